This is an optimization exercise on Yosys and OpenROAD, whose aim is a short achievable clock period and few clock cycles, not a production implementation.
At most, simulation tests tie the RTL to the original design; equivalence was not proved.
The runs stand in the order in which they began. Some may have run side by side, so a run need not build on the results above it, and the first need not be the original design.
The series may have gaps, and a smaller design here may also do less where the tests do not look.
Only the layout flow was run in runs 3 and 4; the RTL was not checked for function there.
Power and IR drop assume default switching activity.

## design.v

```verilog
module cpu (
    input           clk,
    input           rst,
    output          imem_en,
    output          imem_wen,
    output  [31:0]  imem_addr,
    output  [31:0]  imem_wdata,
    input   [31:0]  imem_rdata,
    output          dmem_en,
    output          dmem_wen,
    output  [31:0]  dmem_addr,
    output  [31:0]  dmem_wdata,
    input   [31:0]  dmem_rdata
);
    wire    [31:0]  pc;
    wire    [31:0]  inst;
    wire            branch_en;
    wire    [31:0]  branch_addr;
    wire    [31:0]  imm;
    wire            mem_read;
    wire            mem_write;
    wire            mem2reg;
    wire    [ 3:0]  aluop;
    wire    [ 1:0]  alu_src_a;
    wire    [ 1:0]  alu_src_b;
    wire    [31:0]  rf_qa;
    wire    [31:0]  rf_qb;
    wire    [31:0]  rf_di;
    wire    [31:0]  alu_do;
    wire    [31:0]  mem_do;
    PC u_PC (clk, rst, 32'h00001000, branch_en, branch_addr, pc);
    IF u_IF (pc, inst, imem_en, imem_wen, imem_addr, imem_wdata, imem_rdata);
    ID u_ID (clk, rst, pc, inst, imm, branch_en, branch_addr, mem_read, mem_write, mem2reg, aluop, alu_src_a, alu_src_b, rf_qa, rf_qb, rf_di);
    EX u_EX (pc, imm, rf_qa, rf_qb, aluop, alu_src_a, alu_src_b, alu_do);
    MA u_MA (alu_do, mem_read, mem_do, mem_write, rf_qb, dmem_en, dmem_wen, dmem_addr, dmem_wdata, dmem_rdata);
    WB u_WB (alu_do, mem_do, mem2reg, rf_di);
endmodule
module regfile (
    input           clk,
    input           rst,
    input   [ 4:0]  ra,
    input   [ 4:0]  rb,
    input           we,
    input   [ 4:0]  rd,
    input   [31:0]  di,
    output  [31:0]  qa,
    output  [31:0]  qb
);
    reg [31:0] rf [0:31];
    assign qa = ra == 0 ? 'h0 : rf[ra];
    assign qb = rb == 0 ? 'h0 : rf[rb];
    always @(posedge clk) begin
        if (!rst && we && rd != 0)
            rf[rd] <= di;
    end
endmodule
module PC (
    input           clk,
    input           rst_en,
    input   [31:0]  rst_addr,
    input           branch_en,
    input   [31:0]  branch_addr,
    output  [31:0]  pc
);
    reg [31:0] pcr;
    always @(posedge clk) begin
        if (rst_en)
            pcr <= rst_addr;
        else if (branch_en)
            pcr <= branch_addr;
        else
            pcr <= pcr + 'h4;
    end
    assign pc = pcr;
endmodule
module IF (
    input   [31:0]  pc,
    output  [31:0]  inst,
    output          imem_en,
    output          imem_wen,
    output  [31:0]  imem_addr,
    output  [31:0]  imem_wdata,
    input   [31:0]  imem_rdata
);
    assign  imem_en     = 1;
    assign  imem_wen    = 0;
    assign  imem_addr   = pc;
    assign  imem_wdata  = 'h0;
    assign  inst = { imem_rdata[7:0], imem_rdata[15:8], imem_rdata[23:16], imem_rdata[31:24] };
endmodule
module ID (
    input           clk,
    input           rst,
    input   [31:0]  pc,
    input   [31:0]  inst,
    output  [31:0]  imm,
    output          branch_en,
    output  [31:0]  branch_addr,
    output          mem_read,
    output          mem_write,
    output          mem2reg,
    output  [ 3:0]  aluop,
    output  [ 1:0]  alu_src_a,
    output  [ 1:0]  alu_src_b,
    output  [31:0]  rf_qa,
    output  [31:0]  rf_qb,
    input   [31:0]  rf_di
);
    wire [6:0] opcode = inst[6:0];
    wire [2:0] funct3 = inst[14:12];
    wire [6:0] funct7 = inst[31:25];
    wire lui    = opcode == 7'b0110111;
    wire auipc  = opcode == 7'b0010111;
    wire jal    = opcode == 7'b1101111;
    wire jalr   = opcode == 7'b1100111;
    wire beq    = opcode == 7'b1100011 && funct3 == 3'b000;
    wire bne    = opcode == 7'b1100011 && funct3 == 3'b001;
    wire blt    = opcode == 7'b1100011 && funct3 == 3'b100;
    wire bge    = opcode == 7'b1100011 && funct3 == 3'b101;
    wire bltu   = opcode == 7'b1100011 && funct3 == 3'b110;
    wire bgeu   = opcode == 7'b1100011 && funct3 == 3'b111;
    wire lw     = opcode == 7'b0000011 && funct3 == 3'b010;
    wire sw     = opcode == 7'b0100011 && funct3 == 3'b010;
    wire i_type = opcode == 7'b0010011;
    wire r_type = opcode == 7'b0110011;
    wire       rf_we = lui | auipc | jal | jalr | lw | i_type | r_type;
    wire [4:0] rf_ra = inst[19:15];
    wire [4:0] rf_rb = inst[24:20];
    wire [4:0] rf_rd = inst[11:7];
    regfile u_regfile (clk, rst, rf_ra, rf_rb, rf_we, rf_rd, rf_di, rf_qa, rf_qb);
    assign imm          =   lui | auipc                            ? { inst[31:12], 12'b0 }                                             :
                            jal                                    ? { {12{inst[31]}}, inst[31], inst[19:12], inst[20], inst[30:21] }   :
                            jalr | lw | i_type                     ? { {20{inst[31]}}, inst[31:20] }                                    :
                            beq | bne | blt | bge | bltu | bgeu    ? { {20{inst[31]}}, inst[31], inst[7], inst[30:25], inst[11:8] }     :
                            sw                                     ? { {20{inst[31]}}, inst[31:25], inst[11:7] }                        :
                            'h0;
    assign branch_en    =   jal | jalr |
                            (beq && rf_qa == rf_qb) |
                            (bne && rf_qa != rf_qb) |
                            (blt && $signed(rf_qa) <  $signed(rf_qb)) |
                            (bge && $signed(rf_qa) >= $signed(rf_qb)) |
                            (bltu && $unsigned(rf_qa) <  $unsigned(rf_qb)) |
                            (bgeu && $unsigned(rf_qa) >= $unsigned(rf_qb)) ;
    assign branch_addr  =   jal | beq | bne | blt | bge | bltu | bgeu   ? pc + (imm << 1)               :
                            jalr                                        ? (rf_qa + imm) & 32'hfffffffe  :
                            'h0;
    assign mem_read     =   lw;
    assign mem_write    =   sw;
    assign mem2reg      =   mem_read;
    assign aluop        =   lui | auipc | jal | jalr | lw | sw  ? 4'b0000                                   :
                            i_type                              ? { funct3 == 3'b101 & funct7[5] , funct3 } :
                            r_type                              ? { funct7[5], funct3 }                     :
                            4'b1111;
    assign alu_src_a    =   lw | sw | i_type | r_type        ? 2'b00 :    
                            lui                              ? 2'b10 :    
                            auipc | jal | jalr               ? 2'b01 :    
                            2'b11;
    assign alu_src_b    =   r_type                           ? 2'b00 :    
                            lui | auipc | lw | sw | i_type   ? 2'b01 :    
                            jal | jalr                       ? 2'b10 :    
                            2'b11;
endmodule
module EX (
    input   [31:0]  pc,
    input   [31:0]  imm,
    input   [31:0]  rf_qa,
    input   [31:0]  rf_qb,
    input   [ 3:0]  aluop,
    input   [ 1:0]  alu_src_a,
    input   [ 1:0]  alu_src_b,
    output  [31:0]  alu_do
);
    reg [31:0] at;
    reg [31:0] bt;
    reg [31:0] rt;
    always @(alu_src_a, pc, rf_qa) begin
        case (alu_src_a)
            2'b00: at = rf_qa; 
            2'b01: at = pc; 
            2'b10: at = 'h0; 
            default: at = 'h0;
        endcase
    end
    always @(alu_src_b, imm, rf_qb) begin
        case (alu_src_b)
            2'b00: bt = rf_qb;
            2'b01: bt = imm;
            2'b10: bt = 'h4; 
            default: bt = 'h0;
        endcase
    end
    always @(aluop, at, bt) begin
        case (aluop)
            4'b0000: rt = at + bt;
            4'b1000: rt = at - bt;
            4'b0001: rt = at << bt[4:0];
            4'b0010: rt = $signed(at) < $signed(bt) ? 'h1 : 'h0;
            4'b0011: rt = $unsigned(at) < $unsigned(bt) ? 'h1 : 'h0;
            4'b0100: rt = at ^ bt;
            4'b0101: rt = at >> bt[4:0];
            4'b1101: rt = $signed(at) >>> bt[4:0];
            4'b0110: rt = at | bt;
            4'b0111: rt = at & bt;
            default: rt = 'h0;
        endcase
    end
    assign alu_do = rt;
endmodule
module MA (
    input   [31:0]  alu_do,
    input           mem_read,
    output  [31:0]  mem_do,
    input           mem_write,
    input   [31:0]  rf_qb,
    output          dmem_en,
    output          dmem_wen,
    output  [31:0]  dmem_addr,
    output  [31:0]  dmem_wdata,
    input   [31:0]  dmem_rdata
);
    assign  dmem_en     = mem_read | mem_write;
    assign  dmem_wen    = mem_write;
    assign  dmem_addr   = dmem_en ? alu_do : 'h0;
    assign  dmem_wdata  = dmem_wen ? { rf_qb[7:0], rf_qb[15:8], rf_qb[23:16], rf_qb[31:24] } : 'h0;
    assign  mem_do = { dmem_rdata[7:0], dmem_rdata[15:8], dmem_rdata[23:16], dmem_rdata[31:24] };
endmodule
module WB (
    input   [31:0]  alu_do,
    input   [31:0]  mem_do,
    input           mem2reg,
    output  [31:0]  rf_di
);
    assign rf_di = mem2reg ? mem_do : alu_do;
endmodule
```

## run.sh

```bash
#!/bin/bash
# synth_recipe.tcl (not shown) runs the flow's synth.tcl, then flattens the netlist and writes it again
# the make line also repeats each setting of config.mk as NAME=value (left out here)
make -C /OpenROAD-flow-scripts/flow DESIGN_CONFIG=/design/flow/config.mk WORK_HOME=/design/flow/orfs CLKGATE_MAP_FILE= SYNTH_SCRIPT=/design/flow/synth_recipe.tcl finish
```

## config.mk

```make
export PLATFORM = sky130hd
export DESIGN_NAME = cpu
export DESIGN_NICKNAME = cpu
export VERILOG_FILES = /design/flow/design.v
export SDC_FILE = /design/flow/constraint.sdc
export NUM_CORES = 4
export LEC_CHECK = 0
export CAP_MARGIN = 20
export CORE_MARGIN = 2
export CORE_UTILIZATION = 40
export SLEW_MARGIN = 20
```

## constraint.sdc

```tcl
create_clock -name core_clock -period 11.0 [get_ports {clk}]
set_input_delay 2.2000 -clock core_clock [delete_from_list [all_inputs] [get_ports {clk}]]
set_output_delay 2.2000 -clock core_clock [all_outputs]
set_load 0.01 [all_outputs]
```

==> summary.md, run 1 <==
| Metric | Value |
|---|---|
| Outcome | `finished clean` |
| Yosys reg bits | `1055` |
| Pwr per Cell Area | `124 mW/mm2` |
| Floorplan row count | `147` |
| DP Cell Count | `7329` |
| Avg Cell Area, Syn | `13.2 um2` |
| Total GRT Usage | `0.313` |
| Setup crit end kind | `output pin` |
| Core area | `0.160 mm2` |
| Sequential area share after synthesis | `0.486` |
| Number of global-route vias before repair | `47800` |
| Initial antenna violation count | `9` |
| Wire per inst | `34.8 um` |
| Ys flop type | `edfxtp_1` |
| Fin nets | `5547` |
| Least-Margin Pin Slew | `1.14 ns` |
| Launch point of the worst path | `imem_rdata[9]` |
| Post-DRT Antenna Nets | `0` |
| HP Start | `u_PC.pcr[29]` |
| Async set or reset register ratio after synthesis | `0` |
| Clock skew | `0.0951 ns` |
| CTS tree | `built` |
| DRC | `0` |
| Global-route wire length before repair | `364000 um` |
| Drt via density | `6.57` |
| Commonest non-fill, non-tap cell in the layout | `edfxtp_1` |
| Worst slack at placement | `-0.589 ns` |
| Clock buffer depth | `3` |
| Root Buffer | `clkbuf_16` |
| Mapped cell area | `0.0646 mm2` |
| H-tree level count | `3` |
| Fin crit share | `0.986` |
| Io pins | `198` |
| Drt total wl | `262000 um` |
| Top post-synthesis cells by area | `edfxtp_1 48%, mux4_2 15%, mux2i_1 6.4%` |
| Hold WC Path Type | `flop to flop` |
| Synth-to-layout area growth | `16.3%` |
| Number of DRC markers in iteration 0 | `6776` |
| Critical Path RT | `8.80 ns` |
| Final setup viols | `0` |
| Cell count of the worst hold path | `3` |
| Commonest cells after routing, fill and taps aside | `1024 x edfxtp_1, 434 x mux4_2, 412 x buf_4` |
| DR vias | `49600` |
| Grt ovf | `0` |
| RSZ-0062 raised after global routing | `true` |
| Area share of the largest cell type after synthesis | `0.476` |
| Start of the worst register-to-register path | `u_ID.u_regfile.rf[6][0]` |
| Placer Congestion | `1.06` |
| Library cells used by synthesis | `117` |
| VDD IR-drop max | `0.126 mV` |
| Fin cells | `7544` |
| Fin. Hold Viols | `0` |
| Port Buf Inserts | `162` |
| Maximum clock rate | `92.2 MHz` |
| DIE WIDTH | `406 um` |
| Syn Inst Count | `4887` |
| Clock tree sinks | `1055` |
| Synth warn | `3` |
| Clock latency (worst-skew pair) | `0.80 ns` |
| Die Height | `406 um` |
| Min Tclk post-route | `10.84 ns` |
| Worst relative slew slack | `0.241` |
| Pins Over Slew Limit | `0` |
| Post-synth EDFFs | `1024` |
| Die footprint | `0.165 mm2` |
| Worst Path Max Fanout | `27` |
| R2R depth | `19` |
| Largest net degree at the start of global routing | `76` |
| Area leader, netlist | `edfxtp_1` |
| Worst hold path endpoint | `u_PC.pcr[29]` |
| Arrival @ worst endpoint | `8.64 ns` |
| CP Class | `input port to output pin` |
| Setup WS post-layout | `0.159 ns` |
| Hpwl dp | `184000 um` |
| FF-to-FF End | `u_ID.u_regfile.rf[26][12]` |
| Drt first pass iters | `8` |
| Crit start category | `input port` |
| Reg2Reg Setup Slack | `4.36 ns` |
| Clk pin slew, worst setup/hold paths | `0.05 ns` |
| CTS buffer count | `112` |
| Final core occ | `0.468` |
| Max-cap violation count | `0` |
| Initial Util | `0.403` |
| Pleak | `28.1 nW` |
| Fraction of layout cells with a size suffix above 1 | `0.234` |
-- sequential cells by signal, summed over array words and instances, names as in the netlist --
signal and flops:
u_ID.u_regfile.rf 1024, u_PC.pcr 31
-- cell type report --
cell class / instances / area [um2]
repair buffers: 600 / 5270
flip-flops and latches: 1055 / 31400
clock buffers: 141 / 2940
multi-input cells: 3378 / 31500
diodes: 3 / 7.51
fillers: 14300 / 85300
inverters: 138 / 528
well taps: 2160 / 2700
clock inverters: 69 / 790
-- cell usage after synthesis, types with 49 or more instances --
| cell type | number |
|---|---|
| nand3_1 | 85 |
| inv_1 | 130 |
| mux2i_1 | 411 |
| xnor2_1 | 59 |
| clkbuf_1 | 190 |
| mux4_2 | 434 |
| a21oi_1 | 219 |
| a21o_1 | 73 |
| ha_1 | 192 |
| nand2_1 | 210 |
| buf_4 | 62 |
| a22oi_1 | 219 |
| nor3_1 | 63 |
| mux2_2 | 60 |
| edfxtp_1 | 1024 |
| o21ai_0 | 118 |
| a211oi_1 | 49 |
| nor2_1 | 340 |
| buf_2 | 56 |
-- cell families after synthesis --
group                      share of synthesized area
AOI/OAI and AO/OA                              0.125
xor gates and xnor gates                      0.0122
adders and majority gates                     0.0384
buffers and inverters                         0.0394
DFF                                            0.486
muxes                                          0.227
other                                       0.000116
and+or+nand+nor                               0.0729
-- power breakdown --
part           leakage (nW)  internal [mW]  total (mW)  switching (mW)
Clock                  1.79           2.21        3.85            1.64
Sequential             10.7           4.36        4.38          0.0114
Combinational          15.6          0.423        1.06           0.633
Total                  28.1           6.99        9.28            2.29
-- worst max-delay path: stages --
cell,delay [ns]
clkdlybuf4s50_1,0.58
buf_4,0.35
nor2_4,0.09
buf_12,0.20
buf_4,0.20
a22oi_1,0.23
nand3_1,0.18
nand4_1,0.41
a22o_1,0.34
inv_1,0.07
ha_1,0.37
nand3_1,0.12
o21ai_0,0.40
o2111ai_1,0.27
a311oi_2,0.42
buf_4,0.20
a2111oi_1,0.07
buf_4,0.15
nor2_1,0.15
buf_4,0.14
o21ai_0,0.08
a2bb2oi_2,0.21
a2111oi_4,0.42
buf_4,0.19
a21oi_1,0.06
clkdlybuf4s50_1,0.50
-- through the flow --
stage                     power [mW]  setup TNS, ns  instance area (um2)  hold WS [ns]
after floorplan                 5.07              0                64800         0.547
after global placement          5.48         -0.499                71200         0.691
after detailed placement        5.48         -0.761                71200         0.698
after CTS                       9.29              0                75000         0.704
after global routing            9.52        -0.0312                75100         0.744
final                           9.28              0                75100         0.725
-- worst max path at each step --
stage / endpoint / slack (ns) / cells past startpoint
floorplan: dmem_addr[27] / 0.59 / 25
global placement: dmem_addr[27] / -0.50 / 25
detailed placement: dmem_addr[27] / -0.59 / 25
CTS: dmem_addr[27] / 0.01 / 28
global route: dmem_addr[27] / -0.03 / 26
finish: dmem_addr[27] / 0.16 / 26
-- what timing repair did --
| item | CTS | global route |
|---|---|---|
| setup endpoints to repair | 5 | 11 |
| gates cloned | 0 | 0 |
| resized for setup | 6 | 28 |
| hold buffers | 0 | 0 |
| setup buffers | 0 | 2 |
| pin swaps | 0 | 1 |
-- per-layer routing --
metal  GRT usage  routed length [um]  share of wire
met5           0                  43        0.00016
met2       0.490              119000           0.45
met4       0.151               14900          0.057
met3      0.0703               27400           0.10
met1       0.413              101000           0.38
==> inputs of run 2 (changes only) <==
==> design.v (replaced) <==
module cpu (
    input           clk,
    input           rst,
    output          imem_en,
    output          imem_wen,
    output  [31:0]  imem_addr,
    output  [31:0]  imem_wdata,
    input   [31:0]  imem_rdata,
    output          dmem_en,
    output          dmem_wen,
    output  [31:0]  dmem_addr,
    output  [31:0]  dmem_wdata,
    input   [31:0]  dmem_rdata
);
    function [31:0] bswap(input [31:0] v);
        bswap = {v[7:0], v[15:8], v[23:16], v[31:24]};
    endfunction
    assign imem_en    = 1'b1;
    assign imem_wen   = 1'b0;
    assign imem_wdata = 32'h0;
    wire        flush;           
    wire [31:2] redirect;        
    wire        stall;           
    reg  [31:2] f_pc;
    assign imem_addr = {f_pc, 2'b00};
    reg  [15:0] btb_v;
    reg  [ 9:0] btb_tag [0:15];
    reg  [31:2] btb_tgt [0:15];
    reg  [ 1:0] btb_ctr [0:15];
    wire [ 3:0] f_idx    = f_pc[5:2];
    wire        f_hit    = btb_v[f_idx] && btb_tag[f_idx] == f_pc[15:6];
    wire        f_ptaken = f_hit && btb_ctr[f_idx][1];
    wire [31:2] f_pc4    = f_pc + 30'd1;
    wire [31:2] f_pred   = f_ptaken ? btb_tgt[f_idx] : f_pc4;
    always @(posedge clk) begin
        if (rst)
            f_pc <= 30'h400;
        else if (flush)
            f_pc <= redirect;
        else if (!stall)
            f_pc <= f_pred;
    end
    reg         d_valid;
    reg  [31:0] d_ir;
    reg  [31:2] d_pc;
    reg  [31:2] d_pred;
    always @(posedge clk) begin
        if (rst || flush)
            d_valid <= 1'b0;
        else if (!stall)
            d_valid <= 1'b1;
        if (!stall) begin
            d_ir   <= bswap(imem_rdata);
            d_pc   <= f_pc;
            d_pred <= f_pred;
        end
    end
    wire [6:0] d_op  = d_ir[6:0];
    wire [2:0] d_f3  = d_ir[14:12];
    wire [4:0] d_rs1 = d_ir[19:15];
    wire [4:0] d_rs2 = d_ir[24:20];
    wire [4:0] d_rd  = d_ir[11:7];
    wire d_lui   = d_op == 7'b0110111;
    wire d_auipc = d_op == 7'b0010111;
    wire d_jal   = d_op == 7'b1101111;
    wire d_jalr  = d_op == 7'b1100111;
    wire d_br    = d_op == 7'b1100011;
    wire d_ld    = d_op == 7'b0000011;
    wire d_st    = d_op == 7'b0100011;
    wire d_iop   = d_op == 7'b0010011;
    wire d_rop   = d_op == 7'b0110011;
    wire d_wr      = (d_lui | d_auipc | d_jal | d_jalr | d_ld | d_iop | d_rop) && d_rd != 5'd0;
    wire d_use1    = d_jalr | d_br | d_ld | d_st | d_iop | d_rop;
    wire d_use2    = d_br | d_st | d_rop;
    wire [31:0] d_immI = {{20{d_ir[31]}}, d_ir[31:20]};
    wire [31:0] d_immS = {{20{d_ir[31]}}, d_ir[31:25], d_ir[11:7]};
    wire [31:0] d_immB = {{20{d_ir[31]}}, d_ir[7], d_ir[30:25], d_ir[11:8], 1'b0};
    wire [31:0] d_immU = {d_ir[31:12], 12'b0};
    wire [31:0] d_immJ = {{12{d_ir[31]}}, d_ir[19:12], d_ir[20], d_ir[30:21], 1'b0};
    wire [31:0] d_imm = d_st            ? d_immS :
                        (d_lui|d_auipc) ? d_immU :
                        d_jal           ? 32'd4  :
                                          d_immI;
    wire [31:2] d_tgt = d_pc + (d_jal ? d_immJ[31:2] : d_immB[31:2]);
    wire [31:2] d_pc4 = d_pc + 30'd1;
    reg  [31:0] rf [0:31];
    reg         w_valid;
    reg         w_wr;
    reg  [ 4:0] w_rd;
    reg  [31:0] w_data;
    wire        w_we = w_valid && w_wr;
    always @(posedge clk) begin
        if (w_we)
            rf[w_rd] <= w_data;
    end
    wire [31:0] d_ra = d_rs1 == 5'd0 ? 32'h0 : (w_we && w_rd == d_rs1) ? w_data : rf[d_rs1];
    wire [31:0] d_rb = d_rs2 == 5'd0 ? 32'h0 : (w_we && w_rd == d_rs2) ? w_data : rf[d_rs2];
    reg         e_valid;
    reg         e_wr;
    reg  [ 4:0] e_rd;
    reg         e_ld;
    reg         m_valid;
    reg         m_wr;
    reg  [ 4:0] m_rd;
    wire d_fa_m = e_valid && e_wr && e_rd == d_rs1;
    wire d_fa_w = m_valid && m_wr && m_rd == d_rs1;
    wire d_fb_m = e_valid && e_wr && e_rd == d_rs2;
    wire d_fb_w = m_valid && m_wr && m_rd == d_rs2;
    assign stall = d_valid && e_ld && !d_br &&
                   ((d_fa_m && d_use1) || (d_fb_m && d_use2));
    reg  [31:2] e_pc4;
    reg  [31:2] e_pc;
    reg  [31:2] e_pred;
    reg  [31:2] e_tgt;
    reg  [31:0] e_ra;
    reg  [31:0] e_rb;
    reg  [31:0] e_imm;
    reg         e_bimm;
    reg         e_fa_m, e_fa_w, e_fb_m, e_fb_w;
    reg         e_late_a, e_late_b;
    reg         e_st, e_br, e_jal, e_jalr;
    reg  [ 2:0] e_f3;
    reg  [ 3:0] e_aluop;
    always @(posedge clk) begin
        if (rst || flush || stall)
            e_valid <= 1'b0;
        else
            e_valid <= d_valid;
        e_wr     <= d_wr;
        e_rd     <= d_rd;
        e_ld     <= d_ld;
        e_st     <= d_st;
        e_br     <= d_br;
        e_jal    <= d_jal;
        e_jalr   <= d_jalr;
        e_f3     <= d_f3;
        e_pc     <= d_pc;
        e_pc4    <= d_pc4;
        e_pred   <= d_pred;
        e_tgt    <= d_tgt;
        e_ra     <= d_auipc | d_jal ? {d_pc, 2'b00} : d_lui ? 32'h0 : d_ra;
        e_rb     <= d_rb;
        e_imm    <= d_imm;
        e_bimm   <= !(d_rop | d_br);
        e_fa_m   <= d_fa_m && d_use1;
        e_fa_w   <= d_fa_w && d_use1;
        e_fb_m   <= d_fb_m && d_use2;
        e_fb_w   <= d_fb_w && d_use2;
        e_late_a <= d_fa_m && d_br && e_ld;
        e_late_b <= d_fb_m && d_br && e_ld;
        e_aluop  <= d_rop ? {d_ir[30], d_f3} :
                    d_iop ? {d_f3 == 3'b101 && d_ir[30], d_f3} : 4'b0000;
    end
    reg  [31:0] m_res;
    wire [31:0] e_a  = e_fa_m ? m_res : e_fa_w ? w_data : e_ra;
    wire [31:0] e_b  = e_fb_m ? m_res : e_fb_w ? w_data : e_rb;
    wire [31:0] e_ob = e_bimm ? e_imm : e_b;
    wire [ 4:0] e_sh = e_ob[4:0];
    reg  [31:0] e_alu;
    always @(*) begin
        case (e_aluop)
            4'b0000: e_alu = e_a + e_ob;
            4'b1000: e_alu = e_a - e_ob;
            4'b0001: e_alu = e_a << e_sh;
            4'b0010: e_alu = {31'b0, $signed(e_a) < $signed(e_ob)};
            4'b0011: e_alu = {31'b0, e_a < e_ob};
            4'b0100: e_alu = e_a ^ e_ob;
            4'b0101: e_alu = e_a >> e_sh;
            4'b1101: e_alu = $signed(e_a) >>> e_sh;
            4'b0110: e_alu = e_a | e_ob;
            4'b0111: e_alu = e_a & e_ob;
            default: e_alu = e_a + e_ob;
        endcase
    end
    reg         m_ld, m_br, m_jalr, m_taken_always;
    reg  [ 2:0] m_f3;
    reg  [31:0] m_a, m_b;
    reg         m_late_a, m_late_b;
    reg  [31:2] m_pc, m_pc4, m_tgt;
    reg         m_t_bad, m_nt_bad;
    reg         m_jal;
    reg         m_den, m_dwen;
    reg  [31:0] m_sdata;
    always @(posedge clk) begin
        if (rst || flush) begin
            m_valid <= 1'b0;
            m_den   <= 1'b0;
            m_dwen  <= 1'b0;
        end else begin
            m_valid <= e_valid;
            m_den   <= e_valid && (e_ld || e_st);
            m_dwen  <= e_valid && e_st;
        end
        m_wr     <= e_wr;
        m_rd     <= e_rd;
        m_ld     <= e_ld;
        m_br     <= e_br;
        m_jal    <= e_jal;
        m_jalr   <= e_jalr;
        m_taken_always <= e_jal || e_jalr;
        m_f3     <= e_f3;
        m_a      <= e_a;
        m_b      <= e_b;
        m_late_a <= e_late_a;
        m_late_b <= e_late_b;
        m_pc     <= e_pc;
        m_pc4    <= e_pc4;
        m_tgt    <= e_tgt;
        m_t_bad  <= e_jalr || e_tgt != e_pred;
        m_nt_bad <= e_pc4 != e_pred;
        m_res    <= e_alu;
        m_sdata  <= bswap(e_b);
    end
    assign dmem_en    = m_den;
    assign dmem_wen   = m_dwen;
    assign dmem_addr  = m_res;
    assign dmem_wdata = m_sdata;
    wire [31:0] m_ca = m_late_a ? w_data : m_a;
    wire [31:0] m_cb = m_late_b ? w_data : m_b;
    wire m_eq  = m_ca == m_cb;
    wire m_lt  = $signed(m_ca) < $signed(m_cb);
    wire m_ltu = m_ca < m_cb;
    reg  m_cond;
    always @(*) begin
        case (m_f3)
            3'b000:  m_cond = m_eq;
            3'b001:  m_cond = !m_eq;
            3'b100:  m_cond = m_lt;
            3'b101:  m_cond = !m_lt;
            3'b110:  m_cond = m_ltu;
            default: m_cond = !m_ltu;
        endcase
    end
    wire m_taken = m_taken_always || (m_br && m_cond);
    assign flush    = m_valid && (m_taken ? m_t_bad : m_nt_bad);
    assign redirect = !m_taken ? m_pc4 : m_jalr ? m_res[31:2] : m_tgt;
    always @(posedge clk) begin
        if (rst)
            w_valid <= 1'b0;
        else
            w_valid <= m_valid;
        w_wr   <= m_wr;
        w_rd   <= m_rd;
        w_data <= m_jalr ? {m_pc4, 2'b00} : m_ld ? bswap(dmem_rdata) : m_res;
    end
    reg         u_valid;
    reg         u_taken;
    reg         u_jal;
    reg  [31:2] u_pc;
    reg  [31:2] u_tgt;
    always @(posedge clk) begin
        if (rst)
            u_valid <= 1'b0;
        else
            u_valid <= m_valid && (m_br || m_jal);
        u_taken <= m_taken;
        u_jal   <= m_jal;
        u_pc    <= m_pc;
        u_tgt   <= m_tgt;
    end
    wire [3:0] u_idx = u_pc[5:2];
    wire       u_hit = btb_v[u_idx] && btb_tag[u_idx] == u_pc[15:6];
    wire [1:0] u_ctr = btb_ctr[u_idx];
    always @(posedge clk) begin
        if (rst)
            btb_v <= 16'h0;
        else if (u_valid && u_taken)
            btb_v[u_idx] <= 1'b1;
        if (u_valid) begin
            if (u_taken) begin
                btb_tag[u_idx] <= u_pc[15:6];
                btb_tgt[u_idx] <= u_tgt;
                btb_ctr[u_idx] <= u_jal ? 2'b11 : !u_hit ? 2'b10 : u_ctr == 2'b11 ? 2'b11 : u_ctr + 2'b01;
            end else if (u_hit) begin
                btb_ctr[u_idx] <= u_ctr == 2'b00 ? 2'b00 : u_ctr - 2'b01;
            end
        end
    end
endmodule
==> run 2 against run 1 <==
Net effect:
- still clean
- via count up 36%
- core utilization down 1.5 points
- clock skew is 0.032 ns lower
- hold slack worse by 0.40 ns
==> summary.md, run 2 <==
| Metric | Value |
|---|---|
| Outcome | `finished clean` |
| Placer Congestion | `0.962 (-9.3%)` |
| Fin. Hold Viols | `0 (unchanged)` |
| Drt via density | `6.24 (-5.0%)` |
| Fraction of layout cells with a size suffix above 1 | `0.235 (+0.00116)` |
| Die Height | `524 um (+29%)` |
| Root Buffer | `clkbuf_16` |
| Final setup viols | `0 (unchanged)` |
| Post-DRT Antenna Nets | `0 (unchanged)` |
| Library cells used by synthesis | `93 (-21%)` |
| Setup crit end kind | `flop` |
| Commonest cells after routing, fill and taps aside | `1788 x edfxtp_1, 900 x mux4_2, 538 x dfxtp_1` |
| Wire per inst | `34.5 um (-0.73%)` |
| Pins Over Slew Limit | `0 (unchanged)` |
| Pwr per Cell Area | `185 mW/mm2 (+50%)` |
| CP Class | `flop to flop` |
| Pleak | `41.1 nW (+46%)` |
| Yosys reg bits | `2347 (+120%)` |
| Post_cts resized | `0 (-6)` |
| Least-Margin Pin Slew | `1.20 ns (+0.0646 ns)` |
| Final core occ | `0.454 (-0.0147)` |
| RSZ-0062 raised after global routing | `false` |
| Sequential area share after synthesis | `0.599 (+0.113)` |
| Commonest non-fill, non-tap cell in the layout | `edfxtp_1` |
| Setup WS post-layout | `4.68 ns (+4.52 ns)` |
| Number of DRC markers in iteration 0 | `9416 (+39%)` |
| Global-route wire length before repair | `516000 um (+42%)` |
| Clock tree sinks | `2347 (+120%)` |
| Max stage delay on crit path | `0.70 ns (+0.12 ns)` |
| Synth-to-layout area growth | `13.1%` |
| Critical Path RT | `11.80 ns (+3.00 ns)` |
| Clk pin slew, worst setup/hold paths | `0.06 ns (about the same)` |
| Worst slack at placement | `4.90 ns (+5.49 ns)` |
| Crit start category | `flop` |
| Cts hold-fix bufs | `0 (unchanged)` |
| H-tree level count | `4 (+1)` |
| VDD IR-drop max | `0.162 mV (+28%)` |
| Worst Path Max Fanout | `61 (+130%)` |
| CTS tree | `built` |
| CP top delay family | `compound AO/OA/AOI/OAI gates` |
| Synth top cells by count | `1788 x edfxtp_1, 900 x mux4_2, 559 x dfxtp_1` |
| HP Start | `m_pc[8]` |
| DRC | `0 (unchanged)` |
| Clock skew | `0.0633 ns (-0.0317 ns)` |
| Syn Inst Count | `6849 (+40%)` |
| Min Tclk post-route | `6.32 ns (-4.52 ns)` |
| Fin crit share | `0.575 (-0.411)` |
| Synth warn | `1 (-2)` |
| Setup TNS | `0 ns (unchanged)` |
| Clock power share | `0.362 (-0.053)` |
| Io pins | `198 (unchanged)` |
| Fill count | `23200 (+63%)` |
| Critical path buffer and inverter count | `4 (-6)` |
| Area leader, netlist | `edfxtp_1` |
| Async set or reset register ratio after synthesis | `0 (unchanged)` |
| Total GRT Usage | `0.265 (-0.0486)` |
| CTS buffer count | `237 (+110%)` |
| Number of flip-flops in the largest register | `1024 (unchanged)` |
| Drt total wl | `373000 um (+42%)` |
| Floorplan row count | `191 (+30%)` |
| Mapped cell area | `0.108 mm2 (+68%)` |
| Pwr Total | `22.7 mW (+140%)` |
| P_int | `16.2 mW (+130%)` |
| Port Buf Inserts | `161 (-0.62%)` |
| Hold WC Path Type | `flop to flop` |
| Worst hold path endpoint | `u_pc[8]` |
| Largest net degree at the start of global routing | `127 (+67%)` |
| Core area | `0.270 mm2 (+68%)` |
| Maximum clock rate | `158 MHz (+71%)` |
| Hpwl dp | `238000 um (+29%)` |
| Initial Util | `0.401 (-0.00150)` |
| Top reg by flops | `rf` |
| Top post-synthesis cells by area | `edfxtp_1 50%, mux4_2 19%, dfxtp_1 10%` |
| Switching Fraction | `0.286 (+0.0399)` |
| Seq pwr share | `0.479 (+0.007)` |
| Start of the worst register-to-register path | `e_fb_m` |
| Largest registers | `rf: 1024 flops, btb_tgt: 480 flops, btb_tag: 160 flops` |
| Initial antenna violation count | `17 (+8)` |
| Worst relative slew slack | `0.176 (-0.0642)` |
| Grt ovf | `0 (unchanged)` |
| Most frequent cell after synthesis | `edfxtp_1` |
| DR vias | `67400 (+36%)` |
| Clock buffer depth | `3 (unchanged)` |
| Switch Pwr | `6.49 mW (+180%)` |
| Critical path cell sequence | `buf_4 > inv_1 > a211oi_1 > nor2_4 > inv_2 > buf_4 > fa_1 > nand2b_1 > a2111oi_0 > o31ai_1 > a31oi_1 > a31oi_1 > o21ai_1 > a311oi_1 > o41ai_1 > o32ai_1 > nor3_1` |
| Area share of the largest cell type after synthesis | `0.496 (+0.0195)` |
| Number of global-route vias before repair | `65600 (+37%)` |
| Reg2Reg Setup Slack | `4.68 ns (+0.32 ns)` |
| Avg Cell Area, Syn | `15.8 um2 (+20%)` |
| Max-cap violation count | `0 (unchanged)` |
| Arrival @ worst endpoint | `7.13 ns (-1.51 ns)` |
| Drt first pass iters | `6 (-2)` |
| Die footprint | `0.275 mm2 (+67%)` |
| Post-CTS Setup Inserts | `0 (unchanged)` |
| FF-to-FF End | `m_res[30]` |
| R2R depth | `17 (-2)` |
| Part of the power in combinational logic | `0.159 (+0.045)` |
| Fin nets | `7235 (+30%)` |
| Cell count of the worst hold path | `0 (-3)` |
| Post-synth EDFFs | `1788 (+75%)` |
| DIE WIDTH | `524 um (+29%)` |
| Clock latency (worst-skew pair) | `0.91 ns (+0.11 ns)` |
| Ys flop type | `edfxtp_1` |
| Worst path slowest cell | `a31oi_1` |
[run 2: cell type report]
type                       instances  area (um2)  area share
inverter                         163         618     0.00505
multi-input combinational       3875       41200       0.336
clock buffer                     324        6500      0.0531
sequential                      2347       64900       0.530
clock inverter                   127        1430      0.0117
tap                             3570        4470      0.0365
antenna                           13        32.5    0.000266
timing repair buffer             377        3340      0.0272
[run 2: kinds of logic (layout without fill, tap and decap cells)]
family          count (synthesis)  count (layout)  share of synthesized area
compound gates                972             972                     0.0601
mux                          1357            1357                      0.231
buf+inv                       661             991                     0.0262
other cells                     2              49                  0.0000693
xor+xnor                      203             203                     0.0164
simple gates                 1139            1139                     0.0475
flops                        2347            2347                      0.599
fa+ha+maj                     168             168                     0.0196
[run 2: per-stage QoR]
stage	cell area, um2	hold WS (ns)	cells
floorplan	108000	0.310	6883
detailed placement	115000	0.313	10300
CTS	122000	0.328	10800
global route	122000	0.329	10800
global placement	115000	0.311	10300
finish	123000	0.326	10800
[run 2: how the worst max path moves through the flow]
stage	slack, ns	to	startpoint	depth (start not counted)
floorplan	5.90	m_res[28]	w_data[1]	19
global placement	4.92	m_res[30]	e_fb_m	17
detailed placement	4.90	m_res[30]	e_fb_m	17
CTS	4.85	m_res[30]	e_fb_m	17
global route	4.28	m_res[30]	e_fb_m	17
finish	4.68	m_res[30]	e_fb_m	17
[run 2: per-layer routing]
metal | part of all wire | wire length [um] | up-vias | GRT usage
met5 | 0.000064 | 24 | - | 0
li1 | - | - | 27500 | -
met1 | 0.40 | 149000 | 35400 | 0.366
met4 | 0.053 | 19700 | 4 | 0.128
met3 | 0.090 | 33600 | 647 | 0.0452
met2 | 0.46 | 170000 | 3842 | 0.407
[run 2: power groups by stage]
| stage | combinational (mW) | sequential [mW] | clock [mW] |
|---|---|---|---|
| 2_1_floorplan | 1.84 | 10.9 | 0 |
| 3_3_place_gp | 3.53 | 11.0 | 0 |
| 3_5_place_dp | 3.55 | 11.0 | 0 |
| 4_1_cts | 3.56 | 10.8 | 8.29 |
| 5_1_grt | 3.76 | 10.9 | 8.63 |
| 6_report | 3.61 | 10.9 | 8.20 |
Testbench counts for the RTL of run 2, summed over its fixed seeds: cycles 136,935.
==> inputs of run 3 (changes only) <==
--- a/design.v
+++ b/design.v
@@ -25,10 +25,12 @@
     assign imem_addr = {f_pc, 2'b00};
     reg  [15:0] btb_v;
-    reg  [ 9:0] btb_tag [0:15];
+    reg  [15:0] btb_fold;
+    reg  [31:6] btb_tag [0:15];
     reg  [31:2] btb_tgt [0:15];
     reg  [ 1:0] btb_ctr [0:15];
     wire [ 3:0] f_idx    = f_pc[5:2];
-    wire        f_hit    = btb_v[f_idx] && btb_tag[f_idx] == f_pc[15:6];
+    wire        f_hit    = btb_v[f_idx] && btb_tag[f_idx] == f_pc[31:6];
     wire        f_ptaken = f_hit && btb_ctr[f_idx][1];
+    wire        f_fold   = f_hit && btb_fold[f_idx];
     wire [31:2] f_pc4    = f_pc + 30'd1;
     wire [31:2] f_pred   = f_ptaken ? btb_tgt[f_idx] : f_pc4;
@@ -45,4 +47,5 @@
     reg  [31:2] d_pc;
     reg  [31:2] d_pred;
+    reg         d_fold;
     always @(posedge clk) begin
         if (rst || flush)
@@ -54,4 +57,5 @@
             d_pc   <= f_pc;
             d_pred <= f_pred;
+            d_fold <= f_fold;
         end
     end
@@ -112,4 +116,5 @@
     reg  [31:2] e_pc;
     reg  [31:2] e_pred;
+    reg         e_fold;
     reg  [31:2] e_tgt;
     reg  [31:0] e_ra;
@@ -138,4 +143,5 @@
         e_pc4    <= d_pc4;
         e_pred   <= d_pred;
+        e_fold   <= d_fold;
         e_tgt    <= d_tgt;
         e_ra     <= d_auipc | d_jal ? {d_pc, 2'b00} : d_lui ? 32'h0 : d_ra;
@@ -208,5 +214,5 @@
         m_tgt    <= e_tgt;
         m_t_bad  <= e_jalr || e_tgt != e_pred;
-        m_nt_bad <= e_pc4 != e_pred;
+        m_nt_bad <= (e_br || !e_fold) && e_pc4 != e_pred;
         m_res    <= e_alu;
         m_sdata  <= bswap(e_b);
@@ -235,4 +241,6 @@
     assign flush    = m_valid && (m_taken ? m_t_bad : m_nt_bad);
     assign redirect = !m_taken ? m_pc4 : m_jalr ? m_res[31:2] : m_tgt;
+    reg  [31:2] w_pc;
+    reg         w_ctrl;
     always @(posedge clk) begin
         if (rst)
@@ -242,4 +250,6 @@
         w_wr   <= m_wr;
         w_rd   <= m_rd;
+        w_pc   <= m_pc;
+        w_ctrl <= m_br || m_jal || m_jalr;
         w_data <= m_jalr ? {m_pc4, 2'b00} : m_ld ? bswap(dmem_rdata) : m_res;
     end
@@ -249,4 +259,6 @@
     reg  [31:2] u_pc;
     reg  [31:2] u_tgt;
+    reg         u_fold;
+    reg  [31:2] u_ppc;
     always @(posedge clk) begin
         if (rst)
@@ -258,7 +270,10 @@
         u_pc    <= m_pc;
         u_tgt   <= m_tgt;
-    end
-    wire [3:0] u_idx = u_pc[5:2];
-    wire       u_hit = btb_v[u_idx] && btb_tag[u_idx] == u_pc[15:6];
+        u_fold  <= m_jal && !m_wr && w_valid && !w_ctrl && w_pc + 30'd1 == m_pc;
+        u_ppc   <= w_pc;
+    end
+    wire [31:2] u_epc = u_fold ? u_ppc : u_pc;
+    wire [3:0] u_idx = u_epc[5:2];
+    wire       u_hit = btb_v[u_idx] && !btb_fold[u_idx] && btb_tag[u_idx] == u_epc[31:6];
     wire [1:0] u_ctr = btb_ctr[u_idx];
     always @(posedge clk) begin
@@ -269,5 +284,6 @@
         if (u_valid) begin
             if (u_taken) begin
-                btb_tag[u_idx] <= u_pc[15:6];
+                btb_fold[u_idx] <= u_fold;
+                btb_tag[u_idx] <= u_epc[31:6];
                 btb_tgt[u_idx] <= u_tgt;
                 btb_ctr[u_idx] <= u_jal ? 2'b11 : !u_hit ? 2'b10 : u_ctr == 2'b11 ? 2'b11 : u_ctr + 2'b01;
--- a/config.mk
+++ b/config.mk
@@ -9,3 +9,4 @@
 export CORE_MARGIN = 2
 export CORE_UTILIZATION = 40
+export SETUP_SLACK_MARGIN = 5
 export SLEW_MARGIN = 20
==> run 3 against run 2 <==
Net effect:
- clock skew rose by 0.021 ns
- register-to-register slack improved by 0.49 ns
- synthesized area rose by 15%
- largest power group unchanged
- critical endpoint unchanged
- critical path type unchanged
- combinational power rose by 3%
==> summary.md, run 3 <==
| Metric | Value |
|---|---|
| Worst hold path endpoint | `m_pc[4]` |
| Die Height | `563 um (+7.3%)` |
| Pins Over Slew Limit | `0 (unchanged)` |
| Async set or reset register ratio after synthesis | `0 (unchanged)` |
| DRC | `0 (unchanged)` |
| Floorplan row count | `205 (+7.3%)` |
| Placed Area | `0.132 mm2 (+15%)` |
| Fill count | `27000 (+16%)` |
| Drt total wl | `424000 um (+14%)` |
| Post-DRT Antenna Nets | `0 (unchanged)` |
| Fin nets | `8601 (+19%)` |
| Root Buffer | `clkbuf_16` |
| Core area | `0.311 mm2 (+15%)` |
| Mapped cell area | `0.125 mm2 (+15%)` |
| Setup crit end kind | `flop` |
| CP Class | `flop to flop` |
| Worst slack at placement | `4.07 ns (-0.832 ns)` |
| Commonest cells after routing, fill and taps aside | `2061 x edfxtp_1, 928 x mux4_2, 621 x dfxtp_1` |
| Clk pin slew, worst setup/hold paths | `0.06 ns (about the same)` |
| VDD IR-drop max | `0.108 mV (-33%)` |
| Cts hold-fix bufs | `0 (unchanged)` |
| Arrival @ worst endpoint | `6.55 ns (-0.58 ns)` |
| Min Tclk post-route | `5.84 ns (-0.486 ns)` |
| Synth warn | `1 (unchanged)` |
| Crit start category | `flop` |
| R2R depth | `17 (unchanged)` |
| Maximum clock rate | `171 MHz (+8.3%)` |
| Critical path cell sequence | `buf_4 > mux2_2 > mux2i_1 > o21a_2 > buf_4 > buf_4 > ha_1 > o21ai_0 > o21bai_1 > a21oi_1 > nor3_2 > nor4_1 > or4_1 > a31oi_2 > o41ai_1 > or3b_2 > a32o_1` |
| Number of DRC markers in iteration 0 | `11000 (+16%)` |
| Syn Inst Count | `8220 (+20%)` |
| Drt via density | `6.23 (-0.12%)` |
| Largest registers | `rf: 1024 flops, btb_tgt: 480 flops, btb_tag: 416 flops` |
| Fraction of layout cells with a size suffix above 1 | `0.218 (-0.0175)` |
| Pleak | `47.5 nW (+16%)` |
| Worst path slowest cell | `or4_1` |
| Least-Margin Pin Slew | `1.27 ns (+0.0714 ns)` |
| Setup TNS | `0 ns (unchanged)` |
| Global-route wire length before repair | `593000 um (+15%)` |
| Pwr per Cell Area | `183 mW/mm2 (-1.1%)` |
| Largest net degree at the start of global routing | `141 (+11%)` |
| Final Cell Area | `0.141 mm2 (+15%)` |
| Hold slack | `0.267 ns (-0.0596 ns)` |
| Outcome | `finished clean` |
| Storage element area | `0.0747 mm2 (+15%)` |
| Drt first pass iters | `6 (unchanged)` |
| Grt ovf | `0 (unchanged)` |
| Library cells used by synthesis | `88 (-5.4%)` |
| Launch point of the worst path | `e_fb_w` |
| Number of flip-flops in the largest register | `1024 (unchanged)` |
| Setup WS post-layout | `5.16 ns (+0.486 ns)` |
| Area share of the largest cell type after synthesis | `0.495 (about the same)` |
| Start of the worst register-to-register path | `e_fb_w` |
| Clock buffer depth | `4 (+1)` |
| Worst Path Max Fanout | `37 (-39%)` |
| FF-to-FF End | `m_res[30]` |
| Initial Util | `0.401 (about the same)` |
| Yosys reg bits | `2701 (+15%)` |
| Synth top cells by count | `2061 x edfxtp_1, 928 x mux4_2, 640 x dfxtp_1` |
| Top post-synthesis cells by area | `edfxtp_1 50%, mux4_2 17%, dfxtp_1 10%` |
| Port Buf Inserts | `161 (unchanged)` |
| CTS tree | `built` |
| Final setup viols | `0 (unchanged)` |
| CP most frequent cell | `buf_4` |
| Post-synth EDFFs | `2061 (+15%)` |
| Synth-to-layout area growth | `13.2% (about the same)` |
| Total GRT Usage | `0.262 (-0.00295)` |
| Fin crit share | `0.531 (-0.0442)` |
| Avg Cell Area, Syn | `15.2 um2 (-3.9%)` |
| Clock skew | `0.0844 ns (+0.0211 ns)` |
| Max stage delay on crit path | `0.60 ns (-0.10 ns)` |
| DR vias | `79500 (+18%)` |
| Critical Path RT | `11.71 ns (-0.09 ns)` |
| Number of global-route vias before repair | `78300 (+19%)` |
| Worst relative slew slack | `0.130 (-0.0467)` |
| Hpwl dp | `270000 um (+13%)` |
| Sequential area share after synthesis | `0.598 (-0.00117)` |
| Most frequent cell after synthesis | `edfxtp_1` |
| Post-CTS Setup Inserts | `0 (unchanged)` |
| Reg2Reg Setup Slack | `5.16 ns (+0.49 ns)` |
| Cell count of the worst hold path | `0 (unchanged)` |
| Commonest non-fill, non-tap cell in the layout | `edfxtp_1` |
| Io pins | `198 (unchanged)` |
| Max-cap violation count | `0 (unchanged)` |
| DIE WIDTH | `563 um (+7.3%)` |
| Die footprint | `0.317 mm2 (+15%)` |
| Hold WC Path Type | `flop to flop` |
| Clock tree sinks | `2701 (+15%)` |
| Top reg by flops | `rf` |
| H-tree level count | `5 (+1)` |
| Wire per inst | `33.3 um (-3.7%)` |
| Fin. Hold Viols | `0 (unchanged)` |
| CTS buffer count | `294 (+24%)` |
| Clock latency (worst-skew pair) | `0.88 ns (-0.03 ns)` |
| Placer Congestion | `0.952 (-1.0%)` |
| RSZ-0062 raised after global routing | `false` |
| HP Start | `e_pc[4]` |
| Area leader, netlist | `edfxtp_1` |
| Area of the multi-input gates | `0.0477 mm2 (+16%)` |
| Initial antenna violation count | `25 (+8)` |
| Ys flop type | `edfxtp_1` |
[run 3: changes by cell type after synthesis, moves of 34 or more]
cell,before,now
clkbuf_1,307,342
dfxtp_1,559,640
nand2_1,375,535
edfxtp_1,1788,2061
nand3_1,60,153
o22ai_1,21,70
xnor2_1,129,163
mux2i_1,380,565
a21oi_1,210,295
buf_1,84,131
mux2_2,69,119
[run 3: cells by family (layout without fill, tap and decap cells)]
group | after synthesis | after routing | synth area share
buf+inv | 761 | 1108 | 0.0256
xor+xnor | 264 | 264 | 0.0185
flops | 2701 | 2701 | 0.598
compound gates | 1195 | 1195 | 0.0615
simple gates | 1514 | 1514 | 0.0561
other cells | 2 | 46 | 0.0000601
fa+ha+maj | 168 | 168 | 0.0170
mux | 1615 | 1615 | 0.224
[run 3: critical path: cells and delay by family, from the launching register on]
family,cells,cell delay [ns]
AND/OR/NAND/NOR,4,1.65
AO/OA/AOI/OAI,7,1.46
buffers and inverters,3,1.27
multiplexers,2,0.61
adder cells (fa/ha/maj),1,0.34
flip-flops,1,0.31
[run 3: through the flow]
stage               instances  power [mW]   util
global route            12700        26.6  0.454
detailed placement      12200        16.1  0.423
global placement        12200        16.1  0.423
finish                  12800        25.9  0.454
floorplan                8254        14.3      -
CTS                     12700        25.9  0.454
[run 3: how the worst max path moves through the flow]
stage,end,depth (start not counted),slack (ns)
2_1_floorplan,btb_tag[0][0],11,5.18
3_3_place_gp,btb_ctr[6][0],15,4.12
3_5_place_dp,btb_ctr[6][0],15,4.07
4_1_cts,btb_ctr[10][0],15,5.02
5_1_grt,m_res[30],17,5.02
6_report,m_res[30],17,5.16
[run 3: power by group]
group / switching (mW) / total, mW / internal, mW
Sequential: 0.608 / 12.3 / 11.7
Combinational: 2.40 / 3.71 / 1.32
Clock: 4.18 / 9.86 / 5.69
Total: 7.18 / 25.9 / 18.7
[run 3: timing repair]
item                                   CTS  global route
setup endpoints to repair               64            68
endpoints found under the hold margin    0             0
cloned                                   0             1
resized for setup                        5            12
[run 3: metal layers]
metal / global-route usage / vias to the layer above / routed length (um)
met4: 0.119 / 10 / 22200
li1: - / 32800 / -
met5: 0 / - / 81
met1: 0.357 / 41400 / 168000
met2: 0.410 / 4443 / 195000
met3: 0.0451 / 880 / 38700
[run 3: area by class of cell]
type / instances / area share
Tap cell: 4140 / 0.0366
Timing Repair Buffer: 407 / 0.0253
Clock inverter: 163 / 0.0102
Antenna cell: 10 / 0.000177
Clock buffer: 367 / 0.0572
Inverter: 170 / 0.00473
Sequential cell: 2701 / 0.528
Multi-Input combinational cell: 4792 / 0.337
Timing Repair inverter: 1 / 0.0000796
==> inputs of run 4 (changes only) <==
==> flow/run.sh (new file) <==
#!/bin/bash
# Standard layout, with timing repair aimed at a shorter period than the
# 11 ns constraint (the constraint itself is unchanged).
set -euo pipefail
bash standard.sh SETUP_SLACK_MARGIN=7.5 finish > standard_flow.log 2>&1
==> standard.sh (new file) <==
#!/bin/bash
# synth_recipe.tcl (not shown) runs the flow's synth.tcl, then flattens the netlist and writes it again
# the make line also repeats each setting of config.mk as NAME=value (left out here)
make -C /OpenROAD-flow-scripts/flow DESIGN_CONFIG=/design/flow/config.mk WORK_HOME=/design/flow/orfs CLKGATE_MAP_FILE= SYNTH_SCRIPT=/design/flow/synth_recipe.tcl "${@:-finish}"
--- a/config.mk
+++ b/config.mk
@@ -9,4 +9,3 @@
 export CORE_MARGIN = 2
 export CORE_UTILIZATION = 40
-export SETUP_SLACK_MARGIN = 5
 export SLEW_MARGIN = 20
removed: run.sh
==> run 4 against run 3 <==
Net effect:
- synthesized cell count unchanged
- sequential cell count unchanged
- die area unchanged
- final cell count increased by 3.5%
- critical path type unchanged
- core utilization increased by 3.4 points
- highest routed layer unchanged
- power increased by 4.1%
- critical path depth increased by 2
- final area increased by 7.6%
- sequential share of layout area decreased by 3.5 points
- clock power decreased by 0.9%
- sequential power about the same
- still clean on timing, DRC and antenna
- non-clock buffer count increased by 417
==> summary.md, run 4 <==
| Metric | Value |
|---|---|
| Port Buf Inserts | `161 (unchanged)` |
| Worst path slowest cell | `nor3b_1` |
| Floorplan row count | `205 (unchanged)` |
| Final core occ | `0.489 (+0.0344)` |
| Max stage delay on crit path | `0.53 ns (-0.07 ns)` |
| CP most frequent cell | `a21oi_1` |
| Core area | `0.311 mm2 (unchanged)` |
| Post-synth EDFFs | `2061 (unchanged)` |
| Fraction of layout cells with a size suffix above 1 | `0.328 (+0.110)` |
| DRC | `0 (unchanged)` |
| R2R depth | `19 (+2)` |
| Synth warn | `1 (unchanged)` |
| Drt total wl | `473000 um (+11%)` |
| Post-DRT Antenna Nets | `0 (unchanged)` |
| Switch Pwr | `7.78 mW (+8.3%)` |
| Io pins | `198 (unchanged)` |
| Max-cap violation count | `0 (unchanged)` |
| Pins Over Slew Limit | `0 (unchanged)` |
| Commonest cells after routing, fill and taps aside | `2061 x edfxtp_1, 928 x mux4_2, 516 x nand2_1` |
| Final setup viols | `0 (unchanged)` |
| Sequential area share after synthesis | `0.598 (unchanged)` |
| DIE WIDTH | `563 um (unchanged)` |
| Synth-to-layout area growth | `21.8%` |
| Top reg by flops | `rf` |
| Setup TNS | `0 ns (unchanged)` |
| Pleak | `51.9 nW (+9.3%)` |
| Clock buffer depth | `4 (unchanged)` |
| HP Start | `e_pc[5]` |
| Hpwl dp | `274000 um (+1.7%)` |
| Total GRT Usage | `0.289 (+0.0278)` |
| Initial antenna violation count | `22 (-12%)` |
| Critical path buffer and inverter count | `4 (+1)` |
| Wire per inst | `35.8 um (+7.7%)` |
| Initial Util | `0.401 (unchanged)` |
| Number of DRC markers in iteration 0 | `12000 (+9.1%)` |
| Cell count of the worst hold path | `0 (unchanged)` |
| Ys flop type | `edfxtp_1` |
| Largest registers | `rf: 1024 flops, btb_tgt: 480 flops, btb_tag: 416 flops` |
| CTS buffer count | `294 (unchanged)` |
| Library cells used by synthesis | `88 (unchanged)` |
| Start of the worst register-to-register path | `e_fb_w` |
| Most frequent cell after synthesis | `edfxtp_1` |
| Fill count | `26100 (-3.5%)` |
| Largest net degree at the start of global routing | `72 (-49%)` |
| Synth top cells by count | `2061 x edfxtp_1, 928 x mux4_2, 640 x dfxtp_1` |
| Syn Inst Count | `8220 (unchanged)` |
| Maximum clock rate | `228 MHz (+33%)` |
| FF-to-FF End | `m_res[30]` |
| Clock latency (worst-skew pair) | `0.93 ns (+0.05 ns)` |
| Mapped cell area | `0.125 mm2 (unchanged)` |
| H-tree level count | `5 (unchanged)` |
| Least-Margin Pin Slew | `1.28 ns (+0.00558 ns)` |
| Pwr per Cell Area | `177 mW/mm2 (-3.2%)` |
| Fin crit share | `0.398 (-0.132)` |
| CP Class | `flop to flop` |
| Reg2Reg Setup Slack | `6.62 ns (+1.45 ns)` |
| Die Height | `563 um (unchanged)` |
| CP top delay family | `compound AO/OA/AOI/OAI gates` |
| Grt ovf | `0 (unchanged)` |
| Seq pwr share | `0.461 (-0.015)` |
| Setup crit end kind | `flop` |
| Top post-synthesis cells by area | `edfxtp_1 50%, mux4_2 17%, dfxtp_1 10%` |
| Clk pin slew, worst setup/hold paths | `0.07 ns (about the same)` |
| Clock power share | `0.362 (-0.019)` |
| Fin nets | `9034 (+5.0%)` |
| Arrival @ worst endpoint | `5.16 ns (-1.39 ns)` |
| Die footprint | `0.317 mm2 (unchanged)` |
| Placer Congestion | `0.948 (-0.40%)` |
| Worst relative slew slack | `0.139 (+0.00921)` |
| Number of flip-flops in the largest register | `1024 (unchanged)` |
| Drt via density | `6.33 (+1.5%)` |
| Commonest non-fill, non-tap cell in the layout | `edfxtp_1` |
| CTS tree | `built` |
| Min Tclk post-route | `4.38 ns (-1.45 ns)` |
| RSZ-0062 raised after global routing | `true` |
| Worst hold path endpoint | `m_pc[5]` |
| P_int | `19.2 mW (+2.5%)` |
| Hold WC Path Type | `flop to flop` |
| Worst Path Max Fanout | `8 (-78%)` |
| Clock skew | `0.0603 ns (-0.0241 ns)` |
| Number of global-route vias before repair | `81800 (+4.5%)` |
| Avg Cell Area, Syn | `15.2 um2 (unchanged)` |
| Root Buffer | `clkbuf_16` |
| Outcome | `finished clean` |
| Pwr Total | `27.0 mW (+4.1%)` |
| Critical path cell sequence | `buf_12 > buf_12 > buf_4 > mux2i_2 > nor2_1 > a21oi_1 > o21a_2 > inv_1 > ha_1 > a21oi_1 > nor2b_1 > nor3b_1 > o21ai_4 > a31oi_4 > a21oi_4 > o221ai_1 > a21oi_1 > or3b_2 > a32o_1` |
| Clock tree sinks | `2701 (unchanged)` |
| Crit start category | `flop` |
| Area share of the largest cell type after synthesis | `0.495 (unchanged)` |
| Fin. Hold Viols | `0 (unchanged)` |
| Area leader, netlist | `edfxtp_1` |
| Yosys reg bits | `2701 (unchanged)` |
| Drt first pass iters | `8 (+2)` |
| Critical Path RT | `11.78 ns (+0.07 ns)` |
| Async set or reset register ratio after synthesis | `0 (unchanged)` |
| VDD IR-drop max | `0.121 mV (+12%)` |
| Switching Fraction | `0.288 (+0.0112)` |
| Part of the power in combinational logic | `0.177 (+0.034)` |
| Global-route wire length before repair | `645000 um (+8.8%)` |
| DR vias | `83500 (+5.0%)` |
## run 4: cell counts after synthesis
No cell type changed its count.
## run 4: final cells by class
class	count	area, um2	area share
antenna	19	47.5	0.000312
clock buffer	382	7860	0.0517
clock inverter	147	1460	0.00959
inverter	170	756	0.00497
multi-input combinational	4802	51300	0.337
sequential	2701	75100	0.494
tap	4140	5180	0.0340
timing repair buffer	824	10400	0.0685
timing repair inverter	7	71.3	0.000469
## run 4: power by group through the flow
stage | Clock [mW] | Combinational (mW) | Sequential (mW)
after floorplan | 0 | 2.05 | 12.4
after global placement | 0 | 3.36 | 12.8
after detailed placement | 0 | 3.39 | 12.8
after CTS | 9.84 | 4.44 | 12.4
after global routing | 10.2 | 4.92 | 12.4
final | 9.77 | 4.78 | 12.4
## run 4: repair_timing
item                       4_1_cts  5_1_grt
hold buffers                     0        0
gates cloned                    68       13
setup buffers                  283       94
pin swaps                      123      126
gates resized for setup       1340      276
setup endpoints to repair     1258      353
## run 4: worst max-delay path by stage
| stage | depth (start not counted) | endpoint | slack (ns) | startpoint |
|---|---|---|---|---|
| floorplan | 19 | m_res[30] | 6.73 | e_fb_w |
| global placement | 12 | f_pc[3] | 4.97 | flop |
| detailed placement | 12 | f_pc[3] | 4.87 | flop |
| CTS | 17 | m_res[30] | 6.69 | e_fb_w |
| global route | 19 | m_res[30] | 6.56 | e_fb_w |
| finish | 19 | m_res[30] | 6.62 | e_fb_w |
## run 4: logic make-up (layout without fill, tap and decap cells)
logic type | after synthesis | in the layout | synth area share
DFF | 2701 | 2701 | 0.598
AOI/OAI and AO/OA | 1195 | 1196 | 0.0615
other | 2 | 55 | 0.0000601
and+or+nand+nor | 1514 | 1519 | 0.0561
buffers and inverters | 761 | 1530 | 0.0256
muxes | 1615 | 1619 | 0.224
xor gates and xnor gates | 264 | 264 | 0.0185
adders and majority gates | 168 | 168 | 0.0170
## run 4: layer usage
metal / track usage / share of wire / up-vias
met2: 0.456 / 0.46 / 5305
met1: 0.375 / 0.37 / 43400
met5: 0 / 0.000042 / -
met3: 0.0625 / 0.10 / 1110
li1: - / - / 33700
met4: 0.158 / 0.066 / 4
## run 4: stage by stage
| step | setup WS (ns) | std cells | hold WS, ns | cell area (um2) |
|---|---|---|---|---|
| 6_report | 6.62 | 13200 | 0.316 | 152000 |
| 5_1_grt | 6.56 | 13200 | 0.322 | 152000 |
| 4_1_cts | 6.69 | 13100 | 0.319 | 150000 |
| 3_5_place_dp | 4.87 | 12200 | 0.312 | 133000 |
| 3_3_place_gp | 4.97 | 12200 | 0.311 | 133000 |
| 2_1_floorplan | 6.73 | 8254 | 0.310 | 127000 |
==> inputs of run 5 (changes only) <==
--- a/design.v
+++ b/design.v
@@ -16,4 +16,14 @@
         bswap = {v[7:0], v[15:8], v[23:16], v[31:24]};
     endfunction
+    function cond(input [2:0] f3, input [31:0] a, input [31:0] b);
+        case (f3)
+            3'b000:  cond = a == b;
+            3'b001:  cond = a != b;
+            3'b100:  cond = $signed(a) < $signed(b);
+            3'b101:  cond = $signed(a) >= $signed(b);
+            3'b110:  cond = a < b;
+            default: cond = a >= b;
+        endcase
+    endfunction
     assign imem_en    = 1'b1;
     assign imem_wen   = 1'b0;
@@ -26,13 +36,17 @@
     reg  [15:0] btb_v;
     reg  [15:0] btb_fold;
+    reg  [15:0] btb_br;          
     reg  [31:6] btb_tag [0:15];
-    reg  [31:2] btb_tgt [0:15];
+    reg  [31:2] btb_t   [0:15];  
+    reg  [31:2] btb_nt  [0:15];  
     reg  [ 1:0] btb_ctr [0:15];
+    reg  [ 2:0] btb_f3  [0:15];
+    reg  [ 4:0] btb_rs1 [0:15];
+    reg  [ 4:0] btb_rs2 [0:15];
     wire [ 3:0] f_idx    = f_pc[5:2];
     wire        f_hit    = btb_v[f_idx] && btb_tag[f_idx] == f_pc[31:6];
-    wire        f_ptaken = f_hit && btb_ctr[f_idx][1];
-    wire        f_fold   = f_hit && btb_fold[f_idx];
+    wire        f_ptaken = btb_ctr[f_idx][1];
     wire [31:2] f_pc4    = f_pc + 30'd1;
-    wire [31:2] f_pred   = f_ptaken ? btb_tgt[f_idx] : f_pc4;
+    wire [31:2] f_pred   = !f_hit ? f_pc4 : f_ptaken ? btb_t[f_idx] : btb_nt[f_idx];
     always @(posedge clk) begin
         if (rst)
@@ -47,5 +61,11 @@
     reg  [31:2] d_pc;
     reg  [31:2] d_pred;
-    reg         d_fold;
+    reg         d_fold;          
+    reg         d_bf;            
+    reg         d_bf_pt;         
+    reg  [31:2] d_bf_alt;        
+    reg  [ 2:0] d_bf_f3;
+    reg  [ 4:0] d_bf_rs1;
+    reg  [ 4:0] d_bf_rs2;
     always @(posedge clk) begin
         if (rst || flush)
@@ -54,8 +74,14 @@
             d_valid <= 1'b1;
         if (!stall) begin
-            d_ir   <= bswap(imem_rdata);
-            d_pc   <= f_pc;
-            d_pred <= f_pred;
-            d_fold <= f_fold;
+            d_ir     <= bswap(imem_rdata);
+            d_pc     <= f_pc;
+            d_pred   <= f_pred;
+            d_fold   <= f_hit && btb_fold[f_idx];
+            d_bf     <= f_hit && btb_fold[f_idx] && btb_br[f_idx];
+            d_bf_pt  <= f_ptaken;
+            d_bf_alt <= f_ptaken ? btb_nt[f_idx] : btb_t[f_idx];
+            d_bf_f3  <= btb_f3[f_idx];
+            d_bf_rs1 <= btb_rs1[f_idx];
+            d_bf_rs2 <= btb_rs2[f_idx];
         end
     end
@@ -98,6 +124,11 @@
             rf[w_rd] <= w_data;
     end
-    wire [31:0] d_ra = d_rs1 == 5'd0 ? 32'h0 : (w_we && w_rd == d_rs1) ? w_data : rf[d_rs1];
-    wire [31:0] d_rb = d_rs2 == 5'd0 ? 32'h0 : (w_we && w_rd == d_rs2) ? w_data : rf[d_rs2];
+    function [31:0] rd_reg(input [4:0] r);
+        rd_reg = r == 5'd0 ? 32'h0 : (w_we && w_rd == r) ? w_data : rf[r];
+    endfunction
+    wire [31:0] d_ra = rd_reg(d_rs1);
+    wire [31:0] d_rb = rd_reg(d_rs2);
+    wire [31:0] d_rx = rd_reg(d_bf_rs1);
+    wire [31:0] d_ry = rd_reg(d_bf_rs2);
     reg         e_valid;
     reg         e_wr;
@@ -111,4 +142,8 @@
     wire d_fb_m = e_valid && e_wr && e_rd == d_rs2;
     wire d_fb_w = m_valid && m_wr && m_rd == d_rs2;
+    wire d_fx_m = e_valid && e_wr && e_rd == d_bf_rs1;
+    wire d_fx_w = m_valid && m_wr && m_rd == d_bf_rs1;
+    wire d_fy_m = e_valid && e_wr && e_rd == d_bf_rs2;
+    wire d_fy_w = m_valid && m_wr && m_rd == d_bf_rs2;
     assign stall = d_valid && e_ld && !d_br &&
                    ((d_fa_m && d_use1) || (d_fb_m && d_use2));
@@ -116,15 +151,24 @@
     reg  [31:2] e_pc;
     reg  [31:2] e_pred;
-    reg         e_fold;
     reg  [31:2] e_tgt;
     reg  [31:0] e_ra;
     reg  [31:0] e_rb;
+    reg  [31:0] e_rx;
+    reg  [31:0] e_ry;
     reg  [31:0] e_imm;
     reg         e_bimm;
     reg         e_fa_m, e_fa_w, e_fb_m, e_fb_w;
-    reg         e_late_a, e_late_b;
+    reg         e_fx_m, e_fx_w, e_fy_m, e_fy_w;
+    reg         e_late_a, e_late_b, e_late_x, e_late_y;
+    reg         e_self_x, e_self_y;
     reg         e_st, e_br, e_jal, e_jalr;
     reg  [ 2:0] e_f3;
+    reg  [ 4:0] e_rs1, e_rs2;
     reg  [ 3:0] e_aluop;
+    reg         e_fold;
+    reg         e_bf;
+    reg         e_bf_pt;
+    reg  [31:2] e_bf_alt;
+    reg  [ 2:0] e_bf_f3;
     always @(posedge clk) begin
         if (rst || flush || stall)
@@ -140,11 +184,14 @@
         e_jalr   <= d_jalr;
         e_f3     <= d_f3;
+        e_rs1    <= d_rs1;
+        e_rs2    <= d_rs2;
         e_pc     <= d_pc;
         e_pc4    <= d_pc4;
         e_pred   <= d_pred;
-        e_fold   <= d_fold;
         e_tgt    <= d_tgt;
         e_ra     <= d_auipc | d_jal ? {d_pc, 2'b00} : d_lui ? 32'h0 : d_ra;
         e_rb     <= d_rb;
+        e_rx     <= d_rx;
+        e_ry     <= d_ry;
         e_imm    <= d_imm;
         e_bimm   <= !(d_rop | d_br);
@@ -153,6 +200,19 @@
         e_fb_m   <= d_fb_m && d_use2;
         e_fb_w   <= d_fb_w && d_use2;
+        e_fx_m   <= d_fx_m;
+        e_fx_w   <= d_fx_w;
+        e_fy_m   <= d_fy_m;
+        e_fy_w   <= d_fy_w;
         e_late_a <= d_fa_m && d_br && e_ld;
         e_late_b <= d_fb_m && d_br && e_ld;
+        e_late_x <= d_fx_m && e_ld;
+        e_late_y <= d_fy_m && e_ld;
+        e_self_x <= d_wr && d_rd == d_bf_rs1;
+        e_self_y <= d_wr && d_rd == d_bf_rs2;
+        e_fold   <= d_fold;
+        e_bf     <= d_bf;
+        e_bf_pt  <= d_bf_pt;
+        e_bf_alt <= d_bf_alt;
+        e_bf_f3  <= d_bf_f3;
         e_aluop  <= d_rop ? {d_ir[30], d_f3} :
                     d_iop ? {d_f3 == 3'b101 && d_ir[30], d_f3} : 4'b0000;
@@ -161,4 +221,6 @@
     wire [31:0] e_a  = e_fa_m ? m_res : e_fa_w ? w_data : e_ra;
     wire [31:0] e_b  = e_fb_m ? m_res : e_fb_w ? w_data : e_rb;
+    wire [31:0] e_x  = e_fx_m ? m_res : e_fx_w ? w_data : e_rx;
+    wire [31:0] e_y  = e_fy_m ? m_res : e_fy_w ? w_data : e_ry;
     wire [31:0] e_ob = e_bimm ? e_imm : e_b;
     wire [ 4:0] e_sh = e_ob[4:0];
@@ -181,4 +243,5 @@
     reg         m_ld, m_br, m_jalr, m_taken_always;
     reg  [ 2:0] m_f3;
+    reg  [ 4:0] m_rs1, m_rs2;
     reg  [31:0] m_a, m_b;
     reg         m_late_a, m_late_b;
@@ -188,4 +251,8 @@
     reg         m_den, m_dwen;
     reg  [31:0] m_sdata;
+    reg         m_self_a, m_self_b;
+    reg         m_fold, m_bf, m_bf_pt;
+    reg  [31:2] m_bf_alt;
+    reg  [ 2:0] m_cf3;
     always @(posedge clk) begin
         if (rst || flush) begin
@@ -206,8 +273,13 @@
         m_taken_always <= e_jal || e_jalr;
         m_f3     <= e_f3;
-        m_a      <= e_a;
-        m_b      <= e_b;
-        m_late_a <= e_late_a;
-        m_late_b <= e_late_b;
+        m_rs1    <= e_rs1;
+        m_rs2    <= e_rs2;
+        m_cf3    <= e_bf ? e_bf_f3 : e_f3;
+        m_a      <= e_bf ? e_x : e_a;
+        m_b      <= e_bf ? e_y : e_b;
+        m_late_a <= e_bf ? e_late_x : e_late_a;
+        m_late_b <= e_bf ? e_late_y : e_late_b;
+        m_self_a <= e_bf && e_self_x;
+        m_self_b <= e_bf && e_self_y;
         m_pc     <= e_pc;
         m_pc4    <= e_pc4;
@@ -217,4 +289,8 @@
         m_res    <= e_alu;
         m_sdata  <= bswap(e_b);
+        m_fold   <= e_fold;
+        m_bf     <= e_bf;
+        m_bf_pt  <= e_bf_pt;
+        m_bf_alt <= e_bf_alt;
     end
     assign dmem_en    = m_den;
@@ -222,25 +298,14 @@
     assign dmem_addr  = m_res;
     assign dmem_wdata = m_sdata;
-    wire [31:0] m_ca = m_late_a ? w_data : m_a;
-    wire [31:0] m_cb = m_late_b ? w_data : m_b;
-    wire m_eq  = m_ca == m_cb;
-    wire m_lt  = $signed(m_ca) < $signed(m_cb);
-    wire m_ltu = m_ca < m_cb;
-    reg  m_cond;
-    always @(*) begin
-        case (m_f3)
-            3'b000:  m_cond = m_eq;
-            3'b001:  m_cond = !m_eq;
-            3'b100:  m_cond = m_lt;
-            3'b101:  m_cond = !m_lt;
-            3'b110:  m_cond = m_ltu;
-            default: m_cond = !m_ltu;
-        endcase
-    end
-    wire m_taken = m_taken_always || (m_br && m_cond);
-    assign flush    = m_valid && (m_taken ? m_t_bad : m_nt_bad);
-    assign redirect = !m_taken ? m_pc4 : m_jalr ? m_res[31:2] : m_tgt;
+    wire [31:0] m_host = m_ld ? bswap(dmem_rdata) : m_res;
+    wire [31:0] m_ca = m_self_a ? m_host : m_late_a ? w_data : m_a;
+    wire [31:0] m_cb = m_self_b ? m_host : m_late_b ? w_data : m_b;
+    wire        m_cond  = cond(m_cf3, m_ca, m_cb);
+    wire        m_taken = m_taken_always || (m_br && m_cond);
+    assign flush    = m_valid && (m_bf ? m_cond != m_bf_pt : m_taken ? m_t_bad : m_nt_bad);
+    assign redirect = m_bf ? m_bf_alt : !m_taken ? m_pc4 : m_jalr ? m_res[31:2] : m_tgt;
     reg  [31:2] w_pc;
     reg         w_ctrl;
+    reg         w_bf;
     always @(posedge clk) begin
         if (rst)
@@ -248,17 +313,24 @@
         else
             w_valid <= m_valid;
-        w_wr   <= m_wr;
-        w_rd   <= m_rd;
-        w_pc   <= m_pc;
-        w_ctrl <= m_br || m_jal || m_jalr;
-        w_data <= m_jalr ? {m_pc4, 2'b00} : m_ld ? bswap(dmem_rdata) : m_res;
+        w_wr     <= m_wr;
+        w_rd     <= m_rd;
+        w_data   <= m_jalr ? {m_pc4, 2'b00} : m_ld ? bswap(dmem_rdata) : m_res;
+        w_pc     <= m_pc;
+        w_ctrl   <= m_br || m_jal || m_jalr;
+        w_bf     <= m_bf;
     end
     reg         u_valid;
     reg         u_taken;
     reg         u_jal;
+    reg         u_fold;
     reg  [31:2] u_pc;
     reg  [31:2] u_tgt;
-    reg         u_fold;
-    reg  [31:2] u_ppc;
+    reg  [31:2] u_pc4;
+    reg  [ 2:0] u_f3;
+    reg  [ 4:0] u_rs1, u_rs2;
+    reg         v_valid;
+    reg         v_taken;
+    reg  [31:2] v_pc;
+    wire m_host_ok = w_valid && !w_ctrl && !w_bf;
     always @(posedge clk) begin
         if (rst)
@@ -268,28 +340,62 @@
         u_taken <= m_taken;
         u_jal   <= m_jal;
-        u_pc    <= m_pc;
+        u_fold  <= m_host_ok && (m_br || !m_wr);
+        u_pc    <= (m_host_ok && (m_br || !m_wr)) ? w_pc : m_pc;
         u_tgt   <= m_tgt;
-        u_fold  <= m_jal && !m_wr && w_valid && !w_ctrl && w_pc + 30'd1 == m_pc;
-        u_ppc   <= w_pc;
+        u_pc4   <= m_pc4;
+        u_f3    <= m_f3;
+        u_rs1   <= m_rs1;
+        u_rs2   <= m_rs2;
+        if (rst)
+            v_valid <= 1'b0;
+        else
+            v_valid <= m_valid && m_bf;
+        v_taken <= m_cond;
+        v_pc    <= m_pc;
     end
-    wire [31:2] u_epc = u_fold ? u_ppc : u_pc;
-    wire [3:0] u_idx = u_epc[5:2];
-    wire       u_hit = btb_v[u_idx] && !btb_fold[u_idx] && btb_tag[u_idx] == u_epc[31:6];
+    wire [3:0] u_idx = u_pc[5:2];
+    wire       u_hit = btb_v[u_idx] && !btb_fold[u_idx] && btb_tag[u_idx] == u_pc[31:6];
     wire [1:0] u_ctr = btb_ctr[u_idx];
+    wire [3:0] v_idx = v_pc[5:2];
+    wire       v_hit = btb_v[v_idx] && btb_fold[v_idx] && btb_br[v_idx] && btb_tag[v_idx] == v_pc[31:6];
+    wire [1:0] v_ctr = btb_ctr[v_idx];
+    wire       v_do  = v_valid && v_hit;
     always @(posedge clk) begin
         if (rst)
             btb_v <= 16'h0;
-        else if (u_valid && u_taken)
+        else if (u_valid && (u_taken || u_fold))
             btb_v[u_idx] <= 1'b1;
         if (u_valid) begin
-            if (u_taken) begin
-                btb_fold[u_idx] <= u_fold;
-                btb_tag[u_idx] <= u_epc[31:6];
-                btb_tgt[u_idx] <= u_tgt;
-                btb_ctr[u_idx] <= u_jal ? 2'b11 : !u_hit ? 2'b10 : u_ctr == 2'b11 ? 2'b11 : u_ctr + 2'b01;
+            if (u_fold) begin
+                btb_fold[u_idx] <= 1'b1;
+                btb_br[u_idx]   <= !u_jal;
+                btb_tag[u_idx]  <= u_pc[31:6];
+                btb_rs1[u_idx]  <= u_rs1;
+                btb_rs2[u_idx]  <= u_rs2;
+                btb_f3[u_idx]   <= u_f3;
+                if (u_jal) begin
+                    btb_nt[u_idx]  <= u_tgt;
+                    btb_ctr[u_idx] <= 2'b00;
+                end else begin
+                    btb_t[u_idx]   <= u_tgt;
+                    btb_nt[u_idx]  <= u_pc4;
+                    btb_ctr[u_idx] <= u_taken ? 2'b10 : 2'b01;
+                end
+            end else if (u_taken) begin
+                btb_fold[u_idx] <= 1'b0;
+                btb_tag[u_idx]  <= u_pc[31:6];
+                btb_t[u_idx]    <= u_tgt;
+                btb_nt[u_idx]   <= u_pc4;
+                btb_ctr[u_idx]  <= u_jal ? 2'b11 : !u_hit ? 2'b10 : u_ctr == 2'b11 ? 2'b11 : u_ctr + 2'b01;
             end else if (u_hit) begin
-                btb_ctr[u_idx] <= u_ctr == 2'b00 ? 2'b00 : u_ctr - 2'b01;
+                btb_ctr[u_idx]  <= u_ctr == 2'b00 ? 2'b00 : u_ctr - 2'b01;
             end
         end
+        if (v_do) begin
+            if (v_taken)
+                btb_ctr[v_idx] <= v_ctr == 2'b11 ? 2'b11 : v_ctr + 2'b01;
+            else
+                btb_ctr[v_idx] <= v_ctr == 2'b00 ? 2'b00 : v_ctr - 2'b01;
+        end
     end
 endmodule
==> run 5 against run 4 <==
Net effect:
- hold slack got worse by 0.028 ns
- final area rose by 45%
- clock power up 42%
- register-to-register slack got worse by 0.64 ns
- clock skew grew 0.042 ns
- highest routed layer unchanged
- sequential share of layout area fell by 2.9 points
- die area grew 46%
- sequential cell count increased by 991
- routed wire length increased by 60%
==> summary.md, run 5 <==
| Metric | Value |
|---|---|
| Clock tree sinks | `3692 (+37%)` |
| DRC | `0 (unchanged)` |
| Clock latency (worst-skew pair) | `1.06 ns (+0.13 ns)` |
| Top post-synthesis cells by area | `edfxtp_1 46%, mux4_2 22%, dfxtp_1 9.7%` |
| Clock skew | `0.102 ns (+0.0418 ns)` |
| Commonest cells after routing, fill and taps aside | `2810 x edfxtp_1, 1821 x mux4_2, 746 x dfxtp_1` |
| Post-DRT Antenna Nets | `0 (unchanged)` |
| Root Buffer | `clkbuf_16` |
| Critical Path RT | `11.92 ns (+0.14 ns)` |
| Core area | `0.456 mm2 (+46%)` |
| Number of DRC markers in iteration 0 | `19500 (+63%)` |
| Top reg by flops | `rf` |
| Commonest non-fill, non-tap cell in the layout | `edfxtp_1` |
| Max-cap violation count | `0 (unchanged)` |
| DP Cell Count | `17300 (+42%)` |
| Grt ovf | `0 (unchanged)` |
| Total GRT Usage | `0.316 (+0.0267)` |
| Avg Cell Area, Syn | `15.6 um2 (+2.9%)` |
| Fraction of layout cells with a size suffix above 1 | `0.374 (+0.0457)` |
| Initial Util | `0.401 (about the same)` |
| Ys flop type | `edfxtp_1` |
| Min Tclk post-route | `5.13 ns (+0.752 ns)` |
| Largest registers | `rf: 1024 flops, btb_nt: 480 flops, btb_t: 480 flops` |
| CTS tree | `built` |
| Fin nets | `12500 (+39%)` |
| Port Buf Inserts | `161 (unchanged)` |
| Async set or reset register ratio after synthesis | `0 (unchanged)` |
| Area leader, netlist | `edfxtp_1` |
| Area share of the largest cell type after synthesis | `0.462 (-0.0334)` |
| Syn Inst Count | `11700 (+42%)` |
| Global-route wire length before repair | `1020000 um (+58%)` |
| Yosys reg bits | `3692 (+37%)` |
| Arrival @ worst endpoint | `6.06 ns (+0.90 ns)` |
| Synth-to-layout area growth | `20.5%` |
| Wire per inst | `40.4 um (+13%)` |
| Floorplan row count | `248 (+21%)` |
| Worst Path Max Fanout | `7 (-1)` |
| Synth warn | `1 (unchanged)` |
| Post-synth EDFFs | `2810 (+36%)` |
| Setup WS post-layout | `5.87 ns (-0.752 ns)` |
| Worst slack at placement | `3.39 ns (-1.48 ns)` |
| Hpwl dp | `448000 um (+63%)` |
| Maximum clock rate | `195 MHz (-15%)` |
| Outcome | `finished clean` |
| Hold slack | `0.288 ns (-0.0278 ns)` |
| Largest net degree at the start of global routing | `129 (+79%)` |
| Setup crit end kind | `flop` |
| Number of global-route vias before repair | `122000 (+49%)` |
| Most frequent cell after synthesis | `edfxtp_1` |
| Drt via density | `6.74 (+6.6%)` |
| Pleak | `73.7 nW (+42%)` |
| Synth top cells by count | `2810 x edfxtp_1, 1811 x mux4_2, 882 x dfxtp_1` |
| Final setup viols | `0 (unchanged)` |
| CTS buffer count | `392 (+33%)` |
| Clk pin slew, worst setup/hold paths | `0.06 ns (about the same)` |
| Pins Over Slew Limit | `0 (unchanged)` |
| H-tree level count | `5 (unchanged)` |
| Mapped cell area | `0.183 mm2 (+46%)` |
| Fin cells | `18700 (+41%)` |
| Drt first pass iters | `6 (-2)` |
| VDD IR-drop max | `0.146 mV (+20%)` |
| DIE WIDTH | `680 um (+21%)` |
| Worst relative slew slack | `0.154 (+0.0148)` |
| Pwr Total | `40.1 mW (+49%)` |
| Io pins | `198 (unchanged)` |
| Sequential area share after synthesis | `0.558 (-0.0393)` |
| Initial antenna violation count | `76 (+250%)` |
| Setup TNS | `0 ns (unchanged)` |
| Fill count | `37900 (+45%)` |
| Placer Congestion | `0.957 (+0.90%)` |
| Clock buffer depth | `4 (unchanged)` |
| RSZ-0062 raised after global routing | `true` |
| Die footprint | `0.462 mm2 (+46%)` |
| Drt total wl | `755000 um (+60%)` |
| Final Cell Area | `0.220 mm2 (+45%)` |
| Final core occ | `0.483 (-0.00527)` |
| Die Height | `680 um (+21%)` |
| Fin crit share | `0.467 (+0.0683)` |
| CP Class | `input port to flop` |
| Fin. Hold Viols | `0 (unchanged)` |
| Crit start category | `input port` |
| Library cells used by synthesis | `89 (+1.1%)` |
| Number of flip-flops in the largest register | `1024 (unchanged)` |
| Pwr per Cell Area | `182 mW/mm2 (+2.7%)` |
| Hold WC Path Type | `flop to flop` |
| Placed Area | `0.193 mm2 (+45%)` |
| Least-Margin Pin Slew | `1.27 ns (-0.00866 ns)` |
| DR vias | `126000 (+51%)` |
==> run 5: cell count changes after synthesis, moves of 66 or more <==
| cell | delta |
|---|---|
| buf_1 | +106 |
| nand2_1 | +137 |
| clkbuf_1 | +262 |
| mux2i_1 | +215 |
| mux4_2 | +883 |
| dfxtp_1 | +242 |
| nand3_1 | -66 |
| a221oi_1 | +66 |
| nor2_1 | +174 |
| mux2_2 | +138 |
| a21oi_1 | +76 |
| edfxtp_1 | +749 |
| o21ai_0 | +131 |
==> run 5: metal layers <==
layer | track usage | wire, um | vias to the layer above
li1 | - | - | 48600
met1 | 0.408 | 270000 | 65300
met2 | 0.472 | 330000 | 9681
met3 | 0.0884 | 94300 | 2261
met4 | 0.198 | 59700 | 50
met5 | 0.00271 | 734 | -
==> run 5: kinds of logic after synthesis <==
family | share of synthesized area
muxes | 0.283
xor gates and xnor gates | 0.0142
buffers and inverters | 0.0263
and+or+nand+nor | 0.0431
other | 0.0000411
DFF | 0.558
adders and majority gates | 0.0117
AOI/OAI and AO/OA | 0.0632
==> run 5: path summary, 6_finish.rpt <==
kind / cells past startpoint / to / start / slack [ns]
min: 0 / m_pc[30] / e_pc[30] / 0.29
min reg2reg: 0 / m_pc[30] / e_pc[30] / 0.29
max reg2reg: 20 / f_pc[4] / m_ld / 5.98
max: 19 / f_pc[4] / dmem_rdata[3] / 5.87
==> run 5: repair_timing <==
action | CTS | global route
endpoints found under the hold margin | 0 | 0
gates resized for setup | 1906 | 335
setup endpoints to repair | 2026 | 537
hold buffers | 0 | 0
cloned | 78 | 17
setup buffers | 408 | 101
pin swaps | 262 | 157
==> run 5: critical path, stage by stage <==
cell and delay (ns):
buf_12 0.12, mux2_4 0.31, nand2_2 0.08, o21ai_2 0.08, ha_4 0.31, nand4_1 0.26
or4_4 0.61, a31oi_4 0.26, o31a_1 0.18, nand4_1 0.12, buf_6 0.18, a31oi_4 0.19
buf_12 0.15, buf_6 0.10, mux2i_4 0.24, buf_6 0.14, buf_12 0.12, o211ai_1 0.12
o221a_1 0.27
==> run 5: layout make-up <==
type / instances / area (um2) / share of cell area
Inverter: 195 / 856 / 0.00389
Clock buffer: 500 / 10900 / 0.0495
Timing Repair Buffer: 1143 / 14200 / 0.0644
Clock inverter: 232 / 2480 / 0.0113
Sequential cell: 3692 / 102000 / 0.465
Antenna cell: 35 / 87.6 / 0.000398
Tap cell: 6000 / 7510 / 0.0341
Multi-Input combinational cell: 6854 / 81700 / 0.371
Timing Repair inverter: 9 / 141 / 0.000642
==> run 5: where the power goes <==
part           switching [mW]  internal [mW]  total, mW
sequential              0.755           16.0       16.8
combinational            5.61           3.76       9.37
clock                    5.93           7.99       13.9
total                    12.3           27.8       40.1
Testbench counts for the RTL of run 5, summed over its fixed seeds: cycles 92,093.
==> inputs of run 6 (changes only) <==
--- a/design.v
+++ b/design.v
@@ -16,13 +16,44 @@
         bswap = {v[7:0], v[15:8], v[23:16], v[31:24]};
     endfunction
-    function cond(input [2:0] f3, input [31:0] a, input [31:0] b);
-        case (f3)
-            3'b000:  cond = a == b;
-            3'b001:  cond = a != b;
-            3'b100:  cond = $signed(a) < $signed(b);
-            3'b101:  cond = $signed(a) >= $signed(b);
-            3'b110:  cond = a < b;
-            default: cond = a >= b;
-        endcase
+    function ltu32(input [31:0] a, input [31:0] b);
+        reg [31:0] p, g, gn;
+        integer i, d;
+        begin
+            p = ~(a ^ b);
+            g = a & ~b;
+            g[0] = g[0] | p[0];
+            for (d = 1; d < 32; d = d * 2) begin
+                gn = g;
+                for (i = d; i < 32; i = i + 1) begin
+                    gn[i] = g[i] | (p[i] & g[i-d]);
+                end
+                for (i = 31; i >= d; i = i - 1) begin
+                    p[i] = p[i] & p[i-d];
+                end
+                g = gn;
+            end
+            ltu32 = !g[31];
+        end
+    endfunction
+    function [32:0] add32(input [31:0] a, input [31:0] b, input ci);
+        reg [31:0] p, g, gn, pn;
+        integer i, d;
+        begin
+            p = a ^ b;
+            g = a & b;
+            g[0] = g[0] | (p[0] & ci);
+            pn = p;
+            for (d = 1; d < 32; d = d * 2) begin
+                gn = g;
+                for (i = d; i < 32; i = i + 1) begin
+                    gn[i] = g[i] | (pn[i] & g[i-d]);
+                end
+                for (i = 31; i >= d; i = i - 1) begin
+                    pn[i] = pn[i] & pn[i-d];
+                end
+                g = gn;
+            end
+            add32 = {g[31], p ^ {g[30:0], ci}};
+        end
     endfunction
     assign imem_en    = 1'b1;
@@ -49,11 +80,36 @@
     wire [31:2] f_pc4    = f_pc + 30'd1;
     wire [31:2] f_pred   = !f_hit ? f_pc4 : f_ptaken ? btb_t[f_idx] : btb_nt[f_idx];
+    reg  [15:0] ic_v;
+    reg  [31:6] ic_tag  [0:15];
+    reg  [31:0] ic_word [0:15];
+    reg         f_fill;
+    always @(posedge clk) begin
+        if (rst)
+            ic_v <= 16'h0;
+        else if (f_fill)
+            ic_v[f_idx] <= 1'b1;
+        if (f_fill) begin
+            ic_tag[f_idx]  <= f_pc[31:6];
+            ic_word[f_idx] <= bswap(imem_rdata);
+        end
+    end
+    reg  [31:2] m_bf_alt;
+    wire [ 3:0] a_idx    = m_bf_alt[5:2];
+    wire        a_ic     = ic_v[a_idx] && ic_tag[a_idx] == m_bf_alt[31:6];
+    wire        a_hit    = btb_v[a_idx] && btb_tag[a_idx] == m_bf_alt[31:6];
+    wire        a_ptaken = btb_ctr[a_idx][1];
+    wire [31:2] a_pc4    = m_bf_alt + 30'd1;
+    wire [31:2] a_pred   = !a_hit ? a_pc4 : a_ptaken ? btb_t[a_idx] : btb_nt[a_idx];
+    reg         m_bf;
+    wire        ic_ok    = m_bf && a_ic;
+    wire        use_ic   = flush && ic_ok;
     always @(posedge clk) begin
         if (rst)
             f_pc <= 30'h400;
         else if (flush)
-            f_pc <= redirect;
+            f_pc <= use_ic ? a_pred : redirect;
         else if (!stall)
             f_pc <= f_pred;
+        f_fill <= !rst && flush && !use_ic;
     end
     reg         d_valid;
@@ -69,9 +125,22 @@
     reg  [ 4:0] d_bf_rs2;
     always @(posedge clk) begin
-        if (rst || flush)
+        if (rst)
             d_valid <= 1'b0;
+        else if (flush)
+            d_valid <= use_ic;
         else if (!stall)
             d_valid <= 1'b1;
-        if (!stall) begin
+        if (use_ic) begin
+            d_ir     <= ic_word[a_idx];
+            d_pc     <= m_bf_alt;
+            d_pred   <= a_pred;
+            d_fold   <= a_hit && btb_fold[a_idx];
+            d_bf     <= a_hit && btb_fold[a_idx] && btb_br[a_idx];
+            d_bf_pt  <= a_ptaken;
+            d_bf_alt <= a_ptaken ? btb_nt[a_idx] : btb_t[a_idx];
+            d_bf_f3  <= btb_f3[a_idx];
+            d_bf_rs1 <= btb_rs1[a_idx];
+            d_bf_rs2 <= btb_rs2[a_idx];
+        end else if (!stall) begin
             d_ir     <= bswap(imem_rdata);
             d_pc     <= f_pc;
@@ -147,5 +216,5 @@
     wire d_fy_w = m_valid && m_wr && m_rd == d_bf_rs2;
     assign stall = d_valid && e_ld && !d_br &&
-                   ((d_fa_m && d_use1) || (d_fb_m && d_use2));
+                   ((d_fa_m && d_use1) || (d_fb_m && d_rop));
     reg  [31:2] e_pc4;
     reg  [31:2] e_pc;
@@ -156,14 +225,17 @@
     reg  [31:0] e_rx;
     reg  [31:0] e_ry;
-    reg  [31:0] e_imm;
-    reg         e_bimm;
+    reg  [31:0] e_sv;
+    reg         e_fs_m, e_fs_w;
+    reg         e_sub;
+    reg         e_sel_add, e_sel_sll, e_sel_sr, e_sel_sra, e_sel_slt, e_sel_sltu;
+    reg         e_sel_xor, e_sel_or, e_sel_and;
     reg         e_fa_m, e_fa_w, e_fb_m, e_fb_w;
     reg         e_fx_m, e_fx_w, e_fy_m, e_fy_w;
     reg         e_late_a, e_late_b, e_late_x, e_late_y;
+    reg         e_late_s;
     reg         e_self_x, e_self_y;
     reg         e_st, e_br, e_jal, e_jalr;
     reg  [ 2:0] e_f3;
     reg  [ 4:0] e_rs1, e_rs2;
-    reg  [ 3:0] e_aluop;
     reg         e_fold;
     reg         e_bf;
@@ -191,13 +263,14 @@
         e_tgt    <= d_tgt;
         e_ra     <= d_auipc | d_jal ? {d_pc, 2'b00} : d_lui ? 32'h0 : d_ra;
-        e_rb     <= d_rb;
+        e_rb     <= (d_rop | d_br) ? d_rb : d_imm;
+        e_sv     <= d_rb;
+        e_fs_m   <= d_fb_m && d_st;
+        e_fs_w   <= d_fb_w && d_st;
         e_rx     <= d_rx;
         e_ry     <= d_ry;
-        e_imm    <= d_imm;
-        e_bimm   <= !(d_rop | d_br);
         e_fa_m   <= d_fa_m && d_use1;
         e_fa_w   <= d_fa_w && d_use1;
-        e_fb_m   <= d_fb_m && d_use2;
-        e_fb_w   <= d_fb_w && d_use2;
+        e_fb_m   <= d_fb_m && (d_rop | d_br);
+        e_fb_w   <= d_fb_w && (d_rop | d_br);
         e_fx_m   <= d_fx_m;
         e_fx_w   <= d_fx_w;
@@ -206,4 +279,5 @@
         e_late_a <= d_fa_m && d_br && e_ld;
         e_late_b <= d_fb_m && d_br && e_ld;
+        e_late_s <= d_fb_m && d_st && e_ld;
         e_late_x <= d_fx_m && e_ld;
         e_late_y <= d_fy_m && e_ld;
@@ -215,30 +289,38 @@
         e_bf_alt <= d_bf_alt;
         e_bf_f3  <= d_bf_f3;
-        e_aluop  <= d_rop ? {d_ir[30], d_f3} :
-                    d_iop ? {d_f3 == 3'b101 && d_ir[30], d_f3} : 4'b0000;
+        e_sub      <= (d_rop && d_ir[30] && d_f3 == 3'b000) ||
+                      ((d_rop | d_iop) && (d_f3 == 3'b010 || d_f3 == 3'b011));
+        e_sel_add  <= !(d_rop | d_iop) || d_f3 == 3'b000;
+        e_sel_sll  <= (d_rop | d_iop) && d_f3 == 3'b001;
+        e_sel_slt  <= (d_rop | d_iop) && d_f3 == 3'b010;
+        e_sel_sltu <= (d_rop | d_iop) && d_f3 == 3'b011;
+        e_sel_xor  <= (d_rop | d_iop) && d_f3 == 3'b100;
+        e_sel_sr   <= (d_rop | d_iop) && d_f3 == 3'b101;
+        e_sel_sra  <= d_ir[30];
+        e_sel_or   <= (d_rop | d_iop) && d_f3 == 3'b110;
+        e_sel_and  <= (d_rop | d_iop) && d_f3 == 3'b111;
     end
     reg  [31:0] m_res;
     wire [31:0] e_a  = e_fa_m ? m_res : e_fa_w ? w_data : e_ra;
     wire [31:0] e_b  = e_fb_m ? m_res : e_fb_w ? w_data : e_rb;
+    wire [31:0] e_s  = e_fs_m ? m_res : e_fs_w ? w_data : e_sv;
     wire [31:0] e_x  = e_fx_m ? m_res : e_fx_w ? w_data : e_rx;
     wire [31:0] e_y  = e_fy_m ? m_res : e_fy_w ? w_data : e_ry;
-    wire [31:0] e_ob = e_bimm ? e_imm : e_b;
-    wire [ 4:0] e_sh = e_ob[4:0];
-    reg  [31:0] e_alu;
-    always @(*) begin
-        case (e_aluop)
-            4'b0000: e_alu = e_a + e_ob;
-            4'b1000: e_alu = e_a - e_ob;
-            4'b0001: e_alu = e_a << e_sh;
-            4'b0010: e_alu = {31'b0, $signed(e_a) < $signed(e_ob)};
-            4'b0011: e_alu = {31'b0, e_a < e_ob};
-            4'b0100: e_alu = e_a ^ e_ob;
-            4'b0101: e_alu = e_a >> e_sh;
-            4'b1101: e_alu = $signed(e_a) >>> e_sh;
-            4'b0110: e_alu = e_a | e_ob;
-            4'b0111: e_alu = e_a & e_ob;
-            default: e_alu = e_a + e_ob;
-        endcase
-    end
+    wire [ 2:0] e_cf3    = e_bf ? e_bf_f3 : e_f3;
+    wire        e_t_bad  = e_jalr || e_tgt != e_pred;
+    wire        e_nt_bad = (e_br || !e_fold) && e_pc4 != e_pred;
+    wire [ 4:0] e_sh  = e_b[4:0];
+    wire [32:0] e_sum = add32(e_a, e_b ^ {32{e_sub}}, e_sub);
+    wire        e_ltu = !e_sum[32];
+    wire        e_lt  = e_a[31] != e_b[31] ? e_a[31] : e_sum[31];
+    wire [31:0] e_srx = $signed({e_sel_sra & e_a[31], e_a}) >>> e_sh;
+    wire [31:0] e_alu = ({32{e_sel_add}} & e_sum[31:0]) |
+                        ({32{e_sel_sll}} & (e_a << e_sh)) |
+                        ({32{e_sel_sr}}  & e_srx) |
+                        ({32{e_sel_slt}} & {31'b0, e_lt}) |
+                        ({32{e_sel_sltu}} & {31'b0, e_ltu}) |
+                        ({32{e_sel_xor}} & (e_a ^ e_b)) |
+                        ({32{e_sel_or}}  & (e_a | e_b)) |
+                        ({32{e_sel_and}} & (e_a & e_b));
     reg         m_ld, m_br, m_jalr, m_taken_always;
     reg  [ 2:0] m_f3;
@@ -247,12 +329,14 @@
     reg         m_late_a, m_late_b;
     reg  [31:2] m_pc, m_pc4, m_tgt;
-    reg         m_t_bad, m_nt_bad;
     reg         m_jal;
     reg         m_den, m_dwen;
     reg  [31:0] m_sdata;
-    reg         m_self_a, m_self_b;
-    reg         m_fold, m_bf, m_bf_pt;
-    reg  [31:2] m_bf_alt;
-    reg  [ 2:0] m_cf3;
+    reg  [31:0] m_addr;
+    reg         m_res_a, m_res_b;    
+    reg         m_in_a, m_in_b;      
+    reg         m_fold, m_bf_pt;
+    reg         m_c_eq, m_c_lt, m_c_ltu, m_c_inv;
+    reg         m_fl_t, m_fl_nt, m_fl;
+    reg  [31:2] m_redir;
     always @(posedge clk) begin
         if (rst || flush) begin
@@ -275,18 +359,27 @@
         m_rs1    <= e_rs1;
         m_rs2    <= e_rs2;
-        m_cf3    <= e_bf ? e_bf_f3 : e_f3;
+        m_c_eq   <= !e_cf3[2];
+        m_c_lt   <= e_cf3[2:1] == 2'b10;
+        m_c_ltu  <= e_cf3[2:1] == 2'b11;
+        m_c_inv  <= e_cf3[0];
         m_a      <= e_bf ? e_x : e_a;
         m_b      <= e_bf ? e_y : e_b;
         m_late_a <= e_bf ? e_late_x : e_late_a;
         m_late_b <= e_bf ? e_late_y : e_late_b;
-        m_self_a <= e_bf && e_self_x;
-        m_self_b <= e_bf && e_self_y;
+        m_res_a  <= e_bf && e_self_x && !e_ld;
+        m_res_b  <= e_bf && e_self_y && !e_ld;
+        m_in_a   <= e_bf && e_self_x && e_ld;
+        m_in_b   <= e_bf && e_self_y && e_ld;
+        m_fl_t   <= (e_bf && !e_bf_pt) || (e_br && e_t_bad);
+        m_fl_nt  <= (e_bf && e_bf_pt) || (e_br && e_nt_bad);
+        m_fl     <= !e_bf && !e_br && ((e_jal || e_jalr) ? e_t_bad : e_nt_bad);
+        m_redir  <= e_bf ? e_bf_alt : (e_jal || (e_br && e_t_bad)) ? e_tgt : e_pc4;
         m_pc     <= e_pc;
         m_pc4    <= e_pc4;
         m_tgt    <= e_tgt;
-        m_t_bad  <= e_jalr || e_tgt != e_pred;
-        m_nt_bad <= (e_br || !e_fold) && e_pc4 != e_pred;
         m_res    <= e_alu;
-        m_sdata  <= bswap(e_b);
+        if (e_ld || e_st)
+            m_addr <= e_alu;
+        m_sdata  <= e_late_s ? dmem_rdata : bswap(e_s);
         m_fold   <= e_fold;
         m_bf     <= e_bf;
@@ -296,13 +389,17 @@
     assign dmem_en    = m_den;
     assign dmem_wen   = m_dwen;
-    assign dmem_addr  = m_res;
+    assign dmem_addr  = m_addr;
     assign dmem_wdata = m_sdata;
-    wire [31:0] m_host = m_ld ? bswap(dmem_rdata) : m_res;
-    wire [31:0] m_ca = m_self_a ? m_host : m_late_a ? w_data : m_a;
-    wire [31:0] m_cb = m_self_b ? m_host : m_late_b ? w_data : m_b;
-    wire        m_cond  = cond(m_cf3, m_ca, m_cb);
+    wire [31:0] m_ra = m_res_a ? m_res : m_late_a ? w_data : m_a;
+    wire [31:0] m_rb = m_res_b ? m_res : m_late_b ? w_data : m_b;
+    wire [31:0] m_ca = m_in_a ? bswap(dmem_rdata) : m_ra;
+    wire [31:0] m_cb = m_in_b ? bswap(dmem_rdata) : m_rb;
+    wire        m_eq    = m_ca == m_cb;
+    wire        m_ltu   = ltu32(m_ca, m_cb);
+    wire        m_lt    = ltu32({!m_ca[31], m_ca[30:0]}, {!m_cb[31], m_cb[30:0]});
+    wire        m_cond  = m_c_inv ^ ((m_c_eq & m_eq) | (m_c_lt & m_lt) | (m_c_ltu & m_ltu));
     wire        m_taken = m_taken_always || (m_br && m_cond);
-    assign flush    = m_valid && (m_bf ? m_cond != m_bf_pt : m_taken ? m_t_bad : m_nt_bad);
-    assign redirect = m_bf ? m_bf_alt : !m_taken ? m_pc4 : m_jalr ? m_res[31:2] : m_tgt;
+    assign flush    = m_valid && (m_fl || (m_cond ? m_fl_t : m_fl_nt));
+    assign redirect = m_jalr ? m_res[31:2] : m_redir;
     reg  [31:2] w_pc;
     reg         w_ctrl;
==> run 6 against run 5 <==
Net effect:
- routed wire length rose by 28%
- register-to-register slack improved by 0.10 ns
- die area rose by 29%
- final cell count rose by 25%
- core utilization fell by 0.88 points
- sequential power rose by 27%
- power rose by 42%
- fmax rose by 3.7%
- clock power rose by 32%
- worst setup slack improved by 0.18 ns
- critical path type unchanged
- largest cell class unchanged
- highest routed layer unchanged
==> summary.md, run 6 <==
| Metric | Value |
|---|---|
| Floorplan row count | `282 (+14%)` |
| Number of flip-flops in the largest register | `1024 (unchanged)` |
| Synth warn | `1 (unchanged)` |
| Global-route wire length before repair | `1290000 um (+27%)` |
| Die Height | `773 um (+14%)` |
| Max stage delay on crit path | `0.42 ns (-0.19 ns)` |
| Drt first pass iters | `11 (+5)` |
| Total GRT Usage | `0.312 (-0.00425)` |
| DRC | `0 (unchanged)` |
| Hpwl dp | `562000 um (+25%)` |
| Pwr per Cell Area | `204 mW/mm2 (+12%)` |
| Synth top cells by count | `3770 x edfxtp_1, 2755 x mux4_2, 1028 x nand2_1` |
| Max-cap violation count | `0 (unchanged)` |
| Maximum clock rate | `202 MHz (+3.7%)` |
| Drt via density | `6.79 (+0.70%)` |
| Final core occ | `0.475 (-0.00880)` |
| Commonest non-fill, non-tap cell in the layout | `edfxtp_1` |
| CTS buffer count | `526 (+34%)` |
| Mapped cell area | `0.236 mm2 (+29%)` |
| Part of the power in combinational logic | `0.303 (+0.069)` |
| Clock tree sinks | `4715 (+28%)` |
| Least-Margin Pin Slew | `1.29 ns (+0.0225 ns)` |
| VDD IR-drop max | `0.240 mV (+65%)` |
| Port Buf Inserts | `161 (unchanged)` |
| Area leader, netlist | `edfxtp_1` |
| Async set or reset register ratio after synthesis | `0 (unchanged)` |
| Final setup viols | `0 (unchanged)` |
| Hold slack | `0.325 ns (+0.0372 ns)` |
| Worst Path Max Fanout | `9 (+2)` |
| Synth-to-layout area growth | `18.3%` |
| Fraction of layout cells with a size suffix above 1 | `0.368 (-0.00590)` |
| Post-synth EDFFs | `3770 (+34%)` |
| Most frequent cell after synthesis | `edfxtp_1` |
| Die footprint | `0.597 mm2 (+29%)` |
| Critical path cell sequence | `buf_2 > nand2_1 > o21ai_0 > ha_1 > nand3_4 > o21bai_4 > a211oi_2 > a2111o_1 > buf_6 > a211oi_2 > a31o_4 > o41ai_4 > buf_12 > buf_4 > nor2_4 > buf_12 > buf_16 > a211oi_2 > a21oi_1` |
| Number of DRC markers in iteration 0 | `26200 (+35%)` |
| DR vias | `158000 (+26%)` |
| Drt total wl | `964000 um (+28%)` |
| Largest net degree at the start of global routing | `112 (-13%)` |
| Switching Fraction | `0.334 (+0.0276)` |
| Avg Cell Area, Syn | `16.4 um2 (+4.9%)` |
| Clock skew | `0.0740 ns (-0.0282 ns)` |
| CP Class | `input port to flop` |
| Critical Path RT | `11.87 ns (-0.05 ns)` |
| Io pins | `198 (unchanged)` |
| Top reg by flops | `rf` |
| P_int | `38.0 mW (+37%)` |
| Wire per inst | `41.3 um (+2.2%)` |
| Initial antenna violation count | `117 (+54%)` |
| Core area | `0.589 mm2 (+29%)` |
| Number of global-route vias before repair | `150000 (+23%)` |
| Seq pwr share | `0.375 (-0.044)` |
| Top post-synthesis cells by area | `edfxtp_1 48%, mux4_2 26%, dfxtp_1 8.0%` |
| Min Tclk post-route | `4.95 ns (-0.181 ns)` |
| Largest registers | `rf: 1024 flops, ic_word: 512 flops` |
| Worst relative slew slack | `0.114 (-0.0396)` |
| Hold WC Path Type | `flop to flop` |
| Clock buffer depth | `4 (unchanged)` |
| Area share of the largest cell type after synthesis | `0.479 (+0.0170)` |
| Root Buffer | `clkbuf_16` |
| Commonest cells after routing, fill and taps aside | `3770 x edfxtp_1, 2753 x mux4_2, 1007 x nand2_1` |
| DIE WIDTH | `773 um (+14%)` |
| RSZ-0062 raised after global routing | `true` |
| Arrival @ worst endpoint | `5.82 ns (-0.24 ns)` |
| Pleak | `92.4 nW (+25%)` |
| Post-DRT Antenna Nets | `0 (unchanged)` |
| Grt ovf | `0 (unchanged)` |
| Crit start category | `input port` |
| Initial Util | `0.401 (about the same)` |
| Ys flop type | `edfxtp_1` |
| Clock latency (worst-skew pair) | `1.17 ns (+0.11 ns)` |
| CP top delay family | `compound AO/OA/AOI/OAI gates` |
| Setup crit end kind | `flop` |
| Switch Pwr | `19.1 mW (+55%)` |
| Critical path buffer and inverter count | `6 (unchanged)` |
| Library cells used by synthesis | `98 (+10%)` |
| Fin crit share | `0.450 (-0.0165)` |
| Fin. Hold Viols | `0 (unchanged)` |
| Sequential area share after synthesis | `0.559 (about the same)` |
| Syn Inst Count | `14400 (+23%)` |
| Fill count | `49500 (+30%)` |
| Worst path slowest cell | `ha_1` |
| Clock power share | `0.323 (-0.024)` |
| H-tree level count | `6 (+1)` |
| Yosys reg bits | `4715 (+28%)` |
| Clk pin slew, worst setup/hold paths | `0.06 ns (about the same)` |
| Fin nets | `15300 (+22%)` |
| Pins Over Slew Limit | `0 (unchanged)` |
| CTS tree | `built` |
| Placer Congestion | `0.986 (+3.1%)` |
| Setup TNS | `0 ns (unchanged)` |
| CP most frequent cell | `a211oi_2` |
| Outcome | `finished clean` |
-- run 6: cell types whose count changed after synthesis, sizes merged, moves of 82 or more --
cell,change
a221oi,-82
buf,+142
clkbuf,+117
edfxtp,+960
mux2,-134
mux2i,+95
mux4,+934
nand2,+356
nor2,+97
o21ai,+191
-- run 6: final timing paths --
path                                     start            to  slack, ns  depth (start not counted)
worst max-delay path            dmem_rdata[28]  d_bf_alt[14]       6.05                         19
worst min-delay path                  e_pc[23]      m_pc[23]       0.33                          0
worst max register to register     m_bf_alt[3]       d_ir[6]       6.08                         15
worst min register to register        e_pc[23]      m_pc[23]       0.33                          0
-- run 6: area by class of cell --
type | instances | area, um2 | area share
Clock inverter | 267 | 3230 | 0.0115
Clock buffer | 695 | 14700 | 0.0525
Inverter | 169 | 686 | 0.00245
Sequential cell | 4715 | 132000 | 0.474
Timing Repair Buffer | 1273 | 15900 | 0.0569
Antenna cell | 64 | 160 | 0.000573
Tap cell | 7810 | 9770 | 0.0349
Multi-Input combinational cell | 8337 | 103000 | 0.368
-- run 6: logic make-up (layout without fill, tap and decap cells) --
kind of cell	Yosys count	after routing	share of synthesized area
flops	4715	4715	0.559
mux	3753	3753	0.305
simple gates	2302	2318	0.0426
compound gates	1639	1639	0.0431
buf+inv	1412	2404	0.0255
xor+xnor	416	416	0.0154
fa+ha+maj	174	175	0.00925
other cells	2	100	0.0000318
-- run 6: what timing repair did --
| item | 4_1_cts | 5_1_grt |
|---|---|---|
| hold buffers | 0 | 0 |
| gates cloned | 114 | 32 |
| pin swaps | 207 | 117 |
| gates resized for setup | 1664 | 287 |
| setup buffers | 350 | 119 |
| endpoints found under the setup margin | 2502 | 992 |
| endpoints found under the hold margin | 0 | 0 |
-- run 6: power by group through the flow --
stage | sequential (mW) | clock, mW | combinational [mW]
2_1_floorplan | 21.1 | 0 | 8.74
5_1_grt | 21.3 | 19.2 | 17.6
6_report | 21.4 | 18.4 | 17.3
3_3_place_gp | 21.8 | 0 | 15.0
3_5_place_dp | 21.8 | 0 | 15.0
4_1_cts | 21.3 | 18.5 | 16.4
-- run 6: per-layer routing --
| layer | wire (um) | global-route usage | vias up |
|---|---|---|---|
| li1 | - | - | 60300 |
| met1 | 334000 | 0.393 | 82300 |
| met2 | 412000 | 0.449 | 12600 |
| met3 | 131000 | 0.111 | 3132 |
| met4 | 86300 | 0.218 | 72 |
| met5 | 785 | 0.000797 | - |
-- run 6: metrics by stage --
| step | total power [mW] | cell area (um2) | setup slack (ns) | instances |
|---|---|---|---|---|
| after floorplan | 29.9 | 237000 | 4.40 | 14400 |
| after global placement | 36.8 | 248000 | 3.11 | 21700 |
| after detailed placement | 36.8 | 248000 | 3.01 | 21700 |
| after CTS | 56.1 | 276000 | 6.29 | 23100 |
| after global routing | 58.1 | 280000 | 6.01 | 23300 |
| final | 57.1 | 280000 | 6.05 | 23300 |
Testbench counts for the RTL of run 6, summed over its fixed seeds: cycles 80,939.
==> inputs of run 7 (changes only) <==
--- a/design.v
+++ b/design.v
@@ -80,79 +80,25 @@
     wire [31:2] f_pc4    = f_pc + 30'd1;
     wire [31:2] f_pred   = !f_hit ? f_pc4 : f_ptaken ? btb_t[f_idx] : btb_nt[f_idx];
-    reg  [15:0] ic_v;
-    reg  [31:6] ic_tag  [0:15];
-    reg  [31:0] ic_word [0:15];
-    reg         f_fill;
-    always @(posedge clk) begin
-        if (rst)
-            ic_v <= 16'h0;
-        else if (f_fill)
-            ic_v[f_idx] <= 1'b1;
-        if (f_fill) begin
-            ic_tag[f_idx]  <= f_pc[31:6];
-            ic_word[f_idx] <= bswap(imem_rdata);
-        end
-    end
-    reg  [31:2] m_bf_alt;
-    wire [ 3:0] a_idx    = m_bf_alt[5:2];
-    wire        a_ic     = ic_v[a_idx] && ic_tag[a_idx] == m_bf_alt[31:6];
-    wire        a_hit    = btb_v[a_idx] && btb_tag[a_idx] == m_bf_alt[31:6];
-    wire        a_ptaken = btb_ctr[a_idx][1];
-    wire [31:2] a_pc4    = m_bf_alt + 30'd1;
-    wire [31:2] a_pred   = !a_hit ? a_pc4 : a_ptaken ? btb_t[a_idx] : btb_nt[a_idx];
     reg         m_bf;
-    wire        ic_ok    = m_bf && a_ic;
-    wire        use_ic   = flush && ic_ok;
+    reg  [31:2] m_bf_alt;
     always @(posedge clk) begin
         if (rst)
             f_pc <= 30'h400;
         else if (flush)
-            f_pc <= use_ic ? a_pred : redirect;
+            f_pc <= redirect;
         else if (!stall)
             f_pc <= f_pred;
-        f_fill <= !rst && flush && !use_ic;
-    end
-    reg         d_valid;
-    reg  [31:0] d_ir;
-    reg  [31:2] d_pc;
-    reg  [31:2] d_pred;
-    reg         d_fold;          
-    reg         d_bf;            
-    reg         d_bf_pt;         
-    reg  [31:2] d_bf_alt;        
-    reg  [ 2:0] d_bf_f3;
-    reg  [ 4:0] d_bf_rs1;
-    reg  [ 4:0] d_bf_rs2;
-    always @(posedge clk) begin
-        if (rst)
-            d_valid <= 1'b0;
-        else if (flush)
-            d_valid <= use_ic;
-        else if (!stall)
-            d_valid <= 1'b1;
-        if (use_ic) begin
-            d_ir     <= ic_word[a_idx];
-            d_pc     <= m_bf_alt;
-            d_pred   <= a_pred;
-            d_fold   <= a_hit && btb_fold[a_idx];
-            d_bf     <= a_hit && btb_fold[a_idx] && btb_br[a_idx];
-            d_bf_pt  <= a_ptaken;
-            d_bf_alt <= a_ptaken ? btb_nt[a_idx] : btb_t[a_idx];
-            d_bf_f3  <= btb_f3[a_idx];
-            d_bf_rs1 <= btb_rs1[a_idx];
-            d_bf_rs2 <= btb_rs2[a_idx];
-        end else if (!stall) begin
-            d_ir     <= bswap(imem_rdata);
-            d_pc     <= f_pc;
-            d_pred   <= f_pred;
-            d_fold   <= f_hit && btb_fold[f_idx];
-            d_bf     <= f_hit && btb_fold[f_idx] && btb_br[f_idx];
-            d_bf_pt  <= f_ptaken;
-            d_bf_alt <= f_ptaken ? btb_nt[f_idx] : btb_t[f_idx];
-            d_bf_f3  <= btb_f3[f_idx];
-            d_bf_rs1 <= btb_rs1[f_idx];
-            d_bf_rs2 <= btb_rs2[f_idx];
-        end
     end
+    wire        d_valid  = 1'b1;
+    wire [31:0] d_ir     = bswap(imem_rdata);
+    wire [31:2] d_pc     = f_pc;
+    wire [31:2] d_pred   = f_pred;
+    wire        d_fold   = f_hit && btb_fold[f_idx];             
+    wire        d_bf     = f_hit && btb_fold[f_idx] && btb_br[f_idx];
+    wire        d_bf_pt  = f_ptaken;                           
+    wire [31:2] d_bf_alt = f_ptaken ? btb_nt[f_idx] : btb_t[f_idx];
+    wire [ 2:0] d_bf_f3  = btb_f3[f_idx];
+    wire [ 4:0] d_bf_rs1 = btb_rs1[f_idx];
+    wire [ 4:0] d_bf_rs2 = btb_rs2[f_idx];
     wire [6:0] d_op  = d_ir[6:0];
     wire [2:0] d_f3  = d_ir[14:12];
@@ -181,6 +127,5 @@
                         d_jal           ? 32'd4  :
                                           d_immI;
-    wire [31:2] d_tgt = d_pc + (d_jal ? d_immJ[31:2] : d_immB[31:2]);
-    wire [31:2] d_pc4 = d_pc + 30'd1;
+    wire [31:2] d_pc4 = f_pc4;
     reg  [31:0] rf [0:31];
     reg         w_valid;
@@ -220,5 +165,6 @@
     reg  [31:2] e_pc;
     reg  [31:2] e_pred;
-    reg  [31:2] e_tgt;
+    reg  [31:2] e_boff;
+    wire [31:2] e_tgt = e_pc + e_boff;
     reg  [31:0] e_ra;
     reg  [31:0] e_rb;
@@ -261,5 +207,5 @@
         e_pc4    <= d_pc4;
         e_pred   <= d_pred;
-        e_tgt    <= d_tgt;
+        e_boff   <= d_jal ? d_immJ[31:2] : d_immB[31:2];
         e_ra     <= d_auipc | d_jal ? {d_pc, 2'b00} : d_lui ? 32'h0 : d_ra;
         e_rb     <= (d_rop | d_br) ? d_rb : d_imm;
==> run 7 against run 6 <==
Net effect:
- critical endpoint is now f_pc[10]
- register-to-register slack improved by 0.27 ns
- first-iteration DRC count shrank 8.5%
- global-route usage rose by 3.0 points
- critical path depth shrank 3
- core utilization rose by 3.0 points
- hold slack got worse by 0.0054 ns
- worst setup slack gained 0.22 ns
- sequential cell count decreased by 1136
- clock skew down 0.0014 ns
==> summary.md, run 7 <==
| Metric | Value |
|---|---|
| Outcome | `finished clean` |
| Most frequent cell after synthesis | `edfxtp_1` |
| Setup TNS | `0 ns (unchanged)` |
| Synth-to-layout area growth | `25.8%` |
| Switching Fraction | `0.330 (-0.00448)` |
| Part of the power in combinational logic | `0.280 (-0.023)` |
| Pwr per Cell Area | `187 mW/mm2 (-8.5%)` |
| Io pins | `198 (unchanged)` |
| Min Tclk post-route | `4.74 ns (-0.217 ns)` |
| Max-cap violation count | `0 (unchanged)` |
| CP Class | `input port to flop` |
| P_int | `28.1 mW (-26%)` |
| CTS buffer count | `374 (-29%)` |
| Clock latency (worst-skew pair) | `1.04 ns (-0.13 ns)` |
| RSZ-0062 raised after global routing | `true` |
| Mux share of post-synthesis cell area | `0.272 (-0.0334)` |
| Floorplan row count | `245 (-13%)` |
| Placed Area | `0.188 mm2 (-24%)` |
| Fin. Hold Viols | `0 (unchanged)` |
| Area share of the largest cell type after synthesis | `0.455 (-0.0237)` |
| CTS tree | `built` |
| Port Buf Inserts | `161 (unchanged)` |
| Die footprint | `0.451 mm2 (-24%)` |
| Initial Util | `0.401 (about the same)` |
| Die Height | `672 um (-13%)` |
| Cts hold-fix bufs | `0 (unchanged)` |
| Pleak | `76.1 nW (-18%)` |
| Setup crit end kind | `flop` |
| Commonest cells after routing, fill and taps aside | `2704 x edfxtp_1, 1608 x mux4_2, 943 x mux2i_1` |
| Yosys reg bits | `3579 (-24%)` |
| Area of the multi-input gates | `0.0833 mm2 (-19%)` |
| Root Buffer | `clkbuf_16` |
| Placer Congestion | `0.948 (-3.8%)` |
| Crit start category | `input port` |
| Fraction of layout cells with a size suffix above 1 | `0.384 (+0.0158)` |
| Pins Over Slew Limit | `0 (unchanged)` |
| DR vias | `134000 (-15%)` |
| Seq pwr share | `0.401 (+0.026)` |
| DIE WIDTH | `672 um (-13%)` |
| Final setup viols | `0 (unchanged)` |
| Top reg by flops | `rf` |
| Synth Area in Compound Gates | `0.0735 (+0.0304)` |
| Reg2Reg Setup Slack | `6.35 ns (+0.27 ns)` |
| Total GRT Usage | `0.342 (+0.0305)` |
| Synth warn | `1 (unchanged)` |
| Hold WC Path Type | `flop to flop` |
| Post-synthesis xor/xnor area fraction | `0.0160 (+0.000592)` |
| Mapped cell area | `0.178 mm2 (-25%)` |
| Fill count | `35900 (-27%)` |
| Critical Path RT | `11.88 ns (about the same)` |
| Storage element area | `0.0990 mm2 (-25%)` |
| Commonest non-fill, non-tap cell in the layout | `edfxtp_1` |
| Area leader, netlist | `edfxtp_1` |
| Hpwl dp | `427000 um (-24%)` |
| Clock power share | `0.319 (-0.004)` |
| Ys flop type | `edfxtp_1` |
| Initial antenna violation count | `85 (-27%)` |
| Largest net degree at the start of global routing | `154 (+38%)` |
| Maximum clock rate | `211 MHz (+4.6%)` |
| DRC | `0 (unchanged)` |
| Clock skew | `0.0726 ns (-0.00139 ns)` |
| Drt total wl | `809000 um (-16%)` |
| Worst Path Max Fanout | `8 (-1)` |
| Fin nets | `13100 (-14%)` |
| VDD IR-drop max | `0.149 mV (-38%)` |
| Least-Margin Pin Slew | `1.27 ns (-0.0258 ns)` |
| Library cells used by synthesis | `88 (-10%)` |
| H-tree level count | `5 (-1)` |
| Post-synth EDFFs | `2704 (-28%)` |
| Hold slack | `0.320 ns (-0.00544 ns)` |
| Fin crit share | `0.430 (-0.0197)` |
| Largest family of logic cells by synthesized area | `multiplexers` |
| Largest registers | `rf: 1024 flops, btb_nt: 480 flops, btb_t: 480 flops` |
| Async set or reset register ratio after synthesis | `0 (unchanged)` |
| Clock buffer depth | `4 (unchanged)` |
| Syn Inst Count | `12000 (-17%)` |
| Wire per inst | `42.2 um (+2.1%)` |
| Top post-synthesis cells by area | `edfxtp_1 46%, mux4_2 20%, dfxtp_1 9.8%` |
| Drt via density | `6.98 (+2.8%)` |
| Final Cell Area | `0.225 mm2 (-20%)` |
| Arrival @ worst endpoint | `5.62 ns (-0.20 ns)` |
| Avg Cell Area, Syn | `14.8 um2 (-9.5%)` |
| Post-DRT Antenna Nets | `0 (unchanged)` |
| Sequential area share after synthesis | `0.553 (-0.00558)` |
| Number of global-route vias before repair | `127000 (-15%)` |
| Number of flip-flops in the largest register | `1024 (unchanged)` |
| Clk pin slew, worst setup/hold paths | `0.07 ns (about the same)` |
| Global-route wire length before repair | `1070000 um (-17%)` |
| Synth Area in Adders | `0.0118 (+0.00252)` |
| Switch Pwr | `13.8 mW (-28%)` |
| Grt ovf | `0 (unchanged)` |
| Post-Synth Simple-Gate Area | `0.0465 (+0.00395)` |
| Number of DRC markers in iteration 0 | `24000 (-8.5%)` |
| Drt first pass iters | `19 (+8)` |
| Clock tree sinks | `3579 (-24%)` |
| Core area | `0.445 mm2 (-25%)` |
| Synth top cells by count | `2704 x edfxtp_1, 1609 x mux4_2, 1007 x mux2i_1` |
| Worst relative slew slack | `0.156 (+0.0418)` |
## run 7: repair_timing
item | 4_1_cts | 5_1_grt
cloned | 204 | 44
resized for setup | 2151 | 745
pin swaps | 361 | 358
endpoints found under the setup margin | 2179 | 626
buffers inserted | 494 | 243
## run 7: final timing paths
kind / startpoint / end / cells after the start
worst max-delay path: dmem_rdata[19] / f_pc[10] / 16
worst min-delay path: m_rs1[1] / u_rs1[1] / 0
worst max register to register: m_res_a / f_pc[10] / 21
worst min register to register: m_rs1[1] / u_rs1[1] / 0
## run 7: cells by family (layout without fill, tap and decap cells)
kind of cell               Yosys count  after routing
AOI/OAI and AO/OA                 2019           2027
xor gates and xnor gates           318            318
adders and majority gates          167            167
buffers and inverters             1207           2310
DFF                               3579           3579
muxes                             2811           2815
other                                2            106
and+or+nand+nor                   1920           1926
## run 7: per-layer routing
metal	wire length [um]	up-vias	GRT usage
met2	336000	12600	0.485
met4	81000	44	0.269
met1	266000	67300	0.408
li1	-	50200	-
met5	824	-	0.00616
met3	125000	3721	0.147
## run 7: power by group through the flow
stage	sequential [mW]	clock, mW	combinational (mW)
after global placement	17.0	0	7.63
after detailed placement	17.1	0	7.69
final	16.8	13.4	11.7
after CTS	16.7	13.4	10.4
after global routing	16.8	13.9	11.8
after floorplan	16.4	0	4.97
## run 7: area by class of cell
cell class | instances | area share
antenna | 70 | 0.000780
sequential | 3579 | 0.441
timing repair buffer | 1472 | 0.0951
multi-input combinational | 7289 | 0.371
clock buffer | 507 | 0.0479
clock inverter | 190 | 0.00904
tap | 5928 | 0.0330
inverter | 141 | 0.00250
## run 7: critical path: stages
cell           delay (ns)
dlygate4sd2_1        0.53
a21oi_1              0.15
ha_1                 0.37
nand4_1              0.24
nor2_1               0.22
a21boi_1             0.23
o21ai_1              0.14
a31oi_4              0.18
buf_12               0.15
nor4b_4              0.06
nor4bb_4             0.37
buf_6                0.21
buf_6                0.12
buf_16               0.15
a211oi_2             0.04
a211oi_1             0.23
## run 7: metrics by stage
| stage | utilization | std cells | worst slack, ns | total power [mW] |
|---|---|---|---|---|
| after floorplan | - | 12100 | 6.28 | 21.3 |
| after global placement | 0.422 | 17400 | 4.07 | 24.7 |
| after detailed placement | 0.422 | 17400 | 4.07 | 24.8 |
| after CTS | 0.490 | 18800 | 6.42 | 40.5 |
| after global routing | 0.505 | 19100 | 6.25 | 42.4 |
| final | 0.505 | 19200 | 6.26 | 41.9 |
Testbench counts for the RTL of run 7, summed over its fixed seeds: cycles 80,859.
==> inputs of run 8 (changes only) <==
--- a/design.v
+++ b/design.v
@@ -16,22 +16,23 @@
         bswap = {v[7:0], v[15:8], v[23:16], v[31:24]};
     endfunction
-    function ltu32(input [31:0] a, input [31:0] b);
-        reg [31:0] p, g, gn;
-        integer i, d;
+    function [2:0] cmp3(input [31:0] a, input [31:0] b);
+        reg [31:0] l, e;
+        integer i, n;
         begin
-            p = ~(a ^ b);
-            g = a & ~b;
-            g[0] = g[0] | p[0];
-            for (d = 1; d < 32; d = d * 2) begin
-                gn = g;
-                for (i = d; i < 32; i = i + 1) begin
-                    gn[i] = g[i] | (p[i] & g[i-d]);
-                end
-                for (i = 31; i >= d; i = i - 1) begin
-                    p[i] = p[i] & p[i-d];
+            for (i = 0; i < 31; i = i + 1) begin
+                l[i] = !a[i] & b[i];
+                e[i] = !(a[i] ^ b[i]);
+            end
+            l[31] = 1'b0;
+            e[31] = 1'b1;
+            for (n = 16; n >= 1; n = n / 2) begin
+                for (i = 0; i < n; i = i + 1) begin
+                    l[i] = l[2*i+1] | (e[2*i+1] & l[2*i]);
+                    e[i] = e[2*i+1] & e[2*i];
                 end
-                g = gn;
             end
-            ltu32 = !g[31];
+            cmp3 = {e[0] & (a[31] == b[31]),
+                    (a[31] & !b[31]) | ((a[31] == b[31]) & l[0]),
+                    (!a[31] & b[31]) | ((a[31] == b[31]) & l[0])};
         end
     endfunction
@@ -65,16 +66,18 @@
     reg  [31:2] f_pc;
     assign imem_addr = {f_pc, 2'b00};
-    reg  [15:0] btb_v;
-    reg  [15:0] btb_fold;
-    reg  [15:0] btb_br;          
-    reg  [31:6] btb_tag [0:15];
-    reg  [31:2] btb_t   [0:15];  
-    reg  [31:2] btb_nt  [0:15];  
-    reg  [ 1:0] btb_ctr [0:15];
-    reg  [ 2:0] btb_f3  [0:15];
-    reg  [ 4:0] btb_rs1 [0:15];
-    reg  [ 4:0] btb_rs2 [0:15];
-    wire [ 3:0] f_idx    = f_pc[5:2];
-    wire        f_hit    = btb_v[f_idx] && btb_tag[f_idx] == f_pc[31:6];
+    localparam BI = 3;               
+    localparam BN = 1 << BI;         
+    reg  [BN-1:0] btb_v;
+    reg  [BN-1:0] btb_fold;
+    reg  [BN-1:0] btb_br;          
+    reg  [31:BI+2] btb_tag [0:BN-1];
+    reg  [31:2] btb_t   [0:BN-1];  
+    reg  [31:2] btb_nt  [0:BN-1];  
+    reg  [ 1:0] btb_ctr [0:BN-1];
+    reg  [ 2:0] btb_f3  [0:BN-1];
+    reg  [ 4:0] btb_rs1 [0:BN-1];
+    reg  [ 4:0] btb_rs2 [0:BN-1];
+    wire [BI-1:0] f_idx  = f_pc[BI+1:2];
+    wire        f_hit    = btb_v[f_idx] && btb_tag[f_idx] == f_pc[31:BI+2];
     wire        f_ptaken = btb_ctr[f_idx][1];
     wire [31:2] f_pc4    = f_pc + 30'd1;
@@ -143,6 +146,4 @@
     wire [31:0] d_ra = rd_reg(d_rs1);
     wire [31:0] d_rb = rd_reg(d_rs2);
-    wire [31:0] d_rx = rd_reg(d_bf_rs1);
-    wire [31:0] d_ry = rd_reg(d_bf_rs2);
     reg         e_valid;
     reg         e_wr;
@@ -151,4 +152,5 @@
     reg         m_valid;
     reg         m_wr;
+    reg         m_ld;
     reg  [ 4:0] m_rd;
     wire d_fa_m = e_valid && e_wr && e_rd == d_rs1;
@@ -156,8 +158,4 @@
     wire d_fb_m = e_valid && e_wr && e_rd == d_rs2;
     wire d_fb_w = m_valid && m_wr && m_rd == d_rs2;
-    wire d_fx_m = e_valid && e_wr && e_rd == d_bf_rs1;
-    wire d_fx_w = m_valid && m_wr && m_rd == d_bf_rs1;
-    wire d_fy_m = e_valid && e_wr && e_rd == d_bf_rs2;
-    wire d_fy_w = m_valid && m_wr && m_rd == d_bf_rs2;
     assign stall = d_valid && e_ld && !d_br &&
                    ((d_fa_m && d_use1) || (d_fb_m && d_rop));
@@ -169,6 +167,6 @@
     reg  [31:0] e_ra;
     reg  [31:0] e_rb;
-    reg  [31:0] e_rx;
-    reg  [31:0] e_ry;
+    reg  [ 4:0] e_bf_rs1;
+    reg  [ 4:0] e_bf_rs2;
     reg  [31:0] e_sv;
     reg         e_fs_m, e_fs_w;
@@ -177,6 +175,5 @@
     reg         e_sel_xor, e_sel_or, e_sel_and;
     reg         e_fa_m, e_fa_w, e_fb_m, e_fb_w;
-    reg         e_fx_m, e_fx_w, e_fy_m, e_fy_w;
-    reg         e_late_a, e_late_b, e_late_x, e_late_y;
+    reg         e_late_a, e_late_b;
     reg         e_late_s;
     reg         e_self_x, e_self_y;
@@ -213,19 +210,13 @@
         e_fs_m   <= d_fb_m && d_st;
         e_fs_w   <= d_fb_w && d_st;
-        e_rx     <= d_rx;
-        e_ry     <= d_ry;
+        e_bf_rs1 <= d_bf_rs1;
+        e_bf_rs2 <= d_bf_rs2;
         e_fa_m   <= d_fa_m && d_use1;
         e_fa_w   <= d_fa_w && d_use1;
         e_fb_m   <= d_fb_m && (d_rop | d_br);
         e_fb_w   <= d_fb_w && (d_rop | d_br);
-        e_fx_m   <= d_fx_m;
-        e_fx_w   <= d_fx_w;
-        e_fy_m   <= d_fy_m;
-        e_fy_w   <= d_fy_w;
         e_late_a <= d_fa_m && d_br && e_ld;
         e_late_b <= d_fb_m && d_br && e_ld;
         e_late_s <= d_fb_m && d_st && e_ld;
-        e_late_x <= d_fx_m && e_ld;
-        e_late_y <= d_fy_m && e_ld;
         e_self_x <= d_wr && d_rd == d_bf_rs1;
         e_self_y <= d_wr && d_rd == d_bf_rs2;
@@ -251,6 +242,10 @@
     wire [31:0] e_b  = e_fb_m ? m_res : e_fb_w ? w_data : e_rb;
     wire [31:0] e_s  = e_fs_m ? m_res : e_fs_w ? w_data : e_sv;
-    wire [31:0] e_x  = e_fx_m ? m_res : e_fx_w ? w_data : e_rx;
-    wire [31:0] e_y  = e_fy_m ? m_res : e_fy_w ? w_data : e_ry;
+    wire        e_fx_m   = m_valid && m_wr && m_rd == e_bf_rs1;
+    wire        e_fy_m   = m_valid && m_wr && m_rd == e_bf_rs2;
+    wire        e_late_x = e_fx_m && m_ld;
+    wire        e_late_y = e_fy_m && m_ld;
+    wire [31:0] e_x = e_fx_m ? m_res : rd_reg(e_bf_rs1);
+    wire [31:0] e_y = e_fy_m ? m_res : rd_reg(e_bf_rs2);
     wire [ 2:0] e_cf3    = e_bf ? e_bf_f3 : e_f3;
     wire        e_t_bad  = e_jalr || e_tgt != e_pred;
@@ -269,5 +264,5 @@
                         ({32{e_sel_or}}  & (e_a | e_b)) |
                         ({32{e_sel_and}} & (e_a & e_b));
-    reg         m_ld, m_br, m_jalr, m_taken_always;
+    reg         m_br, m_jalr, m_taken_always;
     reg  [ 2:0] m_f3;
     reg  [ 4:0] m_rs1, m_rs2;
@@ -339,10 +334,10 @@
     wire [31:0] m_ra = m_res_a ? m_res : m_late_a ? w_data : m_a;
     wire [31:0] m_rb = m_res_b ? m_res : m_late_b ? w_data : m_b;
-    wire [31:0] m_ca = m_in_a ? bswap(dmem_rdata) : m_ra;
-    wire [31:0] m_cb = m_in_b ? bswap(dmem_rdata) : m_rb;
-    wire        m_eq    = m_ca == m_cb;
-    wire        m_ltu   = ltu32(m_ca, m_cb);
-    wire        m_lt    = ltu32({!m_ca[31], m_ca[30:0]}, {!m_cb[31], m_cb[30:0]});
-    wire        m_cond  = m_c_inv ^ ((m_c_eq & m_eq) | (m_c_lt & m_lt) | (m_c_ltu & m_ltu));
+    wire [31:0] m_in = bswap(dmem_rdata);
+    wire [ 2:0] m_c_rr = cmp3(m_ra, m_rb);
+    wire [ 2:0] m_c_ir = cmp3(m_in, m_rb);
+    wire [ 2:0] m_c_ri = cmp3(m_ra, m_in);
+    wire [ 2:0] m_c = m_in_a ? (m_in_b ? 3'b100 : m_c_ir) : (m_in_b ? m_c_ri : m_c_rr);
+    wire        m_cond  = m_c_inv ^ ((m_c_eq & m_c[2]) | (m_c_lt & m_c[1]) | (m_c_ltu & m_c[0]));
     wire        m_taken = m_taken_always || (m_br && m_cond);
     assign flush    = m_valid && (m_fl || (m_cond ? m_fl_t : m_fl_nt));
@@ -397,14 +392,14 @@
         v_pc    <= m_pc;
     end
-    wire [3:0] u_idx = u_pc[5:2];
-    wire       u_hit = btb_v[u_idx] && !btb_fold[u_idx] && btb_tag[u_idx] == u_pc[31:6];
+    wire [BI-1:0] u_idx = u_pc[BI+1:2];
+    wire       u_hit = btb_v[u_idx] && !btb_fold[u_idx] && btb_tag[u_idx] == u_pc[31:BI+2];
     wire [1:0] u_ctr = btb_ctr[u_idx];
-    wire [3:0] v_idx = v_pc[5:2];
-    wire       v_hit = btb_v[v_idx] && btb_fold[v_idx] && btb_br[v_idx] && btb_tag[v_idx] == v_pc[31:6];
+    wire [BI-1:0] v_idx = v_pc[BI+1:2];
+    wire       v_hit = btb_v[v_idx] && btb_fold[v_idx] && btb_br[v_idx] && btb_tag[v_idx] == v_pc[31:BI+2];
     wire [1:0] v_ctr = btb_ctr[v_idx];
     wire       v_do  = v_valid && v_hit;
     always @(posedge clk) begin
         if (rst)
-            btb_v <= 16'h0;
+            btb_v <= {BN{1'b0}};
         else if (u_valid && (u_taken || u_fold))
             btb_v[u_idx] <= 1'b1;
@@ -413,5 +408,5 @@
                 btb_fold[u_idx] <= 1'b1;
                 btb_br[u_idx]   <= !u_jal;
-                btb_tag[u_idx]  <= u_pc[31:6];
+                btb_tag[u_idx]  <= u_pc[31:BI+2];
                 btb_rs1[u_idx]  <= u_rs1;
                 btb_rs2[u_idx]  <= u_rs2;
@@ -427,5 +422,5 @@
             end else if (u_taken) begin
                 btb_fold[u_idx] <= 1'b0;
-                btb_tag[u_idx]  <= u_pc[31:6];
+                btb_tag[u_idx]  <= u_pc[31:BI+2];
                 btb_t[u_idx]    <= u_tgt;
                 btb_nt[u_idx]   <= u_pc4;
==> flow/run.sh (replaced) <==
#!/bin/bash
# Standard layout, with timing repair aimed at a shorter period than the
# 11 ns constraint (the constraint itself is unchanged), and plain buffers
# (not delay cells) on the ports.
set -euo pipefail
bash standard.sh SETUP_SLACK_MARGIN=7.5 \
    "BUFFER_PORTS_ARGS=-buffer_cell sky130_fd_sc_hd__buf_4" \
    finish > standard_flow.log 2>&1
==> run 8 against run 7 <==
Net effect:
- final area is 22% lower
- global-route usage grew 0.93 points
- sequential power shrank 27%
- largest cell class unchanged
- largest power group unchanged
==> summary.md, run 8 <==
| Metric | Value |
|---|---|
| Top post-synthesis cells by area | `edfxtp_1 40%, mux4_2 17%, dfxtp_1 11%` |
| Ys flop type | `edfxtp_1` |
| Fin. Hold Viols | `0 (unchanged)` |
| Commonest non-fill, non-tap cell in the layout | `edfxtp_1` |
| Placer Congestion | `1.00 (+5.5%)` |
| Least-Margin Pin Slew | `1.43 ns (+0.161 ns)` |
| Clock tree sinks | `2694 (-25%)` |
| Avg Cell Area, Syn | `13.2 um2 (-11%)` |
| Number of DRC markers in iteration 0 | `20200 (-16%)` |
| DP Cell Count | `15100 (-13%)` |
| Reg2Reg Setup Slack | `6.50 ns (+0.15 ns)` |
| Area leader, netlist | `edfxtp_1` |
| Clock latency (worst-skew pair) | `0.96 ns (-0.08 ns)` |
| Largest registers | `rf: 1024 flops, btb_nt: 240 flops, btb_t: 240 flops` |
| Post-DRT Antenna Nets | `0 (unchanged)` |
| Pins Over Slew Limit | `0 (unchanged)` |
| Crit start category | `flop` |
| Drt first pass iters | `11 (-8)` |
| Worst hold path endpoint | `u_tgt[13]` |
| Worst relative slew slack | `0.0445 (-0.112)` |
| Syn Inst Count | `10800 (-10%)` |
| Total GRT Usage | `0.352 (+0.00934)` |
| Synth-to-layout area growth | `22.9%` |
| Cell count of the worst hold path | `0 (unchanged)` |
| Number of flip-flops in the largest register | `1024 (unchanged)` |
| Most frequent cell after synthesis | `edfxtp_1` |
| Pwr per Cell Area | `188 mW/mm2 (+0.97%)` |
| Clock buffer depth | `4 (unchanged)` |
| Clock skew | `0.0794 ns (+0.00689 ns)` |
| Fraction of layout cells with a size suffix above 1 | `0.314 (-0.0693)` |
| Fill count | `30000 (-17%)` |
| Final setup viols | `0 (unchanged)` |
| Port Buf Inserts | `161 (unchanged)` |
| Initial Util | `0.401 (about the same)` |
| Largest net degree at the start of global routing | `114 (-26%)` |
| Fin nets | `11600 (-11%)` |
| HP Start | `m_tgt[13]` |
| Critical path cell sequence | `buf_12 > mux2i_1 > nor2_1 > a21oi_1 > ha_4 > and4_1 > a221oi_2 > o221ai_2 > a21o_1 > or2_4 > a22oi_2 > buf_4 > o2bb2ai_4 > nand3_4 > buf_12 > buf_16 > mux2_4 > nor2_4` |
| Setup WS post-layout | `6.50 ns (+0.233 ns)` |
| Post-Synth Simple-Gate Area | `0.0609 (+0.0144)` |
| CP Class | `flop to flop` |
| Fin cells | `16400 (-15%)` |
| CP top delay family | `compound AO/OA/AOI/OAI gates` |
| Floorplan row count | `219 (-11%)` |
| CTS tree | `built` |
| Die footprint | `0.361 mm2 (-20%)` |
| Synth Area in Compound Gates | `0.103 (+0.0298)` |
| Synth warn | `1 (unchanged)` |
| Max stage delay on crit path | `0.53 ns (about the same)` |
| Maximum clock rate | `222 MHz (+5.2%)` |
| Min Tclk post-route | `4.50 ns (-0.233 ns)` |
| Worst Path Max Fanout | `16 (+8)` |
| Critical path buffer and inverter count | `4 (-1)` |
| H-tree level count | `5 (unchanged)` |
| Yosys reg bits | `2694 (-25%)` |
| Area share of the largest cell type after synthesis | `0.397 (-0.0576)` |
| Async set or reset register ratio after synthesis | `0 (unchanged)` |
| Worst path slowest cell | `a21oi_1` |
| Hold slack | `0.322 ns (+0.00190 ns)` |
| FF-to-FF End | `f_pc[8]` |
| Root Buffer | `clkbuf_16` |
| Sequential area share after synthesis | `0.511 (-0.0427)` |
| Outcome | `finished clean` |
| Arrival @ worst endpoint | `5.38 ns (-0.24 ns)` |
| Core area | `0.355 mm2 (-20%)` |
| Number of global-route vias before repair | `106000 (-16%)` |
| Drt via density | `6.97 (-0.21%)` |
| Mapped cell area | `0.143 mm2 (-20%)` |
| Worst slack at placement | `4.74 ns (+0.669 ns)` |
| Drt total wl | `674000 um (-17%)` |
| Area of the multi-input gates | `0.0700 mm2 (-16%)` |
| Wire per inst | `41.1 um (-2.5%)` |
| Post-synthesis xor/xnor area fraction | `0.0178 (+0.00180)` |
| Top reg by flops | `rf` |
| Io pins | `198 (unchanged)` |
| Pleak | `61.0 nW (-20%)` |
| WP depth | `18 (+2)` |
| Largest family of logic cells by synthesized area | `multiplexers` |
| R2R depth | `18 (-14%)` |
| Synth Area in Adders | `0.0205 (+0.00872)` |
| CTS buffer count | `293 (-22%)` |
| Start of the worst register-to-register path | `m_late_a` |
| DRC | `0 (unchanged)` |
| Setup crit end kind | `flop` |
| DIE WIDTH | `601 um (-11%)` |
| Mux share of post-synthesis cell area | `0.256 (-0.0162)` |
| Hpwl dp | `388000 um (-9.2%)` |
| Fin crit share | `0.409 (-0.0212)` |
| Clk pin slew, worst setup/hold paths | `0.07 ns (about the same)` |
| RSZ-0062 raised after global routing | `true` |
| Synth top cells by count | `1888 x edfxtp_1, 1077 x mux4_2, 1041 x mux2i_1` |
| VDD IR-drop max | `0.170 mV (+14%)` |
| CP most frequent cell | `buf_12` |
| Die Height | `601 um (-11%)` |
| Setup TNS | `0 ns (unchanged)` |
| Storage element area | `0.0731 mm2 (-26%)` |
| Initial antenna violation count | `72 (-15%)` |
| Post-synth EDFFs | `1888 (-30%)` |
| Commonest cells after routing, fill and taps aside | `1888 x edfxtp_1, 1077 x mux4_2, 977 x mux2i_1` |
| Max-cap violation count | `0 (unchanged)` |
| Global-route wire length before repair | `887000 um (-17%)` |
| Hold WC Path Type | `flop to flop` |
| Critical Path RT | `11.88 ns (about the same)` |
| Library cells used by synthesis | `101 (+15%)` |
| DR vias | `114000 (-15%)` |
| Grt ovf | `0 (unchanged)` |
run 8: how the worst max path moves through the flow:
stage	start	endpoint
after floorplan	dmem_rdata[1]	f_pc[13]
after global placement	imem_rdata[13]	e_rb[20]
after detailed placement	imem_rdata[13]	e_rb[20]
after CTS	dmem_rdata[1]	f_pc[21]
after global routing	dmem_rdata[1]	f_pc[24]
final	m_late_a	f_pc[8]
run 8: power breakdown:
part	switching [mW]	internal, mW	leakage, nW
clock network	4.37	5.84	4.77
logic	6.63	3.90	32.5
registers	0.646	11.6	23.8
run 8: area by class of cell:
class	instances	area share
clock inverters	161	0.00947
inverters	161	0.00375
flip-flops and latches	2694	0.417
clock buffers	381	0.0464
diodes	52	0.000742
repair buffers	1153	0.0895
multi-input cells	7034	0.399
well taps	4751	0.0339
run 8: what timing repair did:
action,CTS,global route
setup endpoints to repair,901,672
buffers inserted,295,205
hold buffers,0,0
resized for setup,1037,482
pin swaps,157,175
cloned,104,55
run 8: cell families after synthesis:
| family | Yosys count |
|---|---|
| AOI/OAI and AO/OA | 2219 |
| xor gates and xnor gates | 285 |
| adders and majority gates | 233 |
| buffers and inverters | 1106 |
| DFF | 2694 |
| muxes | 2277 |
| other | 2 |
| and+or+nand+nor | 1978 |
run 8: through the flow:
| stage | total power [mW] | util | instance area, um2 |
|---|---|---|---|
| 3_5_place_dp | 20.6 | 0.422 | 150000 |
| 5_1_grt | 33.5 | 0.493 | 175000 |
| 6_report | 33.0 | 0.493 | 175000 |
| 2_1_floorplan | 17.1 | - | 144000 |
| 3_3_place_gp | 20.5 | 0.422 | 150000 |
| 4_1_cts | 31.8 | 0.478 | 170000 |
run 8: worst reg2reg max path: stages (launching register included):
cell and delay [ns]:
dfxtp_2 0.41, buf_12 0.21, mux2i_1 0.24, nor2_1 0.08, a21oi_1 0.53, ha_4 0.31
and4_1 0.16, a221oi_2 0.31, o221ai_2 0.24, a21o_1 0.26, or2_4 0.25, a22oi_2 0.28
buf_4 0.19, o2bb2ai_4 0.12, nand3_4 0.12, buf_12 0.18, buf_16 0.16, mux2_4 0.32
nor2_4 0.07
run 8: metal layers:
layer,routed length (um),track usage,up-vias
li1,-,-,43900
met1,234000,0.442,57100
met2,276000,0.498,10400
met3,103000,0.134,2760
met4,60700,0.246,22
met5,351,0,-
Testbench counts for the RTL of run 8, summed over its fixed seeds: cycles 80,859.
==> inputs of run 9 (changes only) <==
--- a/design.v
+++ b/design.v
@@ -17,22 +17,22 @@
     endfunction
     function [2:0] cmp3(input [31:0] a, input [31:0] b);
-        reg [31:0] l, e;
+        reg [31:0] l, g;
         integer i, n;
         begin
             for (i = 0; i < 31; i = i + 1) begin
                 l[i] = !a[i] & b[i];
-                e[i] = !(a[i] ^ b[i]);
+                g[i] = a[i] & !b[i];
             end
             l[31] = 1'b0;
-            e[31] = 1'b1;
+            g[31] = 1'b0;
             for (n = 16; n >= 1; n = n / 2) begin
                 for (i = 0; i < n; i = i + 1) begin
-                    l[i] = l[2*i+1] | (e[2*i+1] & l[2*i]);
-                    e[i] = e[2*i+1] & e[2*i];
+                    l[i] = l[2*i+1] | (!g[2*i+1] & l[2*i]);
+                    g[i] = g[2*i+1] | (!l[2*i+1] & g[2*i]);
                 end
             end
-            cmp3 = {e[0] & (a[31] == b[31]),
-                    (a[31] & !b[31]) | ((a[31] == b[31]) & l[0]),
-                    (!a[31] & b[31]) | ((a[31] == b[31]) & l[0])};
+            cmp3 = {!l[0] & !g[0] & (a[31] == b[31]),
+                    (a[31] & !b[31]) | (!(!a[31] & b[31]) & l[0]),
+                    (!a[31] & b[31]) | (!(a[31] & !b[31]) & l[0])};
         end
     endfunction
@@ -74,5 +74,7 @@
     reg  [31:2] btb_t   [0:BN-1];  
     reg  [31:2] btb_nt  [0:BN-1];  
-    reg  [ 1:0] btb_ctr [0:BN-1];
+    reg  [ 1:0] btb_ctr [0:BN-1];   
+    reg  [ 7:0] btb_hist [0:BN-1];  
+    reg  [511:0] pht;
     reg  [ 2:0] btb_f3  [0:BN-1];
     reg  [ 4:0] btb_rs1 [0:BN-1];
@@ -100,4 +102,5 @@
     wire        d_bf     = f_hit && btb_fold[f_idx] && btb_br[f_idx];
     wire        d_bf_pt  = f_ptaken;                           
+    wire [ 7:0] d_pidx   = btb_hist[f_idx] ^ {f_idx, {8-BI{1'b0}}};
     wire [31:2] d_bf_alt = f_ptaken ? btb_nt[f_idx] : btb_t[f_idx];
     wire [ 2:0] d_bf_f3  = btb_f3[f_idx];
@@ -184,4 +187,5 @@
     reg         e_bf;
     reg         e_bf_pt;
+    reg  [ 7:0] e_pidx;
     reg  [31:2] e_bf_alt;
     reg  [ 2:0] e_bf_f3;
@@ -224,4 +228,5 @@
         e_bf     <= d_bf;
         e_bf_pt  <= d_bf_pt;
+        e_pidx   <= d_pidx;
         e_bf_alt <= d_bf_alt;
         e_bf_f3  <= d_bf_f3;
@@ -253,9 +258,9 @@
     wire [ 4:0] e_sh  = e_b[4:0];
     wire [32:0] e_sum = add32(e_a, e_b ^ {32{e_sub}}, e_sub);
-    wire        e_ltu = !e_sum[32];
-    wire        e_lt  = e_a[31] != e_b[31] ? e_a[31] : e_sum[31];
+    wire [ 2:0] e_cmp = cmp3(e_a, e_b);
+    wire        e_ltu = e_cmp[0];
+    wire        e_lt  = e_cmp[1];
     wire [31:0] e_srx = $signed({e_sel_sra & e_a[31], e_a}) >>> e_sh;
-    wire [31:0] e_alu = ({32{e_sel_add}} & e_sum[31:0]) |
-                        ({32{e_sel_sll}} & (e_a << e_sh)) |
+    wire [31:0] e_oth = ({32{e_sel_sll}} & (e_a << e_sh)) |
                         ({32{e_sel_sr}}  & e_srx) |
                         ({32{e_sel_slt}} & {31'b0, e_lt}) |
@@ -264,9 +269,9 @@
                         ({32{e_sel_or}}  & (e_a | e_b)) |
                         ({32{e_sel_and}} & (e_a & e_b));
+    wire [31:0] e_alu = e_sel_add ? e_sum[31:0] : e_oth;
     reg         m_br, m_jalr, m_taken_always;
     reg  [ 2:0] m_f3;
     reg  [ 4:0] m_rs1, m_rs2;
     reg  [31:0] m_a, m_b;
-    reg         m_late_a, m_late_b;
     reg  [31:2] m_pc, m_pc4, m_tgt;
     reg         m_jal;
@@ -277,4 +282,5 @@
     reg         m_in_a, m_in_b;      
     reg         m_fold, m_bf_pt;
+    reg  [ 7:0] m_pidx;
     reg         m_c_eq, m_c_lt, m_c_ltu, m_c_inv;
     reg         m_fl_t, m_fl_nt, m_fl;
@@ -304,8 +310,8 @@
         m_c_ltu  <= e_cf3[2:1] == 2'b11;
         m_c_inv  <= e_cf3[0];
-        m_a      <= e_bf ? e_x : e_a;
-        m_b      <= e_bf ? e_y : e_b;
-        m_late_a <= e_bf ? e_late_x : e_late_a;
-        m_late_b <= e_bf ? e_late_y : e_late_b;
+        m_a      <= e_bf ? (e_late_x ? bswap(dmem_rdata) : e_x)
+                         : (e_late_a ? bswap(dmem_rdata) : e_a);
+        m_b      <= e_bf ? (e_late_y ? bswap(dmem_rdata) : e_y)
+                         : (e_late_b ? bswap(dmem_rdata) : e_b);
         m_res_a  <= e_bf && e_self_x && !e_ld;
         m_res_b  <= e_bf && e_self_y && !e_ld;
@@ -320,10 +326,10 @@
         m_tgt    <= e_tgt;
         m_res    <= e_alu;
-        if (e_ld || e_st)
-            m_addr <= e_alu;
+        m_addr   <= e_sum[31:0];
         m_sdata  <= e_late_s ? dmem_rdata : bswap(e_s);
         m_fold   <= e_fold;
         m_bf     <= e_bf;
         m_bf_pt  <= e_bf_pt;
+        m_pidx   <= e_pidx;
         m_bf_alt <= e_bf_alt;
     end
@@ -332,11 +338,15 @@
     assign dmem_addr  = m_addr;
     assign dmem_wdata = m_sdata;
-    wire [31:0] m_ra = m_res_a ? m_res : m_late_a ? w_data : m_a;
-    wire [31:0] m_rb = m_res_b ? m_res : m_late_b ? w_data : m_b;
     wire [31:0] m_in = bswap(dmem_rdata);
-    wire [ 2:0] m_c_rr = cmp3(m_ra, m_rb);
-    wire [ 2:0] m_c_ir = cmp3(m_in, m_rb);
-    wire [ 2:0] m_c_ri = cmp3(m_ra, m_in);
-    wire [ 2:0] m_c = m_in_a ? (m_in_b ? 3'b100 : m_c_ir) : (m_in_b ? m_c_ri : m_c_rr);
+    wire [ 2:0] m_c_rr = cmp3(m_a, m_b);
+    wire [ 2:0] m_c_ir = cmp3(m_in, m_b);
+    wire [ 2:0] m_c_ri = cmp3(m_a, m_in);
+    wire [ 2:0] m_c_xr = cmp3(m_res, m_b);
+    wire [ 2:0] m_c_rx = cmp3(m_a, m_res);
+    wire        m_sa = m_in_a | m_res_a;
+    wire        m_sb = m_in_b | m_res_b;
+    wire [ 2:0] m_c = m_sa && m_sb ? 3'b100 :
+                      m_in_a ? m_c_ir : m_in_b ? m_c_ri :
+                      m_res_a ? m_c_xr : m_res_b ? m_c_rx : m_c_rr;
     wire        m_cond  = m_c_inv ^ ((m_c_eq & m_c[2]) | (m_c_lt & m_c[1]) | (m_c_ltu & m_c[0]));
     wire        m_taken = m_taken_always || (m_br && m_cond);
@@ -370,4 +380,5 @@
     reg         v_taken;
     reg  [31:2] v_pc;
+    reg  [ 7:0] v_pidx;
     wire m_host_ok = w_valid && !w_ctrl && !w_bf;
     always @(posedge clk) begin
@@ -391,4 +402,5 @@
         v_taken <= m_cond;
         v_pc    <= m_pc;
+        v_pidx  <= m_pidx;
     end
     wire [BI-1:0] u_idx = u_pc[BI+1:2];
@@ -397,5 +409,10 @@
     wire [BI-1:0] v_idx = v_pc[BI+1:2];
     wire       v_hit = btb_v[v_idx] && btb_fold[v_idx] && btb_br[v_idx] && btb_tag[v_idx] == v_pc[31:BI+2];
-    wire [1:0] v_ctr = btb_ctr[v_idx];
+    wire [1:0] v_ctr  = pht[{v_pidx, 1'b1} -: 2];
+    wire [1:0] v_nctr = v_taken ? (v_ctr == 2'b11 ? 2'b11 : v_ctr + 2'b01)
+                                : (v_ctr == 2'b00 ? 2'b00 : v_ctr - 2'b01);
+    wire [7:0] v_hist = {btb_hist[v_idx][6:0], v_taken};
+    wire [7:0] v_npidx = v_hist ^ {v_idx, {8-BI{1'b0}}};
+    wire       v_npred = v_npidx == v_pidx ? v_nctr[1] : pht[{v_npidx, 1'b1}];
     wire       v_do  = v_valid && v_hit;
     always @(posedge clk) begin
@@ -419,4 +436,5 @@
                     btb_nt[u_idx]  <= u_pc4;
                     btb_ctr[u_idx] <= u_taken ? 2'b10 : 2'b01;
+                    btb_hist[u_idx] <= {7'b0, u_taken};
                 end
             end else if (u_taken) begin
@@ -431,9 +449,13 @@
         end
         if (v_do) begin
-            if (v_taken)
-                btb_ctr[v_idx] <= v_ctr == 2'b11 ? 2'b11 : v_ctr + 2'b01;
-            else
-                btb_ctr[v_idx] <= v_ctr == 2'b00 ? 2'b00 : v_ctr - 2'b01;
+            btb_hist[v_idx] <= v_hist;
+            btb_ctr[v_idx]  <= {v_npred, 1'b0};
         end
     end
+    always @(posedge clk) begin
+        if (rst)
+            pht <= {256{2'b10}};
+        else if (v_valid)
+            pht[{v_pidx, 1'b1} -: 2] <= v_nctr;
+    end
 endmodule
==> run 9 against run 8 <==
Net effect:
- synthesized cell count is 28% higher
- sequential power is 19% higher
- hold slack better by 0.0022 ns
- register-to-register slack worse by 0.03 ns
- critical path depth is 1 lower
- critical path type is now input port to flop
- critical endpoint is now f_pc[5]
- largest power group is now combinational logic
==> summary.md, run 9 <==
| Metric | Value |
|---|---|
| RSZ-0062 raised after global routing | `true` |
| Placer Congestion | `0.987 (-1.3%)` |
| Top reg by flops | `rf` |
| Max-cap violation count | `0 (unchanged)` |
| Commonest non-fill, non-tap cell in the layout | `edfxtp_1` |
| Arrival @ worst endpoint | `5.50 ns (+0.12 ns)` |
| Ys flop type | `edfxtp_1` |
| GRT Max-Usage Layer | `met2` |
| Clock latency (worst-skew pair) | `1.03 ns (+0.07 ns)` |
| Largest net degree at the start of global routing | `245 (+110%)` |
| Switch Pwr | `15.1 mW (+30%)` |
| Min Tclk post-route | `4.58 ns (+0.0777 ns)` |
| Initial antenna violation count | `74 (+2.8%)` |
| Fin cells | `20600 (+26%)` |
| Wire per inst | `37.7 um (-8.3%)` |
| Crit start category | `input port` |
| Clock tree sinks | `3292 (+22%)` |
| Critical path buffer and inverter count | `5 (+1)` |
| Clock skew | `0.0914 ns (+0.0120 ns)` |
| Root Buffer | `clkbuf_16` |
| Pwr per Cell Area | `192 mW/mm2 (+2.1%)` |
| Largest registers | `rf: 1024 flops, pht: 512 flops` |
| Drt total wl | `776000 um (+15%)` |
| Critical Path RT | `11.92 ns (+0.04 ns)` |
| Drt via density | `6.84 (-1.8%)` |
| M3 GR Usage | `0.112 (-0.0220)` |
| CP top delay family | `compound AO/OA/AOI/OAI gates` |
| Fin. Hold Viols | `0 (unchanged)` |
| Commonest cells after routing, fill and taps aside | `1912 x edfxtp_1, 1449 x mux4_2, 1233 x dfxtp_1` |
| Initial Util | `0.402 (+0.000539)` |
| Post-synthesis xor/xnor area fraction | `0.0174 (-0.000414)` |
| Switching Fraction | `0.358 (+0.00557)` |
| Avg Cell Area, Syn | `12.5 um2 (-5.3%)` |
| Final setup viols | `0 (unchanged)` |
| Post-DRT Antenna Nets | `0 (unchanged)` |
| DR vias | `141000 (+23%)` |
| Post-synth EDFFs | `1912 (+1.3%)` |
| Die Height | `662 um (+10%)` |
| Core area | `0.431 mm2 (+21%)` |
| M1 GR Usage | `0.419 (-0.0230)` |
| Clk pin slew, worst setup/hold paths | `0.06 ns (about the same)` |
| Drt first pass iters | `11 (unchanged)` |
| Maximum clock rate | `218 MHz (-1.7%)` |
| Fin nets | `14800 (+27%)` |
| Part of the power in combinational logic | `0.362 (+0.043)` |
| Syn Inst Count | `13900 (+28%)` |
| Max stage delay on crit path | `0.44 ns (-0.09 ns)` |
| Synth top cells by count | `1912 x edfxtp_1, 1449 x mux4_2, 1380 x dfxtp_1` |
| Setup crit end kind | `flop` |
| DP Cell Count | `19000 (+25%)` |
| Async set or reset register ratio after synthesis | `0 (unchanged)` |
| Pins Over Slew Limit | `0 (unchanged)` |
| Seq pwr share | `0.344 (-0.028)` |
| Mapped cell area | `0.173 mm2 (+21%)` |
| Number of flip-flops in the largest register | `1024 (unchanged)` |
| Synth warn | `1 (unchanged)` |
| Worst Path Max Fanout | `6 (-10)` |
| Pleak | `74.3 nW (+22%)` |
| Cts hold-fix bufs | `0 (unchanged)` |
| Die footprint | `0.439 mm2 (+21%)` |
| P_int | `27.1 mW (+27%)` |
| Grt ovf | `0 (unchanged)` |
| Most frequent cell after synthesis | `edfxtp_1` |
| Hpwl dp | `434000 um (+12%)` |
| Global-route wire length before repair | `1030000 um (+17%)` |
| Number of global-route vias before repair | `130000 (+22%)` |
| CTS tree | `built` |
| Number of DRC markers in iteration 0 | `22900 (+14%)` |
| Worst relative slew slack | `0.0825 (+0.0380)` |
| CP Class | `input port to flop` |
| Synth Area in Compound Gates | `0.104 (+0.00106)` |
| DIE WIDTH | `662 um (+10%)` |
| Synth-to-layout area growth | `26.8%` |
| Area leader, netlist | `edfxtp_1` |
| Outcome | `finished clean` |
| Area share of the largest cell type after synthesis | `0.331 (-0.0662)` |
| Fraction of layout cells with a size suffix above 1 | `0.362 (+0.0475)` |
| Mux share of post-synthesis cell area | `0.250 (-0.00560)` |
| Setup TNS | `0 ns (unchanged)` |
| Synth Area in Adders | `0.0222 (+0.00174)` |
| DRC | `0 (unchanged)` |
| Fin crit share | `0.416 (+0.00707)` |
| Clock buffer depth | `4 (unchanged)` |
| Floorplan row count | `241 (+10%)` |
| Hold WC Path Type | `flop to flop` |
| Yosys reg bits | `3292 (+22%)` |
| Port Buf Inserts | `161 (unchanged)` |
| Largest family of logic cells by synthesized area | `multiplexers` |
| VDD IR-drop max | `0.149 mV (-13%)` |
| Io pins | `198 (unchanged)` |
| Total GRT Usage | `0.334 (-0.0173)` |
| Clock power share | `0.294 (-0.015)` |
| CTS buffer count | `355 (+21%)` |
| Top post-synthesis cells by area | `edfxtp_1 33%, mux4_2 19%, dfxtp_1 16%` |
| Least-Margin Pin Slew | `1.38 ns (-0.0508 ns)` |
| CP most frequent cell | `maj3_2` |
| GRT met2 Usage | `0.484 (-0.0131)` |
| Post-Synth Simple-Gate Area | `0.0824 (+0.0214)` |
| Sequential area share after synthesis | `0.491 (-0.0199)` |
| Critical path cell sequence | `buf_12 > nand2b_4 > maj3_2 > maj3_2 > maj3_2 > o21a_4 > a21boi_4 > nand3_2 > o31ai_1 > a221o_2 > buf_6 > buf_12 > buf_6 > o22ai_4 > clkbuf_16 > nand4_1 > a21oi_1` |
| Library cells used by synthesis | `105 (+4.0%)` |
| Worst path slowest cell | `a221o_2` |
| H-tree level count | `5 (unchanged)` |
## run 9: cell types whose count changed after synthesis, moves of 107 or more
cell	previous run	this run
nand3_1	97	288
nand2b_1	33	174
a211o_1	11	222
nand2_1	757	1049
maj3_1	3	126
a221oi_1	309	81
mux4_2	1077	1449
nor2_1	690	1119
mux2i_1	1041	847
clkbuf_1	604	787
o221ai_1	31	185
a21oi_1	460	994
dfxtp_1	806	1380
a22oi_1	256	149
## run 9: per-stage QoR
stage	power [mW]	utilization	area (um2)	worst slack (ns)	hold WS, ns
6_report	42.3	0.509	220000	6.42	0.324
5_1_grt	42.9	0.509	220000	6.37	0.328
4_1_cts	40.7	0.490	211000	6.55	0.323
3_5_place_dp	24.9	0.421	182000	4.65	0.312
3_3_place_gp	24.9	0.421	182000	4.72	0.310
2_1_floorplan	20.9	-	176000	5.92	0.310
## run 9: logic make-up after synthesis
group,after synthesis
AO/OA/AOI/OAI,2763
XOR/XNOR,325
AND/OR/NAND/NOR,3215
multiplexers,2493
flip-flops,3292
adder cells (fa/ha/maj),332
buffers and inverters,1431
other,2
## run 9: worst reg2reg max path: stages (launching register included)
cell and delay [ns]:
dfxtp_4 0.37, buf_12 0.14, buf_12 0.11, buf_12 0.14, mux4_2 0.53, mux2i_1 0.43
a21oi_1 0.23, mux4_2 0.52, mux4_2 0.53, buf_6 0.15, maj3_4 0.38, buf_12 0.15
buf_16 0.14, buf_12 0.15, buf_16 0.14, mux2i_1 0.15, nor2_1 0.08
## run 9: area by class of cell
cell class	instances	area [um2]
sequential	3292	85300
fill	36000	212000
tap	5710	7140
timing repair buffer	1457	21100
multi-input combinational	9189	93200
clock buffer	497	10200
inverter	243	960
clock inverter	154	1600
antenna	52	130
## run 9: routing by layer
metal | part of all wire | wire, um
met1 | 0.34 | 266000
met2 | 0.42 | 325000
met3 | 0.15 | 114000
met4 | 0.091 | 70300
met5 | 0.00037 | 288
## run 9: worst paths after layout
check                startpoint         to  slack [ns]  cells past startpoint
hold / removal        e_pidx[6]  m_pidx[6]        0.32                      0
hold reg to reg       e_pidx[6]  m_pidx[6]        0.32                      0
setup reg to reg      v_pidx[0]   pht[368]        6.47                     16
setup / recovery  dmem_rdata[0]    f_pc[5]        6.42                     17
## run 9: timing repair
item | in CTS | in global routing
pin swaps | 660 | 503
resized for setup | 2142 | 1106
cloned | 197 | 64
setup endpoints to repair | 1692 | 1150
setup buffers | 448 | 220
## run 9: power groups by stage
stage / sequential (mW) / clock, mW / combinational, mW
floorplan: 14.6 / 0 / 6.28
detailed placement: 14.8 / 0 / 10.1
global placement: 14.8 / 0 / 10.0
CTS: 14.5 / 12.4 / 13.7
finish: 14.6 / 12.4 / 15.3
global route: 14.6 / 12.9 / 15.5
Testbench counts for the RTL of run 9, summed over its fixed seeds: cycles 78,661.
==> inputs of run 10 (changes only) <==
--- a/design.v
+++ b/design.v
@@ -74,7 +74,5 @@
     reg  [31:2] btb_t   [0:BN-1];  
     reg  [31:2] btb_nt  [0:BN-1];  
-    reg  [ 1:0] btb_ctr [0:BN-1];   
-    reg  [ 7:0] btb_hist [0:BN-1];  
-    reg  [511:0] pht;
+    reg  [ 1:0] btb_ctr [0:BN-1];
     reg  [ 2:0] btb_f3  [0:BN-1];
     reg  [ 4:0] btb_rs1 [0:BN-1];
@@ -102,5 +100,4 @@
     wire        d_bf     = f_hit && btb_fold[f_idx] && btb_br[f_idx];
     wire        d_bf_pt  = f_ptaken;                           
-    wire [ 7:0] d_pidx   = btb_hist[f_idx] ^ {f_idx, {8-BI{1'b0}}};
     wire [31:2] d_bf_alt = f_ptaken ? btb_nt[f_idx] : btb_t[f_idx];
     wire [ 2:0] d_bf_f3  = btb_f3[f_idx];
@@ -187,5 +184,4 @@
     reg         e_bf;
     reg         e_bf_pt;
-    reg  [ 7:0] e_pidx;
     reg  [31:2] e_bf_alt;
     reg  [ 2:0] e_bf_f3;
@@ -228,5 +224,4 @@
         e_bf     <= d_bf;
         e_bf_pt  <= d_bf_pt;
-        e_pidx   <= d_pidx;
         e_bf_alt <= d_bf_alt;
         e_bf_f3  <= d_bf_f3;
@@ -282,5 +277,4 @@
     reg         m_in_a, m_in_b;      
     reg         m_fold, m_bf_pt;
-    reg  [ 7:0] m_pidx;
     reg         m_c_eq, m_c_lt, m_c_ltu, m_c_inv;
     reg         m_fl_t, m_fl_nt, m_fl;
@@ -331,5 +325,4 @@
         m_bf     <= e_bf;
         m_bf_pt  <= e_bf_pt;
-        m_pidx   <= e_pidx;
         m_bf_alt <= e_bf_alt;
     end
@@ -380,5 +373,4 @@
     reg         v_taken;
     reg  [31:2] v_pc;
-    reg  [ 7:0] v_pidx;
     wire m_host_ok = w_valid && !w_ctrl && !w_bf;
     always @(posedge clk) begin
@@ -402,5 +394,4 @@
         v_taken <= m_cond;
         v_pc    <= m_pc;
-        v_pidx  <= m_pidx;
     end
     wire [BI-1:0] u_idx = u_pc[BI+1:2];
@@ -409,10 +400,5 @@
     wire [BI-1:0] v_idx = v_pc[BI+1:2];
     wire       v_hit = btb_v[v_idx] && btb_fold[v_idx] && btb_br[v_idx] && btb_tag[v_idx] == v_pc[31:BI+2];
-    wire [1:0] v_ctr  = pht[{v_pidx, 1'b1} -: 2];
-    wire [1:0] v_nctr = v_taken ? (v_ctr == 2'b11 ? 2'b11 : v_ctr + 2'b01)
-                                : (v_ctr == 2'b00 ? 2'b00 : v_ctr - 2'b01);
-    wire [7:0] v_hist = {btb_hist[v_idx][6:0], v_taken};
-    wire [7:0] v_npidx = v_hist ^ {v_idx, {8-BI{1'b0}}};
-    wire       v_npred = v_npidx == v_pidx ? v_nctr[1] : pht[{v_npidx, 1'b1}];
+    wire [1:0] v_ctr = btb_ctr[v_idx];
     wire       v_do  = v_valid && v_hit;
     always @(posedge clk) begin
@@ -436,5 +422,4 @@
                     btb_nt[u_idx]  <= u_pc4;
                     btb_ctr[u_idx] <= u_taken ? 2'b10 : 2'b01;
-                    btb_hist[u_idx] <= {7'b0, u_taken};
                 end
             end else if (u_taken) begin
@@ -449,13 +434,9 @@
         end
         if (v_do) begin
-            btb_hist[v_idx] <= v_hist;
-            btb_ctr[v_idx]  <= {v_npred, 1'b0};
+            if (v_taken)
+                btb_ctr[v_idx] <= v_ctr == 2'b11 ? 2'b11 : v_ctr + 2'b01;
+            else
+                btb_ctr[v_idx] <= v_ctr == 2'b00 ? 2'b00 : v_ctr - 2'b01;
         end
     end
-    always @(posedge clk) begin
-        if (rst)
-            pht <= {256{2'b10}};
-        else if (v_valid)
-            pht[{v_pidx, 1'b1} -: 2] <= v_nctr;
-    end
 endmodule
==> run 10 against run 9 <==
Net effect:
- still clean on timing, DRC and antenna
- sequential share of layout area is 2.6 points higher
- critical path depth stayed put
- first-iteration DRC count is 20% lower
- clock power is 19% lower
- critical endpoint is now m_den
- largest cell class is now sequential cells
- largest power group is now sequential cells
- highest routed layer unchanged
==> summary.md, run 10 <==
| Metric | Value |
|---|---|
| Outcome | `finished clean` |
| Start of the worst register-to-register path | `e_pc[2]` |
| Largest net degree at the start of global routing | `98 (-60%)` |
| Clock buffer depth | `4 (unchanged)` |
| Post-synth EDFFs | `1856 (-2.9%)` |
| Area leader, netlist | `edfxtp_1` |
| Grt ovf | `0 (unchanged)` |
| Clock power share | `0.306 (+0.012)` |
| Final setup viols | `0 (unchanged)` |
| Fin crit share | `0.453 (+0.0364)` |
| Arrival @ worst endpoint | `5.79 ns (+0.29 ns)` |
| Area share of the largest cell type after synthesis | `0.392 (+0.0606)` |
| Critical Path RT | `11.81 ns (-0.11 ns)` |
| CTS buffer count | `292 (-18%)` |
| Min Tclk post-route | `4.98 ns (+0.401 ns)` |
| Initial Util | `0.403 (+0.000675)` |
| Cell count of the worst hold path | `0 (unchanged)` |
| H-tree level count | `5 (unchanged)` |
| DP Cell Count | `15000 (-21%)` |
| Hold WC Path Type | `flop to flop` |
| Seq pwr share | `0.377 (+0.033)` |
| Yosys reg bits | `2692 (-18%)` |
| Launch point of the worst path | `dmem_rdata[16]` |
| Switch Pwr | `11.4 mW (-25%)` |
| Fin. Hold Viols | `0 (unchanged)` |
| Top post-synthesis cells by area | `edfxtp_1 39%, mux4_2 19%, dfxtp_1 12%` |
| Least-Margin Pin Slew | `1.26 ns (-0.116 ns)` |
| Fin nets | `11500 (-22%)` |
| Library cells used by synthesis | `97 (-7.6%)` |
| Pleak | `60.8 nW (-18%)` |
| Ys flop type | `edfxtp_1` |
| Root Buffer | `clkbuf_16` |
| Worst Path Max Fanout | `8 (+2)` |
| DRC | `0 (unchanged)` |
| Sequential area share after synthesis | `0.510 (+0.0189)` |
| Setup crit end kind | `flop` |
| Number of global-route vias before repair | `105000 (-19%)` |
| Drt via density | `6.80 (-0.64%)` |
| Commonest cells after routing, fill and taps aside | `1856 x edfxtp_1, 1191 x mux4_2, 688 x dfxtp_1` |
| Number of DRC markers in iteration 0 | `18400 (-20%)` |
| Synth top cells by count | `1856 x edfxtp_1, 1191 x mux4_2, 836 x dfxtp_1` |
| Maximum clock rate | `201 MHz (-8.0%)` |
| Syn Inst Count | `10600 (-24%)` |
| Avg Cell Area, Syn | `13.5 um2 (+7.5%)` |
| Drt total wl | `640000 um (-18%)` |
| Fraction of layout cells with a size suffix above 1 | `0.345 (-0.0170)` |
| Core area | `0.353 mm2 (-18%)` |
| Clock latency (worst-skew pair) | `0.96 ns (-0.07 ns)` |
| Synth-to-layout area growth | `23.4%` |
| Post-DRT Antenna Nets | `0 (unchanged)` |
| Worst relative slew slack | `0.151 (+0.0687)` |
| Floorplan row count | `218 (-9.5%)` |
| Pins Over Slew Limit | `0 (unchanged)` |
| DIE WIDTH | `600 um (-9.4%)` |
| Synth warn | `1 (unchanged)` |
| Reg2Reg Setup Slack | `6.14 ns (-0.33 ns)` |
| Clock tree sinks | `2692 (-18%)` |
| Setup TNS | `0 ns (unchanged)` |
| Die footprint | `0.360 mm2 (-18%)` |
| Pwr per Cell Area | `186 mW/mm2 (-3.2%)` |
| Global-route wire length before repair | `857000 um (-17%)` |
| CP Capture Point | `m_den` |
| Async set or reset register ratio after synthesis | `0 (unchanged)` |
| FF-to-FF End | `m_redir[23]` |
| CTS tree | `built` |
| Wire per inst | `39.4 um (+4.5%)` |
| Total GRT Usage | `0.341 (+0.00668)` |
| Port Buf Inserts | `161 (unchanged)` |
| Die Height | `600 um (-9.4%)` |
| R2R depth | `20 (+4)` |
| Clock skew | `0.105 ns (+0.0133 ns)` |
| RSZ-0062 raised after global routing | `true` |
| Fill count | `29500 (-18%)` |
| VDD IR-drop max | `0.165 mV (+11%)` |
| CP Class | `input port to flop` |
| Mapped cell area | `0.142 mm2 (-18%)` |
| Largest registers | `rf: 1024 flops, btb_nt: 240 flops, btb_t: 240 flops` |
| Top reg by flops | `rf` |
| Part of the power in combinational logic | `0.317 (-0.045)` |
| Hpwl dp | `377000 um (-13%)` |
| Io pins | `198 (unchanged)` |
| Commonest non-fill, non-tap cell in the layout | `edfxtp_1` |
| Initial antenna violation count | `69 (-6.8%)` |
| Crit start category | `input port` |
| DR vias | `110000 (-22%)` |
| Most frequent cell after synthesis | `edfxtp_1` |
| Placer Congestion | `0.981 (-0.58%)` |
| Drt first pass iters | `7 (-4)` |
| P_int | `21.3 mW (-22%)` |
| Storage element area | `0.0728 mm2 (-15%)` |
| Clk pin slew, worst setup/hold paths | `0.06 ns (about the same)` |
| Area of the multi-input gates | `0.0706 mm2 (-24%)` |
| Number of flip-flops in the largest register | `1024 (unchanged)` |
| Fin cells | `16200 (-21%)` |
| Max-cap violation count | `0 (unchanged)` |
| Switching Fraction | `0.349 (-0.00955)` |
[run 10: area by class of cell]
type / instances / share of cell area
Clock inverter: 142 / 0.00811
Inverter: 198 / 0.00472
Multi-Input combinational cell: 6860 / 0.402
Antenna cell: 43 / 0.000613
Tap cell: 4730 / 0.0337
Timing Repair Buffer: 1170 / 0.0891
Clock buffer: 394 / 0.0466
Timing Repair inverter: 2 / 0.0000998
Sequential cell: 2692 / 0.415
[run 10: routing by layer]
| metal | vias to the layer above | global-route usage | routed length, um |
|---|---|---|---|
| met5 | - | 0 | 224 |
| met3 | 2444 | 0.109 | 82800 |
| met1 | 55500 | 0.419 | 222000 |
| met2 | 9229 | 0.504 | 275000 |
| met4 | 32 | 0.251 | 60200 |
| li1 | 43100 | - | - |
[run 10: power groups by stage]
stage / logic, mW / registers, mW / clock network [mW]
4_1_cts: 9.45 / 12.3 / 10.0
3_3_place_gp: 8.00 / 12.6 / 0
6_report: 10.4 / 12.3 / 10.0
2_1_floorplan: 4.89 / 12.3 / 0
3_5_place_dp: 8.07 / 12.6 / 0
5_1_grt: 10.5 / 12.3 / 10.4
[run 10: worst min path at each step]
stage | startpoint | to | slack (ns)
global placement | e_rs1[2] | m_rs1[2] | 0.31
detailed placement | e_rs1[0] | m_rs1[0] | 0.31
finish | e_f3[0] | m_f3[0] | 0.27
global route | e_f3[0] | m_f3[0] | 0.28
floorplan | e_rs1[0] | m_rs1[0] | 0.31
CTS | e_f3[0] | m_f3[0] | 0.27
[run 10: per-stage QoR]
step / worst slack (ns) / instance area (um2) / utilization / total power [mW] / hold WS [ns]
2_1_floorplan: 5.61 / 144000 / - / 17.2 / 0.310
3_3_place_gp: 4.64 / 150000 / 0.424 / 20.6 / 0.310
3_5_place_dp: 4.60 / 150000 / 0.424 / 20.7 / 0.312
4_1_cts: 6.03 / 171000 / 0.484 / 31.8 / 0.269
5_1_grt: 5.90 / 175000 / 0.497 / 33.3 / 0.279
6_report: 6.02 / 176000 / 0.497 / 32.7 / 0.272
[run 10: cell families after synthesis]
logic type	share of synthesized area
buffers and inverters	0.0297
other	0.0000528
AND/OR/NAND/NOR	0.0599
adder cells (fa/ha/maj)	0.0278
AO/OA/AOI/OAI	0.0981
flip-flops	0.510
XOR/XNOR	0.0193
multiplexers	0.255
[run 10: critical path, cell delays in order]
cell and delay [ns]:
buf_6 0.12, nand2b_4 0.13, maj3_2 0.31, maj3_2 0.31, maj3_2 0.34, o21ai_2 0.17, a21oi_4 0.05, o221ai_2 0.15
nand2_1 0.09, a41o_1 0.24, o211ai_4 0.31, xor2_2 0.21, mux2_4 0.32, o21a_4 0.28, buf_6 0.15, nor3b_4 0.24
o21a_1 0.16
[run 10: timing repair]
action | 4_1_cts | 5_1_grt
resized for setup | 1291 | 387
hold buffers | 0 | 0
gates cloned | 110 | 41
setup buffers | 359 | 175
pin swaps | 184 | 185
setup endpoints to repair | 685 | 659
Testbench counts for the RTL of run 10, summed over its fixed seeds: cycles 80,859.
==> inputs of run 11 (changes only) <==
--- a/design.v
+++ b/design.v
@@ -17,22 +17,22 @@
     endfunction
     function [2:0] cmp3(input [31:0] a, input [31:0] b);
-        reg [31:0] l, g;
+        reg [31:0] l, e;
         integer i, n;
         begin
             for (i = 0; i < 31; i = i + 1) begin
                 l[i] = !a[i] & b[i];
-                g[i] = a[i] & !b[i];
+                e[i] = !(a[i] ^ b[i]);
             end
             l[31] = 1'b0;
-            g[31] = 1'b0;
+            e[31] = 1'b1;
             for (n = 16; n >= 1; n = n / 2) begin
                 for (i = 0; i < n; i = i + 1) begin
-                    l[i] = l[2*i+1] | (!g[2*i+1] & l[2*i]);
-                    g[i] = g[2*i+1] | (!l[2*i+1] & g[2*i]);
+                    l[i] = l[2*i+1] | (e[2*i+1] & l[2*i]);
+                    e[i] = e[2*i+1] & e[2*i];
                 end
             end
-            cmp3 = {!l[0] & !g[0] & (a[31] == b[31]),
-                    (a[31] & !b[31]) | (!(!a[31] & b[31]) & l[0]),
-                    (!a[31] & b[31]) | (!(a[31] & !b[31]) & l[0])};
+            cmp3 = {e[0] & (a[31] == b[31]),
+                    (a[31] & !b[31]) | ((a[31] == b[31]) & l[0]),
+                    (!a[31] & b[31]) | ((a[31] == b[31]) & l[0])};
         end
     endfunction
@@ -74,5 +74,7 @@
     reg  [31:2] btb_t   [0:BN-1];  
     reg  [31:2] btb_nt  [0:BN-1];  
-    reg  [ 1:0] btb_ctr [0:BN-1];
+    reg  [ 1:0] btb_ctr [0:BN-1];   
+    reg  [ 7:0] btb_hist [0:BN-1];  
+    reg  [511:0] pht;
     reg  [ 2:0] btb_f3  [0:BN-1];
     reg  [ 4:0] btb_rs1 [0:BN-1];
@@ -100,4 +102,5 @@
     wire        d_bf     = f_hit && btb_fold[f_idx] && btb_br[f_idx];
     wire        d_bf_pt  = f_ptaken;                           
+    wire [ 7:0] d_pidx   = btb_hist[f_idx] ^ {f_idx, {8-BI{1'b0}}};
     wire [31:2] d_bf_alt = f_ptaken ? btb_nt[f_idx] : btb_t[f_idx];
     wire [ 2:0] d_bf_f3  = btb_f3[f_idx];
@@ -184,4 +187,5 @@
     reg         e_bf;
     reg         e_bf_pt;
+    reg  [ 7:0] e_pidx;
     reg  [31:2] e_bf_alt;
     reg  [ 2:0] e_bf_f3;
@@ -224,4 +228,5 @@
         e_bf     <= d_bf;
         e_bf_pt  <= d_bf_pt;
+        e_pidx   <= d_pidx;
         e_bf_alt <= d_bf_alt;
         e_bf_f3  <= d_bf_f3;
@@ -253,9 +258,9 @@
     wire [ 4:0] e_sh  = e_b[4:0];
     wire [32:0] e_sum = add32(e_a, e_b ^ {32{e_sub}}, e_sub);
-    wire [ 2:0] e_cmp = cmp3(e_a, e_b);
-    wire        e_ltu = e_cmp[0];
-    wire        e_lt  = e_cmp[1];
+    wire        e_ltu = !e_sum[32];
+    wire        e_lt  = e_a[31] != e_b[31] ? e_a[31] : e_sum[31];
     wire [31:0] e_srx = $signed({e_sel_sra & e_a[31], e_a}) >>> e_sh;
-    wire [31:0] e_oth = ({32{e_sel_sll}} & (e_a << e_sh)) |
+    wire [31:0] e_alu = ({32{e_sel_add}} & e_sum[31:0]) |
+                        ({32{e_sel_sll}} & (e_a << e_sh)) |
                         ({32{e_sel_sr}}  & e_srx) |
                         ({32{e_sel_slt}} & {31'b0, e_lt}) |
@@ -264,9 +269,9 @@
                         ({32{e_sel_or}}  & (e_a | e_b)) |
                         ({32{e_sel_and}} & (e_a & e_b));
-    wire [31:0] e_alu = e_sel_add ? e_sum[31:0] : e_oth;
     reg         m_br, m_jalr, m_taken_always;
     reg  [ 2:0] m_f3;
     reg  [ 4:0] m_rs1, m_rs2;
     reg  [31:0] m_a, m_b;
+    reg         m_late_a, m_late_b;
     reg  [31:2] m_pc, m_pc4, m_tgt;
     reg         m_jal;
@@ -277,4 +282,5 @@
     reg         m_in_a, m_in_b;      
     reg         m_fold, m_bf_pt;
+    reg  [ 7:0] m_pidx;
     reg         m_c_eq, m_c_lt, m_c_ltu, m_c_inv;
     reg         m_fl_t, m_fl_nt, m_fl;
@@ -304,8 +310,8 @@
         m_c_ltu  <= e_cf3[2:1] == 2'b11;
         m_c_inv  <= e_cf3[0];
-        m_a      <= e_bf ? (e_late_x ? bswap(dmem_rdata) : e_x)
-                         : (e_late_a ? bswap(dmem_rdata) : e_a);
-        m_b      <= e_bf ? (e_late_y ? bswap(dmem_rdata) : e_y)
-                         : (e_late_b ? bswap(dmem_rdata) : e_b);
+        m_a      <= e_bf ? e_x : e_a;
+        m_b      <= e_bf ? e_y : e_b;
+        m_late_a <= e_bf ? e_late_x : e_late_a;
+        m_late_b <= e_bf ? e_late_y : e_late_b;
         m_res_a  <= e_bf && e_self_x && !e_ld;
         m_res_b  <= e_bf && e_self_y && !e_ld;
@@ -320,9 +326,11 @@
         m_tgt    <= e_tgt;
         m_res    <= e_alu;
-        m_addr   <= e_sum[31:0];
+        if (e_ld || e_st)
+            m_addr <= e_alu;
         m_sdata  <= e_late_s ? dmem_rdata : bswap(e_s);
         m_fold   <= e_fold;
         m_bf     <= e_bf;
         m_bf_pt  <= e_bf_pt;
+        m_pidx   <= e_pidx;
         m_bf_alt <= e_bf_alt;
     end
@@ -331,15 +339,11 @@
     assign dmem_addr  = m_addr;
     assign dmem_wdata = m_sdata;
+    wire [31:0] m_ra = m_res_a ? m_res : m_late_a ? w_data : m_a;
+    wire [31:0] m_rb = m_res_b ? m_res : m_late_b ? w_data : m_b;
     wire [31:0] m_in = bswap(dmem_rdata);
-    wire [ 2:0] m_c_rr = cmp3(m_a, m_b);
-    wire [ 2:0] m_c_ir = cmp3(m_in, m_b);
-    wire [ 2:0] m_c_ri = cmp3(m_a, m_in);
-    wire [ 2:0] m_c_xr = cmp3(m_res, m_b);
-    wire [ 2:0] m_c_rx = cmp3(m_a, m_res);
-    wire        m_sa = m_in_a | m_res_a;
-    wire        m_sb = m_in_b | m_res_b;
-    wire [ 2:0] m_c = m_sa && m_sb ? 3'b100 :
-                      m_in_a ? m_c_ir : m_in_b ? m_c_ri :
-                      m_res_a ? m_c_xr : m_res_b ? m_c_rx : m_c_rr;
+    wire [ 2:0] m_c_rr = cmp3(m_ra, m_rb);
+    wire [ 2:0] m_c_ir = cmp3(m_in, m_rb);
+    wire [ 2:0] m_c_ri = cmp3(m_ra, m_in);
+    wire [ 2:0] m_c = m_in_a ? (m_in_b ? 3'b100 : m_c_ir) : (m_in_b ? m_c_ri : m_c_rr);
     wire        m_cond  = m_c_inv ^ ((m_c_eq & m_c[2]) | (m_c_lt & m_c[1]) | (m_c_ltu & m_c[0]));
     wire        m_taken = m_taken_always || (m_br && m_cond);
@@ -373,4 +377,5 @@
     reg         v_taken;
     reg  [31:2] v_pc;
+    reg  [ 7:0] v_pidx;
     wire m_host_ok = w_valid && !w_ctrl && !w_bf;
     always @(posedge clk) begin
@@ -394,4 +399,5 @@
         v_taken <= m_cond;
         v_pc    <= m_pc;
+        v_pidx  <= m_pidx;
     end
     wire [BI-1:0] u_idx = u_pc[BI+1:2];
@@ -400,5 +406,10 @@
     wire [BI-1:0] v_idx = v_pc[BI+1:2];
     wire       v_hit = btb_v[v_idx] && btb_fold[v_idx] && btb_br[v_idx] && btb_tag[v_idx] == v_pc[31:BI+2];
-    wire [1:0] v_ctr = btb_ctr[v_idx];
+    wire [1:0] v_ctr  = pht[{v_pidx, 1'b1} -: 2];
+    wire [1:0] v_nctr = v_taken ? (v_ctr == 2'b11 ? 2'b11 : v_ctr + 2'b01)
+                                : (v_ctr == 2'b00 ? 2'b00 : v_ctr - 2'b01);
+    wire [7:0] v_hist = {btb_hist[v_idx][6:0], v_taken};
+    wire [7:0] v_npidx = v_hist ^ {v_idx, {8-BI{1'b0}}};
+    wire       v_npred = v_npidx == v_pidx ? v_nctr[1] : pht[{v_npidx, 1'b1}];
     wire       v_do  = v_valid && v_hit;
     always @(posedge clk) begin
@@ -422,4 +433,5 @@
                     btb_nt[u_idx]  <= u_pc4;
                     btb_ctr[u_idx] <= u_taken ? 2'b10 : 2'b01;
+                    btb_hist[u_idx] <= {7'b0, u_taken};
                 end
             end else if (u_taken) begin
@@ -434,9 +446,13 @@
         end
         if (v_do) begin
-            if (v_taken)
-                btb_ctr[v_idx] <= v_ctr == 2'b11 ? 2'b11 : v_ctr + 2'b01;
-            else
-                btb_ctr[v_idx] <= v_ctr == 2'b00 ? 2'b00 : v_ctr - 2'b01;
+            btb_hist[v_idx] <= v_hist;
+            btb_ctr[v_idx]  <= {v_npred, 1'b0};
         end
     end
+    always @(posedge clk) begin
+        if (rst)
+            pht <= {256{2'b10}};
+        else if (v_valid)
+            pht[{v_pidx, 1'b1} -: 2] <= v_nctr;
+    end
 endmodule
==> run 11 against run 10 <==
Net effect:
- now fails the layout checks on max-slew violations
- critical path depth rose by 3
- combinational power grew 38%
- clock power up 26%
- fmax grew 11%
- critical endpoint is now btb_ctr[1][1]
- non-clock buffer count up 282
- highest routed layer unchanged
- largest cell class is now multi-input gates
- count of clock-buffer cells in the layout is 105 higher
- routed wire length up 21%
- sequential share of layout area fell by 2.1 points
- synthesized cell count up 33%
- first-iteration DRC count is 27% higher
==> summary.md, run 11 <==
| Metric | Value |
|---|---|
| Pins Over Slew Limit | `140 (+140)` |
| Max-cap violation count | `0 (unchanged)` |
| Worst relative slew slack | `-0.263 (-0.414)` |
| Post-synth EDFFs | `1944 (+4.7%)` |
| Critical path cell sequence | `buf_12 > buf_6 > buf_8 > buf_16 > buf_4 > mux4_2 > mux4_2 > a22oi_2 > a21oi_2 > or3_4 > o31ai_4 > inv_2 > a21oi_4 > buf_6 > buf_6 > buf_6 > a21o_4 > buf_16 > mux2_4 > o21ai_1` |
| Post-DRT Antenna Nets | `0 (unchanged)` |
| Commonest non-fill, non-tap cell in the layout | `edfxtp_1` |
| Floorplan row count | `240 (+10%)` |
| Synth-to-layout area growth | `26.7%` |
| Initial antenna violation count | `65 (-5.8%)` |
| Pleak | `75.8 nW (+25%)` |
| Pwr per Cell Area | `191 mW/mm2 (+2.7%)` |
| Switch Pwr | `15.0 mW (+32%)` |
| DIE WIDTH | `659 um (+9.8%)` |
| Largest net degree at the start of global routing | `185 (+89%)` |
| Final setup viols | `0 (unchanged)` |
| Number of flip-flops in the largest register | `1024 (unchanged)` |
| Start of the worst register-to-register path | `v_pidx[0]` |
| CTS buffer count | `361 (+24%)` |
| Ys flop type | `edfxtp_1` |
| CP most frequent cell | `buf_6` |
| Syn Inst Count | `14100 (+33%)` |
| CP top delay family | `multiplexers` |
| CTS tree | `built` |
| Drt total wl | `775000 um (+21%)` |
| Port Buf Inserts | `161 (unchanged)` |
| P_int | `26.7 mW (+25%)` |
| Fin. Hold Viols | `0 (unchanged)` |
| Clock tree sinks | `3294 (+22%)` |
| Hold WC Path Type | `flop to flop` |
| DR vias | `140000 (+27%)` |
| Mapped cell area | `0.172 mm2 (+21%)` |
| Most frequent cell after synthesis | `edfxtp_1` |
| Placer Congestion | `0.968 (-1.3%)` |
| DRC | `0 (unchanged)` |
| Max stage delay on crit path | `0.52 ns (+0.18 ns)` |
| Yosys reg bits | `3294 (+22%)` |
| Outcome | `failed layout checks` |
| H-tree level count | `5 (unchanged)` |
| Part of the power in combinational logic | `0.345 (+0.028)` |
| Fill count | `35700 (+21%)` |
| Clock skew | `0.155 ns (+0.0498 ns)` |
| Die footprint | `0.435 mm2 (+21%)` |
| Wire per inst | `37.3 um (-5.3%)` |
| Fin crit share | `0.406 (-0.0465)` |
| Worst path slowest cell | `mux4_2` |
| Synth warn | `1 (unchanged)` |
| Fraction of layout cells with a size suffix above 1 | `0.346 (+0.00118)` |
| Drt via density | `6.76 (-0.50%)` |
| Top reg by flops | `rf` |
| Number of global-route vias before repair | `131000 (+25%)` |
| Setup TNS | `0 ns (unchanged)` |
| Layout check failures | `max-slew violations` |
| VDD IR-drop max | `0.145 mV (-12%)` |
| Clock latency (worst-skew pair) | `1.07 ns (+0.11 ns)` |
| Maximum clock rate | `224 MHz (+11%)` |
| Area leader, netlist | `edfxtp_1` |
| Grt ovf | `0 (unchanged)` |
| Critical path buffer and inverter count | `10 (+8)` |
| Crit start category | `flop` |
| Clock power share | `0.302 (-0.004)` |
| Total GRT Usage | `0.338 (-0.00312)` |
| Arrival @ worst endpoint | `5.24 ns (-0.55 ns)` |
| Number of DRC markers in iteration 0 | `23400 (+27%)` |
| Die Height | `659 um (+9.8%)` |
| Clock buffer depth | `4 (unchanged)` |
| Sequential area share after synthesis | `0.497 (-0.0125)` |
| Avg Cell Area, Syn | `12.2 um2 (-9.4%)` |
| Top post-synthesis cells by area | `edfxtp_1 34%, mux4_2 17%, dfxtp_1 16%` |
| CP Class | `flop to flop` |
| HP Start | `m_wr` |
| Launch point of the worst path | `v_pidx[0]` |
| Clk pin slew, worst setup/hold paths | `0.06 ns (about the same)` |
| Fin nets | `15000 (+31%)` |
| Async set or reset register ratio after synthesis | `0 (unchanged)` |
| Largest registers | `rf: 1024 flops, pht: 512 flops` |
| Hpwl dp | `440000 um (+17%)` |
| Library cells used by synthesis | `105 (+8.2%)` |
| Worst Path Max Fanout | `8 (unchanged)` |
| Global-route wire length before repair | `1040000 um (+22%)` |
| Least-Margin Pin Slew | `1.89 ns (+0.635 ns)` |
| Synth top cells by count | `1944 x edfxtp_1, 1534 x nand2_1, 1350 x dfxtp_1` |
| Switching Fraction | `0.360 (+0.0117)` |
| Min Tclk post-route | `4.47 ns (-0.511 ns)` |
| Commonest cells after routing, fill and taps aside | `1944 x edfxtp_1, 1281 x mux4_2, 1225 x dfxtp_1` |
| Core area | `0.428 mm2 (+21%)` |
| Setup crit end kind | `flop` |
| Placed Area | `0.180 mm2 (+20%)` |
| Area share of the largest cell type after synthesis | `0.340 (-0.0521)` |
| Critical Path RT | `11.77 ns (-0.04 ns)` |
| Io pins | `198 (unchanged)` |
| RSZ-0062 raised after global routing | `true` |
| Root Buffer | `clkbuf_16` |
| Seq pwr share | `0.353 (-0.024)` |
| Drt first pass iters | `10 (+3)` |
| Initial Util | `0.402 (-0.000825)` |
| Final Cell Area | `0.218 mm2 (+24%)` |
-- run 11: cell families (layout without fill, tap and decap cells) --
kind of cell / after synthesis / count (layout) / synth area share
flip-flops: 3294 / 3294 / 0.497
AND/OR/NAND/NOR: 3315 / 3326 / 0.0825
other: 2 / 117 / 0.0000437
buffers and inverters: 1477 / 2328 / 0.0349
adder cells (fa/ha/maj): 232 / 232 / 0.0170
multiplexers: 2519 / 2519 / 0.241
XOR/XNOR: 309 / 309 / 0.0160
AO/OA/AOI/OAI: 2944 / 2956 / 0.111
-- run 11: power groups by stage --
stage | clock, mW | combinational (mW) | sequential [mW]
6_report | 12.6 | 14.4 | 14.7
5_1_grt | 13.1 | 14.5 | 14.7
4_1_cts | 12.5 | 12.9 | 14.7
3_5_place_dp | 0 | 9.13 | 15.1
3_3_place_gp | 0 | 9.09 | 15.1
2_1_floorplan | 0 | 5.89 | 14.4
-- run 11: path summary, 6_finish.rpt --
check                                     end  slack, ns  depth (start not counted)
worst min register to register           w_wr       0.31                          0
worst max-delay path            btb_ctr[1][1]       6.53                         20
worst min-delay path                     w_wr       0.31                          0
worst max register to register  btb_ctr[1][1]       6.53                         20
-- run 11: per-stage QoR --
step / instances / total power, mW / utilization / hold WS, ns / worst slack, ns
finish: 20800 / 41.7 / 0.509 / 0.313 / 6.53
global route: 20800 / 42.3 / 0.509 / 0.312 / 6.47
CTS: 20400 / 40.1 / 0.490 / 0.289 / 6.58
detailed placement: 19100 / 24.2 / 0.421 / 0.312 / 4.46
global placement: 19100 / 24.2 / 0.420 / 0.310 / 4.52
floorplan: 14100 / 20.3 / - / 0.310 / 6.19
-- run 11: layout make-up --
cell class,instances,area (um2),share of cell area
diodes,81,203,0.000931
clock buffers,499,10100,0.0464
clock inverters,171,1980,0.00910
inverters,206,860,0.00395
multi-input cells,9378,90900,0.417
flip-flops and latches,3294,85700,0.394
well taps,5687,7120,0.0327
repair buffers,1452,20800,0.0957
-- run 11: repair_timing --
action	CTS	global route
cloned	195	27
setup buffers	451	253
hold buffers	0	0
setup endpoints to repair	1461	1153
pin swaps	317	474
gates resized for setup	1942	1189
-- run 11: layer usage --
| layer | global-route usage | part of all wire | wire [um] | vias to the layer above |
|---|---|---|---|---|
| met5 | 0.00233 | 0.00062 | 478 | - |
| met4 | 0.261 | 0.096 | 74300 | 30 |
| met3 | 0.106 | 0.14 | 106000 | 3070 |
| met2 | 0.489 | 0.42 | 326000 | 11400 |
| met1 | 0.421 | 0.35 | 268000 | 70100 |
| li1 | - | - | - | 55900 |
Testbench counts for the RTL of run 11, summed over its fixed seeds: cycles 78,661.

re-timing with driven ports:
No port has a modelled driver above. Below, the same layouts with a new extraction and two added sets of constraints.
Step 1 assumes that a clkbuf_16 drives the clock port and a buf_2 every other input.
Step 2, shift: input delay + t, output delay - t, t = (earliest + latest rising clock arrival at the registers) / 2. This alone moves slack from input paths to output paths.
Three values: ideal ports, drivers, drivers and shift; two values: the first two.
run	t (ns)	setup WS [ns]	worst hold slack (ns)
run 1	0.834	0.159 / 0.038 / 0.038	0.725 / 0.725 / 0.725
run 2	0.974	4.678 / 4.678 / 4.678	0.326 / 0.326 / 0.326
run 3	0.927	5.164 / 5.164 / 5.164	0.267 / 0.267 / 0.267
run 4	0.995	6.618 / 6.618 / 6.618	0.316 / 0.316 / 0.316
run 5	1.120	5.866 / 5.925 / 4.805	0.288 / 0.288 / 0.288
run 6	1.233	6.048 / 5.901 / 4.668	0.325 / 0.325 / 0.325
run 7	1.121	6.265 / 6.348 / 5.227	0.320 / 0.320 / 0.320
run 8	1.041	6.498 / 6.498 / 5.579	0.322 / 0.322 / 0.322
run 9	1.103	6.420 / 6.415 / 5.312	0.324 / 0.324 / 0.324
run 10	1.030	6.019 / 5.970 / 4.939	0.272 / 0.272 / 0.272
run 11	1.114	6.531 / 6.404 / 5.291	0.313 / 0.313 / 0.313
The setup slack of run 6, which loses most, moves by -0.147 ns with the drivers and by -1.380 ns with both steps.
